What follows belongs to an exercise in optimizing a design on an open flow for small area and a short achievable clock period; a production flow would make more cautious choices. At most, simulation tests tie the RTL to the original design; equivalence was not proved. Order is by start time. A run may have started before the one above it ended, and the first run may already hold edits. Some runs may be left out. An edit can pass the tests and still lose a function that they never use. Function not checked in runs 11 and 12: the RTL went through the layout flow alone.

### flow/run.sh
#!/bin/bash
# synth_recipe.tcl (not shown) runs the flow's synth.tcl, then flattens the netlist and writes it again
# the make line also repeats each setting of config.mk as NAME=value (left out here)
make -C /OpenROAD-flow-scripts/flow DESIGN_CONFIG=/design/flow/config.mk WORK_HOME=/design/flow/orfs CLKGATE_MAP_FILE= SYNTH_SCRIPT=/design/flow/synth_recipe.tcl finish
### flow/config.mk
export PLATFORM = sky130hd
export DESIGN_NAME = Posit_Adder
export DESIGN_NICKNAME = Posit_Adder
export VERILOG_FILES = /design/flow/design.v
export SDC_FILE = /design/flow/constraint.sdc
export NUM_CORES = 4
export LEC_CHECK = 0
export CAP_MARGIN = 20
export CORE_MARGIN = 2
export CORE_UTILIZATION = 40
export SLEW_MARGIN = 20
### flow/constraint.sdc
create_clock -name core_clock -period 120.0 [get_ports {clk}]
set_input_delay 24.0000 -clock core_clock [delete_from_list [all_inputs] [get_ports {clk}]]
set_output_delay 24.0000 -clock core_clock [all_outputs]
set_load 0.01 [all_outputs]
### flow/design.v
module twoscompl(a,out);
  parameter N = 32;
  input [N-1:0] a;
  output reg [N-1:0] out;
  reg [N-2:0]pseudo ;
  reg [N-2:0]pseudo2 ;
  always @*
    begin
      pseudo2 = a[N-2:0];
      pseudo = ~pseudo2+1'b1 ;
      if ( a[N-1] )
        begin
          out = { a[N-1] , pseudo };
        end
      else 
        out = a;
    end
endmodule
module twoscompl_k(a,out);
  parameter N = 32;
  input [N-1:0] a;
  output reg [N-1:0] out;
  reg [N-2:0]pseudo ;
  reg [N-2:0]pseudo2 ;
  always @*
    begin
      pseudo2 = a[N-2:0];
      pseudo = ~pseudo2+1'b1 ;
      if ( a[N-1] )
        begin
          out = { a[N-1] , pseudo };
        end
      else 
        out = a;
    end
endmodule
module operand(common_operand , carryx, final_expo,final_k );
  parameter N=32, ES=4;
  input [0:31]common_operand ;
  input [0:31] carryx;
  output [0:ES-1]final_expo;
  output [0:31]final_k;
  wire [0:31]final_operand; 
  wire [0:31]k_final ;
  wire [0:31] k_interim, k_interim2 , k_interim3 , k_interim5;
  wire [0:32] k_interim4 ;
  wire k_sign ;
  assign final_operand = common_operand + carryx ;
  assign final_expo = final_operand%(2**ES);
  twoscompl_k a1( final_operand , k_interim );
  assign k_sign = k_interim[0] ;
  assign k_interim2 = k_interim << 1'b1 ; 
  assign k_interim3 = k_interim2 >> (ES) ;
  assign k_interim4 = { k_sign , k_interim3}>> 1'b1 ;
  assign k_interim5 = k_interim4 [1:32] ;
  twoscompl_k a2(k_interim5, k_final);
  assign final_k = { {ES{final_operand[0]}} , final_operand[0:31-ES] } ;
endmodule
module regime_bit_detector(inp, k, arr);
  parameter N=32;
  input [N-1:0]inp;
  output reg [31:0]k;
  output reg [31:0]arr;
  integer flag;
  integer count;
  integer i;
  always @*
    begin
      flag = 0;
      count = 0;
      arr = N-1;
      for(i=N-2; i>0; i=i-1)
        begin
          if (inp[i]==1'b1)
            begin
              if (flag==0)
                begin
                  count=count+1;
                  if (inp[i-1]==1'b0)
                    begin
                      flag=1;
                      arr=count+1'b1;                     
                    end
                end
            end
          else if (inp[i]==1'b0)
            begin
              if (flag==0)
                begin
                  count=count+1;
                  if (inp[i-1]==1'b1)
                    begin
                      flag=1;
                      arr=count+1'b1;
                    end
                end
            end
        end
      if (flag==0)
        count = count+1;
      if (inp[N-2]==1'b1)
        k = {1'b0,count-1'b1};
      else if (inp[N-2]==1'b0)
        k = {1'b1,~count+1'b1}; 
      else
        k = 32'b0;
    end
endmodule 
module twoscompl_m(a,out);
  parameter M = 32,ES=4;
  parameter N=35;
  input [N-1:0] a;
  output reg [N-1:0] out;
  reg [N-2:0]pseudo ;
  reg [N-2:0]pseudo2 ;
  always @*
    begin
      pseudo2 = a[N-2:0];
      pseudo = ~pseudo2+1'b1 ;
      if ( a[N-1] )
        begin
          out = { a[N-1] , pseudo };
        end
      else 
        out = a;
    end
endmodule
module mantisa(mantisa_a, mantisa_b, ext_a , ext_b , sign_a,sign_b,sign_out, carryx, mantisa_out);
  parameter N=32, ES=4 ;
  input [0:N-1]mantisa_a, mantisa_b;
  input [0:31]ext_a ,ext_b ;
  input sign_a , sign_b;
  output [0:31]carryx ;
  output sign_out ;
  output [0:N-1]mantisa_out;
  reg [0:31]carryx_i ;
  reg [0:N+1]mantisa_out_i ;
  wire [0:N+1]x;
  wire [0:N+1]y;
  wire [0:N+2] x_final ;
  wire [0:N+2] y_final ;
  wire [0:N+2] x_zz ;
  wire [0:N+2] y_zz ;
  wire [0:N+2] z    ;
  wire [0:N+2] z_zz ;
  wire [0:N+1] z_nn ;
  assign x = { 1'b0 , 1'b1, mantisa_a[0:N-1] }>>ext_a ;
  assign y = { 1'b0 , 1'b1, mantisa_b[0:N-1] }>>ext_b ;
  assign x_final = { sign_a & (|x) , x } ;
  assign y_final = { sign_b & (|y) , y } ;
  twoscompl_m a1( x_final ,x_zz ); 
  twoscompl_m a2( y_final ,y_zz );
  assign z = x_zz + y_zz ;
  twoscompl_m a3( z , z_zz) ;  
  assign sign_out = z_zz[0];
  assign z_nn = z_zz[1:N+1] <<1 ;
  integer index ;
  integer flag ;
  integer i ;
  always @* 
    begin
        index = 0 ;
        flag = 0 ;
        for (i=0 ; i< (N+2) ; i=i+1 ) 
          begin 
            if(flag == 0)
              begin
                if (z_nn[i] == 0)
                  index = index+1 ;
                else 
                  begin 
                    if (z_nn[i] == 1)
                      begin
                        index = index + 1 ;
                        flag = flag + 1 ;
                      end
                  end
              end
            else
              index = index + 0 ;
          end
      carryx_i = 32'b0000_0000_0000_0000_0000_0000_0000_0010  - index ;
      mantisa_out_i = z_nn<<index ;
    end
  assign carryx = carryx_i ;
  assign mantisa_out = mantisa_out_i[0:N-1] ;
endmodule
module k_to_regime(k,regime);
  parameter N= 32 ;
  input [0:31]k;
  output [0:N-1]regime ;
  wire sign ;
  wire [0:31]magnitude ;
  wire [0:31]magnitude2 ;
  wire [0:31]magnitude3 ;
  reg [0:N-1]r ;
  assign sign =  k [0] ;
  twoscompl_k a1(k , magnitude3 );
  assign magnitude = magnitude3<<1;
  assign magnitude2 = magnitude>>1; 
  integer i;
  always @*
    begin
      for (i =0 ; i<N ; i=i+1)
        begin
          if (sign)
            r[i] = (magnitude2 == i) ;
          else
            r[i] = ((magnitude2+1) != i) ;
        end
    end
  assign regime = r  ;  
endmodule
module sub_Posit_Adder(sign_a, sign_b,expo_a,expo_b, k_a,k_b,mantisa_a, mantisa_b, Final_posit);
  parameter N=32, ES =4;
  input sign_a,sign_b;
  input [0:ES-1] expo_a;
  input [0:ES-1] expo_b;
  input [0:31]k_a;
  input [0:31]k_b;
  input [0:N-1]mantisa_a, mantisa_b;
  wire [0:31]carryx;
  wire sign_out;
  wire [0:ES-1]final_expo;
  wire [0:31]final_k;
  wire [0:N-1]mantisa_out;
  wire [0:N-1]regime_out ;
  wire [0:31]   final_regime_len ;
  wire [0:31]   dummy_k ;
  wire [0:N-1] A ;
  wire [0:N-1]      A_rshift ;
  wire [0: 2*N +ES] A_big ;
  wire [0: 2*N +ES]      A_reqd ;
  output [0:N-1]Final_posit;
  wire [0:31]operand_a ;
  wire [0:31]operand_b ;
  wire [0:31]common_operand ;
  wire [0:31]ext_a ;
  wire [0:31]ext_b ;
  wire [0:31] op_a1;
  wire [0:31] op_b1;
  wire sign_op_a1,sign_op_b1;
  reg [0:31] common_operand_1;
  assign operand_a = expo_a + (2**ES)*(k_a) ;
  assign operand_b = expo_b + (2**ES)*(k_b) ;
  twoscompl_k j1(operand_a, op_a1);
  twoscompl_k m1(operand_b, op_b1);
  assign sign_op_a1 = op_a1[0];
  assign sign_op_b1 = op_b1[0];
  always @*
    begin 
      if(sign_op_a1==1 && sign_op_b1==0)
          common_operand_1 = operand_b;
      else if (sign_op_a1==0 && sign_op_b1==1)
        common_operand_1 = operand_a;
      else if(sign_op_a1==0 && sign_op_b1==0)
        common_operand_1 = (op_a1 > op_b1 )? operand_a : operand_b ;
      else
        common_operand_1 = (op_a1 < op_b1 )? operand_a : operand_b ; 
    end
  assign common_operand = common_operand_1 ;
  assign ext_a = common_operand - operand_a ;
  assign ext_b = common_operand - operand_b ;
  mantisa     a1 (mantisa_a, mantisa_b, ext_a , ext_b , sign_a,sign_b,sign_out, carryx, mantisa_out);
  operand     a2 (common_operand ,carryx, final_expo,final_k);
  k_to_regime a3 (final_k , regime_out) ;
  assign A = { sign_out , regime_out[0:N-2] } ;
  regime_bit_detector a4(A, dummy_k , final_regime_len) ;
  assign A_rshift = A>>(N - final_regime_len -1'b1);
  assign A_big = { A_rshift , final_expo , mantisa_out } ;
  assign A_reqd = A_big<<(N - final_regime_len)  ;
  assign Final_posit = A_reqd[0:N-1] ;
endmodule
module extraction(inpt, r, sign, exp,frac);
  parameter N=32,ES=4 ;
  input [N-1:0]inpt;
  input [9:0]r ;
  output sign;
  output [ES-1:0]exp;
  output [N-1:0]frac;
  wire [N-1:0]inpt1,inpt2 ;
  assign sign = inpt[N-1];
  assign inpt1 = inpt<<(1+r) ;
  assign exp = inpt1[N-1:N-ES];
  assign inpt2 = inpt1<<ES ;
  assign frac = inpt2;
endmodule
module Posit_Adder(A1,B1,clk, reset,OUT);
  parameter N=32,ES=4;
  input [0:N-1] A1,B1 ;
  input clk, reset;
  output reg [0: N-1] OUT ;
  reg [0:N-1] a,b ;
  reg [0: N-1] out ;
  always@(posedge clk) begin
    if(reset) begin
      a<=32'b0;
      b<=32'b0;
      OUT<=32'b0;
    end
    else begin
      a<=A1;
      b<=B1;
      OUT<=out;
    end
  end
  wire sign_a,sign_b;
  wire [0:ES-1] expo_a;
  wire [0:ES-1] expo_b;
  wire [0:31] k_a;
  wire [0:31] k_b;
  wire [0:N-1] mantisa_a, mantisa_b;
  wire [0:N-1]Final_posit ;
  wire [0:N-1]Final_posit_perfect ;
  wire [0:N-1]A;
  wire [0:N-1]B; 
  wire [0:31]r_a, r_b ;
  twoscompl a1(a,A);
  twoscompl a2(b,B);
  regime_bit_detector a3(A, k_a , r_a); 
  regime_bit_detector a4(B, k_b , r_b); 
  extraction a5(A, r_a, sign_a, expo_a, mantisa_a);
  extraction a6(B, r_b, sign_b, expo_b, mantisa_b);
  sub_Posit_Adder  a7(sign_a, sign_b,expo_a,expo_b, k_a,k_b,mantisa_a, mantisa_b, Final_posit);
  twoscompl a12(Final_posit,Final_posit_perfect);
  always @(posedge clk)
    begin
      if(A=='b0)
        out <= b;
      else if(B=='b0)
        out <= a;
      else if((a[0]==1'b1 & a[1:N-1]=='b0) | (b[0]==1'b1 & b[1:N-1]=='b0) )
        out <= 1'b1 << (N-1);  
      else if(A[1:N-1]==B[1:N-1] & A[0]==!B[0])
        begin
          out <= 'b0;
        end
      else
        begin
          out <= Final_posit_perfect;
        end
    end
endmodule
==> run notes, run 1 <==
* Outcome: timing/DRC/antenna clean
* WL/cell at 23.41 um
* Die width at 454.5 um
* Placement Setup Slack at 4552 ps
* CTS max path bufs at 2
* Most frequent cells in the layout: nand2_1, nor2_1, xnor2_1
* FF-to-FF End: out[21]$_DFF_P_
* Crit. End Element: register
* Die area at 206600 um^2
* Post-route DRC at 0
* Max_slew headroom at 0.1908
* Syn avg cell area at 6.646 um^2
* Area Overhead vs Synth at 5.858%
* Syn Inst Count at 12215
* Num ports at 98
* Worst hold path class: reg2reg
* Tightest Pin Transition at 1180 ps
* Max Slew Vio Count at 0
* Fin Setup TNS at 0 ps
* Final #Nets at 12494
* Final critical-path required period at 111580 ps
* Via-to-Cell Ratio at 6.532
* First-pass GRT wire length at 524.6 mm
* Worst EP arrival at 111870 ps
* Async SR Flop Fraction at 0
* FF-to-FF path depth at 473
* Detailed-route via count at 95644
* Final ANT Viol Nets at 0
* Data required, critical path at 120290 ps
* Core Region at 201900 um^2
* GR Util All Layers at 0.3116
* Synth top area share at 0.09073
* Fmax at 8.962 MHz
* CTS Sinks at 128
* Critical Path Source Type: register
* Hold buffer count at cts at 0
* Largest net degree at the start of global routing at 97
* Number of library cell types mapped by synthesis at 169
* Critical path class: reg2reg
* Worst r2r src: b[14]$_SDFF_PP0_
* Setup violators final at 0
* Final hold vios at 0
* Vias in the first global route at 88804
* Sequential fraction of the synthesis area at 0.03156
* Total wire length at 342.8 mm
* Die Ht at 454.5 um
* Congestion Overflow GR at 0
* Commonest register cell after synthesis: dfxtp_1
* CTS clk-pin slew, worst paths at 60 ps
* Synthesized flop and latch total at 128
* Root buf cell: clkbuf_16
* Bufs and invs on worst path at 44
* Synth area leader: xnor2_1
* EDFF count, synth at 0
* TritonCTS clock tree: yes
* Final Skew at 14.00 ps
* Clock latency (worst-skew pair) at 420 ps
* Placer Congestion at 1.053
* Dominant cells by area after synthesis: xnor2_1, ha_1, nand2_1, nor2_1, o21ai_0
* Dpl hpwl at 275.2 mm
* Hold Path Cell Cnt at 1
* Rows at 165
* Max FO, Critical Path at 36
* Initial antenna violation count at 3
* CP most frequent cell: ha_1
* Hold path endpoint: OUT[21]$_SDFF_PP0_
* Hold_sp: out[21]$_DFF_P_
* I/O Buffers at 97
* H-tree depth at 4
* DRT iter0 DRCs at 11549
* Initial Util at 0.4021
* Fraction of layout cells with a size suffix above 1 at 0.07670
* Fin worst setup slack at 8423 ps
* Total of max-cap violations at 0
* Tcrit/Tclk final at 0.9298
* CP max stage cell: a311oi_1
* Max incr delay on CP at 740 ps
* Yosys warning count at 10
* Flop2flop setup slack at 8420 ps
* CTS Buf Count at 17
* Commonest non-fill, non-tap cell in the layout: nand2_1
* Delay-heaviest family, CP: simple AND/OR/NAND/NOR gates
* First-pass detailed-route iteration total at 7
* Cell Area, Synth at 81180 um^2
[Yosys cell counts (142+ instances only)]
cell type and count:
and2_1 170, a211oi_1 148, ha_1 467, xnor2_1 841, o211ai_1 156, a21oi_1 792, inv_1 422, nand2_1 1402
nor2_1 1227, xor2_1 411, nor3_1 447, nand3_1 458, o21ai_0 801, nand4_1 152, nor4_1 142, nor2b_1 170
and3_1 216, a31oi_1 180, clkbuf_1 449, mux2i_1 287
[cells by family after synthesis]
logic type / synth area share
muxes: 0.05243
buffers and inverters: 0.05638
DFF: 0.03156
other: 0.00009251
AOI/OAI and AO/OA: 0.3057
xor gates and xnor gates: 0.1723
adders and majority gates: 0.07432
and+or+nand+nor: 0.3072
[timing repair]
action                                  CTS  global route
resized for setup                         0            91
buffers inserted                          0            18
endpoints found under the setup margin    0            32
hold endpoints to repair                  0             0
[routing by layer]
layer  wire length [um]  track usage
met1             146600       0.4191
met5                 88            0
met2             154300       0.5093
met3              27870      0.03839
met4              14000       0.1085
[worst max path at each step]
stage	start	to	slack (ps)	cells past startpoint
after floorplan	b[16]$_SDFF_PP0_	out[13]$_DFF_P_	22760	511
after global placement	b[14]$_SDFF_PP0_	out[21]$_DFF_P_	6730	476
after detailed placement	b[14]$_SDFF_PP0_	out[21]$_DFF_P_	4550	470
after CTS	b[14]$_SDFF_PP0_	out[21]$_DFF_P_	4000	470
after global routing	b[14]$_SDFF_PP0_	out[13]$_DFF_P_	-8	478
final	b[14]$_SDFF_PP0_	out[21]$_DFF_P_	8420	473
[through the flow]
step	instances	instance area, um^2	util	hold WS [ps]
global placement	14587	84660	0.4193	431.2
floorplan	12253	81330	-	413.8
global route	14641	85930	0.4256	463.1
detailed placement	14587	84680	0.4194	428.9
CTS	14618	85270	0.4223	442.9
finish	14643	85940	0.4256	439.0
[layout make-up]
class                      count  area, um^2
inverter                     446        1685
multi-input combinational  11039       75040
timing repair inverter         1       5.005
tap                         2672        3343
antenna                        2       5.005
sequential                   128        2562
clock buffer                  18       439.2
fill                       21462      116000
timing repair buffer         324        2700
clock inverter                13       155.1
[worst register-to-register path: cells and delay by family (launching register included)]
kind	cells	cell delay (ps)
mux	28	6450
xor+xnor	31	7970
flops	1	430
simple gates	149	31960
compound gates	133	31430
fa+ha+maj	88	28270
buf+inv	44	4930
[state kept, by name (all words and copies together), names as in the netlist]
register  cells
OUT          32
out          32
a            32
b            32
Power of run 1 is left out: the tool's default activity adds up to more than one toggle a clock period on the data nets, which glitch-free logic cannot reach.
==> run 2: changes to the inputs <==
==> flow/design.v (replaced) <==
module Posit_Adder(A1,B1,clk, reset,OUT);
  input  [0:31] A1, B1;
  input  clk, reset;
  output reg [0:31] OUT;
  reg [31:0] a, b;           
  reg        r1, r2;         
  reg [27:0] s2_w;           
  reg [9:0]  s2_sc;          
  reg        s2_s;           
  reg        s2_k;           
  function [30:0] cneg;
    input s;
    input [30:0] x;
    integer i;
    reg p;
    begin
      p = 1'b0;
      for (i = 0; i < 31; i = i + 1) begin
        cneg[i] = x[i] ^ (s & p);
        p = p | x[i];
      end
    end
  endfunction
  function [38:0] strip;
    input [30:0] m;
    reg rb;
    reg [29:0] v;
    reg [4:0] c;
    begin
      rb = m[30];
      v = m[29:0];
      c = 5'd0;
      if (v[29:14] == {16{rb}}) begin v = {v[13:0], 16'd0}; c[4] = 1'b1; end
      if (v[29:22] == {8{rb}})  begin v = {v[21:0], 8'd0};  c[3] = 1'b1; end
      if (v[29:26] == {4{rb}})  begin v = {v[25:0], 4'd0};  c[2] = 1'b1; end
      if (v[29:28] == {2{rb}})  begin v = {v[27:0], 2'd0};  c[1] = 1'b1; end
      if (v[29] == rb)          begin v = {v[28:0], 1'd0};  c[0] = 1'b1; end
      strip = {~rb, c ^ {5{~rb}}, v[28:25], v[28:0]};
    end
  endfunction
  function [13:0] radd14;
    input [13:0] x;
    input [13:0] y;
    input ci;
    integer i;
    reg c;
    begin
      c = ci;
      for (i = 0; i < 14; i = i + 1) begin
        radd14[i] = x[i] ^ y[i] ^ c;
        c = (x[i] & y[i]) | (x[i] & c) | (y[i] & c);
      end
    end
  endfunction
  function carry14;
    input [13:0] x;
    input [13:0] y;
    input ci;
    integer i;
    reg c;
    begin
      c = ci;
      for (i = 0; i < 14; i = i + 1)
        c = (x[i] & y[i]) | (x[i] & c) | (y[i] & c);
      carry14 = c;
    end
  endfunction
  wire sa = a[31];
  wire sb = b[31];
  wire [30:0] ma = cneg(sa, a[30:0]);
  wire [30:0] mb = cneg(sb, b[30:0]);
  wire za = (a[30:0] == 31'd0);
  wire zb = (b[30:0] == 31'd0);
  wire nar = (za & sa) | (zb & sb);
  reg gt;
  integer j;
  always @* begin
    gt = 1'b0;
    for (j = 0; j < 31; j = j + 1)
      gt = (mb[j] & ~ma[j]) | (mb[j] & gt) | (~ma[j] & gt);
  end
  wire [30:0] mL = gt ? mb : ma;
  wire [30:0] mS = gt ? ma : mb;
  wire sL = gt ? sb : sa;
  wire sS = gt ? sa : sb;
  wire [38:0] dL = strip(mL);
  wire [38:0] dS = strip(mS);
  wire [9:0]  scL = dL[38:29];
  wire [9:0]  scS = dS[38:29];
  wire [24:0] fL = dL[24:0];
  wire [24:0] fS = dS[24:0];
  wire [9:0] ext = scL - scS;
  wire [32:0] xs = (ext[9:6] != 4'd0) ? 33'd0 : ({~(za | zb), fS, 7'd0} >> ext[5:0]);
  wire sticky = |xs[5:0];
  wire sub = sL ^ sS;
  wire [27:0] XL = {2'b01, fL, 1'b0};
  wire [27:0] XS = {1'b0, xs[32:6]} ^ {28{sub}};
  wire        ci = sub & ~sticky;
  wire [13:0] w_lo  = radd14(XL[13:0], XS[13:0], ci);
  wire        c14   = carry14(XL[13:0], XS[13:0], ci);
  wire [13:0] w_hi0 = radd14(XL[27:14], XS[27:14], 1'b0);
  wire [13:0] w_hi1 = radd14(XL[27:14], XS[27:14], 1'b1);
  wire [27:0] W = {c14 ? w_hi1 : w_hi0, w_lo};
  wire kill1 = nar | (za & zb);
  reg [27:0] v;
  reg [4:0]  q;
  always @* begin
    v = s2_w;
    q = 5'd0;
    if (v[27:12] == 16'd0) begin v = {v[11:0], 16'd0}; q[4] = 1'b1; end
    if (v[27:20] == 8'd0)  begin v = {v[19:0], 8'd0};  q[3] = 1'b1; end
    if (v[27:24] == 4'd0)  begin v = {v[23:0], 4'd0};  q[2] = 1'b1; end
    if (v[27:26] == 2'd0)  begin v = {v[25:0], 2'd0};  q[1] = 1'b1; end
    if (v[27] == 1'b0)     begin v = {v[26:0], 1'd0};  q[0] = 1'b1; end
  end
  wire wz = ~v[27];           
  wire [10:0] fs   = {s2_sc[9], s2_sc} + 11'd1 - {6'd0, q};
  wire        kneg = fs[10];
  wire [5:0]  nsh  = fs[9:4] ^ {6{kneg}};
  wire signed [30:0] ev = {~kneg, kneg, fs[3:0], v[26:2]};
  wire [30:0] evsh = ev >>> nsh[4:0];
  wire [30:0] R    = nsh[5] ? {31{~kneg}} : evsh;
  wire        osign = s2_s & (s2_k | ~wz);
  wire [30:0] omag  = cneg(osign, R);
  always @(posedge clk) begin
    a     <= A1;
    b     <= B1;
    r1    <= reset;
    r2    <= r1;
    s2_w  <= W;
    s2_sc <= scL;
    s2_s  <= nar | sL;
    s2_k  <= kill1;
    if (reset | r2)
      OUT <= 32'd0;
    else
      OUT <= {osign, (s2_k | wz) ? 31'd0 : omag};
  end
endmodule
--- a/flow/config.mk
+++ b/flow/config.mk
@@ -7,2 +7,3 @@
 export LEC_CHECK = 0
+export ABC_AREA = 1
 export CAP_MARGIN = 20
==> run notes, run 2 <==
* Outcome: timing/DRC/antenna clean
* Clock latency (worst-skew pair) at 490 ps (+70 ps)
* WL/cell at 14.28 um (-39%)
* Hold_sp: r1$_DFF_P_
* Via-to-Cell Ratio at 5.072 (-22%)
* Dominant cells by area after synthesis: nand2_1, dfxtp_1, o21ai_0, inv_1, nand3_1
* GR Layer Usage met2 at 0.3915 (-0.1178)
* FF-to-FF End: s2_w[26]$_DFF_P_
* Commonest register cell after synthesis: dfxtp_1
* Most frequent cells in the layout: nand2_1, inv_1, o21ai_0
* Cell Area, Placed at 18910 um^2 (-78%)
* Detailed-route via count at 18863 (-80%)
* Async SR Flop Fraction at 0 (unchanged)
* Initial Util at 0.4042 (+0.002096)
* Bufs and invs on worst path at 1 (-98%)
* Total of max-cap violations at 0 (unchanged)
* CTS Buf Count at 17 (unchanged)
* Most common library cells after synthesis: nand2_1, inv_1, o21ai_0, nand3_1, nor2_1
* Unrepaired setup endpoints after global routing: no
* Sequential fraction of the synthesis area at 0.1509 (+0.1194)
* EDFF count, synth at 0 (unchanged)
* Setup violators final at 0 (unchanged)
* Max FO, Critical Path at 1 (-97%)
* Fin Setup TNS at 0 ps (unchanged)
* Final critical-path required period at 25340 ps (-86240 ps)
* Die width at 217.9 um (-52%)
* Worst path cell trace: clkdlybuf4s50_1
* Count leader, synth: nand2_1
* Most used routing layer: met2
* Final #Nets at 3227 (-74%)
* First-pass GRT wire length at 86.50 mm (-84%)
* Initial antenna violation count at 0 (-3)
* FF-to-FF path depth at 89 (-81%)
* Number of library cell types mapped by synthesis at 74 (-56%)
* Tightest Pin Transition at 1106 ps (-74.51 ps)
* Total wire length at 53.09 mm (-85%)
* Post-CTS sizing at 0 (unchanged)
* Num ports at 98 (unchanged)
* H-tree depth at 4 (unchanged)
* Die Ht at 217.9 um (-52%)
* Cell Area, Synth at 18300 um^2 (-77%)
* Multi-input logic area at 12590 um^2 (-83%)
* CTS clk-pin slew, worst paths at 70 ps (about the same)
* Congestion Overflow GR at 0 (unchanged)
* Largest regs: OUT (32), a (32), b (32)
* Final hold vios at 0 (unchanged)
* Fraction of layout cells with a size suffix above 1 at 0.09846 (+0.02176)
* CTS max path bufs at 2 (unchanged)
* Synth area leader: nand2_1
* Final core utilization at 0.4304 (+0.004762)
* Fillers at 5022 (-77%)
* FF/Latch Area at 2763 um^2 (+7.8%)
* DRT iter0 DRCs at 1290 (-89%)
* Area Overhead vs Synth at 6.487%
* Post-CTS setup buffers at 0 (unchanged)
* Final Instance Area at 19490 um^2 (-77%)
* CP max stage cell: clkdlybuf4s50_1
* First-pass detailed-route iteration total at 6 (-1)
* Max Slew Vio Count at 0 (unchanged)
* Met1 Usage GRT at 0.2806 (-0.1386)
* Root buf cell: clkbuf_16
* Yosys warning count at 1 (-9)
* Worst EP arrival at 1340 ps (-110530 ps)
* Hold path endpoint: r2$_DFF_P_
* Synth top area share at 0.1889 (+0.09815)
* CTS Sinks at 138 (+7.8%)
* Data required, critical path at 96000 ps (-24290 ps)
* Largest net degree at the start of global routing at 125 (+29%)
* Worst r2r src: b[0]$_DFF_P_
* Commonest non-fill, non-tap cell in the layout: nand2_1
* Post-route DRC at 0 (unchanged)
* Syn Inst Count at 3128 (-74%)
* I/O Buffers at 97 (unchanged)
* Core Region at 45280 um^2 (-78%)
* Met3 Use GR at 0.03752 (-0.0008718)
* Max incr delay on CP at 530 ps (-210 ps)
* Fmax at 39.46 MHz (+340%)
* Tcrit/Tclk final at 0.2112 (-0.7186)
* Synthesized flop and latch total at 138 (+7.8%)
* Max_slew headroom at 0.2552 (+0.06439)
* Worst hold path class: reg2reg
* TritonCTS clock tree: yes
* Delay-heaviest family, CP: buffers and inverters
* Vias in the first global route at 17147 (-81%)
* Final ANT Viol Nets at 0 (unchanged)
* Die area at 47480 um^2 (-77%)
* Final Skew at 18.26 ps (+4.256 ps)
* Hold Path Cell Cnt at 0 (-1)
* Syn avg cell area at 5.851 um^2 (-12%)
* Critical Path Source Type: register
* Rows at 78 (-53%)
* GR Util All Layers at 0.2260 (-0.08561)
* Dpl hpwl at 43.70 mm (-84%)
* Critical path class: reg2out
* Hold buffer count at cts at 0 (unchanged)
* Crit. End Element: primary output
* Flop2flop setup slack at 98190 ps (+89770 ps)
* Placer Congestion at 0.9533 (-9.4%)
-- run 2: cell count changes after synthesis, sizes merged, moves of 177 or more --
cell / delta
nor3: -453
and3: -221
nand3: -237
xnor2: -871
nand2: -399
mux2i: -283
and2: -177
ha: -427
clkbuf: -377
xor2: -354
o21ai: -424
a21oi: -696
nor2: -1034
-- run 2: cell families (layout without fill, tap and decap cells) --
family,count (synthesis),in the layout,share of synthesized area
flops,138,138,0.1509
xor+xnor,91,91,0.04519
fa+ha+maj,55,55,0.04375
compound gates,680,680,0.2089
other cells,0,1,0
simple gates,1549,1549,0.3865
buf+inv,610,600,0.1620
mux,5,5,0.002735
-- run 2: area by class of cell --
cell class,count,area share
well taps,600,0.03852
flip-flops and latches,138,0.1417
clock buffers,18,0.02202
inverters,457,0.08878
diodes,1,0.0001284
multi-input cells,2380,0.6459
clock inverters,13,0.007319
repair buffers,112,0.05559
-- run 2: worst register-to-register path, delay by kind of cell (launching register included) --
kind	cells	cell delay (ps)
XOR/XNOR	2	400
AND/OR/NAND/NOR	52	8380
AO/OA/AOI/OAI	10	3580
adder cells (fa/ha/maj)	17	6930
flip-flops	1	400
buffers and inverters	8	2000
-- run 2: layer usage --
metal,up-vias,wire length [um],share of wire
met5,-,0,0
met4,0,1653,0.031
met3,76,2086,0.039
met2,400,25450,0.48
met1,8430,23900,0.45
li1,9957,-,-
-- run 2: worst max path at each step --
stage	slack (ps)	start	cells past startpoint	endpoint
floorplan	94930	reset	4	OUT[10]$_SDFF_PP0_
finish	94660	OUT[19]$_SDFF_PP0_	1	OUT[19]
detailed placement	94270	reset	5	OUT[19]$_SDFF_PP0_
CTS	94610	OUT[19]$_SDFF_PP0_	1	OUT[19]
global placement	94320	reset	5	OUT[1]$_SDFF_PP0_
global route	94590	OUT[19]$_SDFF_PP0_	1	OUT[19]
-- run 2: metrics by stage --
step	worst slack, ps	cells	hold slack, ps
6_report	94660	3719	325.6
5_1_grt	94590	3718	336.8
4_1_cts	94610	3718	328.3
3_5_place_dp	94270	3687	313.2
3_3_place_gp	94320	3687	324.9
2_1_floorplan	94930	3128	309.6
Power of run 2 is left out for the same reason.
==> run 3: changes to the inputs <==
--- a/flow/design.v
+++ b/flow/design.v
@@ -6,3 +6,5 @@
   reg        r1, r2;         
-  reg [27:0] s2_w;           
+  reg [24:0] s2_fl;          
+  reg [27:0] s2_xs;          
+  reg        s2_ci;          
   reg [9:0]  s2_sc;          
@@ -19,2 +21,22 @@
         cneg[i] = x[i] ^ (s & p);
+        p = p | x[i];
+      end
+    end
+  endfunction
+  function [30:0] cnegf;
+    input s;
+    input [30:0] x;
+    integer i;
+    reg [3:0] bo;
+    reg p, q;
+    begin
+      for (i = 0; i < 4; i = i + 1)
+        bo[i] = |(({1'b0, x} >> (8 * i)) & 32'hFF);
+      q = 1'b0;
+      for (i = 0; i < 31; i = i + 1) begin
+        if (i % 8 == 0) begin
+          p = q;
+          q = q | bo[i / 8];
+        end
+        cnegf[i] = x[i] ^ (s & p);
         p = p | x[i];
@@ -95,7 +117,7 @@
   wire sub = sL ^ sS;
-  wire [27:0] XL = {2'b01, fL, 1'b0};
-  wire [27:0] XS = {1'b0, xs[32:6]} ^ {28{sub}};
-  wire        ci = sub & ~sticky;
-  wire [13:0] w_lo  = radd14(XL[13:0], XS[13:0], ci);
-  wire        c14   = carry14(XL[13:0], XS[13:0], ci);
+  wire kill1 = nar | (za & zb);
+  wire [27:0] XL = {2'b01, s2_fl, 1'b0};
+  wire [27:0] XS = s2_xs;
+  wire [13:0] w_lo  = radd14(XL[13:0], XS[13:0], s2_ci);
+  wire        c14   = carry14(XL[13:0], XS[13:0], s2_ci);
   wire [13:0] w_hi0 = radd14(XL[27:14], XS[27:14], 1'b0);
@@ -103,3 +125,2 @@
   wire [27:0] W = {c14 ? w_hi1 : w_hi0, w_lo};
-  wire kill1 = nar | (za & zb);
   reg [27:0] v;
@@ -107,3 +128,3 @@
   always @* begin
-    v = s2_w;
+    v = W;
     q = 5'd0;
@@ -123,3 +144,3 @@
   wire        osign = s2_s & (s2_k | ~wz);
-  wire [30:0] omag  = cneg(osign, R);
+  wire [30:0] omag  = cnegf(osign, R);
   always @(posedge clk) begin
@@ -129,3 +150,5 @@
     r2    <= r1;
-    s2_w  <= W;
+    s2_fl  <= fL;
+    s2_xs  <= {1'b0, xs[32:6]} ^ {28{sub}};
+    s2_ci  <= sub & ~sticky;
     s2_sc <= scL;
==> flow/flow/run.sh (new file) <==
#!/bin/bash
# Layout flow: the standard flow (standard.sh), with one change in
# synthesis: ABC maps the logic with an area-oriented mapper (amap), then
# buffers and resizes gates for delay. Registers, their names and cells are
# those of the standard synthesis, which runs unchanged up to the ABC call.
set -euo pipefail
W=$(pwd)

cp "$W/flow/abc_map.script" "$W/abc_map.script"

# synth_recipe.tcl with ABC's script replaced by ours
{
  printf '%s\n' "proc abc {args} {" \
    "  set i [lsearch -exact \$args -script]" \
    "  if {\$i >= 0} { lset args [expr {\$i + 1}] {$W/abc_map.script} }" \
    "  yosys abc {*}\$args" \
    "}"
  cat "$W/synth_recipe.tcl"
} > "$W/flow_synth.tcl"

grep -q "$W/synth_recipe.tcl" "$W/standard.sh"
sed "s#$W/synth_recipe.tcl#$W/flow_synth.tcl#g" "$W/standard.sh" > "$W/flow_standard.sh"

bash "$W/flow_standard.sh" > "$W/flow_make.log" 2>&1
test -f "$W/out/final.def"
==> flow/flow/abc_map.script (new file) <==
strash
dch
amap
topo
stime -c
buffer -c
upsize -c
dnsize -c
==> flow/standard.sh (new file) <==
#!/bin/bash
# synth_recipe.tcl (not shown) runs the flow's synth.tcl, then flattens the netlist and writes it again
# the make line also repeats each setting of config.mk as NAME=value (left out here)
make -C /OpenROAD-flow-scripts/flow DESIGN_CONFIG=/design/flow/config.mk WORK_HOME=/design/flow/orfs CLKGATE_MAP_FILE= SYNTH_SCRIPT=/design/flow/synth_recipe.tcl "${@:-finish}"
--- a/flow/config.mk
+++ b/flow/config.mk
@@ -7,3 +7,2 @@
 export LEC_CHECK = 0
-export ABC_AREA = 1
 export CAP_MARGIN = 20
removed: flow/run.sh
==> run notes, run 3 <==
* Syn Inst Count at 2098 (-33%)
* Max_slew headroom at 0.3064 (+0.05121)
* GR Util All Layers at 0.2301 (+0.004156)
* Final Skew at 10.69 ps (-7.566 ps)
* Main combinational cell family by area after synthesis: compound AO/OA/AOI/OAI gates
* Hold Path Cell Cnt at 0 (unchanged)
* Metal-1 WL at 20.60 mm (-14%)
* Async SR Flop Fraction at 0 (unchanged)
* CP max stage cell: clkdlybuf4s50_1
* Flop2flop setup slack at 97610 ps (-580 ps)
* Most common library cells after synthesis: nor2_1, o22a_1, o22ai_1, dfxtp_1, inv_1
* Outcome: timing/DRC/antenna clean
* Largest net degree at the start of global routing at 64 (-49%)
* Clock latency (worst-skew pair) at 450 ps (-40 ps)
* Fin Setup TNS at 0 ps (unchanged)
* Post-CTS sizing at 0 (unchanged)
* Final core utilization at 0.4570 (+0.02663)
* Dpl hpwl at 35.18 mm (-19%)
* FF/Latch Area at 3283 um^2 (+19%)
* Delay-heaviest family, CP: buffers and inverters
* Tightest Pin Transition at 1040 ps (-65.27 ps)
* Largest regs: OUT (32), a (32), b (32)
* Rows at 69 (-12%)
* Synth area leader: dfxtp_1
* EDFF count, synth at 0 (unchanged)
* Synthesized flop and latch total at 164 (+19%)
* Fin worst setup slack at 94670 ps (+11.40 ps)
* First-pass GRT wire length at 71.08 mm (-18%)
* Initial Util at 0.4079 (+0.003725)
* Vias in the first global route at 13861 (-19%)
* Sequential fraction of the synthesis area at 0.2257 (+0.07480)
* Root buf cell: clkbuf_16
* Commonest register cell after synthesis: dfxtp_1
* Die width at 194.7 um (-11%)
* Synth Area in Compound Gates at 0.4477 (+0.2388)
* Wire length on met3 at 2.175 mm (+4.3%)
* Hold Worst Slack at 330.0 ps (+4.440 ps)
* Area Overhead vs Synth at 12.04%
* Congestion Overflow GR at 0 (unchanged)
* CTS max path bufs at 2 (unchanged)
* Post-synthesis adder-cell area fraction at 0.05506 (+0.01131)
* Routed met2 length at 21.03 mm (-17%)
* Simple-Gate Fraction of Synth Area at 0.1827 (-0.2037)
* Critical path class: reg2out
* Core Region at 35660 um^2 (-21%)
* Total wire length at 44.71 mm (-16%)
* Data required, critical path at 96000 ps (about the same)
* Fillers at 3670 (-27%)
* Number of library cell types mapped by synthesis at 62 (-16%)
* Die Ht at 194.7 um (-11%)
* Commonest non-fill, non-tap cell in the layout: nor2_1
* Synth top area share at 0.2257 (+0.03686)
* Uppermost layer routed: met4
* CTS Buf Count at 17 (unchanged)
* Multi-input logic area at 10030 um^2 (-20%)
* Detailed-route via count at 15356 (-19%)
* I/O Buffers at 97 (unchanged)
* Instance count on the critical path at 1 (unchanged)
* Worst EP arrival at 1330 ps (about the same)
* Final #Nets at 2203 (-32%)
* CTS Sinks at 164 (+19%)
* Final hold vios at 0 (unchanged)
* # diodes at 0 (-1)
* Max FO, Critical Path at 1 (unchanged)
* Die area at 37900 um^2 (-20%)
* Count leader, synth: nor2_1
* Max Slew Vio Count at 0 (unchanged)
* Initial antenna violation count at 0 (unchanged)
* Yosys warning count at 1 (unchanged)
* TritonCTS clock tree: yes
* Setup violators final at 0 (unchanged)
* First-pass detailed-route iteration total at 7 (+1)
* Hold buffer count at cts at 0 (unchanged)
* Worst hold path class: reg2reg
* Max incr delay on CP at 540 ps (about the same)
* Critical Path Source Type: register
* Crit. End Element: primary output
* Fmax at 39.48 MHz (about the same)
* Cell Area, Synth at 14540 um^2 (-21%)
* CTS clk-pin slew, worst paths at 70 ps (about the same)
* Post-route DRC at 0 (unchanged)
* Total of max-cap violations at 0 (unchanged)
* Placement Setup Slack at 94430 ps (+159.0 ps)
* Worst path cell trace: clkdlybuf4s50_1
* Post-CTS setup buffers at 0 (unchanged)
* WL/cell at 17.49 um (+23%)
* Fraction of layout cells with a size suffix above 1 at 0.05776 (-0.04070)
* Synth Area in XOR/XNOR at 0 (-0.04519)
* Num ports at 98 (unchanged)
* Placer Congestion at 0.9615 (+0.86%)
* Unrepaired setup endpoints after global routing: no
* H-tree depth at 4 (unchanged)
* Tcrit/Tclk final at 0.2111 (about the same)
* Mux share of post-synthesis cell area at 0 (-0.002734)
* Final critical-path required period at 25330 ps (-11.40 ps)
* Most frequent cells in the layout: nor2_1, o22a_1, o22ai_1
* Bufs and invs on worst path at 1 (unchanged)
* DRT iter0 DRCs at 1360 (+5.4%)
* Syn avg cell area at 6.932 um^2 (+18%)
* Dominant cells by area after synthesis: dfxtp_1, o22a_1, o22ai_1, nor2_1, a21oi_1
* FF-to-FF path depth at 105 (+18%)
* Via-to-Cell Ratio at 6.008 (+18%)
* Final ANT Viol Nets at 0 (unchanged)
run 3: changes by cell type after synthesis, sizes merged, moves of 40 or more:
| cell | before | now |
|---|---|---|
| a21oi | 112 | 152 |
| nand3 | 223 | 28 |
| xor2 | 73 | 0 |
| nor2 | 207 | 294 |
| o21ai | 471 | 146 |
| o22a | 0 | 254 |
| o22ai | 16 | 228 |
| nand2 | 1010 | 132 |
| inv | 449 | 180 |
run 3: final timing paths:
kind,from,to
setup reg to reg,s2_ci$_DFF_P_,OUT[8]$_SDFF_PP0_
hold reg to reg,r1$_DFF_P_,r2$_DFF_P_
hold / removal,r1$_DFF_P_,r2$_DFF_P_
setup / recovery,OUT[10]$_SDFF_PP0_,OUT[10]
run 3: cell families after synthesis:
kind of cell,after synthesis
AOI/OAI and AO/OA,941
and+or+nand+nor,601
DFF,164
buffers and inverters,337
adders and majority gates,55
run 3: routing by layer:
metal / global-route usage / vias to the layer above
met4: 0.06296 / 0
met3: 0.03123 / 62
met1: 0.3038 / 7025
met2: 0.3928 / 396
met5: 0 / -
li1: - / 7873
run 3: through the flow:
step	instance area, um^2	std cells
global placement	15700	2524
floorplan	14540	2098
CTS	16300	2556
detailed placement	15710	2524
global route	16300	2556
finish	16300	2556
run 3: area by class of cell:
type,instances,share of cell area
tap,461,0.03540
multi-input combinational,1597,0.6157
inverter,185,0.04277
clock inverter,14,0.008907
sequential,164,0.2015
timing repair buffer,117,0.06880
clock buffer,18,0.02695
Power of run 3 is left out for the same reason.
==> run 4: changes to the inputs <==
--- a/flow/flow/run.sh
+++ b/flow/flow/run.sh
@@ -2,5 +2,7 @@
 # Layout flow: the standard flow (standard.sh), with one change in
-# synthesis: ABC maps the logic with an area-oriented mapper (amap), then
+# synthesis: ABC restructures the logic (&dc2, &syn2, &dch), maps it with an
+# area-oriented mapper (amap), then
 # buffers and resizes gates for delay. Registers, their names and cells are
 # those of the standard synthesis, which runs unchanged up to the ABC call.
+# Placement buffers each port with buf_1 instead of the default buffer.
 set -euo pipefail
@@ -23,3 +25,5 @@
 
-bash "$W/flow_standard.sh" > "$W/flow_make.log" 2>&1
+# every port still gets its own buffer, the smallest one
+bash "$W/flow_standard.sh" "BUFFER_PORTS_ARGS=-buffer_cell sky130_fd_sc_hd__buf_1" finish \
+  > "$W/flow_make.log" 2>&1
 test -f "$W/out/final.def"
==> flow/flow/abc_map.script (replaced) <==
&get -n
&st
&dc2
&syn2
&dch -f
&put
amap
topo
stime -c
buffer -c
upsize -c
dnsize -c
==> run notes, run 4 <==
* Worst path cell trace: buf_1
* Detailed-route via count at 16413 (+6.9%)
* CTS Buf Count at 17 (unchanged)
* Syn avg cell area at 6.808 um^2 (-1.8%)
* H-tree depth at 4 (unchanged)
* Synthesized flop and latch total at 164 (unchanged)
* Hold path endpoint: r2$_DFF_P_
* Async SR Flop Fraction at 0 (unchanged)
* Critical path class: reg2out
* Commonest non-fill, non-tap cell in the layout: nor2_1
* Data required, critical path at 96000 ps (about the same)
* Number of library cell types mapped by synthesis at 82 (+32%)
* Worst r2r src: s2_ci$_DFF_P_
* Most common library cells after synthesis: nor2_1, o22ai_1, inv_1, dfxtp_1, nand2_1
* Hold Path Cell Cnt at 0 (unchanged)
* Worst hold path class: reg2reg
* DRT iter0 DRCs at 1595 (+17%)
* Tightest Pin Transition at 1121 ps (+80.46 ps)
* Most frequent cells in the layout: nor2_1, o22ai_1, inv_1
* Post-CTS sizing at 0 (unchanged)
* Fraction of layout cells with a size suffix above 1 at 0.08081 (+0.02306)
* Root buf cell: clkbuf_16
* Die area at 39180 um^2 (+3.4%)
* Commonest register cell after synthesis: dfxtp_1
* Sequential fraction of the synthesis area at 0.2182 (-0.007528)
* Bufs and invs on worst path at 1 (unchanged)
* Initial antenna violation count at 1 (+1)
* Largest regs: OUT (32), a (32), b (32)
* Final ANT Viol Nets at 0 (unchanged)
* Hold_sp: r1$_DFF_P_
* Vias in the first global route at 15103 (+9.0%)
* Dpl hpwl at 38.55 mm (+9.6%)
* Fillers at 3936 (+7.2%)
* Area Overhead vs Synth at 6.445%
* CP max stage cell: dfxtp_1
* Setup violators final at 0 (unchanged)
* CTS Sinks at 164 (unchanged)
* Congestion Overflow GR at 0 (unchanged)
* EDFF count, synth at 0 (unchanged)
* Met1 Usage GRT at 0.3065 (+0.002672)
* TritonCTS clock tree: yes
* FF-to-FF End: OUT[1]$_SDFF_PP0_
* Fmax at 40.10 MHz (+1.6%)
* Die width at 197.9 um (+1.7%)
* Synth area leader: dfxtp_1
* First-pass detailed-route iteration total at 6 (-1)
* Most used routing layer: met2
* Critical Path Source Type: register
* GR Layer Usage met2 at 0.4400 (+0.04721)
* Count leader, synth: nor2_1
* Total of max-cap violations at 0 (unchanged)
* CTS clk-pin slew, worst paths at 70 ps (about the same)
* Total wire length at 49.30 mm (+10%)
* Final critical-path required period at 24940 ps (-388.4 ps)
* Core Region at 37310 um^2 (+4.6%)
* Synth top area share at 0.2182 (-0.007528)
* Max FO, Critical Path at 1 (unchanged)
* Cell Area, Synth at 15050 um^2 (+3.4%)
* Rows at 71 (+2.9%)
* Met3 Use GR at 0.03321 (+0.001980)
* Syn Inst Count at 2210 (+5.3%)
* Worst EP arrival at 940 ps (-390 ps)
* Max_slew headroom at 0.2518 (-0.05457)
* Max incr delay on CP at 320 ps (-220 ps)
* Via-to-Cell Ratio at 6.104 (+1.6%)
* Max Slew Vio Count at 0 (unchanged)
* Post-route DRC at 0 (unchanged)
* GR Util All Layers at 0.2485 (+0.01832)
* WL/cell at 18.33 um (+4.8%)
* Hold buffer count at cts at 0 (unchanged)
* Num ports at 98 (unchanged)
* Crit. End Element: primary output
* Largest net degree at the start of global routing at 68 (+6.3%)
* Placer Congestion at 0.9781 (+1.7%)
* Final #Nets at 2323 (+5.4%)
* Initial Util at 0.4033 (-0.004650)
* Final Skew at 14.83 ps (+4.135 ps)
* I/O Buffers at 97 (unchanged)
* Clock latency (worst-skew pair) at 470 ps (+20 ps)
* Delay-heaviest family, CP: flip-flops
* Unrepaired setup endpoints after global routing: no
* Fin Setup TNS at 0 ps (unchanged)
* Outcome: timing/DRC/antenna clean
* FF-to-FF path depth at 98 (-6.7%)
* Flop2flop setup slack at 100120 ps (+2510 ps)
* Yosys warning count at 1 (unchanged)
* First-pass GRT wire length at 77.69 mm (+9.3%)
* # diodes at 0 (unchanged)
* Dominant cells by area after synthesis: dfxtp_1, o22ai_1, nor2_1, a21oi_1, inv_1
* Final hold vios at 0 (unchanged)
* CTS max path bufs at 2 (unchanged)
* Die Ht at 197.9 um (+1.7%)
* Tcrit/Tclk final at 0.2078 (-0.003237)
* Post-CTS setup buffers at 0 (unchanged)
[run 4: how the worst max path moves through the flow]
stage,from,end,cells past startpoint
after detailed placement,reset,OUT[5]$_SDFF_PP0_,5
after global routing,OUT[18]$_SDFF_PP0_,OUT[18],1
after CTS,OUT[18]$_SDFF_PP0_,OUT[18],1
final,OUT[17]$_SDFF_PP0_,OUT[17],1
after global placement,reset,OUT[29]$_SDFF_PP0_,5
after floorplan,reset,OUT[29]$_SDFF_PP0_,5
[run 4: kinds of logic (layout without fill, tap and decap cells)]
kind of cell | count (synthesis) | in the layout | synth area share
flip-flops | 164 | 164 | 0.2182
adder cells (fa/ha/maj) | 55 | 55 | 0.05322
AND/OR/NAND/NOR | 665 | 665 | 0.1943
buffers and inverters | 373 | 378 | 0.1102
AO/OA/AOI/OAI | 953 | 953 | 0.4241
[run 4: cell type report]
cell class | instances | area (um^2) | share of cell area
clock buffer | 18 | 439.2 | 0.02742
clock inverter | 14 | 167.7 | 0.01047
inverter | 227 | 860.8 | 0.05375
multi-input combinational | 1673 | 10140 | 0.6332
sequential | 164 | 3284 | 0.2051
tap | 474 | 593.1 | 0.03703
timing repair buffer | 119 | 529.3 | 0.03305
[run 4: per-stage QoR]
step	cells	hold WS (ps)	instance area (um^2)	setup slack [ps]	utilization
after floorplan	2210	309.6	15050	94990	-
after global routing	2689	355.5	16020	95010	0.4292
final	2689	329.6	16020	95060	0.4292
after detailed placement	2657	312.1	15400	94690	0.4127
after global placement	2657	310.1	15400	94760	0.4127
after CTS	2689	328.5	16010	95030	0.4290
[run 4: worst register-to-register path, delay by kind of cell, from the launching register on]
kind                     cells  cell delay, ps
flip-flops                   1             320
AND/OR/NAND/NOR             44            7030
AO/OA/AOI/OAI               23            3980
buffers and inverters       15            3090
adder cells (fa/ha/maj)     16            5340
[run 4: per-layer routing]
metal	share of wire	up-vias
met3	0.053	81
li1	-	8211
met5	0	-
met4	0.026	0
met1	0.43	7602
met2	0.49	519
Power of run 4 is left out for the same reason.
==> run 5: changes to the inputs <==
--- a/flow/flow/run.sh
+++ b/flow/flow/run.sh
@@ -2,4 +2,3 @@
 # Layout flow: the standard flow (standard.sh), with one change in
-# synthesis: ABC restructures the logic (&dc2, &syn2, &dch), maps it with an
-# area-oriented mapper (amap), then
+# synthesis: ABC maps the logic with an area-oriented mapper (amap), then
 # buffers and resizes gates for delay. Registers, their names and cells are
==> flow/flow/abc_map.script (replaced) <==
strash
dch
amap
topo
stime -c
buffer -c
upsize -c
dnsize -c
==> run notes, run 5 <==
* Outcome: timing/DRC/antenna clean
* Bufs and invs on worst path at 1 (unchanged)
* Max incr delay on CP at 330 ps (about the same)
* Yosys warning count at 1 (unchanged)
* Final ANT Viol Nets at 0 (unchanged)
* Post-CTS setup buffers at 0 (unchanged)
* Clock latency (worst-skew pair) at 450 ps (-20 ps)
* First-pass GRT wire length at 69.82 mm (-10%)
* Critical Path Source Type: register
* Area Overhead vs Synth at 8.354%
* Commonest register cell after synthesis: dfxtp_1
* # diodes at 0 (unchanged)
* TritonCTS clock tree: yes
* Worst path cell trace: buf_1
* Fin Setup TNS at 0 ps (unchanged)
* Main combinational cell family by area after synthesis: compound AO/OA/AOI/OAI gates
* Fraction of layout cells with a size suffix above 1 at 0.05821 (-0.02261)
* Setup violators final at 0 (unchanged)
* Dpl hpwl at 34.53 mm (-10%)
* Die area at 37900 um^2 (-3.3%)
* Tcrit/Tclk final at 0.2078 (about the same)
* CTS Buf Count at 17 (unchanged)
* Detailed-route via count at 15243 (-7.1%)
* First-pass detailed-route iteration total at 6 (unchanged)
* Core Region at 35660 um^2 (-4.4%)
* Synth Area in Compound Gates at 0.4477 (+0.02358)
* GR Util All Layers at 0.2249 (-0.02357)
* Mux share of post-synthesis cell area at 0 (unchanged)
* Initial Util at 0.4079 (+0.004650)
* Die width at 194.7 um (-1.6%)
* Dominant cells by area after synthesis: dfxtp_1, o22a_1, o22ai_1, nor2_1, a21oi_1
* Count leader, synth: nor2_1
* Syn Inst Count at 2098 (-5.1%)
* Crit. End Element: primary output
* H-tree depth at 4 (unchanged)
* Synth Area in XOR/XNOR at 0 (unchanged)
* Post-route DRC at 0 (unchanged)
* Total wire length at 43.86 mm (-11%)
* Critical path class: reg2out
* Num ports at 98 (unchanged)
* Largest regs: OUT (32), a (32), b (32)
* Data required, critical path at 96000 ps (about the same)
* Cell Area, Synth at 14540 um^2 (-3.3%)
* Unrepaired setup endpoints after global routing: no
* CTS Sinks at 164 (unchanged)
* Hold buffer count at cts at 0 (unchanged)
* Initial antenna violation count at 1 (unchanged)
* Worst EP arrival at 940 ps (about the same)
* Synth top area share at 0.2257 (+0.007528)
* Post-synthesis adder-cell area fraction at 0.05506 (+0.001836)
* CTS clk-pin slew, worst paths at 70 ps (about the same)
* Die Ht at 194.7 um (-1.6%)
* Placer Congestion at 0.9456 (-3.3%)
* Largest net degree at the start of global routing at 64 (-5.9%)
* EDFF count, synth at 0 (unchanged)
* Most common library cells after synthesis: nor2_1, o22a_1, o22ai_1, dfxtp_1, inv_1
* Sequential fraction of the synthesis area at 0.2257 (+0.007528)
* Tightest Pin Transition at 1033 ps (-87.52 ps)
* Synthesized flop and latch total at 164 (unchanged)
* DRT iter0 DRCs at 1304 (-18%)
* Async SR Flop Fraction at 0 (unchanged)
* Via-to-Cell Ratio at 5.961 (-2.3%)
* Fmax at 40.09 MHz (about the same)
* Syn avg cell area at 6.932 um^2 (+1.8%)
* Post-CTS sizing at 0 (unchanged)
* Max_slew headroom at 0.3111 (+0.05928)
* Rows at 69 (-2.8%)
* CTS max path bufs at 2 (unchanged)
* Most frequent cells in the layout: nor2_1, o22a_1, o22ai_1
* Final Skew at 12.60 ps (-2.224 ps)
* Vias in the first global route at 13676 (-9.4%)
* Synth area leader: dfxtp_1
* I/O Buffers at 97 (unchanged)
* Number of library cell types mapped by synthesis at 62 (-24%)
* Commonest non-fill, non-tap cell in the layout: nor2_1
* Congestion Overflow GR at 0 (unchanged)
* Delay-heaviest family, CP: flip-flops
* Max FO, Critical Path at 1 (unchanged)
* Root buf cell: clkbuf_16
* Final hold vios at 0 (unchanged)
* Final #Nets at 2205 (-5.1%)
* WL/cell at 17.15 um (-6.4%)
* Max Slew Vio Count at 0 (unchanged)
* Simple-Gate Fraction of Synth Area at 0.1827 (-0.01154)
* Worst hold path class: reg2reg
* Final critical-path required period at 24940 ps (+0.8000 ps)
* CP max stage cell: dfxtp_1
* Total of max-cap violations at 0 (unchanged)
-- run 5: cell types whose count changed after synthesis, moves of 18 or more --
cell / change
a22oi_1: -18
a31oi_1: -18
a32oi_1: -19
clkbuf_1: +50
inv_1: -35
nand2_1: -25
nor2_1: -57
o221ai_1: -24
o22a_1: +192
o22ai_1: -79
-- run 5: logic make-up after synthesis --
kind of cell,Yosys count
adder cells (fa/ha/maj),55
AND/OR/NAND/NOR,601
flip-flops,164
AO/OA/AOI/OAI,941
buffers and inverters,337
-- run 5: final cells by class --
type	instances	area, um^2
clock buffer	19	442.9
clock inverter	12	193.9
fill	3724	19900
inverter	185	696.9
multi-input combinational	1597	10030
sequential	164	3283
tap	461	576.8
timing repair buffer	119	536.8
-- run 5: metal layers --
| layer | vias up | routed length [um] | global-route usage |
|---|---|---|---|
| met5 | - | 0 | 0 |
| met1 | 6940 | 20480 | 0.2997 |
| met4 | 0 | 537 | 0.05271 |
| met3 | 44 | 2372 | 0.03765 |
| li1 | 7873 | - | - |
| met2 | 386 | 20470 | 0.3790 |
-- run 5: path summary, 6_finish.rpt --
kind | start | to | slack [ps] | cells past startpoint
worst max-delay path | OUT[2]$_SDFF_PP0_ | OUT[2] | 95060 | 1
worst min-delay path | r1$_DFF_P_ | r2$_DFF_P_ | 330 | 0
worst max register to register | s2_ci$_DFF_P_ | OUT[8]$_SDFF_PP0_ | 97410 | 106
worst min register to register | r1$_DFF_P_ | r2$_DFF_P_ | 330 | 0
-- run 5: metrics by stage --
stage	hold WS [ps]	instance area [um^2]	util	setup slack (ps)	instances
finish	333.4	15760	0.4420	95060	2557
global route	346.0	15760	0.4420	94880	2557
CTS	338.7	15760	0.4420	95030	2557
detailed placement	322.2	15120	0.4241	94690	2526
global placement	314.6	15110	0.4237	94770	2525
floorplan	309.6	14540	-	95020	2098
Power of run 5 is left out for the same reason.
==> run 6: changes to the inputs <==
--- a/flow/flow/run.sh
+++ b/flow/flow/run.sh
@@ -2,3 +2,4 @@
 # Layout flow: the standard flow (standard.sh), with one change in
-# synthesis: ABC maps the logic with an area-oriented mapper (amap), then
+# synthesis: ABC restructures the logic (&syn2, &dch), maps it with an
+# area-oriented mapper (amap), then
 # buffers and resizes gates for delay. Registers, their names and cells are
==> flow/flow/abc_map.script (replaced) <==
&get -n
&st
&syn2
&dch
&put
amap
topo
stime -c
buffer -c
upsize -c
dnsize -c
==> run notes, run 6 <==
* Die width at 192.6 um (-1.0%)
* First-pass detailed-route iteration total at 6 (unchanged)
* Worst hold path class: reg2reg
* Setup violators final at 0 (unchanged)
* Post-route DRC at 0 (unchanged)
* Synthesized flop and latch total at 164 (unchanged)
* Instance count on the critical path at 1 (unchanged)
* Critical path class: reg2out
* Fin Setup TNS at 0 ps (unchanged)
* Hold buffer count at cts at 0 (unchanged)
* CTS clk-pin slew, worst paths at 70 ps (about the same)
* Max_slew headroom at 0.3145 (+0.003394)
* Unrepaired setup endpoints after global routing: no
* Critical Path Source Type: register
* CTS Sinks at 164 (unchanged)
* Max Slew Vio Count at 0 (unchanged)
* CTS Buf Count at 17 (unchanged)
* EDFF count, synth at 0 (unchanged)
* Commonest register cell after synthesis: dfxtp_1
* Most frequent cells in the layout: nor2_1, o22ai_1, a21oi_1
* Initial Util at 0.4031 (-0.004763)
* Total wire length at 44.20 mm (+0.79%)
* H-tree depth at 4 (unchanged)
* Yosys warning count at 1 (unchanged)
* Dominant cells by area after synthesis: dfxtp_1, o22ai_1, nor2_1, a21oi_1, o21ai_0
* Tcrit/Tclk final at 0.2080 (about the same)
* Placer Congestion at 0.9255 (-2.1%)
* First-pass GRT wire length at 69.59 mm (-0.34%)
* Final #Nets at 2268 (+2.9%)
* Post-Layout Cell Count at 2621 (+2.5%)
* FF-to-FF path depth at 91 (-14%)
* Vias in the first global route at 13942 (+1.9%)
* Final hold vios at 0 (unchanged)
* Final critical-path required period at 24960 ps (+15.00 ps)
* Final Skew at 6.149 ps (-6.453 ps)
* CP max stage cell: dfxtp_1
* # diodes at 0 (unchanged)
* CTS max path bufs at 2 (unchanged)
* Largest regs: OUT (32), a (32), b (32)
* Core Region at 35310 um^2 (-0.97%)
* Cell Area, Synth at 14230 um^2 (-2.1%)
* Num ports at 98 (unchanged)
* Crit. End Element: primary output
* TritonCTS clock tree: yes
* Congestion Overflow GR at 0 (unchanged)
* Delay-heaviest family, CP: flip-flops
* Worst path cell trace: buf_1
* Max incr delay on CP at 350 ps (+20 ps)
* Syn avg cell area at 6.615 um^2 (-4.6%)
* Fmax at 40.07 MHz (about the same)
* GR Util All Layers at 0.2348 (+0.009913)
* Commonest non-fill, non-tap cell in the layout: nor2_1
* Synth top area share at 0.2306 (+0.004901)
* Syn Inst Count at 2152 (+2.6%)
* Die area at 37110 um^2 (-2.1%)
* Fraction of layout cells with a size suffix above 1 at 0.04769 (-0.01052)
* Number of library cell types mapped by synthesis at 63 (+1.6%)
* Synth area leader: dfxtp_1
* Post-CTS sizing at 0 (unchanged)
* Sequential fraction of the synthesis area at 0.2306 (+0.004901)
* WL/cell at 16.87 um (-1.7%)
* Die Ht at 192.6 um (-1.0%)
* Hold Path Cell Cnt at 0 (unchanged)
* Bufs and invs on worst path at 1 (unchanged)
* DRT iter0 DRCs at 1508 (+16%)
* Count leader, synth: nor2_1
* Via-to-Cell Ratio at 5.963 (about the same)
* Max FO, Critical Path at 1 (unchanged)
* Async SR Flop Fraction at 0 (unchanged)
* Most common library cells after synthesis: nor2_1, o22ai_1, a21oi_1, dfxtp_1, inv_1
* Initial antenna violation count at 0 (-1)
* Rows at 69 (unchanged)
* Largest net degree at the start of global routing at 63 (-1.6%)
* Detailed-route via count at 15629 (+2.5%)
* Outcome: timing/DRC/antenna clean
* Clock latency (worst-skew pair) at 450 ps (about the same)
* Data required, critical path at 96000 ps (about the same)
* Area Overhead vs Synth at 8.219%
* Tightest Pin Transition at 1028 ps (-4.952 ps)
* Dpl hpwl at 34.82 mm (+0.84%)
* Post-CTS setup buffers at 0 (unchanged)
* DP Cell Count at 2589 (+2.5%)
* I/O Buffers at 97 (unchanged)
* Root buf cell: clkbuf_16
* Worst EP arrival at 960 ps (+20 ps)
* Total of max-cap violations at 0 (unchanged)
* Final ANT Viol Nets at 0 (unchanged)
==> run 6: cell types whose count changed after synthesis, moves of 18 or more <==
cell | before | now
nand2_1 | 132 | 150
clkbuf_1 | 124 | 105
o22ai_1 | 225 | 362
o22a_1 | 254 | 27
o32ai_1 | 2 | 29
nor2_1 | 293 | 374
a21oi_1 | 149 | 180
==> run 6: final timing paths <==
check	startpoint	endpoint	slack, ps
max	OUT[12]$_SDFF_PP0_	OUT[12]	95040
min	r1$_DFF_P_	r2$_DFF_P_	340
max reg2reg	s2_xs[0]$_DFF_P_	OUT[1]$_SDFF_PP0_	98380
min reg2reg	r1$_DFF_P_	r2$_DFF_P_	340
==> run 6: cell families after synthesis <==
group / after synthesis / synth area share
and+or+nand+nor: 680 / 0.2066
adders and majority gates: 55 / 0.05625
DFF: 164 / 0.2306
buffers and inverters: 316 / 0.08711
AOI/OAI and AO/OA: 937 / 0.4194
==> run 6: area by class of cell <==
| class | count | area (um^2) |
|---|---|---|
| Fill cell | 3705 | 19910 |
| Multi-Input combinational cell | 1672 | 9761 |
| Sequential cell | 164 | 3283 |
| Inverter | 174 | 653.1 |
| Tap cell | 461 | 576.8 |
| Timing Repair Buffer | 118 | 521.8 |
| Clock buffer | 19 | 442.9 |
| Clock inverter | 13 | 166.4 |
==> run 6: metal layers <==
| metal | global-route usage | vias to the layer above | wire, um | part of all wire |
|---|---|---|---|---|
| met5 | 0 | - | 0 | 0 |
| met4 | 0.08426 | 0 | 1266 | 0.029 |
| met3 | 0.03110 | 70 | 2057 | 0.047 |
| met2 | 0.4098 | 428 | 21360 | 0.48 |
| met1 | 0.2943 | 7091 | 19520 | 0.44 |
| li1 | - | 8040 | - | - |
==> run 6: per-stage QoR <==
stage,area [um^2],utilization,hold WS (ps),setup slack (ps)
detailed placement,14790,0.4188,314.7,94760
CTS,15400,0.4361,341.3,95020
floorplan,14230,-,309.6,95020
finish,15400,0.4363,338.4,95040
global route,15400,0.4363,354.1,95010
global placement,14780,0.4186,316.8,94730
Power of run 6 is left out for the same reason.
==> run 7: changes to the inputs <==
--- a/flow/config.mk
+++ b/flow/config.mk
@@ -10,2 +10,3 @@
 export CORE_UTILIZATION = 40
+export CTS_BUF_LIST = sky130_fd_sc_hd__clkbuf_8
 export SLEW_MARGIN = 20
==> run notes, run 7 <==
* Sequential fraction of the synthesis area at 0.2306 (unchanged)
* Cell Area, Placed at 14790 um^2 (unchanged)
* Post-CTS setup buffers at 0 (unchanged)
* Initial antenna violation count at 0 (unchanged)
* Placer Congestion at 0.9255 (unchanged)
* Final #Nets at 2268 (unchanged)
* Final critical-path required period at 25010 ps (+55.40 ps)
* Dominant cells by area after synthesis: dfxtp_1, o22ai_1, nor2_1, a21oi_1, o21ai_0
* Clock latency (worst-skew pair) at 490 ps (+40 ps)
* Tcrit/Tclk final at 0.2084 (+0.0004617)
* Final ANT Viol Nets at 0 (unchanged)
* Most common library cells after synthesis: nor2_1, o22ai_1, a21oi_1, dfxtp_1, inv_1
* First-pass detailed-route iteration total at 5 (-1)
* Data required, critical path at 96000 ps (about the same)
* Critical path class: reg2out
* Dpl hpwl at 34.82 mm (unchanged)
* Number of library cell types mapped by synthesis at 63 (unchanged)
* Synth area leader: dfxtp_1
* Delay-heaviest family, CP: flip-flops
* Outcome: timing/DRC/antenna clean
* Die area at 37110 um^2 (unchanged)
* Final hold vios at 0 (unchanged)
* WL/cell at 16.89 um (+0.15%)
* Fmax at 39.98 MHz (-0.22%)
* CTS clk-pin slew, worst paths at 90 ps (+20 ps)
* Syn avg cell area at 6.615 um^2 (unchanged)
* Synth top area share at 0.2306 (unchanged)
* Max_slew headroom at 0.3252 (+0.01068)
* First-pass GRT wire length at 69.64 mm (about the same)
* Die Ht at 192.6 um (unchanged)
* Total wire length at 44.29 mm (+0.18%)
* CTS max path bufs at 2 (unchanged)
* Rows at 69 (unchanged)
* Count leader, synth: nor2_1
* Post-route DRC at 0 (unchanged)
* Largest regs: OUT (32), a (32), b (32)
* Total of max-cap violations at 0 (unchanged)
* CTS Buf Count at 17 (unchanged)
* Worst hold path class: reg2reg
* CP max stage cell: dfxtp_1
* Flop2flop setup slack at 98400 ps (+20 ps)
* Synthesized flop and latch total at 164 (unchanged)
* Worst path cell trace: buf_1
* Core Region at 35310 um^2 (unchanged)
* Crit. End Element: primary output
* Detailed-route via count at 15678 (+0.31%)
* Fraction of layout cells with a size suffix above 1 at 0.04769 (unchanged)
* Area Overhead vs Synth at 6.891%
* Hold buffer count at cts at 0 (unchanged)
* Max FO, Critical Path at 1 (unchanged)
* Via-to-Cell Ratio at 5.979 (+0.28%)
* Commonest non-fill, non-tap cell in the layout: nor2_1
* TritonCTS clock tree: yes
* Num ports at 98 (unchanged)
* Commonest register cell after synthesis: dfxtp_1
* Cell Area, Synth at 14230 um^2 (unchanged)
* Max Slew Vio Count at 0 (unchanged)
* Largest net degree at the start of global routing at 63 (unchanged)
* Max incr delay on CP at 360 ps (about the same)
* Final Skew at 7.457 ps (+1.309 ps)
* Unrepaired setup endpoints after global routing: no
* DRT iter0 DRCs at 1532 (+1.6%)
* I/O Buffers at 97 (unchanged)
* Setup violators final at 0 (unchanged)
* Post-CTS sizing at 0 (unchanged)
* Final Instance Area at 15220 um^2 (-1.2%)
* Placement Setup Slack at 94760 ps (unchanged)
* GR Util All Layers at 0.2348 (about the same)
* Fin worst setup slack at 94990 ps (-55.40 ps)
* Congestion Overflow GR at 0 (unchanged)
* Root buf cell: clkbuf_8
* Tightest Pin Transition at 1012 ps (-16.02 ps)
* CTS Sinks at 164 (unchanged)
* Bufs and invs on worst path at 1 (unchanged)
* Worst EP arrival at 1010 ps (+50 ps)
* Yosys warning count at 1 (unchanged)
* Async SR Flop Fraction at 0 (unchanged)
* Fin Setup TNS at 0 ps (unchanged)
* Syn Inst Count at 2152 (unchanged)
* Vias in the first global route at 13981 (+0.28%)
* H-tree depth at 4 (unchanged)
* EDFF count, synth at 0 (unchanged)
* Critical Path Source Type: register
* Most frequent cells in the layout: nor2_1, o22ai_1, a21oi_1
* Initial Util at 0.4031 (unchanged)
* Die width at 192.6 um (unchanged)
## run 7: cell families after synthesis
family                     synth area share
and+or+nand+nor                      0.2066
DFF                                  0.2306
AOI/OAI and AO/OA                    0.4194
adders and majority gates           0.05625
buffers and inverters               0.08711
## run 7: final cells by class
type / count / area, um^2
fillers: 3729 / 20090
multi-input cells: 1672 / 9761
flip-flops and latches: 164 / 3283
inverters: 174 / 653.1
well taps: 461 / 576.8
repair buffers: 118 / 521.8
clock buffers: 18 / 247.7
clock inverters: 14 / 170.2
diodes: 1 / 2.502
## run 7: final timing paths
| check | from | to | cells after the start |
|---|---|---|---|
| max | OUT[12]$_SDFF_PP0_ | OUT[12] | 1 |
| min | r1$_DFF_P_ | r2$_DFF_P_ | 0 |
| max reg2reg | s2_xs[0]$_DFF_P_ | OUT[1]$_SDFF_PP0_ | 91 |
| min reg2reg | r1$_DFF_P_ | r2$_DFF_P_ | 0 |
## run 7: layer usage
metal / vias to the layer above / routed length (um) / GRT usage
li1: 8037 / - / -
met4: 0 / 1323 / 0.09043
met1: 7121 / 19670 / 0.2940
met2: 447 / 21310 / 0.4089
met5: - / 0 / 0
met3: 73 / 1976 / 0.02928
## run 7: metrics by stage
stage                     utilization  hold slack [ps]  cells
final                          0.4309            344.2   2622
after global routing           0.4308            359.1   2621
after CTS                      0.4306            347.9   2621
after detailed placement       0.4188            314.7   2589
after global placement         0.4186            316.8   2589
after floorplan                     -            309.6   2152
Power of run 7 is left out for the same reason.
==> run 8: changes to the inputs <==
--- a/flow/flow/run.sh
+++ b/flow/flow/run.sh
@@ -2,3 +2,3 @@
 # Layout flow: the standard flow (standard.sh), with one change in
-# synthesis: ABC restructures the logic (&syn2, &dch), maps it with an
+# synthesis: ABC restructures the logic (&dc2, &syn3, &dch), maps it with an
 # area-oriented mapper (amap), then
==> flow/flow/abc_map.script (replaced) <==
&get -n
&st
&dc2
&syn3
&dch
&put
amap
topo
stime -c
buffer -c
upsize -c
dnsize -c
--- a/flow/config.mk
+++ b/flow/config.mk
@@ -10,3 +10,2 @@
 export CORE_UTILIZATION = 40
-export CTS_BUF_LIST = sky130_fd_sc_hd__clkbuf_8
 export SLEW_MARGIN = 20
==> run notes, run 8 <==
* Outcome: timing/DRC/antenna clean
* Core Region at 33700 um^2 (-4.6%)
* Placement Setup Slack at 94640 ps (-118.7 ps)
* Final Skew at 22.76 ps (+15.30 ps)
* Max incr delay on CP at 310 ps (-50 ps)
* Dominant cells by area after synthesis: dfxtp_1, o22ai_1, nor2_1, a21oi_1, o21ai_0
* Area Overhead vs Synth at 8.183%
* Setup violators final at 0 (unchanged)
* Max FO, Critical Path at 1 (unchanged)
* Post-Layout Cell Count at 2510 (-4.3%)
* Final critical-path required period at 24930 ps (-85.30 ps)
* Post-route DRC at 0 (unchanged)
* Die width at 189.6 um (-1.6%)
* Final hold vios at 0 (unchanged)
* Number of library cell types mapped by synthesis at 66 (+4.8%)
* WL/cell at 17.37 um (+2.9%)
* Fin worst setup slack at 95070 ps (+85.30 ps)
* Congestion Overflow GR at 0 (unchanged)
* Synthesized flop and latch total at 164 (unchanged)
* CTS Sinks at 164 (unchanged)
* Most frequent cells in the layout: o22ai_1, nor2_1, dfxtp_1
* Synth area leader: dfxtp_1
* Largest net degree at the start of global routing at 65 (+3.2%)
* Num ports at 98 (unchanged)
* Total wire length at 43.61 mm (-1.5%)
* Synth top area share at 0.2383 (+0.007666)
* DRT iter0 DRCs at 1386 (-9.5%)
* Syn avg cell area at 6.717 um^2 (+1.5%)
* Fin Setup TNS at 0 ps (unchanged)
* Delay-heaviest family, CP: flip-flops
* Largest regs: OUT (32), a (32), b (32)
* Worst path cell trace: buf_1
* Die area at 35940 um^2 (-3.2%)
* Max Slew Vio Count at 0 (unchanged)
* TritonCTS clock tree: yes
* Final #Nets at 2170 (-4.3%)
* Total of max-cap violations at 0 (unchanged)
* Met3 Use GR at 0.03247 (+0.003188)
* FF-to-FF End: OUT[1]$_SDFF_PP0_
* Unrepaired setup endpoints after global routing: no
* DP Cell Count at 2478 (-4.3%)
* GR Layer Usage met2 at 0.4172 (+0.008282)
* Tightest Pin Transition at 1031 ps (+19.16 ps)
* Die Ht at 189.6 um (-1.6%)
* Critical Path Source Type: register
* First-pass GRT wire length at 69.26 mm (-0.54%)
* Via-to-Cell Ratio at 6.037 (+0.97%)
* Initial antenna violation count at 1 (+1)
* CTS clk-pin slew, worst paths at 70 ps (-20 ps)
* Final ANT Viol Nets at 0 (unchanged)
* I/O Buffers at 97 (unchanged)
* Rows at 67 (-2.9%)
* Root buf cell: clkbuf_16
* Tcrit/Tclk final at 0.2077 (-0.0007108)
* Fmax at 40.12 MHz (+0.34%)
* Dpl hpwl at 34.06 mm (-2.2%)
* H-tree depth at 4 (unchanged)
* CTS Buf Count at 17 (unchanged)
* CTS max path bufs at 2 (unchanged)
* Flop2flop setup slack at 98670 ps (+270 ps)
* Worst hold path class: reg2reg
* Bufs and invs on worst path at 1 (unchanged)
* Hold buffer count at cts at 0 (unchanged)
* # diodes at 0 (-1)
* Cell Area, Synth at 13780 um^2 (-3.2%)
* Worst EP arrival at 930 ps (-80 ps)
* Count leader, synth: o22ai_1
* Met1 Usage GRT at 0.3010 (+0.006957)
* Hold Worst Slack at 328.4 ps (-15.81 ps)
* Most used routing layer: met2
* Commonest register cell after synthesis: dfxtp_1
* Placer Congestion at 0.9352 (+1.0%)
* Vias in the first global route at 13550 (-3.1%)
* CP max stage cell: dfxtp_1
* CP startpoint: OUT[7]$_SDFF_PP0_
* Yosys warning count at 1 (unchanged)
* Instance count on the critical path at 1 (unchanged)
* Worst Setup EP: OUT[7]
* Clock latency (worst-skew pair) at 450 ps (-40 ps)
* Commonest non-fill, non-tap cell in the layout: o22ai_1
* Detailed-route via count at 15154 (-3.3%)
* Post-CTS setup buffers at 0 (unchanged)
* Max_slew headroom at 0.3099 (-0.01531)
* Data required, critical path at 96000 ps (about the same)
* Sequential fraction of the synthesis area at 0.2383 (+0.007666)
* Fraction of layout cells with a size suffix above 1 at 0.05092 (+0.003236)
* Worst r2r src: s2_xs[0]$_DFF_P_
* Critical path class: reg2out
* First-pass detailed-route iteration total at 8 (+3)
* EDFF count, synth at 0 (unchanged)
* FF-to-FF path depth at 103 (+13%)
* Hold_sp: r1$_DFF_P_
* Initial Util at 0.4088 (+0.005675)
* Async SR Flop Fraction at 0 (unchanged)
* Syn Inst Count at 2051 (-4.7%)
* Post-CTS sizing at 0 (unchanged)
* Crit. End Element: primary output
* Most common library cells after synthesis: o22ai_1, nor2_1, dfxtp_1, a21oi_1, nand2_1
* GR Util All Layers at 0.2376 (+0.002708)
[run 8: cell type report]
| type | count | area [um^2] |
|---|---|---|
| clock inverters | 14 | 141.4 |
| multi-input cells | 1588 | 9361 |
| flip-flops and latches | 164 | 3283 |
| inverters | 161 | 604.3 |
| clock buffers | 18 | 439.2 |
| fillers | 3534 | 18800 |
| well taps | 448 | 560.5 |
| repair buffers | 117 | 514.2 |
[run 8: layer usage]
metal / up-vias / wire length (um)
li1: 7707 / -
met1: 6887 / 19560
met2: 473 / 20860
met3: 87 / 2095
met4: 0 / 1093
met5: - / 0
[run 8: worst min path at each step]
| stage | endpoint | cells after the start |
|---|---|---|
| global placement | r2$_DFF_P_ | 0 |
| global route | r2$_DFF_P_ | 0 |
| CTS | r2$_DFF_P_ | 0 |
| detailed placement | r2$_DFF_P_ | 0 |
| finish | r2$_DFF_P_ | 0 |
| floorplan | r2$_DFF_P_ | 0 |
[run 8: logic make-up after synthesis]
logic type | Yosys count | share of synthesized area
buffers and inverters | 299 | 0.08582
adders and majority gates | 55 | 0.05812
and+or+nand+nor | 612 | 0.1891
DFF | 164 | 0.2383
AOI/OAI and AO/OA | 921 | 0.4287
[run 8: metrics by stage]
step                      cell area [um^2]  utilization
final                                14900       0.4423
after global routing                 14900       0.4423
after CTS                            14890       0.4418
after detailed placement             14310       0.4246
after global placement               14310       0.4246
after floorplan                      13780            -
Power of run 8 is left out for the same reason.
==> run 9: changes to the inputs <==
--- a/flow/config.mk
+++ b/flow/config.mk
@@ -10,2 +10,3 @@
 export CORE_UTILIZATION = 40
+export CTS_BUF_LIST = sky130_fd_sc_hd__clkbuf_8
 export SLEW_MARGIN = 20
==> run notes, run 9 <==
* Outcome: timing/DRC/antenna clean
* Synthesized flop and latch total at 164 (unchanged)
* Hold_sp: r1$_DFF_P_
* # diodes at 0 (unchanged)
* Fillers at 3568 (+0.96%)
* Dominant cells by area after synthesis: dfxtp_1, o22ai_1, nor2_1, a21oi_1, o21ai_0
* Count leader, synth: o22ai_1
* Multi-input logic area at 9361 um^2 (unchanged)
* Critical path class: reg2out
* Cell Area, Synth at 13780 um^2 (unchanged)
* Rows at 67 (unchanged)
* Max FO, Critical Path at 1 (unchanged)
* Clock latency (worst-skew pair) at 490 ps (+40 ps)
* Total wire length at 43.58 mm (about the same)
* Vias in the first global route at 13538 (-0.089%)
* Crit. End Element: primary output
* Post-Layout Cell Count at 2510 (unchanged)
* DP Cell Count at 2478 (unchanged)
* Dpl hpwl at 34.06 mm (unchanged)
* TritonCTS clock tree: yes
* First-pass detailed-route iteration total at 8 (unchanged)
* CTS max path bufs at 2 (unchanged)
* Max Slew Vio Count at 0 (unchanged)
* Initial Util at 0.4088 (unchanged)
* Final #Nets at 2170 (unchanged)
* FF-to-FF path depth at 103 (unchanged)
* I/O Buffers at 97 (unchanged)
* Worst r2r src: s2_xs[0]$_DFF_P_
* Core Region at 33700 um^2 (unchanged)
* Detailed-route via count at 15152 (-0.013%)
* Largest net degree at the start of global routing at 65 (unchanged)
* FF/Latch Area at 3283 um^2 (unchanged)
* Fraction of layout cells with a size suffix above 1 at 0.05092 (unchanged)
* Root buf cell: clkbuf_8
* Number of library cell types mapped by synthesis at 66 (unchanged)
* Setup violators final at 0 (unchanged)
* Max_slew headroom at 0.3293 (+0.01946)
* Most frequent cells in the layout: o22ai_1, nor2_1, dfxtp_1
* Fin Setup TNS at 0 ps (unchanged)
* Worst hold path class: reg2reg
* Worst path cell trace: buf_1
* Synth top area share at 0.2383 (unchanged)
* Final hold vios at 0 (unchanged)
* Largest regs: OUT (32), a (32), b (32)
* Die width at 189.6 um (unchanged)
* WL/cell at 17.36 um (about the same)
* Most common library cells after synthesis: o22ai_1, nor2_1, dfxtp_1, a21oi_1, nand2_1
* Initial antenna violation count at 1 (unchanged)
* Via-to-Cell Ratio at 6.037 (about the same)
* Unrepaired setup endpoints after global routing: no
* CP max stage cell: dfxtp_1
* Die Ht at 189.6 um (unchanged)
* First-pass GRT wire length at 69.06 mm (-0.30%)
* Hold Path Cell Cnt at 0 (unchanged)
* Synth area leader: dfxtp_1
* Fin worst setup slack at 95020 ps (-56.70 ps)
* Num ports at 98 (unchanged)
* CTS Buf Count at 17 (unchanged)
* Sequential fraction of the synthesis area at 0.2383 (unchanged)
* Critical Path Source Type: register
* Syn avg cell area at 6.717 um^2 (unchanged)
* CTS Sinks at 164 (unchanged)
* Final critical-path required period at 24980 ps (+56.70 ps)
* Data required, critical path at 96000 ps (about the same)
* Fmax at 40.03 MHz (-0.23%)
* H-tree depth at 4 (unchanged)
* Final Skew at 23.56 ps (+0.8001 ps)
* GR Util All Layers at 0.2370 (-0.0005123)
* Commonest non-fill, non-tap cell in the layout: o22ai_1
* Yosys warning count at 1 (unchanged)
* Total of max-cap violations at 0 (unchanged)
* Worst EP arrival at 980 ps (+50 ps)
* Final ANT Viol Nets at 0 (unchanged)
* Placement Setup Slack at 94640 ps (unchanged)
* Die area at 35940 um^2 (unchanged)
* Hold buffer count at cts at 0 (unchanged)
* Area Overhead vs Synth at 6.793%
* DRT iter0 DRCs at 1378 (-0.58%)
* Max incr delay on CP at 330 ps (+20 ps)
* Delay-heaviest family, CP: flip-flops
* Congestion Overflow GR at 0 (unchanged)
* Post-CTS sizing at 0 (unchanged)
* Placer Congestion at 0.9352 (unchanged)
* Syn Inst Count at 2051 (unchanged)
* CTS clk-pin slew, worst paths at 100 ps (+30 ps)
* Async SR Flop Fraction at 0 (unchanged)
* Instance count on the critical path at 1 (unchanged)
* Tightest Pin Transition at 1002 ps (-29.08 ps)
* Post-CTS setup buffers at 0 (unchanged)
* EDFF count, synth at 0 (unchanged)
* Final core utilization at 0.4366 (-0.005680)
* CP startpoint: OUT[7]$_SDFF_PP0_
* Bufs and invs on worst path at 1 (unchanged)
* Post-route DRC at 0 (unchanged)
* Tcrit/Tclk final at 0.2082 (+0.0004725)
* Commonest register cell after synthesis: dfxtp_1
## run 9: cell counts after synthesis
No cell type changed its count.
## run 9: path summary, 6_finish.rpt
path | slack [ps] | to
setup / recovery | 95020 | OUT[7]
hold / removal | 340 | r2$_DFF_P_
setup reg to reg | 98740 | OUT[1]$_SDFF_PP0_
hold reg to reg | 340 | r2$_DFF_P_
## run 9: logic make-up (layout without fill, tap and decap cells)
group | count (synthesis) | in the layout | synth area share
AND/OR/NAND/NOR | 612 | 612 | 0.1891
adder cells (fa/ha/maj) | 55 | 55 | 0.05812
flip-flops | 164 | 164 | 0.2383
AO/OA/AOI/OAI | 921 | 921 | 0.4287
buffers and inverters | 299 | 310 | 0.08582
## run 9: final cells by class
cell class	count	area share
clock buffer	18	0.01684
clock inverter	14	0.009610
inverter	161	0.04107
multi-input combinational	1588	0.6363
sequential	164	0.2231
tap	448	0.03810
timing repair buffer	117	0.03495
## run 9: stage by stage
stage,hold WS (ps),cell area (um^2)
after floorplan,309.6,13780
after global placement,327.2,14310
after detailed placement,313.8,14310
after CTS,339.2,14700
after global routing,354.6,14710
final,336.2,14710
## run 9: worst register-to-register path, delay by kind of cell, from the launching register on
kind                     cells  cell delay (ps)
AO/OA/AOI/OAI               25             5090
flip-flops                   1              330
AND/OR/NAND/NOR             49             7430
adder cells (fa/ha/maj)     16             5360
buffers and inverters       13             2940
## run 9: routing by layer
metal	GRT usage	routed length [um]	share of wire	up-vias
met4	0.07812	1077	0.025	0
met5	0	0	0	-
met2	0.4153	20860	0.48	486
met3	0.03413	2099	0.048	84
li1	-	-	-	7698
met1	0.2986	19540	0.45	6884
Power of run 9 is left out for the same reason.
==> run 10: changes to the inputs <==
--- a/flow/flow/run.sh
+++ b/flow/flow/run.sh
@@ -4,3 +4,4 @@
 # area-oriented mapper (amap), then
-# buffers and resizes gates for delay. Registers, their names and cells are
+# buffers and resizes gates for delay, then downsizes gates off the critical
+# paths. Registers, their names and cells are
 # those of the standard synthesis, which runs unchanged up to the ABC call.
==> flow/flow/abc_map.script (replaced) <==
&get -n
&st
&dc2
&syn3
&dch
&put
amap
topo
stime -c
buffer -c
upsize -c
dnsize -c
stime -c
dnsize -c -D 20000 -I 20
stime -c
--- a/flow/config.mk
+++ b/flow/config.mk
@@ -9,3 +9,3 @@
 export CORE_MARGIN = 2
-export CORE_UTILIZATION = 40
+export CORE_UTILIZATION = 60
 export CTS_BUF_LIST = sky130_fd_sc_hd__clkbuf_8
==> run notes, run 10 <==
* Placer Congestion at 0.9849 (+5.3%)
* Synth Area in XOR/XNOR at 0 (unchanged)
* Total of max-cap violations at 0 (unchanged)
* Worst EP arrival at 1010 ps (+30 ps)
* Max Slew Vio Count at 0 (unchanged)
* Fraction of layout cells with a size suffix above 1 at 0.04495 (-0.005972)
* Worst path cell trace: buf_1
* Simple-Gate Fraction of Synth Area at 0.1890 (about the same)
* Worst hold path class: reg2reg
* Commonest non-fill, non-tap cell in the layout: o22ai_1
* DRT iter0 DRCs at 1515 (+9.9%)
* Clock latency (worst-skew pair) at 490 ps (about the same)
* Final ANT Viol Nets at 0 (unchanged)
* Root buf cell: clkbuf_8
* Dominant cells by area after synthesis: dfxtp_1, o22ai_1, nor2_1, a21oi_1, o21ai_0
* Syn Inst Count at 2051 (unchanged)
* CTS clk-pin slew, worst paths at 110 ps (about the same)
* Initial Util at 0.6059 (+0.1971)
* Crit. End Element: primary output
* Vias in the first global route at 13519 (-0.14%)
* Core Region at 22430 um^2 (-33%)
* Synth Area in Compound Gates at 0.4280 (-0.0006431)
* Via-to-Cell Ratio at 6.586 (+9.1%)
* Post-synthesis adder-cell area fraction at 0.05891 (+0.0007865)
* Setup violators final at 0 (unchanged)
* Yosys warning count at 1 (unchanged)
* Max incr delay on CP at 370 ps (+40 ps)
* Bufs and invs on worst path at 1 (unchanged)
* First-pass GRT wire length at 65.59 mm (-5.0%)
* Syn avg cell area at 6.628 um^2 (-1.3%)
* Max_slew headroom at 0.3407 (+0.01139)
* Fin Setup TNS at 0 ps (unchanged)
* Cell Area, Synth at 13590 um^2 (-1.3%)
* Post-CTS sizing at 0 (unchanged)
* First-pass detailed-route iteration total at 7 (-1)
* Final Skew at 34.67 ps (+11.10 ps)
* Unrepaired setup endpoints after global routing: no
* Commonest register cell after synthesis: dfxtp_1
* Mux share of post-synthesis cell area at 0 (unchanged)
* Largest regs: OUT (32), a (32), b (32)
* Congestion Overflow GR at 0 (unchanged)
* Area Overhead vs Synth at 6.526%
* Hold buffer count at cts at 0 (unchanged)
* Final #Nets at 2177 (+0.32%)
* Detailed-route via count at 15503 (+2.3%)
* Tcrit/Tclk final at 0.2084 (about the same)
* CTS max path bufs at 2 (unchanged)
* Num ports at 98 (unchanged)
* Rows at 55 (-18%)
* Critical path class: reg2out
* Main combinational cell family by area after synthesis: compound AO/OA/AOI/OAI gates
* Synth top area share at 0.2415 (+0.003225)
* TritonCTS clock tree: yes
* GR Util All Layers at 0.3328 (+0.09571)
* EDFF count, synth at 0 (unchanged)
* Die Ht at 154.5 um (-18%)
* Largest net degree at the start of global routing at 65 (unchanged)
* CP max stage cell: dfxtp_1
* Final hold vios at 0 (unchanged)
* Most common library cells after synthesis: o22ai_1, nor2_1, dfxtp_1, a21oi_1, nand2_1
* # diodes at 0 (unchanged)
* Count leader, synth: o22ai_1
* Data required, critical path at 96000 ps (about the same)
* Total wire length at 40.92 mm (-6.1%)
* Tightest Pin Transition at 985.3 ps (-17.02 ps)
* WL/cell at 17.38 um (+0.12%)
* Post-CTS setup buffers at 0 (unchanged)
* Post-route DRC at 0 (unchanged)
* Number of library cell types mapped by synthesis at 50 (-24%)
* H-tree depth at 4 (unchanged)
* Dpl hpwl at 31.84 mm (-6.5%)
* Die area at 23870 um^2 (-34%)
* Delay-heaviest family, CP: flip-flops
* CTS Buf Count at 17 (unchanged)
* Synthesized flop and latch total at 164 (unchanged)
* I/O Buffers at 97 (unchanged)
* Final critical-path required period at 25010 ps (+22.40 ps)
* Most frequent cells in the layout: o22ai_1, nor2_1, dfxtp_1
* CTS Sinks at 164 (unchanged)
* Outcome: timing/DRC/antenna clean
* Critical Path Source Type: register
* Async SR Flop Fraction at 0 (unchanged)
* Initial antenna violation count at 0 (-1)
* Hold Worst Slack at 374.4 ps (+38.16 ps)
* Sequential fraction of the synthesis area at 0.2415 (+0.003225)
* Synth area leader: dfxtp_1
* Fmax at 39.99 MHz (about the same)
* Die width at 154.5 um (-18%)
* Max FO, Critical Path at 1 (unchanged)
-- run 10: area by class of cell --
cell class,instances,area [um^2]
Clock buffer,18,247.7
Clock inverter,14,165.2
Fill cell,2051,7954
Inverter,161,604.3
Multi-Input combinational cell,1588,9256
Sequential cell,164,3283
Tap cell,285,356.6
Timing Repair Buffer,124,566.8
-- run 10: worst paths after layout --
check,startpoint,end,slack (ps),cells past startpoint
worst max register to register,s2_ci$_DFF_P_,OUT[1]$_SDFF_PP0_,97780,103
worst min-delay path,r1$_DFF_P_,r2$_DFF_P_,370,0
worst max-delay path,OUT[4]$_SDFF_PP0_,OUT[4],94990,1
worst min register to register,r1$_DFF_P_,r2$_DFF_P_,370,0
-- run 10: routing by layer --
metal  global-route usage  vias up  part of all wire
met5                    0        -                 0
met4               0.1239        0             0.030
met3              0.04931      117             0.076
met2               0.5668      623              0.48
met1               0.4280     7027              0.42
li1                     -     7736                 -
-- run 10: kinds of logic (layout without fill, tap and decap cells) --
group | Yosys count | after routing
DFF | 164 | 164
adders and majority gates | 55 | 55
and+or+nand+nor | 612 | 612
buffers and inverters | 299 | 317
AOI/OAI and AO/OA | 921 | 921
-- run 10: per-stage QoR --
step                cells  setup slack (ps)  instance area, um^2    util
floorplan            2051             94870                13590       -
global placement     2322             94780                14050  0.6262
global route         2354             94940                14480  0.6455
detailed placement   2322             94710                14050  0.6262
CTS                  2354             94960                14460  0.6446
finish               2354             94990                14480  0.6455
Power of run 10 is left out for the same reason.
==> run 11: changes to the inputs <==
--- a/flow/design.v
+++ b/flow/design.v
@@ -5,3 +5,3 @@
   reg [31:0] a, b;           
-  reg        r1, r2;         
+  reg        r1;             
   reg [24:0] s2_fl;          
@@ -149,3 +149,2 @@
     r1    <= reset;
-    r2    <= r1;
     s2_fl  <= fL;
@@ -154,5 +153,5 @@
     s2_sc <= scL;
-    s2_s  <= nar | sL;
-    s2_k  <= kill1;
-    if (reset | r2)
+    s2_s  <= (nar | sL) & ~r1;
+    s2_k  <= kill1 | r1;
+    if (reset)
       OUT <= 32'd0;
--- a/flow/flow/run.sh
+++ b/flow/flow/run.sh
@@ -4,3 +4,3 @@
 # area-oriented mapper (amap), then
-# buffers and resizes gates for delay, then downsizes gates off the critical
+# resizes gates for delay, then downsizes gates off the critical
 # paths. Registers, their names and cells are
--- a/flow/flow/abc_map.script
+++ b/flow/flow/abc_map.script
@@ -9,3 +9,2 @@
 stime -c
-buffer -c
 upsize -c
--- a/flow/config.mk
+++ b/flow/config.mk
@@ -9,3 +9,3 @@
 export CORE_MARGIN = 2
-export CORE_UTILIZATION = 60
+export CORE_UTILIZATION = 40
 export CTS_BUF_LIST = sky130_fd_sc_hd__clkbuf_8
==> run notes, run 11 <==
* Post-CTS setup buffers at 0 (unchanged)
* Post-CTS sizing at 0 (unchanged)
* Vias in the first global route at 13508 (-0.081%)
* Die area at 34270 um^2 (+44%)
* Tcrit/Tclk final at 0.2083 (about the same)
* Instance count on the critical path at 1 (unchanged)
* Critical Path Source Type: register
* Final Instance Area at 14730 um^2 (+1.7%)
* Critical path class: reg2out
* First-pass GRT wire length at 68.32 mm (+4.2%)
* Sequential fraction of the synthesis area at 0.2487 (+0.007157)
* CTS clk-pin slew, worst paths at 100 ps (about the same)
* WL/cell at 17.16 um (-1.3%)
* Post-route DRC at 0 (unchanged)
* DRT iter0 DRCs at 1245 (-18%)
* Worst path cell trace: buf_1
* Delay-heaviest family, CP: flip-flops
* First-pass detailed-route iteration total at 7 (unchanged)
* TritonCTS clock tree: yes
* Syn avg cell area at 6.792 um^2 (+2.5%)
* Detailed-route via count at 15272 (-1.5%)
* H-tree depth at 4 (unchanged)
* Congestion Overflow GR at 0 (unchanged)
* FF-to-FF path depth at 100 (-2.9%)
* CTS Sinks at 163 (-0.61%)
* Dominant cells by area after synthesis: dfxtp_1, o22ai_1, nor2_1, o21ai_0, a21oi_1
* GR Util All Layers at 0.2488 (-0.08394)
* Setup violators final at 0 (unchanged)
* CTS Buf Count at 17 (unchanged)
* Final #Nets at 2195 (+0.83%)
* Num ports at 98 (unchanged)
* Rows at 66 (+20%)
* Synthesized flop and latch total at 163 (-0.61%)
* Synth top area share at 0.2487 (+0.007157)
* Fmax at 40.00 MHz (about the same)
* I/O Buffers at 97 (unchanged)
* Commonest register cell after synthesis: dfxtp_1
* Die Ht at 185.1 um (+20%)
* Bufs and invs on worst path at 1 (unchanged)
* Core Region at 32450 um^2 (+45%)
* Commonest non-fill, non-tap cell in the layout: o22ai_1
* Unrepaired setup endpoints after global routing: no
* Synth area leader: dfxtp_1
* Final ANT Viol Nets at 0 (unchanged)
* Max incr delay on CP at 340 ps (-30 ps)
* Root buf cell: clkbuf_8
* Placer Congestion at 0.9485 (-3.7%)
* Hold Path Cell Cnt at 1 (+1)
* EDFF count, synth at 0 (unchanged)
* Data required, critical path at 96000 ps (about the same)
* Fraction of layout cells with a size suffix above 1 at 0.04217 (-0.002783)
* Final hold vios at 0 (unchanged)
* Clock latency (worst-skew pair) at 500 ps (about the same)
* Largest net degree at the start of global routing at 62 (-4.6%)
* Initial Util at 0.4043 (-0.2016)
* Syn Inst Count at 1932 (-5.8%)
* Largest regs: OUT (32), a (32), b (32)
* Number of library cell types mapped by synthesis at 54 (+8.0%)
* Worst hold path class: reg2reg
* Dpl hpwl at 34.24 mm (+7.6%)
* Count leader, synth: o22ai_1
* Async SR Flop Fraction at 0 (unchanged)
* Fin Setup TNS at 0 ps (unchanged)
* Hold buffer count at cts at 0 (unchanged)
* Fillers at 3388 (+65%)
* Final critical-path required period at 25000 ps (-5.500 ps)
* Tightest Pin Transition at 1026 ps (+40.21 ps)
* Crit. End Element: primary output
* Total of max-cap violations at 0 (unchanged)
* Area Overhead vs Synth at 12.24%
* Initial antenna violation count at 0 (unchanged)
* CTS max path bufs at 2 (unchanged)
* Total wire length at 43.41 mm (+6.1%)
* Die width at 185.1 um (+20%)
* Outcome: timing/DRC/antenna clean
* Max_slew headroom at 0.3162 (-0.02447)
* Cell Area, Placed at 14290 um^2 (+1.8%)
* CP max stage cell: dfxtp_1
* Cell Area, Synth at 13120 um^2 (-3.5%)
* Via-to-Cell Ratio at 6.039 (-8.3%)
* # diodes at 0 (unchanged)
* Most common library cells after synthesis: o22ai_1, nor2_1, nand2_1, dfxtp_1, o21ai_0
* Final Skew at 17.52 ps (-17.14 ps)
* Max Slew Vio Count at 0 (unchanged)
* Yosys warning count at 1 (unchanged)
* Max FO, Critical Path at 1 (unchanged)
* Most frequent cells in the layout: o22ai_1, nor2_1, nand2_1
* Worst EP arrival at 1000 ps (about the same)
-- run 11: cell types whose count changed in the layout (fill, tap and decap cells not counted), sizes merged, moves of 6 or more --
cell	delta
or3	-7
o221ai	+8
a221o	-15
o21a	-6
clkinv	+135
inv	-118
nor2	-39
nand2	+24
o21ai	+33
o22ai	-9
-- run 11: through the flow --
stage                     instances  utilization  hold slack, ps  setup slack (ps)
after floorplan                1932            -           389.6             94500
after global placement         2497       0.4404           444.0             94710
after detailed placement       2497       0.4404           429.5             94700
after CTS                      2529       0.4534           456.7             94950
after global routing           2529       0.4538           484.4             94920
final                          2529       0.4538           440.2             95000
-- run 11: kinds of logic (layout without fill, tap and decap cells) --
| logic type | Yosys count | in the layout | synth area share |
|---|---|---|---|
| AOI/OAI and AO/OA | 939 | 939 | 0.4473 |
| xor gates and xnor gates | 1 | 1 | 0.0006676 |
| adders and majority gates | 55 | 55 | 0.06103 |
| buffers and inverters | 179 | 334 | 0.05140 |
| DFF | 163 | 163 | 0.2487 |
| and+or+nand+nor | 595 | 595 | 0.1909 |
-- run 11: final timing paths --
path                          start           endpoint  slack [ps]
setup reg to reg      s2_ci$_DFF_P_  OUT[1]$_SDFF_PP0_       98270
hold reg to reg          r1$_DFF_P_       s2_s$_DFF_P_         440
hold / removal           r1$_DFF_P_       s2_s$_DFF_P_         440
setup / recovery  OUT[4]$_SDFF_PP0_             OUT[4]       95000
-- run 11: final cells by class --
type,instances,area (um^2),area share
Inverter,179,674.4,0.04579
Timing Repair Buffer,123,559.3,0.03797
Tap cell,442,553.0,0.03755
Multi-Input combinational cell,1590,9259,0.6287
Clock inverter,15,185.2,0.01257
Clock buffer,17,234.0,0.01589
Sequential cell,163,3263,0.2216
-- run 11: metal layers --
layer | global-route usage | vias to the layer above | wire length (um)
met2 | 0.4376 | 434 | 20900
met3 | 0.03519 | 71 | 1953
met5 | 0 | - | 0
met1 | 0.3195 | 6942 | 19650
met4 | 0.06159 | 0 | 907
li1 | - | 7825 | -
Power of run 11 is left out for the same reason.
==> run 12: changes to the inputs <==
--- a/flow/config.mk
+++ b/flow/config.mk
@@ -11,2 +11,3 @@
 export CTS_BUF_LIST = sky130_fd_sc_hd__clkbuf_8
+export GPL_TIMING_DRIVEN = 0
 export SLEW_MARGIN = 20
==> run notes, run 12 <==
* Fraction of layout cells with a size suffix above 1 at 0.04432 (+0.002150)
* Die area at 34270 um^2 (unchanged)
* Initial Util at 0.4043 (unchanged)
* WL/cell at 17.28 um (+0.69%)
* Num ports at 98 (unchanged)
* Post-CTS setup buffers at 0 (unchanged)
* Max Slew Vio Count at 0 (unchanged)
* Delay-heaviest family, CP: flip-flops
* Worst EP arrival at 980 ps (-20 ps)
* Setup violators final at 0 (unchanged)
* Final #Nets at 2184 (-0.50%)
* Fmax at 40.03 MHz (about the same)
* Critical path class: reg2out
* CTS Buf Count at 17 (unchanged)
* Tcrit/Tclk final at 0.2082 (about the same)
* H-tree depth at 4 (unchanged)
* Final Skew at 14.49 ps (-3.029 ps)
* GR Util All Layers at 0.2519 (+0.003061)
* EDFF count, synth at 0 (unchanged)
* Unrepaired setup endpoints after global routing: no
* Fillers at 3407 (+0.56%)
* Bufs and invs on worst path at 1 (unchanged)
* Max_slew headroom at 0.3111 (-0.005145)
* CP max stage cell: dfxtp_1
* Area Overhead vs Synth at 12.65%
* TritonCTS clock tree: yes
* Commonest register cell after synthesis: dfxtp_1
* Critical Path Source Type: register
* Commonest non-fill, non-tap cell in the layout: o22ai_1
* CTS Sinks at 163 (unchanged)
* Final hold vios at 0 (unchanged)
* Syn avg cell area at 6.792 um^2 (unchanged)
* Final core utilization at 0.4555 (+0.001658)
* FF/Latch Area at 3266 um^2 (about the same)
* Hold buffer count at cts at 0 (unchanged)
* Fin Setup TNS at 0 ps (unchanged)
* Placer Congestion at 0.9649 (+1.7%)
* # diodes at 0 (unchanged)
* Die width at 185.1 um (unchanged)
* Largest net degree at the start of global routing at 62 (unchanged)
* Total wire length at 43.52 mm (+0.26%)
* Final ANT Viol Nets at 0 (unchanged)
* Initial antenna violation count at 0 (unchanged)
* Via-to-Cell Ratio at 5.997 (-0.69%)
* CTS max path bufs at 2 (unchanged)
* Syn Inst Count at 1932 (unchanged)
* Tightest Pin Transition at 1023 ps (-2.951 ps)
* Cell Area, Synth at 13120 um^2 (unchanged)
* Clock latency (worst-skew pair) at 500 ps (about the same)
* Max incr delay on CP at 330 ps (about the same)
* CTS clk-pin slew, worst paths at 100 ps (about the same)
* Yosys warning count at 1 (unchanged)
* I/O Buffers at 97 (unchanged)
* Congestion Overflow GR at 0 (unchanged)
* Post-CTS sizing at 0 (unchanged)
* Sequential fraction of the synthesis area at 0.2487 (unchanged)
* DRT iter0 DRCs at 1507 (+21%)
* Count leader, synth: o22ai_1
* Final critical-path required period at 24980 ps (-19.80 ps)
* Worst path cell trace: buf_1
* First-pass detailed-route iteration total at 6 (-1)
* Dominant cells by area after synthesis: dfxtp_1, o22ai_1, nor2_1, o21ai_0, a21oi_1
* Post-route DRC at 0 (unchanged)
* Number of library cell types mapped by synthesis at 54 (unchanged)
* Root buf cell: clkbuf_8
* Dpl hpwl at 34.26 mm (about the same)
* Data required, critical path at 96000 ps (about the same)
* Crit. End Element: primary output
* Synth area leader: dfxtp_1
* Max FO, Critical Path at 1 (unchanged)
* Most frequent cells in the layout: o22ai_1, nor2_1, nand2_1
* First-pass GRT wire length at 68.95 mm (+0.92%)
* Synth top area share at 0.2487 (unchanged)
* Most common library cells after synthesis: o22ai_1, nor2_1, nand2_1, dfxtp_1, o21ai_0
* Synthesized flop and latch total at 163 (unchanged)
* Die Ht at 185.1 um (unchanged)
* Rows at 66 (unchanged)
* Outcome: timing/DRC/antenna clean
* Detailed-route via count at 15100 (-1.1%)
* Multi-input logic area at 9316 um^2 (+0.62%)
* Vias in the first global route at 13430 (-0.58%)
* Worst hold path class: reg2reg
* Total of max-cap violations at 0 (unchanged)
* Largest regs: OUT (32), a (32), b (32)
* Core Region at 32450 um^2 (unchanged)
* Async SR Flop Fraction at 0 (unchanged)
[run 12: cell families (layout without fill, tap and decap cells)]
kind of cell,Yosys count,after routing,synth area share
AO/OA/AOI/OAI,939,939,0.4473
XOR/XNOR,1,1,0.0006676
adder cells (fa/ha/maj),55,55,0.06103
buffers and inverters,179,323,0.05140
flip-flops,163,163,0.2487
AND/OR/NAND/NOR,595,595,0.1909
[run 12: area by class of cell]
class | instances | share of cell area
clock buffers | 17 | 0.01583
well taps | 442 | 0.03741
inverters | 179 | 0.04562
clock inverters | 15 | 0.01320
repair buffers | 112 | 0.03674
flip-flops and latches | 163 | 0.2209
multi-input cells | 1590 | 0.6303
[run 12: worst paths after layout]
kind / cells past startpoint / endpoint / slack, ps / start
worst max-delay path: 1 / OUT[8] / 95020 / OUT[8]$_SDFF_PP0_
worst max register to register: 100 / OUT[1]$_SDFF_PP0_ / 97310 / s2_xs[0]$_DFF_P_
worst min-delay path: 1 / s2_s$_DFF_P_ / 430 / r1$_DFF_P_
worst min register to register: 1 / s2_s$_DFF_P_ / 430 / r1$_DFF_P_
[run 12: stage by stage]
stage / instance area [um^2] / hold WS, ps / worst slack [ps] / cells
after floorplan: 13120 / 389.6 / 94500 / 1932
after global placement: 14040 / 416.7 / 90950 / 2471
after detailed placement: 14350 / 405.8 / 94800 / 2486
after CTS: 14780 / 431.8 / 94980 / 2518
after global routing: 14780 / 464.4 / 94610 / 2518
final: 14780 / 430.4 / 95020 / 2518
[run 12: routing by layer]
metal	part of all wire	GRT usage	up-vias	wire length [um]
li1	-	-	7772	-
met1	0.45	0.3298	6849	19560
met2	0.48	0.4342	422	21050
met3	0.046	0.02989	57	2019
met4	0.020	0.07365	0	891
met5	0	0	-	0
Power of run 12 is left out for the same reason.
==> run 13: changes to the inputs <==
--- a/flow/design.v
+++ b/flow/design.v
@@ -5,3 +5,3 @@
   reg [31:0] a, b;           
-  reg        r1;             
+  reg        r1, r2;         
   reg [24:0] s2_fl;          
@@ -149,2 +149,3 @@
     r1    <= reset;
+    r2    <= r1;
     s2_fl  <= fL;
@@ -153,5 +154,5 @@
     s2_sc <= scL;
-    s2_s  <= (nar | sL) & ~r1;
-    s2_k  <= kill1 | r1;
-    if (reset)
+    s2_s  <= nar | sL;
+    s2_k  <= kill1;
+    if (reset | r2)
       OUT <= 32'd0;
--- a/flow/config.mk
+++ b/flow/config.mk
@@ -9,5 +9,5 @@
 export CORE_MARGIN = 2
-export CORE_UTILIZATION = 40
+export CORE_UTILIZATION = 55
 export CTS_BUF_LIST = sky130_fd_sc_hd__clkbuf_8
-export GPL_TIMING_DRIVEN = 0
+export PLACE_DENSITY = 0.75
 export SLEW_MARGIN = 20
==> run notes, run 13 <==
* Synth area leader: dfxtp_1
* Syn Inst Count at 1913 (-0.98%)
* WL/cell at 17.43 um (+0.86%)
* Data required, critical path at 96000 ps (about the same)
* First-pass GRT wire length at 64.47 mm (-6.5%)
* Delay-heaviest family, CP: flip-flops
* First-pass detailed-route iteration total at 7 (+1)
* Outcome: timing/DRC/antenna clean
* Vias in the first global route at 13271 (-1.2%)
* Final hold vios at 0 (unchanged)
* H-tree depth at 4 (unchanged)
* Dominant cells by area after synthesis: dfxtp_1, o22ai_1, nor2_1, a21oi_1, o21ai_0
* Root buf cell: clkbuf_8
* Num ports at 98 (unchanged)
* Synthesized flop and latch total at 164 (+0.61%)
* Synth Area in XOR/XNOR at 0 (-0.0006675)
* Fmax at 40.02 MHz (about the same)
* CTS Sinks at 164 (+0.61%)
* Crit. End Element: primary output
* Post-Layout Cell Count at 2388 (-5.2%)
* Worst EP arrival at 980 ps (about the same)
* CTS Buf Count at 17 (unchanged)
* Post-route DRC at 0 (unchanged)
* Fin Setup TNS at 0 ps (unchanged)
* Most frequent cells in the layout: o22ai_1, nor2_1, dfxtp_1
* Die area at 25030 um^2 (-27%)
* Dpl hpwl at 32.30 mm (-5.7%)
* FF/Latch Area at 3283 um^2 (+0.54%)
* Final ANT Viol Nets at 0 (unchanged)
* Final Instance Area at 14500 um^2 (-1.9%)
* Worst hold path class: reg2reg
* Yosys warning count at 1 (unchanged)
* CTS clk-pin slew, worst paths at 110 ps (about the same)
* Worst path cell trace: buf_1
* Worst r2r src: s2_ci$_DFF_P_
* CP startpoint: OUT[19]$_SDFF_PP0_
* Max Slew Vio Count at 0 (unchanged)
* EDFF count, synth at 0 (unchanged)
* Max FO, Critical Path at 1 (unchanged)
* Critical path class: reg2out
* Final #Nets at 2177 (-0.32%)
* Bufs and invs on worst path at 1 (unchanged)
* Tcrit/Tclk final at 0.2082 (about the same)
* Initial Util at 0.5589 (+0.1546)
* DP Cell Count at 2356 (-5.2%)
* Critical Path Source Type: register
* Fillers at 2285 (-33%)
* Tightest Pin Transition at 1000 ps (-22.09 ps)
* Clock latency (worst-skew pair) at 490 ps (about the same)
* Post-synthesis adder-cell area fraction at 0.06122 (+0.0001926)
* Simple-Gate Fraction of Synth Area at 0.1966 (+0.005672)
* Rows at 56 (-15%)
* Fraction of layout cells with a size suffix above 1 at 0.04157 (-0.002750)
* Synth top area share at 0.2510 (+0.002316)
* Sequential fraction of the synthesis area at 0.2510 (+0.002316)
* Area Overhead vs Synth at 10.89%
* Die Ht at 158.2 um (-15%)
* # diodes at 0 (unchanged)
* Multi-input logic area at 9249 um^2 (-0.73%)
* Cell Area, Synth at 13080 um^2 (-0.31%)
* Commonest non-fill, non-tap cell in the layout: o22ai_1
* Detailed-route via count at 15575 (+3.1%)
* TritonCTS clock tree: yes
* Core Region at 23400 um^2 (-28%)
* Via-to-Cell Ratio at 6.522 (+8.8%)
* Synth Area in Compound Gates at 0.4448 (-0.002510)
* Number of library cell types mapped by synthesis at 50 (-7.4%)
* Commonest register cell after synthesis: dfxtp_1
* Total wire length at 41.63 mm (-4.3%)
* Congestion Overflow GR at 0 (unchanged)
* Final Skew at 23.65 ps (+9.154 ps)
* Max incr delay on CP at 350 ps (+20 ps)
* DRT iter0 DRCs at 1412 (-6.3%)
* Hold_sp: r1$_DFF_P_
* Syn avg cell area at 6.837 um^2 (+0.68%)
* Mux share of post-synthesis cell area at 0 (unchanged)
* Final critical-path required period at 24990 ps (+5.100 ps)
* GR Util All Layers at 0.3214 (+0.06948)
* Max_slew headroom at 0.3158 (+0.004686)
* CTS max path bufs at 2 (unchanged)
* Initial antenna violation count at 0 (unchanged)
* Largest regs: OUT (32), a (32), b (32)
* I/O Buffers at 97 (unchanged)
* Hold buffer count at cts at 0 (unchanged)
* Most common library cells after synthesis: o22ai_1, nor2_1, dfxtp_1, a21oi_1, nand2_1
* Largest net degree at the start of global routing at 65 (+4.8%)
* Post-CTS sizing at 0 (unchanged)
* Main combinational cell family by area after synthesis: compound AO/OA/AOI/OAI gates
* Count leader, synth: o22ai_1
* Cell Area, Placed at 14090 um^2 (-1.8%)
* Die width at 158.2 um (-15%)
* Placer Congestion at 0.9937 (+3.0%)
* Setup violators final at 0 (unchanged)
* Total of max-cap violations at 0 (unchanged)
* Post-CTS setup buffers at 0 (unchanged)
* Unrepaired setup endpoints after global routing: no
* CP max stage cell: dfxtp_1
* Async SR Flop Fraction at 0 (unchanged)
-- run 13: changes by cell type after synthesis, sizes merged, moves of 6 or more --
cell,delta
o221ai,-8
o22ai,+9
o21a,+6
clkinv,-18
or3,+7
nor2,+39
o21ai,-33
nand2,-24
a221o,+15
-- run 13: through the flow --
step / util / setup slack (ps) / hold slack (ps)
after detailed placement: 0.6022 / 94690 / 333.7
after global routing: 0.6198 / 94970 / 364.2
after global placement: 0.6022 / 94760 / 323.1
final: 0.6198 / 95020 / 365.1
after floorplan: - / 94470 / 309.6
after CTS: 0.6192 / 95000 / 363.6
-- run 13: final cells by class --
class                           count  share of cell area
Clock inverter                     15             0.01139
Multi-Input combinational cell   1588              0.6377
Timing Repair Buffer              124             0.03908
Sequential cell                   164              0.2264
Clock buffer                       17             0.01613
Inverter                          161             0.04184
Tap cell                          319             0.02752
-- run 13: layer usage --
metal / GRT usage / wire length, um
met5: 0 / 0
met4: 0.1158 / 1296
met3: 0.05831 / 3207
met2: 0.5340 / 18860
met1: 0.4176 / 18260
-- run 13: cells by family after synthesis --
group,count (synthesis)
AO/OA/AOI/OAI,921
adder cells (fa/ha/maj),55
AND/OR/NAND/NOR,612
flip-flops,164
buffers and inverters,161
-- run 13: path summary, 6_finish.rpt --
check                           end  slack, ps  cells past startpoint
setup / recovery            OUT[19]      95020                      1
hold / removal           r2$_DFF_P_        370                      0
setup reg to reg  OUT[1]$_SDFF_PP0_      97420                    102
hold reg to reg          r2$_DFF_P_        370                      0
Power of run 13 is left out for the same reason.
==> run 14: changes to the inputs <==
--- a/flow/config.mk
+++ b/flow/config.mk
@@ -9,5 +9,4 @@
 export CORE_MARGIN = 2
-export CORE_UTILIZATION = 55
-export CTS_BUF_LIST = sky130_fd_sc_hd__clkbuf_8
-export PLACE_DENSITY = 0.75
+export CORE_UTILIZATION = 40
+export CTS_BUF_LIST = sky130_fd_sc_hd__clkbuf_4 sky130_fd_sc_hd__clkbuf_8
 export SLEW_MARGIN = 20
==> run notes, run 14 <==
* CTS Sinks at 164 (unchanged)
* Clock latency (worst-skew pair) at 510 ps (+20 ps)
* Multi-input logic area at 9244 um^2 (about the same)
* Final ANT Viol Nets at 0 (unchanged)
* Fin Setup TNS at 0 ps (unchanged)
* Synth area leader: dfxtp_1
* Core Region at 32370 um^2 (+38%)
* FF/Latch Area at 3283 um^2 (unchanged)
* Critical path class: reg2out
* Area Overhead vs Synth at 12.12%
* Instance count on the critical path at 1 (unchanged)
* Crit. End Element: primary output
* Fraction of layout cells with a size suffix above 1 at 0.04247 (+0.0009051)
* Post-CTS sizing at 0 (unchanged)
* Hold Path Cell Cnt at 0 (unchanged)
* Fmax at 40.00 MHz (about the same)
* Critical Path Source Type: register
* Hold_sp: r1$_DFF_P_
* Most common library cells after synthesis: o22ai_1, nor2_1, dfxtp_1, a21oi_1, nand2_1
* Delay-heaviest family, CP: flip-flops
* First-pass GRT wire length at 69.10 mm (+7.2%)
* CP startpoint: OUT[5]$_SDFF_PP0_
* Initial antenna violation count at 0 (unchanged)
* Hold buffer count at cts at 0 (unchanged)
* I/O Buffers at 97 (unchanged)
* Data required, critical path at 96000 ps (about the same)
* TritonCTS clock tree: yes
* First-pass detailed-route iteration total at 6 (-1)
* Placement Setup Slack at 94890 ps (+196.4 ps)
* Num ports at 98 (unchanged)
* CTS max path bufs at 2 (unchanged)
* Worst r2r src: s2_ci$_DFF_P_
* Via-to-Cell Ratio at 6.042 (-7.4%)
* DRT iter0 DRCs at 1300 (-7.9%)
* Total wire length at 43.38 mm (+4.2%)
* Max_slew headroom at 0.3470 (+0.03125)
* Max Slew Vio Count at 0 (unchanged)
* Setup violators final at 0 (unchanged)
* Worst hold path class: reg2reg
* Die Ht at 184.8 um (+17%)
* Tightest Pin Transition at 975.9 ps (-24.61 ps)
* Detailed-route via count at 15190 (-2.5%)
* CP max stage cell: dfxtp_1
* Final Skew at 22.09 ps (-1.559 ps)
* Synthesized flop and latch total at 164 (unchanged)
* CTS Buf Count at 17 (unchanged)
* Max FO, Critical Path at 1 (unchanged)
* Post-route DRC at 0 (unchanged)
* Number of library cell types mapped by synthesis at 50 (unchanged)
* Placer Congestion at 0.9170 (-7.7%)
* Final #Nets at 2180 (+0.14%)
* Syn Inst Count at 1913 (unchanged)
* Fillers at 3502 (+53%)
* Rows at 66 (+18%)
* FF-to-FF path depth at 104 (+2.0%)
* Commonest non-fill, non-tap cell in the layout: o22ai_1
* Most frequent cells in the layout: o22ai_1, nor2_1, dfxtp_1
* Worst EP arrival at 1000 ps (+20 ps)
* Final critical-path required period at 25000 ps (+15.70 ps)
* Total of max-cap violations at 0 (unchanged)
* CTS clk-pin slew, worst paths at 100 ps (about the same)
* Max incr delay on CP at 350 ps (about the same)
* Tcrit/Tclk final at 0.2083 (about the same)
* Largest net degree at the start of global routing at 64 (-1.5%)
* Unrepaired setup endpoints after global routing: no
* Bufs and invs on worst path at 1 (unchanged)
* Fin worst setup slack at 95000 ps (-15.70 ps)
* Congestion Overflow GR at 0 (unchanged)
* Root buf cell: clkbuf_8
* Worst path cell trace: buf_1
* Syn avg cell area at 6.837 um^2 (unchanged)
* Async SR Flop Fraction at 0 (unchanged)
* EDFF count, synth at 0 (unchanged)
* # diodes at 0 (unchanged)
* Outcome: timing/DRC/antenna clean
* Vias in the first global route at 13466 (+1.5%)
* Commonest register cell after synthesis: dfxtp_1
* Die width at 184.8 um (+17%)
* Final hold vios at 0 (unchanged)
* H-tree depth at 4 (unchanged)
* Post-CTS setup buffers at 0 (unchanged)
* Dominant cells by area after synthesis: dfxtp_1, o22ai_1, nor2_1, a21oi_1, o21ai_0
* Count leader, synth: o22ai_1
* Cell Area, Synth at 13080 um^2 (unchanged)
* Dpl hpwl at 33.94 mm (+5.1%)
* WL/cell at 17.25 um (-1.0%)
* Yosys warning count at 1 (unchanged)
* Largest regs: OUT (32), a (32), b (32)
* GR Util All Layers at 0.2514 (-0.07001)
* Synth top area share at 0.2510 (unchanged)
* Die area at 34160 um^2 (+36%)
* Initial Util at 0.4041 (-0.1549)
* Sequential fraction of the synthesis area at 0.2510 (unchanged)
-- run 14: cell types whose count changed in the layout (fill, tap and decap cells not counted), moves of 2 or more --
cell      delta
buf_4        +3
clkinv_8     -2
nor2_1       +2
nor2_2       -2
-- run 14: stage by stage --
stage                 util  instance area (um^2)  instances  hold slack, ps
global placement    0.4408                 14270       2482           320.1
floorplan                -                 13080       1913           309.6
detailed placement  0.4408                 14270       2482           319.7
global route        0.4530                 14670       2514           357.5
finish              0.4530                 14670       2514           346.2
CTS                 0.4528                 14660       2514           350.8
-- run 14: routing by layer --
| metal | up-vias | wire [um] | track usage |
|---|---|---|---|
| li1 | 7743 | - | - |
| met1 | 6944 | 19470 | 0.3207 |
| met2 | 448 | 20920 | 0.4367 |
| met3 | 55 | 1989 | 0.03205 |
| met4 | 0 | 1001 | 0.08476 |
| met5 | - | 0 | 0 |
-- run 14: path summary, 6_finish.rpt --
check,to,slack (ps)
worst max-delay path,OUT[5],95000
worst min register to register,r2$_DFF_P_,350
worst min-delay path,r2$_DFF_P_,350
worst max register to register,OUT[1]$_SDFF_PP0_,98370
-- run 14: final cells by class --
type                            instances  area share
Clock buffer                           18     0.01689
Clock inverter                         14    0.009641
Inverter                              161     0.04138
Multi-Input combinational cell       1588      0.6303
Sequential cell                       164      0.2239
Tap cell                              442     0.03771
Timing Repair Buffer                  127     0.04018
-- run 14: logic make-up after synthesis --
| kind of cell | count (synthesis) | share of synthesized area |
|---|---|---|
| AO/OA/AOI/OAI | 921 | 0.4448 |
| adder cells (fa/ha/maj) | 55 | 0.06122 |
| buffers and inverters | 161 | 0.04639 |
| flip-flops | 164 | 0.2510 |
| AND/OR/NAND/NOR | 612 | 0.1966 |
Power of run 14 is left out for the same reason.
==> run 15: changes to the inputs <==
--- a/flow/config.mk
+++ b/flow/config.mk
@@ -10,3 +10,3 @@
 export CORE_UTILIZATION = 40
-export CTS_BUF_LIST = sky130_fd_sc_hd__clkbuf_4 sky130_fd_sc_hd__clkbuf_8
+export CTS_BUF_LIST = sky130_fd_sc_hd__clkbuf_8
 export SLEW_MARGIN = 20
==> run notes, run 15 <==
* Delay-heaviest family, CP: flip-flops
* Via-to-Cell Ratio at 6.042 (unchanged)
* Max FO, Critical Path at 1 (unchanged)
* Tcrit/Tclk final at 0.2083 (unchanged)
* Outcome: timing/DRC/antenna clean
* Synthesized flop and latch total at 164 (unchanged)
* Synth top area share at 0.2510 (unchanged)
* Most common library cells after synthesis: o22ai_1, nor2_1, dfxtp_1, a21oi_1, nand2_1
* WL/cell at 17.25 um (unchanged)
* I/O Buffers at 97 (unchanged)
* Initial antenna violation count at 0 (unchanged)
* Hold Path Cell Cnt at 0 (unchanged)
* CTS Buf Count at 17 (unchanged)
* Commonest register cell after synthesis: dfxtp_1
* Initial Util at 0.4041 (unchanged)
* Syn Inst Count at 1913 (unchanged)
* Number of library cell types mapped by synthesis at 50 (unchanged)
* CTS clk-pin slew, worst paths at 100 ps (about the same)
* Core Region at 32370 um^2 (unchanged)
* Detailed-route via count at 15190 (unchanged)
* Rows at 66 (unchanged)
* Tightest Pin Transition at 975.9 ps (unchanged)
* Data required, critical path at 96000 ps (about the same)
* Critical Path Source Type: register
* First-pass GRT wire length at 69.10 mm (unchanged)
* Async SR Flop Fraction at 0 (unchanged)
* Fmax at 40.00 MHz (unchanged)
* Worst path cell trace: buf_1
* CTS Sinks at 164 (unchanged)
* Sequential fraction of the synthesis area at 0.2510 (unchanged)
* Largest net degree at the start of global routing at 64 (unchanged)
* FF-to-FF path depth at 104 (unchanged)
* Congestion Overflow GR at 0 (unchanged)
* Count leader, synth: o22ai_1
* Final core utilization at 0.4530 (unchanged)
* Die area at 34160 um^2 (unchanged)
* Syn avg cell area at 6.837 um^2 (unchanged)
* Worst EP arrival at 1000 ps (about the same)
* Cell Area, Synth at 13080 um^2 (unchanged)
* Final hold vios at 0 (unchanged)
* Root buf cell: clkbuf_8
* Post-route DRC at 0 (unchanged)
* Num ports at 98 (unchanged)
* Fraction of layout cells with a size suffix above 1 at 0.04247 (unchanged)
* Fin Setup TNS at 0 ps (unchanged)
* Synth area leader: dfxtp_1
* # diodes at 0 (unchanged)
* DRT iter0 DRCs at 1300 (unchanged)
* EDFF count, synth at 0 (unchanged)
* Hold_sp: r1$_DFF_P_
* Dominant cells by area after synthesis: dfxtp_1, o22ai_1, nor2_1, a21oi_1, o21ai_0
* CTS max path bufs at 2 (unchanged)
* Post-CTS sizing at 0 (unchanged)
* Crit. End Element: primary output
* Critical path class: reg2out
* Final Skew at 22.09 ps (unchanged)
* Max incr delay on CP at 350 ps (about the same)
* CP startpoint: OUT[5]$_SDFF_PP0_
* Fillers at 3502 (unchanged)
* Vias in the first global route at 13466 (unchanged)
* Area Overhead vs Synth at 12.12% (unchanged)
* Total of max-cap violations at 0 (unchanged)
* Hold path endpoint: r2$_DFF_P_
* Clock latency (worst-skew pair) at 510 ps (about the same)
* Most frequent cells in the layout: o22ai_1, nor2_1, dfxtp_1
* Commonest non-fill, non-tap cell in the layout: o22ai_1
* Die width at 184.8 um (unchanged)
* Bufs and invs on worst path at 1 (unchanged)
* Setup violators final at 0 (unchanged)
* CP max stage cell: dfxtp_1
* Final ANT Viol Nets at 0 (unchanged)
* FF-to-FF End: OUT[1]$_SDFF_PP0_
* TritonCTS clock tree: yes
* First-pass detailed-route iteration total at 6 (unchanged)
* Final #Nets at 2180 (unchanged)
* Dpl hpwl at 33.94 mm (unchanged)
* Max_slew headroom at 0.3470 (unchanged)
* Hold buffer count at cts at 0 (unchanged)
* Post-CTS setup buffers at 0 (unchanged)
* Die Ht at 184.8 um (unchanged)
* Unrepaired setup endpoints after global routing: no
* Max Slew Vio Count at 0 (unchanged)
* H-tree depth at 4 (unchanged)
* Largest regs: OUT (32), a (32), b (32)
* Total wire length at 43.38 mm (unchanged)
* Worst hold path class: reg2reg
* Worst r2r src: s2_ci$_DFF_P_
* Yosys warning count at 1 (unchanged)
* Final critical-path required period at 25000 ps (unchanged)
* GR Util All Layers at 0.2514 (unchanged)
* Placer Congestion at 0.9170 (unchanged)
* Flop2flop setup slack at 98370 ps (about the same)
-- run 15: per-stage QoR --
stage               hold slack (ps)  std cells  instance area, um^2  setup slack [ps]
global placement              320.1       2482                14270             94940
CTS                           350.8       2514                14660             94950
global route                  357.5       2514                14670             94940
finish                        346.2       2514                14670             95000
detailed placement            319.7       2482                14270             94890
floorplan                     309.6       1913                13080             94470
-- run 15: worst max path at each step --
stage | endpoint | cells after the start
after floorplan | OUT[12]$_SDFF_PP0_ | 6
after global placement | OUT[12]$_SDFF_PP0_ | 8
after detailed placement | OUT[30]$_SDFF_PP0_ | 6
after CTS | OUT[23] | 1
after global routing | OUT[23] | 1
final | OUT[5] | 1
-- run 15: per-layer routing --
layer  GRT usage  up-vias  share of wire
met5           0        -              0
met4     0.08476        0          0.023
met1      0.3207     6944           0.45
li1            -     7743              -
met2      0.4367      448           0.48
met3     0.03205       55          0.046
-- run 15: final cells by class --
type | count | area, um^2 | area share
clock buffer | 18 | 247.7 | 0.01689
clock inverter | 14 | 141.4 | 0.009641
inverter | 161 | 606.8 | 0.04138
multi-input combinational | 1588 | 9244 | 0.6303
sequential | 164 | 3283 | 0.2239
tap | 442 | 553.0 | 0.03771
timing repair buffer | 127 | 589.3 | 0.04018
-- run 15: logic make-up (layout without fill, tap and decap cells) --
family	after synthesis	in the layout	synth area share
AO/OA/AOI/OAI	921	921	0.4448
AND/OR/NAND/NOR	612	612	0.1966
flip-flops	164	164	0.2510
buffers and inverters	161	320	0.04639
adder cells (fa/ha/maj)	55	55	0.06122
Power of run 15 is left out for the same reason.
==> run 16: changes to the inputs <==
--- a/flow/config.mk
+++ b/flow/config.mk
@@ -7,3 +7,3 @@
 export LEC_CHECK = 0
-export CAP_MARGIN = 20
+export CAP_MARGIN = 5
 export CORE_MARGIN = 2
@@ -11,2 +11,2 @@
 export CTS_BUF_LIST = sky130_fd_sc_hd__clkbuf_8
-export SLEW_MARGIN = 20
+export SLEW_MARGIN = 5
==> run notes, run 16 <==
* Delay-heaviest family, CP: flip-flops
* Outcome: timing/DRC/antenna clean
* First-pass GRT wire length at 69.10 mm (unchanged)
* Dominant cells by area after synthesis: dfxtp_1, o22ai_1, nor2_1, a21oi_1, o21ai_0
* Total wire length at 43.33 mm (-0.11%)
* Max_slew headroom at 0.1979 (-0.1491)
* Most common library cells after synthesis: o22ai_1, nor2_1, dfxtp_1, a21oi_1, nand2_1
* Post-CTS sizing at 0 (unchanged)
* Bufs and invs on worst path at 1 (unchanged)
* CTS clk-pin slew, worst paths at 100 ps (about the same)
* Commonest non-fill, non-tap cell in the layout: o22ai_1
* FF-to-FF path depth at 104 (unchanged)
* Core Region at 32370 um^2 (unchanged)
* Rows at 66 (unchanged)
* Cell Area, Synth at 13080 um^2 (unchanged)
* Fmax at 39.99 MHz (about the same)
* CTS Sinks at 164 (unchanged)
* Die width at 184.8 um (unchanged)
* Max incr delay on CP at 350 ps (about the same)
* Fraction of layout cells with a size suffix above 1 at 0.04247 (unchanged)
* Critical path class: reg2out
* CTS max path bufs at 2 (unchanged)
* Unrepaired setup endpoints after global routing: no
* Most frequent cells in the layout: o22ai_1, nor2_1, dfxtp_1
* FF/Latch Area at 3283 um^2 (unchanged)
* Final #Nets at 2180 (unchanged)
* Count leader, synth: o22ai_1
* Hold buffer count at cts at 0 (unchanged)
* Hold path endpoint: r2$_DFF_P_
* Max Slew Vio Count at 0 (unchanged)
* Syn avg cell area at 6.837 um^2 (unchanged)
* Initial Util at 0.4041 (unchanged)
* TritonCTS clock tree: yes
* Die Ht at 184.8 um (unchanged)
* Final hold vios at 0 (unchanged)
* Setup violators final at 0 (unchanged)
* Yosys warning count at 1 (unchanged)
* Vias in the first global route at 13466 (unchanged)
* Tightest Pin Transition at 1203 ps (+227.3 ps)
* I/O Buffers at 97 (unchanged)
* Final Skew at 21.97 ps (-0.1112 ps)
* Number of library cell types mapped by synthesis at 50 (unchanged)
* Worst r2r src: s2_ci$_DFF_P_
* Num ports at 98 (unchanged)
* Max FO, Critical Path at 1 (unchanged)
* WL/cell at 17.24 um (-0.11%)
* CP max stage cell: dfxtp_1
* First-pass detailed-route iteration total at 7 (+1)
* Worst hold path class: reg2reg
* Synthesized flop and latch total at 164 (unchanged)
* Dpl hpwl at 33.94 mm (unchanged)
* Largest regs: OUT (32), a (32), b (32)
* Clock latency (worst-skew pair) at 510 ps (about the same)
* Via-to-Cell Ratio at 6.044 (about the same)
* Synth area leader: dfxtp_1
* Largest net degree at the start of global routing at 64 (unchanged)
* Multi-input logic area at 9236 um^2 (about the same)
* Sequential fraction of the synthesis area at 0.2510 (unchanged)
* GR Util All Layers at 0.2514 (unchanged)
* Congestion Overflow GR at 0 (unchanged)
* Die area at 34160 um^2 (unchanged)
* Post-route DRC at 0 (unchanged)
* FF-to-FF End: OUT[1]$_SDFF_PP0_
* Post-CTS setup buffers at 0 (unchanged)
* Hold Worst Slack at 346.2 ps (-0.003000 ps)
* Fillers at 3500 (-0.057%)
* Worst path cell trace: buf_1
* Total of max-cap violations at 0 (unchanged)
* Hold_sp: r1$_DFF_P_
* CTS Buf Count at 17 (unchanged)
* Area Overhead vs Synth at 12.06% (about the same)
* Detailed-route via count at 15195 (+0.033%)
* H-tree depth at 4 (unchanged)
* Flop2flop setup slack at 98340 ps (-30 ps)
* Syn Inst Count at 1913 (unchanged)
* Initial antenna violation count at 0 (unchanged)
* EDFF count, synth at 0 (unchanged)
* Final ANT Viol Nets at 0 (unchanged)
* Final critical-path required period at 25010 ps (+5.000 ps)
* Hold Path Cell Cnt at 0 (unchanged)
* Critical Path Source Type: register
* Data required, critical path at 96000 ps (about the same)
* Tcrit/Tclk final at 0.2084 (about the same)
* DRT iter0 DRCs at 1330 (+2.3%)
* Root buf cell: clkbuf_8
* Synth top area share at 0.2510 (unchanged)
* Fin Setup TNS at 0 ps (unchanged)
* Worst EP arrival at 1010 ps (about the same)
* Crit. End Element: primary output
* Commonest register cell after synthesis: dfxtp_1
* Placer Congestion at 0.9170 (unchanged)
* Async SR Flop Fraction at 0 (unchanged)
* # diodes at 0 (unchanged)
run 16: cell counts after synthesis:
No cell type changed its count.
run 16: layout make-up:
class,instances,share of cell area
Tap cell,442,0.03773
Inverter,161,0.04140
Clock inverter,14,0.009646
Clock buffer,18,0.01690
Multi-Input combinational cell,1588,0.6301
Timing Repair Buffer,127,0.04020
Sequential cell,164,0.2240
run 16: cells by family (layout without fill, tap and decap cells):
family                     count (synthesis)  after routing  synth area share
adders and majority gates                 55             55           0.06122
AOI/OAI and AO/OA                        921            921            0.4448
DFF                                      164            164            0.2510
and+or+nand+nor                          612            612            0.1966
buffers and inverters                    161            320           0.04639
run 16: how the worst max path moves through the flow:
stage	from	to	slack, ps	cells past startpoint
6_report	OUT[5]$_SDFF_PP0_	OUT[5]	94990	1
5_1_grt	OUT[23]$_SDFF_PP0_	OUT[23]	94940	1
3_3_place_gp	reset	OUT[12]$_SDFF_PP0_	94940	8
3_5_place_dp	reset	OUT[30]$_SDFF_PP0_	94890	6
4_1_cts	OUT[23]$_SDFF_PP0_	OUT[23]	94950	1
2_1_floorplan	reset	OUT[12]$_SDFF_PP0_	94470	6
run 16: routing by layer:
layer / GRT usage / share of wire / vias to the layer above
li1: - / - / 7745
met1: 0.3207 / 0.44 / 6934
met2: 0.4367 / 0.48 / 455
met3: 0.03205 / 0.049 / 61
met4: 0.08476 / 0.023 / 0
met5: 0 / 0 / -
run 16: metrics by stage:
stage	utilization	setup WS (ps)	area, um^2	instances
2_1_floorplan	-	94470	13080	1913
3_3_place_gp	0.4408	94940	14270	2482
3_5_place_dp	0.4408	94890	14270	2482
4_1_cts	0.4528	94950	14660	2514
5_1_grt	0.4528	94940	14660	2514
6_report	0.4528	94990	14660	2514
Power of run 16 is left out for the same reason.
==> run 17: changes to the inputs <==
--- a/flow/config.mk
+++ b/flow/config.mk
@@ -7,3 +7,3 @@
 export LEC_CHECK = 0
-export CAP_MARGIN = 5
+export CAP_MARGIN = 20
 export CORE_MARGIN = 2
@@ -11,2 +11,4 @@
 export CTS_BUF_LIST = sky130_fd_sc_hd__clkbuf_8
-export SLEW_MARGIN = 5
+export CTS_CLUSTER_DIAMETER = 100
+export CTS_CLUSTER_SIZE = 30
+export SLEW_MARGIN = 20
==> run notes, run 17 <==
* Hold buffer count at cts at 0 (unchanged)
* Largest regs: OUT (32), a (32), b (32)
* Clock latency (worst-skew pair) at 510 ps (about the same)
* TritonCTS clock tree: yes
* Total wire length at 43.38 mm (+0.11%)
* Setup violators final at 0 (unchanged)
* Max FO, Critical Path at 1 (unchanged)
* CTS Buf Count at 17 (unchanged)
* Final critical-path required period at 25000 ps (-5.000 ps)
* Critical Path Source Type: register
* Max Slew Vio Count at 0 (unchanged)
* Cell Area, Placed at 14270 um^2 (unchanged)
* Dpl hpwl at 33.94 mm (unchanged)
* Post-synthesis adder-cell area fraction at 0.06122 (unchanged)
* Post-route DRC at 0 (unchanged)
* Critical path class: reg2out
* Synth area leader: dfxtp_1
* Delay-heaviest family, CP: flip-flops
* Final ANT Viol Nets at 0 (unchanged)
* H-tree depth at 4 (unchanged)
* Initial antenna violation count at 0 (unchanged)
* Placer Congestion at 0.9170 (unchanged)
* Final hold vios at 0 (unchanged)
* Final Skew at 22.09 ps (+0.1112 ps)
* Die width at 184.8 um (unchanged)
* Worst path cell trace: buf_1
* Sequential fraction of the synthesis area at 0.2510 (unchanged)
* Fillers at 3502 (+0.057%)
* Most frequent cells in the layout: o22ai_1, nor2_1, dfxtp_1
* Final #Nets at 2180 (unchanged)
* First-pass GRT wire length at 69.10 mm (unchanged)
* Core Region at 32370 um^2 (unchanged)
* Post-CTS setup buffers at 0 (unchanged)
* GR Util All Layers at 0.2514 (unchanged)
* Mux share of post-synthesis cell area at 0 (unchanged)
* Max_slew headroom at 0.3470 (+0.1491)
* Largest net degree at the start of global routing at 64 (unchanged)
* Tightest Pin Transition at 975.9 ps (-227.3 ps)
* Synthesized flop and latch total at 164 (unchanged)
* Max incr delay on CP at 350 ps (about the same)
* Worst EP arrival at 1000 ps (about the same)
* First-pass detailed-route iteration total at 6 (-1)
* CP max stage cell: dfxtp_1
* Detailed-route via count at 15190 (-0.033%)
* Post-CTS sizing at 0 (unchanged)
* Crit. End Element: primary output
* Synth Area in XOR/XNOR at 0 (unchanged)
* Number of library cell types mapped by synthesis at 50 (unchanged)
* EDFF count, synth at 0 (unchanged)
* Most common library cells after synthesis: o22ai_1, nor2_1, dfxtp_1, a21oi_1, nand2_1
* Yosys warning count at 1 (unchanged)
* Total of max-cap violations at 0 (unchanged)
* Rows at 66 (unchanged)
* CTS Sinks at 164 (unchanged)
* Count leader, synth: o22ai_1
* Cell Area, Synth at 13080 um^2 (unchanged)
* DRT iter0 DRCs at 1300 (-2.3%)
* I/O Buffers at 97 (unchanged)
* Final Instance Area at 14670 um^2 (about the same)
* Die area at 34160 um^2 (unchanged)
* Synth Area in Compound Gates at 0.4448 (unchanged)
* Area Overhead vs Synth at 12.12% (about the same)
* WL/cell at 17.25 um (+0.11%)
* Via-to-Cell Ratio at 6.042 (about the same)
* Congestion Overflow GR at 0 (unchanged)
* Vias in the first global route at 13466 (unchanged)
* Num ports at 98 (unchanged)
* Root buf cell: clkbuf_8
* Async SR Flop Fraction at 0 (unchanged)
* Outcome: timing/DRC/antenna clean
* Commonest register cell after synthesis: dfxtp_1
* Unrepaired setup endpoints after global routing: no
* FF/Latch Area at 3283 um^2 (unchanged)
* Initial Util at 0.4041 (unchanged)
* Commonest non-fill, non-tap cell in the layout: o22ai_1
* Dominant cells by area after synthesis: dfxtp_1, o22ai_1, nor2_1, a21oi_1, o21ai_0
* Simple-Gate Fraction of Synth Area at 0.1966 (unchanged)
* Fmax at 40.00 MHz (about the same)
* CTS clk-pin slew, worst paths at 100 ps (about the same)
* Die Ht at 184.8 um (unchanged)
* Fin Setup TNS at 0 ps (unchanged)
* # diodes at 0 (unchanged)
* Worst hold path class: reg2reg
* Fraction of layout cells with a size suffix above 1 at 0.04247 (unchanged)
* Syn Inst Count at 1913 (unchanged)
* Main combinational cell family by area after synthesis: compound AO/OA/AOI/OAI gates
* Multi-input logic area at 9244 um^2 (about the same)
* Bufs and invs on worst path at 1 (unchanged)
* CTS max path bufs at 2 (unchanged)
* Syn avg cell area at 6.837 um^2 (unchanged)
* Tcrit/Tclk final at 0.2083 (about the same)
* Data required, critical path at 96000 ps (about the same)
* Synth top area share at 0.2510 (unchanged)
[run 17: changes by cell type in the layout (fill, tap and decap cells not counted)]
cell	previous run	this run
a21oi_2	1	0
a21oi_4	0	1
[run 17: final cells by class]
cell class              instances  share of cell area
clock buffers                  18             0.01689
clock inverters                14            0.009641
inverters                     161             0.04138
multi-input cells            1588              0.6303
flip-flops and latches        164              0.2239
well taps                     442             0.03771
repair buffers                127             0.04018
[run 17: worst paths after layout]
| check | startpoint | endpoint | slack (ps) | cells past startpoint |
|---|---|---|---|---|
| worst min-delay path | r1$_DFF_P_ | r2$_DFF_P_ | 350 | 0 |
| worst max-delay path | OUT[5]$_SDFF_PP0_ | OUT[5] | 95000 | 1 |
| worst max register to register | s2_ci$_DFF_P_ | OUT[1]$_SDFF_PP0_ | 98370 | 104 |
| worst min register to register | r1$_DFF_P_ | r2$_DFF_P_ | 350 | 0 |
[run 17: per-layer routing]
| layer | routed length, um | vias up | global-route usage | share of wire |
|---|---|---|---|---|
| met3 | 1989 | 55 | 0.03205 | 0.046 |
| met2 | 20920 | 448 | 0.4367 | 0.48 |
| met5 | 0 | - | 0 | 0 |
| met1 | 19470 | 6944 | 0.3207 | 0.45 |
| met4 | 1001 | 0 | 0.08476 | 0.023 |
| li1 | - | 7743 | - | - |
[run 17: cell families after synthesis]
kind of cell / Yosys count
AOI/OAI and AO/OA: 921
and+or+nand+nor: 612
DFF: 164
buffers and inverters: 161
adders and majority gates: 55
[run 17: stage by stage]
step / setup slack (ps) / util / hold slack, ps / instances
2_1_floorplan: 94470 / - / 309.6 / 1913
3_3_place_gp: 94940 / 0.4408 / 320.1 / 2482
3_5_place_dp: 94890 / 0.4408 / 319.7 / 2482
4_1_cts: 94950 / 0.4528 / 350.8 / 2514
5_1_grt: 94940 / 0.4530 / 357.5 / 2514
6_report: 95000 / 0.4530 / 346.2 / 2514
Power of run 17 is left out for the same reason.
==> run 18: changes to the inputs <==
--- a/flow/config.mk
+++ b/flow/config.mk
@@ -11,4 +11,3 @@
 export CTS_BUF_LIST = sky130_fd_sc_hd__clkbuf_8
-export CTS_CLUSTER_DIAMETER = 100
-export CTS_CLUSTER_SIZE = 30
+export CTS_CLUSTER_SIZE = 22
 export SLEW_MARGIN = 20
==> run notes, run 18 <==
* Outcome: timing/DRC/antenna clean
* Cell Area, Placed at 14270 um^2 (unchanged)
* Post-CTS sizing at 0 (unchanged)
* Num ports at 98 (unchanged)
* Die area at 34160 um^2 (unchanged)
* Delay-heaviest family, CP: flip-flops
* CTS max path bufs at 2 (unchanged)
* Largest regs: OUT (32), a (32), b (32)
* Simple-Gate Fraction of Synth Area at 0.1966 (unchanged)
* Final hold vios at 0 (unchanged)
* Worst hold path class: reg2reg
* Instance count on the critical path at 1 (unchanged)
* Max FO, Critical Path at 1 (unchanged)
* Synth Area in Compound Gates at 0.4448 (unchanged)
* DRT iter0 DRCs at 1300 (unchanged)
* Max incr delay on CP at 350 ps (about the same)
* Area Overhead vs Synth at 12.12% (unchanged)
* Fin worst setup slack at 95000 ps (unchanged)
* Commonest register cell after synthesis: dfxtp_1
* Via-to-Cell Ratio at 6.042 (unchanged)
* DP Cell Count at 2482 (unchanged)
* Post-route DRC at 0 (unchanged)
* CTS clk-pin slew, worst paths at 100 ps (about the same)
* EDFF count, synth at 0 (unchanged)
* TritonCTS clock tree: yes
* Max_slew headroom at 0.3470 (unchanged)
* Critical path class: reg2out
* Dominant cells by area after synthesis: dfxtp_1, o22ai_1, nor2_1, a21oi_1, o21ai_0
* FF-to-FF End: OUT[1]$_SDFF_PP0_
* Fillers at 3502 (unchanged)
* Cell Area, Synth at 13080 um^2 (unchanged)
* FF/Latch Area at 3283 um^2 (unchanged)
* Syn avg cell area at 6.837 um^2 (unchanged)
* Count leader, synth: o22ai_1
* Mux share of post-synthesis cell area at 0 (unchanged)
* Hold buffer count at cts at 0 (unchanged)
* First-pass detailed-route iteration total at 6 (unchanged)
* Post-Layout Cell Count at 2514 (unchanged)
* Syn Inst Count at 1913 (unchanged)
* Async SR Flop Fraction at 0 (unchanged)
* Congestion Overflow GR at 0 (unchanged)
* Total of max-cap violations at 0 (unchanged)
* Flop2flop setup slack at 98370 ps (about the same)
* H-tree depth at 4 (unchanged)
* Max Slew Vio Count at 0 (unchanged)
* Placer Congestion at 0.9170 (unchanged)
* Final critical-path required period at 25000 ps (unchanged)
* Final #Nets at 2180 (unchanged)
* Multi-input logic area at 9244 um^2 (unchanged)
* Post-CTS setup buffers at 0 (unchanged)
* Initial Util at 0.4041 (unchanged)
* CP max stage cell: dfxtp_1
* Setup violators final at 0 (unchanged)
* Number of library cell types mapped by synthesis at 50 (unchanged)
* CP startpoint: OUT[5]$_SDFF_PP0_
* Worst Setup EP: OUT[5]
* Tcrit/Tclk final at 0.2083 (unchanged)
* Synthesized flop and latch total at 164 (unchanged)
* GR Util All Layers at 0.2514 (unchanged)
* Tightest Pin Transition at 975.9 ps (unchanged)
* Bufs and invs on worst path at 1 (unchanged)
* CTS Buf Count at 17 (unchanged)
* Rows at 66 (unchanged)
* Die Ht at 184.8 um (unchanged)
* Synth Area in XOR/XNOR at 0 (unchanged)
* Clock latency (worst-skew pair) at 510 ps (about the same)
* Dpl hpwl at 33.94 mm (unchanged)
* Core Region at 32370 um^2 (unchanged)
* Final Skew at 22.09 ps (unchanged)
* Data required, critical path at 96000 ps (about the same)
* Placement Setup Slack at 94890 ps (unchanged)
* Unrepaired setup endpoints after global routing: no
* Synth area leader: dfxtp_1
* CTS Sinks at 164 (unchanged)
* Worst r2r src: s2_ci$_DFF_P_
* Worst path cell trace: buf_1
* Sequential fraction of the synthesis area at 0.2510 (unchanged)
* Most frequent cells in the layout: o22ai_1, nor2_1, dfxtp_1
* WL/cell at 17.25 um (unchanged)
* Synth top area share at 0.2510 (unchanged)
* Yosys warning count at 1 (unchanged)
* Most common library cells after synthesis: o22ai_1, nor2_1, dfxtp_1, a21oi_1, nand2_1
* Root buf cell: clkbuf_8
* Fmax at 40.00 MHz (unchanged)
* Total wire length at 43.38 mm (unchanged)
* First-pass GRT wire length at 69.10 mm (unchanged)
* Post-synthesis adder-cell area fraction at 0.06122 (unchanged)
* # diodes at 0 (unchanged)
* Detailed-route via count at 15190 (unchanged)
* Worst EP arrival at 1000 ps (about the same)
* Die width at 184.8 um (unchanged)
* Fin Setup TNS at 0 ps (unchanged)
* Critical Path Source Type: register
* Crit. End Element: primary output
* I/O Buffers at 97 (unchanged)
* Commonest non-fill, non-tap cell in the layout: o22ai_1
* Largest net degree at the start of global routing at 64 (unchanged)
* Initial antenna violation count at 0 (unchanged)
* FF-to-FF path depth at 104 (unchanged)
* Final ANT Viol Nets at 0 (unchanged)
* Fraction of layout cells with a size suffix above 1 at 0.04247 (unchanged)
* Vias in the first global route at 13466 (unchanged)
* Main combinational cell family by area after synthesis: compound AO/OA/AOI/OAI gates
* Final Instance Area at 14670 um^2 (unchanged)
-- run 18: cell counts after synthesis --
Identical to the previous run, type by type.
-- run 18: per-stage QoR --
stage | hold WS, ps | utilization
final | 346.2 | 0.4530
after global routing | 357.5 | 0.4530
after CTS | 350.8 | 0.4528
after detailed placement | 319.7 | 0.4408
after global placement | 320.1 | 0.4408
after floorplan | 309.6 | -
-- run 18: area by class of cell --
type                    instances  share of cell area
clock buffers                  18             0.01689
clock inverters                14            0.009641
inverters                     161             0.04138
multi-input cells            1588              0.6303
flip-flops and latches        164              0.2239
well taps                     442             0.03771
repair buffers                127             0.04018
-- run 18: cell families after synthesis --
kind of cell | count (synthesis)
adder cells (fa/ha/maj) | 55
AND/OR/NAND/NOR | 612
AO/OA/AOI/OAI | 921
buffers and inverters | 161
flip-flops | 164
-- run 18: worst min path at each step --
stage                     from          to  slack, ps  cells after the start
floorplan           r1$_DFF_P_  r2$_DFF_P_        310                      0
global placement    r1$_DFF_P_  r2$_DFF_P_        320                      0
detailed placement  r1$_DFF_P_  r2$_DFF_P_        320                      0
CTS                 r1$_DFF_P_  r2$_DFF_P_        350                      0
global route        r1$_DFF_P_  r2$_DFF_P_        360                      0
finish              r1$_DFF_P_  r2$_DFF_P_        350                      0
-- run 18: routing by layer --
| layer | vias to the layer above | track usage | part of all wire |
|---|---|---|---|
| li1 | 7743 | - | - |
| met1 | 6944 | 0.3207 | 0.45 |
| met2 | 448 | 0.4367 | 0.48 |
| met3 | 55 | 0.03205 | 0.046 |
| met4 | 0 | 0.08476 | 0.023 |
| met5 | - | 0 | 0 |
Power of run 18 is left out for the same reason.

==> what the ideal ports hide <==
No port has a modelled driver above. Below, the same layouts with a new extraction and two added sets of constraints. Step 1, drivers: a clkbuf_16 drives clk and a buf_2 each remaining input, both assumed. Step 2, shift: input delay + t, output delay - t, t = (earliest + latest rising clock arrival at the registers) / 2. This alone moves slack from input paths to output paths. a / b / c = ideal / step 1 / step 2; a / b = the first two.
| run | t, ns | setup slack, ns | worst slew at a driven data input, ns |
|---|---|---|---|
| run 1 | 0.449 | 8.423 / 8.423 / 8.423 | 0.06 |
| run 2 | 0.539 | 94.660 / 94.602 / 94.293 | 0.04 |
| run 3 | 0.491 | 94.671 / 94.620 / 94.428 | 0.04 |
| run 4 | 0.512 | 95.060 / 95.007 / 94.763 | 0.03 |
| run 5 | 0.489 | 95.059 / 95.012 / 94.693 | 0.04 |
| run 6 | 0.498 | 95.044 / 94.989 / 94.755 | 0.04 |
| run 7 | 0.534 | 94.989 / 94.941 / 94.761 | 0.04 |
| run 8 | 0.490 | 95.074 / 95.020 / 94.721 | 0.04 |
| run 9 | 0.531 | 95.017 / 94.968 / 94.734 | 0.04 |
| run 10 | 0.517 | 94.995 / 94.948 / 94.781 | 0.03 |
| run 11 | 0.536 | 95.000 / 94.951 / 94.908 | 0.03 |
| run 12 | 0.538 | 95.020 / 94.972 / 94.791 | 0.04 |
| run 13 | 0.520 | 95.015 / 94.970 / 94.864 | 0.03 |
| run 14 | 0.543 | 94.999 / 94.950 / 94.903 | 0.04 |
| run 15 | 0.543 | 94.999 / 94.950 / 94.903 | 0.04 |
| run 16 | 0.547 | 94.994 / 94.945 / 94.894 | 0.04 |
| run 17 | 0.543 | 94.999 / 94.950 / 94.903 | 0.04 |
| run 18 | 0.543 | 94.999 / 94.950 / 94.903 | 0.04 |
After both steps every run listed still meets setup and hold. For run 2, which loses most, drivers alone change the setup slack by -0.058 ns; drivers and shift together by -0.367 ns.
